Context: an optimization exercise on an open-source flow, tuned for small area and a short achievable clock period. The choices shown serve that exercise and are no tape-out recipe.
The RTL was checked by simulation tests, not by an equivalence proof against the original design.
Order is by start time. A run may have started before the one above it ended, and the first run may already hold edits.
Not every run is shown, and edits may drop behaviour that the tests do not exercise.
No activity file was given, so power comes from the tool's default toggle rates.

==> flow/design.v <==
module IF_ID_Register (
    input wire clk,                    
    input wire rst,                    
    input wire [7:0] inPC,             
    input wire [31:0] inInstruction,   
	 output reg [7:0] newPC,
    output reg [7:0] outPC,            
    output reg [31:0] outInstruction   
);
    always @(posedge clk) begin
        if (rst) begin
          	newPC <= 8'b0;
            outPC <= 8'b0;
            outInstruction <= 32'b11111000000000000000000000000000;
        end else begin
          	newPC <= inPC + 1;
            outPC <= inPC;
            outInstruction <= inInstruction;
        end
    end
endmodule
module Mux2to1 (
  	input wire [7:0] in0,     
  	input wire [7:0] in1,     
    input wire sel,            
  	output wire [7:0] out     
);
    assign out = (sel == 1'b0) ? in0 : in1;
endmodule
module IF_STAGE(
	clk,
	rst,
	BranchTaken,
	imem_rdata,
	imem_addr,
	BranchTarget,
	IF_ID_Instruction,
	IF_ID_PC
);
input wire	clk;
input wire	rst;
input wire	BranchTaken;
input wire	[7:0] BranchTarget;
input wire	[31:0] imem_rdata;
output wire	[7:0] imem_addr;
output wire	[31:0] IF_ID_Instruction;
output wire	[7:0] IF_ID_PC;
wire	[31:0] SYNTHESIZED_WIRE_0;
wire	[7:0] SYNTHESIZED_WIRE_4;
wire	[7:0] SYNTHESIZED_WIRE_3;
IF_ID_Register	b2v_inst(
	.clk(clk),
	.rst(rst),
	.inInstruction(SYNTHESIZED_WIRE_0),
	.inPC(SYNTHESIZED_WIRE_4),
	.newPC(SYNTHESIZED_WIRE_3),
	.outInstruction(IF_ID_Instruction),
	.outPC(IF_ID_PC));
assign	imem_addr = SYNTHESIZED_WIRE_4;
assign	SYNTHESIZED_WIRE_0 = imem_rdata;
Mux2to1	b2v_inst4(
	.sel(BranchTaken),
	.in0(SYNTHESIZED_WIRE_3),
	.in1(BranchTarget),
	.out(SYNTHESIZED_WIRE_4));
endmodule
module InstructionDecoder (
    input wire [31:0] IF_ID_Instruction,   
    output wire [4:0] opcode,             
    output wire [4:0] rb,                 
    output wire [4:0] rd,                 
    output wire [15:0] immediate          
);
    assign opcode = IF_ID_Instruction[31:27];
    assign rb = IF_ID_Instruction[26:22];
    assign rd = IF_ID_Instruction[21:17];
    assign immediate = IF_ID_Instruction[15:0];
endmodule
module SignExtend (
    input wire [15:0] immediate,         
    output wire [31:0] signExtImm        
);
    assign signExtImm = {{16{immediate[15]}}, immediate};
endmodule
module Control (                
    input wire [4:0] opcode,          
    output reg RegDst,                
    output reg ALUSrc,                
    output reg MemToReg,              
    output reg RegWrite,              
    output reg MemRead,               
    output reg MemWrite,              
    output reg Branch,                
    output reg [4:0] ALUOp            
);
parameter LW_1  = 5'b00000,   
			 LW_2  = 5'b00001,   
			 LW_3  = 5'b00010,   
			 SW_1  = 5'b00011,   
			 SW_2  = 5'b00100,   
			 MOV   = 5'b00101,   
			 ADD   = 5'b00110,   
			 SUB   = 5'b00111,   
			 MUL   = 5'b01000,   
			 DIV   = 5'b01001,   
			 AND   = 5'b01010,   
			 OR    = 5'b01011,   
			 SHL   = 5'b01100,   
			 SHR   = 5'b01101,   
			 CMP   = 5'b01110,   
			 NOT   = 5'b01111,   
			 JR    = 5'b10000,   
			 JPC   = 5'b10001,   
			 BRFL  = 5'b10010,   
			 CALL  = 5'b10011,   
			 RET   = 5'b10100,   
			 NOP   = 5'b10101;   
always @(*) begin
    case (opcode)
        LW_1: begin
            RegDst = 0;
            ALUSrc = 1;
            MemToReg = 1;
            RegWrite = 1;
            MemRead = 1;
            MemWrite = 0;
            Branch = 0;
            ALUOp = LW_1;
        end
         LW_2: begin
            RegDst = 0;
            ALUSrc = 0;
            MemToReg = 1;
            RegWrite = 1;
            MemRead = 1;
            MemWrite = 0;
            Branch = 0;
            ALUOp = LW_2; 
        end
        LW_3: begin
            RegDst = 0;
            ALUSrc = 1;
            MemToReg = 1;
            RegWrite = 1;
            MemRead = 1;
            MemWrite = 0;
            Branch = 0;
            ALUOp = LW_3; 
        end
        SW_1: begin
           	RegDst = 1'b0;
            ALUSrc = 1;
            MemToReg = 1'b0;
            RegWrite = 0;
            MemRead = 0;
            MemWrite = 1;
            Branch = 0;
            ALUOp = SW_1;
        end
        SW_2: begin
            RegDst = 1'b0;
            ALUSrc = 0;
            MemToReg = 1'b0;
            RegWrite = 0;
            MemRead = 0;
            MemWrite = 1;
            Branch = 0;
            ALUOp = SW_2;
        end
        MOV: begin
            RegDst = 1;
            ALUSrc = 0;
            MemToReg = 0;
            RegWrite = 1;
            MemRead = 0;
            MemWrite = 0;
            Branch = 0;
            ALUOp = MOV;
        end
        ADD: begin
            RegDst = 1;
            ALUSrc = 0;
            MemToReg = 0;
            RegWrite = 1;
            MemRead = 0;
            MemWrite = 0;
            Branch = 0;
            ALUOp = ADD;
        end
        SUB: begin
            RegDst = 1;
            ALUSrc = 0;
            MemToReg = 0;
            RegWrite = 1;
            MemRead = 0;
            MemWrite = 0;
            Branch = 0;
            ALUOp = SUB;
        end
        MUL: begin
            RegDst = 1;
            ALUSrc = 0;
            MemToReg = 0;
            RegWrite = 1;
            MemRead = 0;
            MemWrite = 0;
            Branch = 0;
            ALUOp = MUL;
        end
        DIV: begin
            RegDst = 1;
            ALUSrc = 0;
            MemToReg = 0;
            RegWrite = 1;
            MemRead = 0;
            MemWrite = 0;
            Branch = 0;
            ALUOp = DIV;
        end
        AND: begin
            RegDst = 1;
            ALUSrc = 0;
            MemToReg = 0;
            RegWrite = 1;
            MemRead = 0;
            MemWrite = 0;
            Branch = 0;
            ALUOp = AND;
        end
        OR: begin
            RegDst = 1;
            ALUSrc = 0;
            MemToReg = 0;
            RegWrite = 1;
            MemRead = 0;
            MemWrite = 0;
            Branch = 0;
            ALUOp = OR;
        end
        SHL: begin
            RegDst = 1;
            ALUSrc = 0;
            MemToReg = 0;
            RegWrite = 1;
            MemRead = 0;
            MemWrite = 0;
            Branch = 0;
            ALUOp = SHL;
        end
        SHR: begin
            RegDst = 1;
            ALUSrc = 0;
            MemToReg = 0;
            RegWrite = 1;
            MemRead = 0;
            MemWrite = 0;
            Branch = 0;
            ALUOp = SHR;
        end
        CMP: begin
            RegDst = 1;
            ALUSrc = 0;
            MemToReg = 0;
            RegWrite = 0;
            MemRead = 0;
            MemWrite = 0;
            Branch = 0;
            ALUOp = CMP;
        end
        NOT: begin
            RegDst = 1;
            ALUSrc = 0;
            MemToReg = 0;
            RegWrite = 1;
            MemRead = 0;
            MemWrite = 0;
            Branch = 0;
            ALUOp = NOT;
        end
        JR: begin
            RegDst = 0;
            ALUSrc = 0;
            MemToReg = 0;
            RegWrite = 0;
            MemRead = 0;
            MemWrite = 0;
            Branch = 1;
            ALUOp = JR;
        end
        JPC: begin
            RegDst = 0;
            ALUSrc = 1;
            MemToReg = 0;
            RegWrite = 0;
            MemRead = 0;
            MemWrite = 0;
            Branch = 1;
            ALUOp = JPC;
        end
        BRFL: begin
            RegDst = 0;
            ALUSrc = 0;
            MemToReg = 0;
            RegWrite = 0;
            MemRead = 0;
            MemWrite = 0;
            Branch = 1;
            ALUOp = BRFL;
        end
        CALL: begin
            RegDst = 0;
            ALUSrc = 0;
            MemToReg = 0;
            RegWrite = 1;
            MemRead = 0;
            MemWrite = 0;
            Branch = 1;
            ALUOp = CALL;
        end
        RET: begin
            RegDst = 0;
            ALUSrc = 0;
            MemToReg = 0;
            RegWrite = 0;
            MemRead = 0;
            MemWrite = 0;
            Branch = 1;
            ALUOp = RET;
        end
        NOP: begin
            RegDst = 0;
            ALUSrc = 0;
            MemToReg = 0;
            RegWrite = 0;
            MemRead = 0;
            MemWrite = 0;
            Branch = 0;
            ALUOp = NOP;
        end
        default: begin
            RegDst = 0;
            ALUSrc = 0;
            MemToReg = 0;
            RegWrite = 0;
            MemRead = 0;
            MemWrite = 0;
            Branch = 0;
          	ALUOp = 5'b11111;  
        end
    endcase
end
endmodule
module RegisterFile (
    input wire clk,                  
    input wire rst,                  
    input wire [4:0] readReg1,       
    input wire [4:0] readReg2,       
    input wire [4:0] writeReg,       
    input wire [31:0] writeData,     
    input wire RegWrite,             
    output wire [31:0] readData1,    
    output wire [31:0] readData2     
);
    reg [31:0] registers [31:0];
    assign readData1 = (RegWrite && writeReg != 5'b00000 && writeReg == readReg1) ? writeData : registers[readReg1];
    assign readData2 = (RegWrite && writeReg != 5'b00000 && writeReg == readReg2) ? writeData : registers[readReg2];
    always @(posedge clk) begin
        if (rst) begin
            registers[0] <= 32'b0;
            registers[1] <= 32'b0;
            registers[2] <= 32'b0;
            registers[3] <= 32'b0;
            registers[4] <= 32'b0;
            registers[5] <= 32'b0;
            registers[6] <= 32'b0;
            registers[7] <= 32'b0;
            registers[8] <= 32'b0;
            registers[9] <= 32'b0;
            registers[10] <= 32'b0;
            registers[11] <= 32'b0;
            registers[12] <= 32'b0;
            registers[13] <= 32'b0;
            registers[14] <= 32'b0;
            registers[15] <= 32'b0;
            registers[16] <= 32'b0;
            registers[17] <= 32'b0;
            registers[18] <= 32'b0;
            registers[19] <= 32'b0;
            registers[20] <= 32'b0;
            registers[21] <= 32'b0;
            registers[22] <= 32'b0;
            registers[23] <= 32'b0;
            registers[24] <= 32'b0;
            registers[25] <= 32'b0;
            registers[26] <= 32'b0;
            registers[27] <= 32'b0;
            registers[28] <= 32'b0;
            registers[29] <= 32'b0;
            registers[30] <= 32'b0;
            registers[31] <= 32'b0;
        end else if (RegWrite && writeReg != 5'b00000) begin
            registers[writeReg] <= writeData;
        end
    end
endmodule
module ID_EX_Register (
    input wire clk,
    input wire rst,                   
	 input wire [7:0] inPc,
    input wire [31:0] inReadData1,         
    input wire [31:0] inReadData2,         
    input wire [31:0] inSignExtImm,        
    input wire [4:0] inRb,                 
    input wire [4:0] inRd,                 
    input wire inRegDst,                   
    input wire inALUSrc,                   
    input wire inMemToReg,                 
    input wire inRegWrite,                 
    input wire inMemRead,                  
    input wire inMemWrite,                 
    input wire inBranch,                   
  	 input wire [4:0] inALUOp,              
    output reg [31:0] outReadData1,        
    output reg [31:0] outReadData2,        
    output reg [31:0] outSignExtImm,       
    output reg [4:0] outRd,                
  	 output reg [7:0] outPc,
    output reg outALUSrc,                  
    output reg outMemToReg,                
    output reg outRegWrite,                
    output reg outMemRead,                 
    output reg outMemWrite,                
    output reg outBranch,                  
  	 output reg [4:0] outALUOp              
);
  always @(posedge clk) begin
        if (rst) begin
            outReadData1 <= 32'b0;
            outReadData2 <= 32'b0;
            outSignExtImm <= 32'b0;
            outRd <= 5'b0;
          	outPc <= 8'b0;
            outALUSrc <= 1'b0;  
            outMemToReg <= 1'b0;  
            outRegWrite <= 1'b0;  
            outMemRead <= 1'b0;  
            outMemWrite <= 1'b0;  
            outBranch <= 1'b0;  
            outALUOp <= 5'b11111;  
        end else begin
            outReadData1 <= inReadData1;
            outReadData2 <= inReadData2;
            outSignExtImm <= inSignExtImm;
            outRd <= inRd;
          	outPc <= inPc;
            outALUSrc <= inALUSrc;  
            outMemToReg <= inMemToReg;  
            outRegWrite <= inRegWrite;  
            outMemRead <= inMemRead;  
            outMemWrite <= inMemWrite;  
            outBranch <= inBranch;   
            outALUOp <= inALUOp;  
        end
    end
endmodule
module ID_STAGE(
	RegWrite,
	clk,
	rst,
	IF_ID_Instruction,
	IF_ID_PC,
	writeData,
	writeReg,
	ID_EX_ALUSrc,
	ID_EX_MemToReg,
	ID_EX_RegWrite,
	ID_EX_MemRead,
	ID_EX_MemWrite,
	ID_EX_Branch,
	ID_EX_ALUOp,
	ID_EX_PC,
	ID_EX_Rd,
	ID_EX_ReadData1,
	ID_EX_ReadData2,
	ID_EX_SignExtImm
);
input wire	RegWrite;
input wire	clk;
input wire	rst;
input wire	[31:0] IF_ID_Instruction;
input wire	[7:0] IF_ID_PC;
input wire	[31:0] writeData;
input wire	[4:0] writeReg;
output wire	ID_EX_ALUSrc;
output wire	ID_EX_MemToReg;
output wire	ID_EX_RegWrite;
output wire	ID_EX_MemRead;
output wire	ID_EX_MemWrite;
output wire	ID_EX_Branch;
output wire	[4:0] ID_EX_ALUOp;
output wire	[7:0] ID_EX_PC;
output wire	[4:0] ID_EX_Rd;
output wire	[31:0] ID_EX_ReadData1;
output wire	[31:0] ID_EX_ReadData2;
output wire	[31:0] ID_EX_SignExtImm;
wire	SYNTHESIZED_WIRE_0;
wire	SYNTHESIZED_WIRE_1;
wire	SYNTHESIZED_WIRE_2;
wire	SYNTHESIZED_WIRE_3;
wire	SYNTHESIZED_WIRE_4;
wire	SYNTHESIZED_WIRE_5;
wire	SYNTHESIZED_WIRE_6;
wire	[4:0] SYNTHESIZED_WIRE_7;
wire	[4:0] SYNTHESIZED_WIRE_17;
wire	[4:0] SYNTHESIZED_WIRE_18;
wire	[31:0] SYNTHESIZED_WIRE_10;
wire	[31:0] SYNTHESIZED_WIRE_11;
wire	[31:0] SYNTHESIZED_WIRE_12;
wire	[15:0] SYNTHESIZED_WIRE_13;
wire	[4:0] SYNTHESIZED_WIRE_16;
ID_EX_Register	b2v_inst5(
	.clk(clk),
	.rst(rst),
	.inRegDst(SYNTHESIZED_WIRE_0),
	.inALUSrc(SYNTHESIZED_WIRE_1),
	.inMemToReg(SYNTHESIZED_WIRE_2),
	.inRegWrite(SYNTHESIZED_WIRE_3),
	.inMemRead(SYNTHESIZED_WIRE_4),
	.inMemWrite(SYNTHESIZED_WIRE_5),
	.inBranch(SYNTHESIZED_WIRE_6),
	.inALUOp(SYNTHESIZED_WIRE_7),
	.inPc(IF_ID_PC),
	.inRb(SYNTHESIZED_WIRE_17),
	.inRd(SYNTHESIZED_WIRE_18),
	.inReadData1(SYNTHESIZED_WIRE_10),
	.inReadData2(SYNTHESIZED_WIRE_11),
	.inSignExtImm(SYNTHESIZED_WIRE_12),
	.outALUSrc(ID_EX_ALUSrc),
	.outMemToReg(ID_EX_MemToReg),
	.outRegWrite(ID_EX_RegWrite),
	.outMemRead(ID_EX_MemRead),
	.outMemWrite(ID_EX_MemWrite),
	.outBranch(ID_EX_Branch),
	.outALUOp(ID_EX_ALUOp),
	.outPc(ID_EX_PC),
	.outRd(ID_EX_Rd),
	.outReadData1(ID_EX_ReadData1),
	.outReadData2(ID_EX_ReadData2),
	.outSignExtImm(ID_EX_SignExtImm));
SignExtend	b2v_inst6(
	.immediate(SYNTHESIZED_WIRE_13),
	.signExtImm(SYNTHESIZED_WIRE_12));
RegisterFile	b2v_inst7(
	.clk(clk),
	.rst(rst),
	.RegWrite(RegWrite),
	.readReg1(SYNTHESIZED_WIRE_17),
	.readReg2(SYNTHESIZED_WIRE_18),
	.writeData(writeData),
	.writeReg(writeReg),
	.readData1(SYNTHESIZED_WIRE_10),
	.readData2(SYNTHESIZED_WIRE_11));
Control	b2v_inst8(
	.opcode(SYNTHESIZED_WIRE_16),
	.RegDst(SYNTHESIZED_WIRE_0),
	.ALUSrc(SYNTHESIZED_WIRE_1),
	.MemToReg(SYNTHESIZED_WIRE_2),
	.RegWrite(SYNTHESIZED_WIRE_3),
	.MemRead(SYNTHESIZED_WIRE_4),
	.MemWrite(SYNTHESIZED_WIRE_5),
	.Branch(SYNTHESIZED_WIRE_6),
	.ALUOp(SYNTHESIZED_WIRE_7));
	defparam	b2v_inst8.ADD = 5'b00110;
	defparam	b2v_inst8.AND = 5'b01010;
	defparam	b2v_inst8.BRFL = 5'b10010;
	defparam	b2v_inst8.CALL = 5'b10011;
	defparam	b2v_inst8.CMP = 5'b01110;
	defparam	b2v_inst8.DIV = 5'b01001;
	defparam	b2v_inst8.JPC = 5'b10001;
	defparam	b2v_inst8.JR = 5'b10000;
	defparam	b2v_inst8.LW_1 = 5'b00000;
	defparam	b2v_inst8.LW_2 = 5'b00001;
	defparam	b2v_inst8.LW_3 = 5'b00010;
	defparam	b2v_inst8.MOV = 5'b00101;
	defparam	b2v_inst8.MUL = 5'b01000;
	defparam	b2v_inst8.NOP = 5'b10101;
	defparam	b2v_inst8.NOT = 5'b01111;
	defparam	b2v_inst8.OR = 5'b01011;
	defparam	b2v_inst8.RET = 5'b10100;
	defparam	b2v_inst8.SHL = 5'b01100;
	defparam	b2v_inst8.SHR = 5'b01101;
	defparam	b2v_inst8.SUB = 5'b00111;
	defparam	b2v_inst8.SW_1 = 5'b00011;
	defparam	b2v_inst8.SW_2 = 5'b00100;
InstructionDecoder	b2v_inst9(
	.IF_ID_Instruction(IF_ID_Instruction),
	.immediate(SYNTHESIZED_WIRE_13),
	.opcode(SYNTHESIZED_WIRE_16),
	.rb(SYNTHESIZED_WIRE_17),
	.rd(SYNTHESIZED_WIRE_18));
endmodule
module ALU32Bits(
    input wire signed [31:0] data1, data2,
    input wire [4:0] ALUControl,
	 input wire [7:0] PC,
    output reg zero,
    output reg signed [31:0] ALUResult,
	 output reg [31:0] BranchTarget
);
reg signed [63:0] MUL_Result;
reg [4:0] RFlags;  
parameter LW_1  = 5'b00000,   
          LW_2  = 5'b00001,   
          LW_3  = 5'b00010,   
          SW_1  = 5'b00011,   
          SW_2  = 5'b00100,   
          MOV   = 5'b00101,   
          ADD   = 5'b00110,   
          SUB   = 5'b00111,   
          MUL   = 5'b01000,   
          DIV   = 5'b01001,   
          AND   = 5'b01010,   
          OR    = 5'b01011,   
          SHL   = 5'b01100,   
          SHR   = 5'b01101,   
          CMP   = 5'b01110,   
          NOT   = 5'b01111,   
          JR    = 5'b10000,   
          JPC   = 5'b10001,   
          BRFL  = 5'b10010,   
          CALL  = 5'b10011,   
          RET   = 5'b10100,   
          NOP   = 5'b10101;   
always @(*) begin
	 ALUResult = 32'b0;
	 BranchTarget = 32'b0;
    zero = 1'b0;
    RFlags = 5'b00000;
    MUL_Result = 64'b0;
    case (ALUControl)
        LW_1: begin
            ALUResult = data1 + data2;
        end
        LW_2: begin
            ALUResult = data1;
        end
        LW_3: begin
            ALUResult = data1;
        end
        SW_1: begin
            ALUResult = data1 + 8;
        end
        SW_2: begin
            ALUResult = data1;
        end
        MOV: begin
            ALUResult = {data1[4:0],data2[4:0]};
        end
        ADD: begin
            ALUResult = data1 + data2;
            if ((data1[31] == data2[31]) && (ALUResult[31] != data1[31])) begin
                RFlags[0] = 1'b1;  
                RFlags[4] = 1'b1;  
            end
            if (ALUResult == 0)
                zero = 1'b1;
        end
        SUB: begin
            ALUResult = data1 - data2;
            if ((data1[31] != data2[31]) && (ALUResult[31] != data1[31])) begin
                RFlags[0] = 1'b1;  
                RFlags[4] = 1'b1;  
            end
            if (ALUResult == 0)
                zero = 1'b1;
        end
        MUL: begin
            MUL_Result = data1 * data2;
            ALUResult = MUL_Result[31:0];
            if (MUL_Result[63:32] != 0) begin
                RFlags[0] = 1'b1;    
                RFlags[4] = 1'b1;    
            end
            if (ALUResult == 0)
                zero = 1'b1;
        end
        DIV: begin
            if (data2 == 0) begin
                ALUResult = 0;
                RFlags[4] = 1'b1;  
            end 
            else if (data1 == 32'sh80000000 && data2 == -32'sd1) begin
                ALUResult = 32'sh80000000;
            end
            else begin
                ALUResult = data1 / data2;
            end
            if (ALUResult == 0)
                zero = 1'b1;
        end
        AND: begin
            ALUResult = data1 & data2;
            if (ALUResult == 0)
                zero = 1'b1;
        end
        OR: begin
            ALUResult = data1 | data2;
            if (ALUResult == 0)
                zero = 1'b1;
        end
        SHL: begin
            ALUResult = data1 << data2;
        end
        SHR: begin
            ALUResult = data2 >> data2;
        end
        CMP: begin
            if (data1 == data2)
                RFlags[3] = 1'b1;  
            else if (data1 > data2)
                RFlags[1] = 1'b1;  
            else
                RFlags[2] = 1'b1;  
        end
        NOT: begin
            ALUResult = ~data1;
        end
        JR: begin
            BranchTarget = data1;
            zero = 1;
        end
        JPC: begin
            BranchTarget = PC + data2;
            zero = 1;
        end
        BRFL: begin
            if (data2[4:0] == 5'b00000) begin  
                zero = 1'b1;  
                ALUResult = data1;  
            end else begin
                ALUResult = 32'b0;  
                zero = 1'b1;
            end
        end
        CALL: begin
            ALUResult = data1;
            zero = 1'b1;
        end
        default: begin
				BranchTarget = 0;
            ALUResult = 0;
            zero = 1'b1;
        end
    endcase
end
endmodule
module Mux2to1_32bits (
    input [31:0] in0,        
    input [31:0] in1,        
    input select,            
    output reg [31:0] out    
);
    always @(*) begin
        case (select)
            1'b0: out = in0;   
            1'b1: out = in1;   
            default: out = 32'b0;  
        endcase
    end
endmodule
module EX_MEM_REGISTER (
    input wire clk, reset,
    input wire RegWrite, MemtoReg,
    input wire MemWrite, MemRead,
    input wire [31:0] ALUresult, writedata,
    input wire [4:0] writeReg,
	 input wire inBranchTaken,
	 input wire [31:0] inBranchTarget,
	 output reg [31:0] outALUResult,
	 output reg [31:0] writedataOut,
	 output reg MemWriteOut,
	 output reg [4:0]writeRegOut,
    output reg MemtoRegOut,  
    output reg RegWriteOut,
    output reg MemReadOut,
	 output reg outBranchTaken,
	 output reg [7:0] outBranchTarget
    );
always@(posedge clk)
if (reset) begin
    RegWriteOut <= 1'b0;
    MemtoRegOut <= 1'b0;
    MemWriteOut <= 1'b0;
    MemReadOut <= 1'b0;
    writedataOut <= 32'b0;
    writeRegOut <= 4'b0;
	 outALUResult <= 32'b0;
	 outBranchTaken <= 1'b0;
	 outBranchTarget <= 8'b0;
end
else begin
    RegWriteOut <= RegWrite;
    MemtoRegOut <= MemtoReg;
    MemWriteOut <= MemWrite;
    MemReadOut <= MemRead;
    writedataOut <= writedata;
    writeRegOut <= writeReg;
	 outALUResult <= ALUresult;
	 outBranchTaken <= inBranchTaken;
	 outBranchTarget <= inBranchTarget[7:0];
end
endmodule
module EX_STAGE(
	ID_EX_ALUSrc,
	rst,
	clk,
	ID_EX_RegWrite,
	ID_EX_MemtoReg,
	ID_EX_MemWrite,
	ID_EX_MemRead,
	ID_EX_Branch,
	ID_EX_ALUOp,
	ID_EX_PC,
	ID_EX_Rd,
	ID_EX_ReadData1,
	ID_EX_ReadData2,
	ID_EX_SignExtImm,
	EX_MEM_MemtoRegOut,
	EX_MEM_MemWriteOut,
	EX_MEM_MemReadOut,
	EX_MEM_Branch,
	EX_MEM_RegWrite,
	EX_MEM_ALUResult,
	EX_MEM_BranchTarget,
	EX_MEM_WriteData,
	EX_MEM_WriteReg
);
input wire	ID_EX_ALUSrc;
input wire	rst;
input wire	clk;
input wire	ID_EX_RegWrite;
input wire	ID_EX_MemtoReg;
input wire	ID_EX_MemWrite;
input wire	ID_EX_MemRead;
input wire	ID_EX_Branch;
input wire	[4:0] ID_EX_ALUOp;
input wire	[7:0] ID_EX_PC;
input wire	[4:0] ID_EX_Rd;
input wire	[31:0] ID_EX_ReadData1;
input wire	[31:0] ID_EX_ReadData2;
input wire	[31:0] ID_EX_SignExtImm;
output wire	EX_MEM_MemtoRegOut;
output wire	EX_MEM_MemWriteOut;
output wire	EX_MEM_MemReadOut;
output wire	EX_MEM_Branch;
output wire	EX_MEM_RegWrite;
output wire	[31:0] EX_MEM_ALUResult;
output wire	[7:0] EX_MEM_BranchTarget;
output wire	[31:0] EX_MEM_WriteData;
output wire	[4:0] EX_MEM_WriteReg;
wire	[31:0] SYNTHESIZED_WIRE_0;
wire	SYNTHESIZED_WIRE_1;
wire	[31:0] SYNTHESIZED_WIRE_2;
wire	[31:0] SYNTHESIZED_WIRE_3;
wire	SYNTHESIZED_WIRE_4;
ALU32Bits	b2v_inst(
	.ALUControl(ID_EX_ALUOp),
	.data1(ID_EX_ReadData1),
	.data2(SYNTHESIZED_WIRE_0),
	.PC(ID_EX_PC),
	.zero(SYNTHESIZED_WIRE_4),
	.ALUResult(SYNTHESIZED_WIRE_2),
	.BranchTarget(SYNTHESIZED_WIRE_3));
	defparam	b2v_inst.ADD = 5'b00110;
	defparam	b2v_inst.AND = 5'b01010;
	defparam	b2v_inst.BRFL = 5'b10010;
	defparam	b2v_inst.CALL = 5'b10011;
	defparam	b2v_inst.CMP = 5'b01110;
	defparam	b2v_inst.DIV = 5'b01001;
	defparam	b2v_inst.JPC = 5'b10001;
	defparam	b2v_inst.JR = 5'b10000;
	defparam	b2v_inst.LW_1 = 5'b00000;
	defparam	b2v_inst.LW_2 = 5'b00001;
	defparam	b2v_inst.LW_3 = 5'b00010;
	defparam	b2v_inst.MOV = 5'b00101;
	defparam	b2v_inst.MUL = 5'b01000;
	defparam	b2v_inst.NOP = 5'b10101;
	defparam	b2v_inst.NOT = 5'b01111;
	defparam	b2v_inst.OR = 5'b01011;
	defparam	b2v_inst.RET = 5'b10100;
	defparam	b2v_inst.SHL = 5'b01100;
	defparam	b2v_inst.SHR = 5'b01101;
	defparam	b2v_inst.SUB = 5'b00111;
	defparam	b2v_inst.SW_1 = 5'b00011;
	defparam	b2v_inst.SW_2 = 5'b00100;
EX_MEM_REGISTER	b2v_inst12(
	.clk(clk),
	.reset(rst),
	.RegWrite(ID_EX_RegWrite),
	.MemtoReg(ID_EX_MemtoReg),
	.MemWrite(ID_EX_MemWrite),
	.MemRead(ID_EX_MemRead),
	.inBranchTaken(SYNTHESIZED_WIRE_1),
	.ALUresult(SYNTHESIZED_WIRE_2),
	.inBranchTarget(SYNTHESIZED_WIRE_3),
	.writedata(ID_EX_SignExtImm),
	.writeReg(ID_EX_Rd),
	.MemWriteOut(EX_MEM_MemWriteOut),
	.MemtoRegOut(EX_MEM_MemtoRegOut),
	.RegWriteOut(EX_MEM_RegWrite),
	.MemReadOut(EX_MEM_MemReadOut),
	.outBranchTaken(EX_MEM_Branch),
	.outALUResult(EX_MEM_ALUResult),
	.outBranchTarget(EX_MEM_BranchTarget),
	.writedataOut(EX_MEM_WriteData),
	.writeRegOut(EX_MEM_WriteReg));
assign	SYNTHESIZED_WIRE_1 = ID_EX_Branch & SYNTHESIZED_WIRE_4;
Mux2to1_32bits	b2v_inst8(
	.select(ID_EX_ALUSrc),
	.in0(ID_EX_ReadData2),
	.in1(ID_EX_SignExtImm),
	.out(SYNTHESIZED_WIRE_0));
endmodule
module ExtractMSB (
    input  wire [31:0] data_in,   
    output wire [7:0]  data_out   
);
    assign data_out = data_in[7:0];
endmodule
module MEM_WB_Register (
    input wire clk,
    input wire rst,
    input wire [31:0] inALUResult,
    input wire [31:0] inReadData,
    input wire [4:0] inWriteReg,
    input wire inMemToReg,
    input wire inRegWrite,
    output reg [31:0] outALUResult,
    output reg [31:0] outReadData,
    output reg [4:0] outWriteReg,
    output reg outMemToReg,
    output reg outRegWrite
);
    always @(posedge clk) begin
        if (rst) begin
            outALUResult <= 32'b0;
            outReadData <= 32'b0;
            outWriteReg <= 5'b0;
            outMemToReg <= 1'b0;
            outRegWrite <= 1'b0;
        end else begin
            outALUResult <= inALUResult;
            outReadData <= inReadData;
            outWriteReg <= inWriteReg;
            outMemToReg <= inMemToReg;
            outRegWrite <= inRegWrite;
        end
    end
endmodule
module Mem_Stage(
	clk,
	EX_MEM_MemWrite,
	rst,
	EX_MEM_MemToReg,
	EX_MEM_RegWrite,
	EX_MEM_MemRead,
	EX_MEM_ALUResult,
	EX_MEM_Data,
	EX_MEM_WriteReg,
	dmem_rdata,
	dmem_addr,
	dmem_wdata,
	dmem_we,
	dmem_re,
	MEM_WB_MemToReg,
	MEM_WB_RegWrite,
	MEM_WB_ALUResult,
	MEM_WB_ReadData,
	MEM_WB_WriteReg
);
input wire	clk;
input wire	EX_MEM_MemWrite;
input wire	rst;
input wire	EX_MEM_MemToReg;
input wire	EX_MEM_RegWrite;
input wire	EX_MEM_MemRead;
input wire	[31:0] EX_MEM_ALUResult;
input wire	[31:0] EX_MEM_Data;
input wire	[4:0] EX_MEM_WriteReg;
input wire	[31:0] dmem_rdata;
output wire	[7:0] dmem_addr;
output wire	[31:0] dmem_wdata;
output wire	dmem_we;
output wire	dmem_re;
output wire	MEM_WB_MemToReg;
output wire	MEM_WB_RegWrite;
output wire	[31:0] MEM_WB_ALUResult;
output wire	[31:0] MEM_WB_ReadData;
output wire	[4:0] MEM_WB_WriteReg;
wire	[31:0] SYNTHESIZED_WIRE_0;
wire	[7:0] SYNTHESIZED_WIRE_1;
MEM_WB_Register	b2v_inst(
	.clk(clk),
	.rst(rst),
	.inMemToReg(EX_MEM_MemToReg),
	.inRegWrite(EX_MEM_RegWrite),
	.inALUResult(EX_MEM_ALUResult),
	.inReadData(SYNTHESIZED_WIRE_0),
	.inWriteReg(EX_MEM_WriteReg),
	.outMemToReg(MEM_WB_MemToReg),
	.outRegWrite(MEM_WB_RegWrite),
	.outALUResult(MEM_WB_ALUResult),
	.outReadData(MEM_WB_ReadData),
	.outWriteReg(MEM_WB_WriteReg));
assign	dmem_addr = SYNTHESIZED_WIRE_1;
assign	dmem_wdata = EX_MEM_Data;
assign	dmem_we = EX_MEM_MemWrite;
assign	dmem_re = EX_MEM_MemRead;
assign	SYNTHESIZED_WIRE_0 = dmem_rdata;
ExtractMSB	b2v_inst2(
	.data_in(EX_MEM_ALUResult),
	.data_out(SYNTHESIZED_WIRE_1));
endmodule
module WB_Stage (
	 input wire [31:0] ALUResult,         
	 input wire [31:0] MemData,           
	 input wire [4:0] WriteReg,           
    input wire MemToReg,                 
    input wire RegWrite,                 
    output wire [31:0] WriteData,        
    output wire [4:0] WriteRegOut,       
    output wire RegWriteOut              
);
    assign WriteData = (MemToReg) ? MemData : ALUResult;
    assign WriteRegOut = WriteReg;
    assign RegWriteOut = RegWrite;
endmodule
module ProcessadorPipeline(
	clk,
	rst,
	imem_rdata,
	dmem_rdata,
	imem_addr,
	dmem_addr,
	dmem_wdata,
	dmem_we,
	dmem_re,
	wb_we,
	wb_reg,
	wb_data
);
input wire	clk;
input wire	rst;
input wire	[31:0] imem_rdata;
input wire	[31:0] dmem_rdata;
output wire	[7:0] imem_addr;
output wire	[7:0] dmem_addr;
output wire	[31:0] dmem_wdata;
output wire	dmem_we;
output wire	dmem_re;
output wire	wb_we;
output wire	[4:0] wb_reg;
output wire	[31:0] wb_data;
wire	SYNTHESIZED_WIRE_0;
wire	[7:0] SYNTHESIZED_WIRE_1;
wire	SYNTHESIZED_WIRE_2;
wire	[31:0] SYNTHESIZED_WIRE_3;
wire	[7:0] SYNTHESIZED_WIRE_4;
wire	[31:0] SYNTHESIZED_WIRE_5;
wire	[4:0] SYNTHESIZED_WIRE_6;
wire	SYNTHESIZED_WIRE_7;
wire	SYNTHESIZED_WIRE_8;
wire	SYNTHESIZED_WIRE_9;
wire	SYNTHESIZED_WIRE_10;
wire	SYNTHESIZED_WIRE_11;
wire	SYNTHESIZED_WIRE_12;
wire	[4:0] SYNTHESIZED_WIRE_13;
wire	[7:0] SYNTHESIZED_WIRE_14;
wire	[4:0] SYNTHESIZED_WIRE_15;
wire	[31:0] SYNTHESIZED_WIRE_16;
wire	[31:0] SYNTHESIZED_WIRE_17;
wire	[31:0] SYNTHESIZED_WIRE_18;
wire	SYNTHESIZED_WIRE_19;
wire	SYNTHESIZED_WIRE_20;
wire	SYNTHESIZED_WIRE_21;
wire	SYNTHESIZED_WIRE_22;
wire	[31:0] SYNTHESIZED_WIRE_23;
wire	[31:0] SYNTHESIZED_WIRE_24;
wire	[4:0] SYNTHESIZED_WIRE_25;
wire	SYNTHESIZED_WIRE_26;
wire	SYNTHESIZED_WIRE_27;
wire	[31:0] SYNTHESIZED_WIRE_28;
wire	[31:0] SYNTHESIZED_WIRE_29;
wire	[4:0] SYNTHESIZED_WIRE_30;
assign	wb_we = SYNTHESIZED_WIRE_2;
assign	wb_reg = SYNTHESIZED_WIRE_6;
assign	wb_data = SYNTHESIZED_WIRE_5;
IF_STAGE	b2v_inst(
	.BranchTaken(SYNTHESIZED_WIRE_0),
	.clk(clk),
	.rst(rst),
	.BranchTarget(SYNTHESIZED_WIRE_1),
	.imem_rdata(imem_rdata),
	.imem_addr(imem_addr),
	.IF_ID_Instruction(SYNTHESIZED_WIRE_3),
	.IF_ID_PC(SYNTHESIZED_WIRE_4));
ID_STAGE	b2v_inst1(
	.RegWrite(SYNTHESIZED_WIRE_2),
	.clk(clk),
	.rst(rst),
	.IF_ID_Instruction(SYNTHESIZED_WIRE_3),
	.IF_ID_PC(SYNTHESIZED_WIRE_4),
	.writeData(SYNTHESIZED_WIRE_5),
	.writeReg(SYNTHESIZED_WIRE_6),
	.ID_EX_ALUSrc(SYNTHESIZED_WIRE_7),
	.ID_EX_MemToReg(SYNTHESIZED_WIRE_8),
	.ID_EX_RegWrite(SYNTHESIZED_WIRE_9),
	.ID_EX_MemRead(SYNTHESIZED_WIRE_10),
	.ID_EX_MemWrite(SYNTHESIZED_WIRE_11),
	.ID_EX_Branch(SYNTHESIZED_WIRE_12),
	.ID_EX_ALUOp(SYNTHESIZED_WIRE_13),
	.ID_EX_PC(SYNTHESIZED_WIRE_14),
	.ID_EX_Rd(SYNTHESIZED_WIRE_15),
	.ID_EX_ReadData1(SYNTHESIZED_WIRE_16),
	.ID_EX_ReadData2(SYNTHESIZED_WIRE_17),
	.ID_EX_SignExtImm(SYNTHESIZED_WIRE_18));
EX_STAGE	b2v_inst3(
	.ID_EX_ALUSrc(SYNTHESIZED_WIRE_7),
	.ID_EX_MemtoReg(SYNTHESIZED_WIRE_8),
	.ID_EX_RegWrite(SYNTHESIZED_WIRE_9),
	.ID_EX_MemRead(SYNTHESIZED_WIRE_10),
	.ID_EX_MemWrite(SYNTHESIZED_WIRE_11),
	.ID_EX_Branch(SYNTHESIZED_WIRE_12),
	.clk(clk),
	.rst(rst),
	.ID_EX_ALUOp(SYNTHESIZED_WIRE_13),
	.ID_EX_PC(SYNTHESIZED_WIRE_14),
	.ID_EX_Rd(SYNTHESIZED_WIRE_15),
	.ID_EX_ReadData1(SYNTHESIZED_WIRE_16),
	.ID_EX_ReadData2(SYNTHESIZED_WIRE_17),
	.ID_EX_SignExtImm(SYNTHESIZED_WIRE_18),
	.EX_MEM_MemWriteOut(SYNTHESIZED_WIRE_19),
	.EX_MEM_MemtoRegOut(SYNTHESIZED_WIRE_20),
	.EX_MEM_RegWrite(SYNTHESIZED_WIRE_21),
	.EX_MEM_MemReadOut(SYNTHESIZED_WIRE_22),
	.EX_MEM_Branch(SYNTHESIZED_WIRE_0),
	.EX_MEM_ALUResult(SYNTHESIZED_WIRE_23),
	.EX_MEM_BranchTarget(SYNTHESIZED_WIRE_1),
	.EX_MEM_WriteData(SYNTHESIZED_WIRE_24),
	.EX_MEM_WriteReg(SYNTHESIZED_WIRE_25));
Mem_Stage	b2v_inst4(
	.EX_MEM_MemWrite(SYNTHESIZED_WIRE_19),
	.EX_MEM_MemToReg(SYNTHESIZED_WIRE_20),
	.EX_MEM_RegWrite(SYNTHESIZED_WIRE_21),
	.EX_MEM_MemRead(SYNTHESIZED_WIRE_22),
	.clk(clk),
	.rst(rst),
	.EX_MEM_ALUResult(SYNTHESIZED_WIRE_23),
	.EX_MEM_Data(SYNTHESIZED_WIRE_24),
	.EX_MEM_WriteReg(SYNTHESIZED_WIRE_25),
	.dmem_rdata(dmem_rdata),
	.dmem_addr(dmem_addr),
	.dmem_wdata(dmem_wdata),
	.dmem_we(dmem_we),
	.dmem_re(dmem_re),
	.MEM_WB_MemToReg(SYNTHESIZED_WIRE_26),
	.MEM_WB_RegWrite(SYNTHESIZED_WIRE_27),
	.MEM_WB_ALUResult(SYNTHESIZED_WIRE_28),
	.MEM_WB_ReadData(SYNTHESIZED_WIRE_29),
	.MEM_WB_WriteReg(SYNTHESIZED_WIRE_30));
WB_Stage	b2v_inst5(
	.MemToReg(SYNTHESIZED_WIRE_26),
	.RegWrite(SYNTHESIZED_WIRE_27),
	.ALUResult(SYNTHESIZED_WIRE_28),
	.MemData(SYNTHESIZED_WIRE_29),
	.WriteReg(SYNTHESIZED_WIRE_30),
	.RegWriteOut(SYNTHESIZED_WIRE_2),
	.WriteData(SYNTHESIZED_WIRE_5),
	.WriteRegOut(SYNTHESIZED_WIRE_6));
endmodule
==> flow/run.sh <==
#!/bin/bash
# synth_recipe.tcl (not shown) runs the flow's synth.tcl, then flattens the netlist and writes it again
# the make line also repeats each setting of config.mk as NAME=value (left out here)
make -C /OpenROAD-flow-scripts/flow DESIGN_CONFIG=/design/flow/config.mk WORK_HOME=/design/flow/orfs CLKGATE_MAP_FILE= SYNTH_SCRIPT=/design/flow/synth_recipe.tcl finish
==> flow/config.mk <==
export PLATFORM = sky130hd
export DESIGN_NAME = ProcessadorPipeline
export DESIGN_NICKNAME = ProcessadorPipeline
export VERILOG_FILES = /design/flow/design.v
export SDC_FILE = /design/flow/constraint.sdc
export NUM_CORES = 4
export LEC_CHECK = 0
export CAP_MARGIN = 20
export CORE_MARGIN = 2
export CORE_UTILIZATION = 40
export SLEW_MARGIN = 20
==> flow/constraint.sdc <==
create_clock -name core_clock -period 95.0 [get_ports {clk}]
set_input_delay 19.0000 -clock core_clock [delete_from_list [all_inputs] [get_ports {clk}]]
set_output_delay 19.0000 -clock core_clock [all_outputs]
set_load 0.01 [all_outputs]
==> key figures, run 1 <==
Synth
  – Post-Syn Area per Cell: a little under 10 um2
  – FF+latch count, synth: roughly 1300
  – Register area share after synthesis: about a third
  – Count of cell types in the netlist: 115
  – Post-Syn Area: 0.115 mm2
  – Primary FF master, synth: edfxtp_1
  – Yosys warns: 8
  – Async S/R FF share, synth: 0%
  – Synth Instances: approximately 12000
  – EDFF count, synth: between 1000 and 1500

Clock network
  – Htree depth: 4
  – Cts hold-fix bufs: 0
  – Sinks on Clock Net: between 1000 and 1500
  – Clk Latency, worst-skew pair: 820 ps
  – CTS tree: built
  – Clock Tree Buf Depth: 4
  – TritonCTS Buffers: around 140
  – CTS clk-pin slew, worst paths: around 60 ps
  – CTS root buf: clkbuf_16

Cells and area
  – Synth-to-Final Area Change: 17.3%
  – Layout cell share with drive strength beyond 1: a little over a fifth
  – Fin nets: between 10000 and 15000

Floorplan
  – Row Count: 197
  – Die X: 541 um
  – IO Pins: between 150 and 200
  – Die area: around 0.29 mm2
  – Starting Density: about 40%
  – Chip height: 541 um
  – Core ar.: about 0.29 mm2

Critical path
  – Critical Path AT: slightly above 90000 ps
  – Buf/Inv on CP: 69
  – Worst path slowest cell: or4_1
  – Most frequent CP cell: buf_4
  – Worst R2R Start: b2v_inst1.b2v_inst5.outSignExtImm[1]
  – Crit. path cell count: 365
  – Slowest stage delay, CP: about 760 ps
  – CP endpoint kind: register
  – Worst R2R Setup Slack: roughly 4700 ps
  – Critical Setup Path Class: register to register
  – Critical path required time: approximately 96000 ps
  – FF-to-FF End: b2v_inst3.b2v_inst12.outBranchTaken
  – Crit path max fanout: 24
  – Worst Reg-to-Reg Cells: roughly 370
  – CP startpoint kind: register
  – Family with the most delay on the worst path: compound AO/OA/AOI/OAI gates

Route
  – Final ANT Viol Nets: 0
  – Via/cell ratio: between 6 and 7
  – Vias: slightly above 100k
  – WL final: ~480000 um
  – Iter 0 DRT Violations: approximately 12000
  – WL/cell: roughly 29 um
  – DRC errors left: 0
  – DR pass1 iterations: 8

Global route
  – First-pass GRT wire length: about 700000 um
  – Vias in the first global route: ~100k
  – Grt total ovfl: 0
  – Total GRT Usage: about 33%
  – Initial antenna violation count: 25
  – Largest net degree at the start of global routing: 150

Timing
  – Hold Vio Cnt, Final: 0
  – Final min period: ~90000 ps
  – Hold Slack: 439 ps
  – Least-Margin Pin Slew: around 1200 ps
  – Clk_skew: 47.3 ps
  – Final TNS setup: 0 ps
  – Final setup violating endpoints: 0
  – Slew Limit Fails: 0
  – Slew HR: approximately 18%
  – Period Utilization, post-route: 95.1%
  – RSZ-0062 raised after global routing: false
  – Max Freq: between 10 and 15 MHz

Min path
  – Hold EP: b2v_inst1.b2v_inst5.outSignExtImm[6]
  – Hold depth: 1
  – Start point of the worst hold path: b2v_inst.b2v_inst.outInstruction[6]
  – Hold Path Class: register to register

Place
  – HPWL after detailed placement: between 300000 and 400000 um
  – GP Congestion: about 1.1
  – PortBufs: about 150

Job
  – MaxCap Viol Count: 0

Run status
  – Status: timing/DRC/antenna clean
==> worst max path at each step <==
stage	from	endpoint	slack [ps]
after CTS	b2v_inst1.b2v_inst5.outSignExtImm[1]	b2v_inst3.b2v_inst12.outBranchTaken	3320
after global placement	b2v_inst1.b2v_inst5.outSignExtImm[1]	b2v_inst3.b2v_inst12.outBranchTaken	4150
final	b2v_inst1.b2v_inst5.outSignExtImm[1]	b2v_inst3.b2v_inst12.outBranchTaken	4680
after floorplan	b2v_inst1.b2v_inst5.outALUSrc	b2v_inst3.b2v_inst12.outBranchTaken	14980
after global routing	b2v_inst1.b2v_inst5.outSignExtImm[1]	b2v_inst3.b2v_inst12.outBranchTaken	180
after detailed placement	b2v_inst1.b2v_inst5.outSignExtImm[1]	b2v_inst3.b2v_inst12.outBranchTaken	3860
==> per-layer routing <==
layer	track usage, %	routed length (um)	up-vias
met5	0	136	-
met4	19.5	34000	18
met3	5.91	45900	1404
met2	52.7	224000	5583
met1	40.6	181000	50625
li1	-	-	44333
==> kinds of logic (layout without fill, tap and decap cells) <==
family,count (synthesis),count (layout),share of synthesized area (%)
AOI/OAI and AO/OA,2176,2176,12.6
xor gates and xnor gates,580,580,4.42
adders and majority gates,1199,1199,15.7
buffers and inverters,1606,2691,5.37
DFF,1310,1310,31.6
muxes,873,873,14.7
other,1,45,0.00325
and+or+nand+nor,3992,3992,15.6
==> final cells by class <==
| cell class | count | area, um2 |
|---|---|---|
| Inverter | 842 | 3160 |
| Sequential cell | 1310 | 36500 |
| Fill cell | 26804 | 152000 |
| Clock inverter | 59 | 542 |
| Clock buffer | 187 | 3880 |
| Multi-Input combinational cell | 8852 | 73800 |
| Antenna cell | 13 | 32.5 |
| Tap cell | 3781 | 4730 |
| Timing Repair Buffer | 1603 | 12600 |
==> placed cells by master, fill, tap and decap left out, types with 34 or more instances in the layout <==
cell type           n
nor2_1           2152
buf_4            1437
edfxtp_1         1024
inv_1             824
ha_1              788
mux4_2            640
nand2_1           594
a21oi_1           561
fa_1              411
xnor2_1           394
o21ai_0           326
dfxtp_1           274
nor2b_1           250
nor3_1            180
xor2_1            167
a21o_1            166
nand3_1           162
a211oi_1          157
clkdlybuf4s50_1   151
clkbuf_16         146
o21a_1            132
mux2_2            108
a31oi_1           105
nand4_1            96
mux2i_1            76
o31ai_1            71
o21bai_1           68
and3_1             67
o211ai_1           66
or3_1              65
nand2b_1           56
nor4_1             55
or2_2              50
a221oi_1           48
mux2i_4            45
and2_1             44
o22ai_1            39
clkbuf_1           34
==> what timing repair did <==
item,CTS,global route
endpoints found under the setup margin,0,33
resized for setup,0,18
buffers inserted,0,7
==> synth_stat cells, types with 96 or more instances <==
cell type / instances / share of area (%)
edfxtp_1: 1024 / 27
nor2_1: 2157 / 7.0
xor2_1: 167 / 1.3
clkbuf_1: 600 / 2.0
o21ai_0: 331 / 1.4
o21a_1: 132 / 0.86
fa_1: 411 / 7.1
nand3_1: 166 / 0.72
a21oi_1: 563 / 2.4
a21o_1: 167 / 1.1
inv_1: 823 / 2.7
nand4_1: 96 / 0.52
mux2i_1: 124 / 1.1
mux4_2: 640 / 13
a31oi_1: 105 / 0.57
nand2_1: 623 / 2.0
a211oi_1: 159 / 1.0
dfxtp_1: 286 / 5.0
mux2_2: 108 / 1.1
buf_1: 106 / 0.35
xnor2_1: 411 / 3.1
nor3_1: 184 / 0.80
nor2b_1: 250 / 1.4
ha_1: 788 / 8.6
==> flip-flops by register name, indices dropped and copies added (netlist names), 5 cells and up <==
register,flops
b2v_inst.b2v_inst.newPC,8
b2v_inst.b2v_inst.outInstruction,31
b2v_inst.b2v_inst.outPC,8
b2v_inst1.b2v_inst5.outALUOp,5
b2v_inst1.b2v_inst5.outPc,8
b2v_inst1.b2v_inst5.outRd,5
b2v_inst1.b2v_inst5.outReadData1,32
b2v_inst1.b2v_inst5.outReadData2,32
b2v_inst1.b2v_inst5.outSignExtImm,16
b2v_inst1.b2v_inst7.registers,1024
b2v_inst3.b2v_inst12.outALUResult,32
b2v_inst3.b2v_inst12.outBranchTarget,8
b2v_inst3.b2v_inst12.writeRegOut,5
b2v_inst3.b2v_inst12.writedataOut,16
b2v_inst4.b2v_inst.outALUResult,32
b2v_inst4.b2v_inst.outReadData,32
b2v_inst4.b2v_inst.outWriteReg,5
==> per-stage QoR <==
step	instances	cell area (um2)	util (%)	setup WS [ps]
after floorplan	11768	115000	-	14980
after global routing	16634	135000	47.0	183
after detailed placement	16381	131000	45.4	3860
after global placement	16380	131000	45.4	4150
final	16647	135000	47.0	4680
after CTS	16627	135000	47.0	3320
Power of run 1 is not shown: default switching activity piles up to over one toggle a cycle in this logic, so the estimate is an artifact.
==> run 2: changes to the inputs <==
==> flow/design.v (replaced) <==
module DivStageID (
    input  wire [31:0] P,     
    input  wire [31:0] D,     
    input  wire [33:0] D3,    
    output wire [31:0] Po,
    output wire [9:0] q
);
  wire [1:0] t2 = P[31:30];
  wire [2:0] e1_2 = {1'b0,t2} - {1'b0,D[1:0]};
  wire g1_2 = (~|D[31:2]) & ~e1_2[2];
  wire [2:0] e2_2 = {1'b0,t2} - {1'b0,{D[0:0],1'b0}};
  wire [2:0] e3_2 = {1'b0,t2} - {1'b0,D3[1:0]};
  wire g2_2 = (~|D[31:1]) & ~e2_2[2];
  wire g3_2 = (~|D3[33:2]) & ~e3_2[2];
  assign q[9] = g2_2;
  assign q[8] = g3_2 | (g1_2 & ~g2_2);
  wire [1:0] r2 = g3_2 ? e3_2[1:0] : g2_2 ? e2_2[1:0] : g1_2 ? e1_2[1:0] : t2;
  wire [31:0] p2 = {r2, P[29:0]};
  wire [3:0] t4 = p2[31:28];
  wire [4:0] e1_4 = {1'b0,t4} - {1'b0,D[3:0]};
  wire g1_4 = (~|D[31:4]) & ~e1_4[4];
  wire [4:0] e2_4 = {1'b0,t4} - {1'b0,{D[2:0],1'b0}};
  wire [4:0] e3_4 = {1'b0,t4} - {1'b0,D3[3:0]};
  wire g2_4 = (~|D[31:3]) & ~e2_4[4];
  wire g3_4 = (~|D3[33:4]) & ~e3_4[4];
  assign q[7] = g2_4;
  assign q[6] = g3_4 | (g1_4 & ~g2_4);
  wire [3:0] r4 = g3_4 ? e3_4[3:0] : g2_4 ? e2_4[3:0] : g1_4 ? e1_4[3:0] : t4;
  wire [31:0] p4 = {r4, p2[27:0]};
  wire [5:0] t6 = p4[31:26];
  wire [6:0] e1_6 = {1'b0,t6} - {1'b0,D[5:0]};
  wire g1_6 = (~|D[31:6]) & ~e1_6[6];
  wire [6:0] e2_6 = {1'b0,t6} - {1'b0,{D[4:0],1'b0}};
  wire [6:0] e3_6 = {1'b0,t6} - {1'b0,D3[5:0]};
  wire g2_6 = (~|D[31:5]) & ~e2_6[6];
  wire g3_6 = (~|D3[33:6]) & ~e3_6[6];
  assign q[5] = g2_6;
  assign q[4] = g3_6 | (g1_6 & ~g2_6);
  wire [5:0] r6 = g3_6 ? e3_6[5:0] : g2_6 ? e2_6[5:0] : g1_6 ? e1_6[5:0] : t6;
  wire [31:0] p6 = {r6, p4[25:0]};
  wire [7:0] t8 = p6[31:24];
  wire [8:0] e1_8 = {1'b0,t8} - {1'b0,D[7:0]};
  wire g1_8 = (~|D[31:8]) & ~e1_8[8];
  wire [8:0] e2_8 = {1'b0,t8} - {1'b0,{D[6:0],1'b0}};
  wire [8:0] e3_8 = {1'b0,t8} - {1'b0,D3[7:0]};
  wire g2_8 = (~|D[31:7]) & ~e2_8[8];
  wire g3_8 = (~|D3[33:8]) & ~e3_8[8];
  assign q[3] = g2_8;
  assign q[2] = g3_8 | (g1_8 & ~g2_8);
  wire [7:0] r8 = g3_8 ? e3_8[7:0] : g2_8 ? e2_8[7:0] : g1_8 ? e1_8[7:0] : t8;
  wire [31:0] p8 = {r8, p6[23:0]};
  wire [9:0] t10 = p8[31:22];
  wire [10:0] e1_10 = {1'b0,t10} - {1'b0,D[9:0]};
  wire g1_10 = (~|D[31:10]) & ~e1_10[10];
  wire [10:0] e2_10 = {1'b0,t10} - {1'b0,{D[8:0],1'b0}};
  wire [10:0] e3_10 = {1'b0,t10} - {1'b0,D3[9:0]};
  wire g2_10 = (~|D[31:9]) & ~e2_10[10];
  wire g3_10 = (~|D3[33:10]) & ~e3_10[10];
  assign q[1] = g2_10;
  assign q[0] = g3_10 | (g1_10 & ~g2_10);
  wire [9:0] r10 = g3_10 ? e3_10[9:0] : g2_10 ? e2_10[9:0] : g1_10 ? e1_10[9:0] : t10;
  wire [31:0] p10 = {r10, p8[21:0]};
  assign Po = p10;
endmodule
module DivStageEX (
    input  wire [31:0] P,     
    input  wire [31:0] D,     
    input  wire [33:0] D3,    
    output wire [31:0] Po,
    output wire [11:0] q
);
  wire [11:0] t12 = P[31:20];
  wire [12:0] e1_12 = {1'b0,t12} - {1'b0,D[11:0]};
  wire g1_12 = (~|D[31:12]) & ~e1_12[12];
  wire [12:0] e2_12 = {1'b0,t12} - {1'b0,{D[10:0],1'b0}};
  wire [12:0] e3_12 = {1'b0,t12} - {1'b0,D3[11:0]};
  wire g2_12 = (~|D[31:11]) & ~e2_12[12];
  wire g3_12 = (~|D3[33:12]) & ~e3_12[12];
  assign q[11] = g2_12;
  assign q[10] = g3_12 | (g1_12 & ~g2_12);
  wire [11:0] r12 = g3_12 ? e3_12[11:0] : g2_12 ? e2_12[11:0] : g1_12 ? e1_12[11:0] : t12;
  wire [31:0] p12 = {r12, P[19:0]};
  wire [13:0] t14 = p12[31:18];
  wire [14:0] e1_14 = {1'b0,t14} - {1'b0,D[13:0]};
  wire g1_14 = (~|D[31:14]) & ~e1_14[14];
  wire [14:0] e2_14 = {1'b0,t14} - {1'b0,{D[12:0],1'b0}};
  wire [14:0] e3_14 = {1'b0,t14} - {1'b0,D3[13:0]};
  wire g2_14 = (~|D[31:13]) & ~e2_14[14];
  wire g3_14 = (~|D3[33:14]) & ~e3_14[14];
  assign q[9] = g2_14;
  assign q[8] = g3_14 | (g1_14 & ~g2_14);
  wire [13:0] r14 = g3_14 ? e3_14[13:0] : g2_14 ? e2_14[13:0] : g1_14 ? e1_14[13:0] : t14;
  wire [31:0] p14 = {r14, p12[17:0]};
  wire [15:0] t16 = p14[31:16];
  wire [16:0] e1_16 = {1'b0,t16} - {1'b0,D[15:0]};
  wire g1_16 = (~|D[31:16]) & ~e1_16[16];
  wire [16:0] e2_16 = {1'b0,t16} - {1'b0,{D[14:0],1'b0}};
  wire [16:0] e3_16 = {1'b0,t16} - {1'b0,D3[15:0]};
  wire g2_16 = (~|D[31:15]) & ~e2_16[16];
  wire g3_16 = (~|D3[33:16]) & ~e3_16[16];
  assign q[7] = g2_16;
  assign q[6] = g3_16 | (g1_16 & ~g2_16);
  wire [15:0] r16 = g3_16 ? e3_16[15:0] : g2_16 ? e2_16[15:0] : g1_16 ? e1_16[15:0] : t16;
  wire [31:0] p16 = {r16, p14[15:0]};
  wire [17:0] t18 = p16[31:14];
  wire [18:0] e1_18 = {1'b0,t18} - {1'b0,D[17:0]};
  wire g1_18 = (~|D[31:18]) & ~e1_18[18];
  wire [18:0] e2_18 = {1'b0,t18} - {1'b0,{D[16:0],1'b0}};
  wire [18:0] e3_18 = {1'b0,t18} - {1'b0,D3[17:0]};
  wire g2_18 = (~|D[31:17]) & ~e2_18[18];
  wire g3_18 = (~|D3[33:18]) & ~e3_18[18];
  assign q[5] = g2_18;
  assign q[4] = g3_18 | (g1_18 & ~g2_18);
  wire [17:0] r18 = g3_18 ? e3_18[17:0] : g2_18 ? e2_18[17:0] : g1_18 ? e1_18[17:0] : t18;
  wire [31:0] p18 = {r18, p16[13:0]};
  wire [19:0] t20 = p18[31:12];
  wire [20:0] e1_20 = {1'b0,t20} - {1'b0,D[19:0]};
  wire g1_20 = (~|D[31:20]) & ~e1_20[20];
  wire [20:0] e2_20 = {1'b0,t20} - {1'b0,{D[18:0],1'b0}};
  wire [20:0] e3_20 = {1'b0,t20} - {1'b0,D3[19:0]};
  wire g2_20 = (~|D[31:19]) & ~e2_20[20];
  wire g3_20 = (~|D3[33:20]) & ~e3_20[20];
  assign q[3] = g2_20;
  assign q[2] = g3_20 | (g1_20 & ~g2_20);
  wire [19:0] r20 = g3_20 ? e3_20[19:0] : g2_20 ? e2_20[19:0] : g1_20 ? e1_20[19:0] : t20;
  wire [31:0] p20 = {r20, p18[11:0]};
  wire [21:0] t22 = p20[31:10];
  wire [22:0] e1_22 = {1'b0,t22} - {1'b0,D[21:0]};
  wire g1_22 = (~|D[31:22]) & ~e1_22[22];
  wire [22:0] e2_22 = {1'b0,t22} - {1'b0,{D[20:0],1'b0}};
  wire [22:0] e3_22 = {1'b0,t22} - {1'b0,D3[21:0]};
  wire g2_22 = (~|D[31:21]) & ~e2_22[22];
  wire g3_22 = (~|D3[33:22]) & ~e3_22[22];
  assign q[1] = g2_22;
  assign q[0] = g3_22 | (g1_22 & ~g2_22);
  wire [21:0] r22 = g3_22 ? e3_22[21:0] : g2_22 ? e2_22[21:0] : g1_22 ? e1_22[21:0] : t22;
  wire [31:0] p22 = {r22, p20[9:0]};
  assign Po = p22;
endmodule
module DivStageMEM (
    input  wire [31:0] P,     
    input  wire [31:0] D,     
    input  wire [33:0] D3,    
    output wire [31:0] Po,
    output wire [9:0] q
);
  wire [23:0] t24 = P[31:8];
  wire [24:0] e1_24 = {1'b0,t24} - {1'b0,D[23:0]};
  wire g1_24 = (~|D[31:24]) & ~e1_24[24];
  wire [24:0] e2_24 = {1'b0,t24} - {1'b0,{D[22:0],1'b0}};
  wire [24:0] e3_24 = {1'b0,t24} - {1'b0,D3[23:0]};
  wire g2_24 = (~|D[31:23]) & ~e2_24[24];
  wire g3_24 = (~|D3[33:24]) & ~e3_24[24];
  assign q[9] = g2_24;
  assign q[8] = g3_24 | (g1_24 & ~g2_24);
  wire [23:0] r24 = g3_24 ? e3_24[23:0] : g2_24 ? e2_24[23:0] : g1_24 ? e1_24[23:0] : t24;
  wire [31:0] p24 = {r24, P[7:0]};
  wire [25:0] t26 = p24[31:6];
  wire [26:0] e1_26 = {1'b0,t26} - {1'b0,D[25:0]};
  wire g1_26 = (~|D[31:26]) & ~e1_26[26];
  wire [26:0] e2_26 = {1'b0,t26} - {1'b0,{D[24:0],1'b0}};
  wire [26:0] e3_26 = {1'b0,t26} - {1'b0,D3[25:0]};
  wire g2_26 = (~|D[31:25]) & ~e2_26[26];
  wire g3_26 = (~|D3[33:26]) & ~e3_26[26];
  assign q[7] = g2_26;
  assign q[6] = g3_26 | (g1_26 & ~g2_26);
  wire [25:0] r26 = g3_26 ? e3_26[25:0] : g2_26 ? e2_26[25:0] : g1_26 ? e1_26[25:0] : t26;
  wire [31:0] p26 = {r26, p24[5:0]};
  wire [27:0] t28 = p26[31:4];
  wire [28:0] e1_28 = {1'b0,t28} - {1'b0,D[27:0]};
  wire g1_28 = (~|D[31:28]) & ~e1_28[28];
  wire [28:0] e2_28 = {1'b0,t28} - {1'b0,{D[26:0],1'b0}};
  wire [28:0] e3_28 = {1'b0,t28} - {1'b0,D3[27:0]};
  wire g2_28 = (~|D[31:27]) & ~e2_28[28];
  wire g3_28 = (~|D3[33:28]) & ~e3_28[28];
  assign q[5] = g2_28;
  assign q[4] = g3_28 | (g1_28 & ~g2_28);
  wire [27:0] r28 = g3_28 ? e3_28[27:0] : g2_28 ? e2_28[27:0] : g1_28 ? e1_28[27:0] : t28;
  wire [31:0] p28 = {r28, p26[3:0]};
  wire [29:0] t30 = p28[31:2];
  wire [30:0] e1_30 = {1'b0,t30} - {1'b0,D[29:0]};
  wire g1_30 = (~|D[31:30]) & ~e1_30[30];
  wire [30:0] e2_30 = {1'b0,t30} - {1'b0,{D[28:0],1'b0}};
  wire [30:0] e3_30 = {1'b0,t30} - {1'b0,D3[29:0]};
  wire g2_30 = (~|D[31:29]) & ~e2_30[30];
  wire g3_30 = (~|D3[33:30]) & ~e3_30[30];
  assign q[3] = g2_30;
  assign q[2] = g3_30 | (g1_30 & ~g2_30);
  wire [29:0] r30 = g3_30 ? e3_30[29:0] : g2_30 ? e2_30[29:0] : g1_30 ? e1_30[29:0] : t30;
  wire [31:0] p30 = {r30, p28[1:0]};
  wire [31:0] t32 = p30[31:0];
  wire [32:0] e1_32 = {1'b0,t32} - {1'b0,D[31:0]};
  wire g1_32 = (1'b1) & ~e1_32[32];
  wire [32:0] e2_32 = {1'b0,t32} - {1'b0,{D[30:0],1'b0}};
  wire [32:0] e3_32 = {1'b0,t32} - {1'b0,D3[31:0]};
  wire g2_32 = (~|D[31:31]) & ~e2_32[32];
  wire g3_32 = (~|D3[33:32]) & ~e3_32[32];
  assign q[1] = g2_32;
  assign q[0] = g3_32 | (g1_32 & ~g2_32);
  wire [31:0] r32 = g3_32 ? e3_32[31:0] : g2_32 ? e2_32[31:0] : g1_32 ? e1_32[31:0] : t32;
  wire [31:0] p32 = r32;
  assign Po = p32;
endmodule
module mul32(input [31:0] a, input [31:0] b, output [31:0] p);
  wire neg0 = b[1];
  wire one0 = b[0] ^ 1'b0;
  wire two0 = (b[1] & ~b[0] & ~1'b0) | (~b[1] & b[0] & 1'b0);
  wire pp0_0 = ((one0 & a[0]) | (two0 & 1'b0)) ^ neg0;
  wire pp0_1 = ((one0 & a[1]) | (two0 & a[0])) ^ neg0;
  wire pp0_2 = ((one0 & a[2]) | (two0 & a[1])) ^ neg0;
  wire pp0_3 = ((one0 & a[3]) | (two0 & a[2])) ^ neg0;
  wire pp0_4 = ((one0 & a[4]) | (two0 & a[3])) ^ neg0;
  wire pp0_5 = ((one0 & a[5]) | (two0 & a[4])) ^ neg0;
  wire pp0_6 = ((one0 & a[6]) | (two0 & a[5])) ^ neg0;
  wire pp0_7 = ((one0 & a[7]) | (two0 & a[6])) ^ neg0;
  wire pp0_8 = ((one0 & a[8]) | (two0 & a[7])) ^ neg0;
  wire pp0_9 = ((one0 & a[9]) | (two0 & a[8])) ^ neg0;
  wire pp0_10 = ((one0 & a[10]) | (two0 & a[9])) ^ neg0;
  wire pp0_11 = ((one0 & a[11]) | (two0 & a[10])) ^ neg0;
  wire pp0_12 = ((one0 & a[12]) | (two0 & a[11])) ^ neg0;
  wire pp0_13 = ((one0 & a[13]) | (two0 & a[12])) ^ neg0;
  wire pp0_14 = ((one0 & a[14]) | (two0 & a[13])) ^ neg0;
  wire pp0_15 = ((one0 & a[15]) | (two0 & a[14])) ^ neg0;
  wire pp0_16 = ((one0 & a[16]) | (two0 & a[15])) ^ neg0;
  wire pp0_17 = ((one0 & a[17]) | (two0 & a[16])) ^ neg0;
  wire pp0_18 = ((one0 & a[18]) | (two0 & a[17])) ^ neg0;
  wire pp0_19 = ((one0 & a[19]) | (two0 & a[18])) ^ neg0;
  wire pp0_20 = ((one0 & a[20]) | (two0 & a[19])) ^ neg0;
  wire pp0_21 = ((one0 & a[21]) | (two0 & a[20])) ^ neg0;
  wire pp0_22 = ((one0 & a[22]) | (two0 & a[21])) ^ neg0;
  wire pp0_23 = ((one0 & a[23]) | (two0 & a[22])) ^ neg0;
  wire pp0_24 = ((one0 & a[24]) | (two0 & a[23])) ^ neg0;
  wire pp0_25 = ((one0 & a[25]) | (two0 & a[24])) ^ neg0;
  wire pp0_26 = ((one0 & a[26]) | (two0 & a[25])) ^ neg0;
  wire pp0_27 = ((one0 & a[27]) | (two0 & a[26])) ^ neg0;
  wire pp0_28 = ((one0 & a[28]) | (two0 & a[27])) ^ neg0;
  wire pp0_29 = ((one0 & a[29]) | (two0 & a[28])) ^ neg0;
  wire pp0_30 = ((one0 & a[30]) | (two0 & a[29])) ^ neg0;
  wire pp0_31 = ((one0 & a[31]) | (two0 & a[30])) ^ neg0;
  wire neg1 = b[3];
  wire one1 = b[2] ^ b[1];
  wire two1 = (b[3] & ~b[2] & ~b[1]) | (~b[3] & b[2] & b[1]);
  wire pp1_0 = ((one1 & a[0]) | (two1 & 1'b0)) ^ neg1;
  wire pp1_1 = ((one1 & a[1]) | (two1 & a[0])) ^ neg1;
  wire pp1_2 = ((one1 & a[2]) | (two1 & a[1])) ^ neg1;
  wire pp1_3 = ((one1 & a[3]) | (two1 & a[2])) ^ neg1;
  wire pp1_4 = ((one1 & a[4]) | (two1 & a[3])) ^ neg1;
  wire pp1_5 = ((one1 & a[5]) | (two1 & a[4])) ^ neg1;
  wire pp1_6 = ((one1 & a[6]) | (two1 & a[5])) ^ neg1;
  wire pp1_7 = ((one1 & a[7]) | (two1 & a[6])) ^ neg1;
  wire pp1_8 = ((one1 & a[8]) | (two1 & a[7])) ^ neg1;
  wire pp1_9 = ((one1 & a[9]) | (two1 & a[8])) ^ neg1;
  wire pp1_10 = ((one1 & a[10]) | (two1 & a[9])) ^ neg1;
  wire pp1_11 = ((one1 & a[11]) | (two1 & a[10])) ^ neg1;
  wire pp1_12 = ((one1 & a[12]) | (two1 & a[11])) ^ neg1;
  wire pp1_13 = ((one1 & a[13]) | (two1 & a[12])) ^ neg1;
  wire pp1_14 = ((one1 & a[14]) | (two1 & a[13])) ^ neg1;
  wire pp1_15 = ((one1 & a[15]) | (two1 & a[14])) ^ neg1;
  wire pp1_16 = ((one1 & a[16]) | (two1 & a[15])) ^ neg1;
  wire pp1_17 = ((one1 & a[17]) | (two1 & a[16])) ^ neg1;
  wire pp1_18 = ((one1 & a[18]) | (two1 & a[17])) ^ neg1;
  wire pp1_19 = ((one1 & a[19]) | (two1 & a[18])) ^ neg1;
  wire pp1_20 = ((one1 & a[20]) | (two1 & a[19])) ^ neg1;
  wire pp1_21 = ((one1 & a[21]) | (two1 & a[20])) ^ neg1;
  wire pp1_22 = ((one1 & a[22]) | (two1 & a[21])) ^ neg1;
  wire pp1_23 = ((one1 & a[23]) | (two1 & a[22])) ^ neg1;
  wire pp1_24 = ((one1 & a[24]) | (two1 & a[23])) ^ neg1;
  wire pp1_25 = ((one1 & a[25]) | (two1 & a[24])) ^ neg1;
  wire pp1_26 = ((one1 & a[26]) | (two1 & a[25])) ^ neg1;
  wire pp1_27 = ((one1 & a[27]) | (two1 & a[26])) ^ neg1;
  wire pp1_28 = ((one1 & a[28]) | (two1 & a[27])) ^ neg1;
  wire pp1_29 = ((one1 & a[29]) | (two1 & a[28])) ^ neg1;
  wire neg2 = b[5];
  wire one2 = b[4] ^ b[3];
  wire two2 = (b[5] & ~b[4] & ~b[3]) | (~b[5] & b[4] & b[3]);
  wire pp2_0 = ((one2 & a[0]) | (two2 & 1'b0)) ^ neg2;
  wire pp2_1 = ((one2 & a[1]) | (two2 & a[0])) ^ neg2;
  wire pp2_2 = ((one2 & a[2]) | (two2 & a[1])) ^ neg2;
  wire pp2_3 = ((one2 & a[3]) | (two2 & a[2])) ^ neg2;
  wire pp2_4 = ((one2 & a[4]) | (two2 & a[3])) ^ neg2;
  wire pp2_5 = ((one2 & a[5]) | (two2 & a[4])) ^ neg2;
  wire pp2_6 = ((one2 & a[6]) | (two2 & a[5])) ^ neg2;
  wire pp2_7 = ((one2 & a[7]) | (two2 & a[6])) ^ neg2;
  wire pp2_8 = ((one2 & a[8]) | (two2 & a[7])) ^ neg2;
  wire pp2_9 = ((one2 & a[9]) | (two2 & a[8])) ^ neg2;
  wire pp2_10 = ((one2 & a[10]) | (two2 & a[9])) ^ neg2;
  wire pp2_11 = ((one2 & a[11]) | (two2 & a[10])) ^ neg2;
  wire pp2_12 = ((one2 & a[12]) | (two2 & a[11])) ^ neg2;
  wire pp2_13 = ((one2 & a[13]) | (two2 & a[12])) ^ neg2;
  wire pp2_14 = ((one2 & a[14]) | (two2 & a[13])) ^ neg2;
  wire pp2_15 = ((one2 & a[15]) | (two2 & a[14])) ^ neg2;
  wire pp2_16 = ((one2 & a[16]) | (two2 & a[15])) ^ neg2;
  wire pp2_17 = ((one2 & a[17]) | (two2 & a[16])) ^ neg2;
  wire pp2_18 = ((one2 & a[18]) | (two2 & a[17])) ^ neg2;
  wire pp2_19 = ((one2 & a[19]) | (two2 & a[18])) ^ neg2;
  wire pp2_20 = ((one2 & a[20]) | (two2 & a[19])) ^ neg2;
  wire pp2_21 = ((one2 & a[21]) | (two2 & a[20])) ^ neg2;
  wire pp2_22 = ((one2 & a[22]) | (two2 & a[21])) ^ neg2;
  wire pp2_23 = ((one2 & a[23]) | (two2 & a[22])) ^ neg2;
  wire pp2_24 = ((one2 & a[24]) | (two2 & a[23])) ^ neg2;
  wire pp2_25 = ((one2 & a[25]) | (two2 & a[24])) ^ neg2;
  wire pp2_26 = ((one2 & a[26]) | (two2 & a[25])) ^ neg2;
  wire pp2_27 = ((one2 & a[27]) | (two2 & a[26])) ^ neg2;
  wire neg3 = b[7];
  wire one3 = b[6] ^ b[5];
  wire two3 = (b[7] & ~b[6] & ~b[5]) | (~b[7] & b[6] & b[5]);
  wire pp3_0 = ((one3 & a[0]) | (two3 & 1'b0)) ^ neg3;
  wire pp3_1 = ((one3 & a[1]) | (two3 & a[0])) ^ neg3;
  wire pp3_2 = ((one3 & a[2]) | (two3 & a[1])) ^ neg3;
  wire pp3_3 = ((one3 & a[3]) | (two3 & a[2])) ^ neg3;
  wire pp3_4 = ((one3 & a[4]) | (two3 & a[3])) ^ neg3;
  wire pp3_5 = ((one3 & a[5]) | (two3 & a[4])) ^ neg3;
  wire pp3_6 = ((one3 & a[6]) | (two3 & a[5])) ^ neg3;
  wire pp3_7 = ((one3 & a[7]) | (two3 & a[6])) ^ neg3;
  wire pp3_8 = ((one3 & a[8]) | (two3 & a[7])) ^ neg3;
  wire pp3_9 = ((one3 & a[9]) | (two3 & a[8])) ^ neg3;
  wire pp3_10 = ((one3 & a[10]) | (two3 & a[9])) ^ neg3;
  wire pp3_11 = ((one3 & a[11]) | (two3 & a[10])) ^ neg3;
  wire pp3_12 = ((one3 & a[12]) | (two3 & a[11])) ^ neg3;
  wire pp3_13 = ((one3 & a[13]) | (two3 & a[12])) ^ neg3;
  wire pp3_14 = ((one3 & a[14]) | (two3 & a[13])) ^ neg3;
  wire pp3_15 = ((one3 & a[15]) | (two3 & a[14])) ^ neg3;
  wire pp3_16 = ((one3 & a[16]) | (two3 & a[15])) ^ neg3;
  wire pp3_17 = ((one3 & a[17]) | (two3 & a[16])) ^ neg3;
  wire pp3_18 = ((one3 & a[18]) | (two3 & a[17])) ^ neg3;
  wire pp3_19 = ((one3 & a[19]) | (two3 & a[18])) ^ neg3;
  wire pp3_20 = ((one3 & a[20]) | (two3 & a[19])) ^ neg3;
  wire pp3_21 = ((one3 & a[21]) | (two3 & a[20])) ^ neg3;
  wire pp3_22 = ((one3 & a[22]) | (two3 & a[21])) ^ neg3;
  wire pp3_23 = ((one3 & a[23]) | (two3 & a[22])) ^ neg3;
  wire pp3_24 = ((one3 & a[24]) | (two3 & a[23])) ^ neg3;
  wire pp3_25 = ((one3 & a[25]) | (two3 & a[24])) ^ neg3;
  wire neg4 = b[9];
  wire one4 = b[8] ^ b[7];
  wire two4 = (b[9] & ~b[8] & ~b[7]) | (~b[9] & b[8] & b[7]);
  wire pp4_0 = ((one4 & a[0]) | (two4 & 1'b0)) ^ neg4;
  wire pp4_1 = ((one4 & a[1]) | (two4 & a[0])) ^ neg4;
  wire pp4_2 = ((one4 & a[2]) | (two4 & a[1])) ^ neg4;
  wire pp4_3 = ((one4 & a[3]) | (two4 & a[2])) ^ neg4;
  wire pp4_4 = ((one4 & a[4]) | (two4 & a[3])) ^ neg4;
  wire pp4_5 = ((one4 & a[5]) | (two4 & a[4])) ^ neg4;
  wire pp4_6 = ((one4 & a[6]) | (two4 & a[5])) ^ neg4;
  wire pp4_7 = ((one4 & a[7]) | (two4 & a[6])) ^ neg4;
  wire pp4_8 = ((one4 & a[8]) | (two4 & a[7])) ^ neg4;
  wire pp4_9 = ((one4 & a[9]) | (two4 & a[8])) ^ neg4;
  wire pp4_10 = ((one4 & a[10]) | (two4 & a[9])) ^ neg4;
  wire pp4_11 = ((one4 & a[11]) | (two4 & a[10])) ^ neg4;
  wire pp4_12 = ((one4 & a[12]) | (two4 & a[11])) ^ neg4;
  wire pp4_13 = ((one4 & a[13]) | (two4 & a[12])) ^ neg4;
  wire pp4_14 = ((one4 & a[14]) | (two4 & a[13])) ^ neg4;
  wire pp4_15 = ((one4 & a[15]) | (two4 & a[14])) ^ neg4;
  wire pp4_16 = ((one4 & a[16]) | (two4 & a[15])) ^ neg4;
  wire pp4_17 = ((one4 & a[17]) | (two4 & a[16])) ^ neg4;
  wire pp4_18 = ((one4 & a[18]) | (two4 & a[17])) ^ neg4;
  wire pp4_19 = ((one4 & a[19]) | (two4 & a[18])) ^ neg4;
  wire pp4_20 = ((one4 & a[20]) | (two4 & a[19])) ^ neg4;
  wire pp4_21 = ((one4 & a[21]) | (two4 & a[20])) ^ neg4;
  wire pp4_22 = ((one4 & a[22]) | (two4 & a[21])) ^ neg4;
  wire pp4_23 = ((one4 & a[23]) | (two4 & a[22])) ^ neg4;
  wire neg5 = b[11];
  wire one5 = b[10] ^ b[9];
  wire two5 = (b[11] & ~b[10] & ~b[9]) | (~b[11] & b[10] & b[9]);
  wire pp5_0 = ((one5 & a[0]) | (two5 & 1'b0)) ^ neg5;
  wire pp5_1 = ((one5 & a[1]) | (two5 & a[0])) ^ neg5;
  wire pp5_2 = ((one5 & a[2]) | (two5 & a[1])) ^ neg5;
  wire pp5_3 = ((one5 & a[3]) | (two5 & a[2])) ^ neg5;
  wire pp5_4 = ((one5 & a[4]) | (two5 & a[3])) ^ neg5;
  wire pp5_5 = ((one5 & a[5]) | (two5 & a[4])) ^ neg5;
  wire pp5_6 = ((one5 & a[6]) | (two5 & a[5])) ^ neg5;
  wire pp5_7 = ((one5 & a[7]) | (two5 & a[6])) ^ neg5;
  wire pp5_8 = ((one5 & a[8]) | (two5 & a[7])) ^ neg5;
  wire pp5_9 = ((one5 & a[9]) | (two5 & a[8])) ^ neg5;
  wire pp5_10 = ((one5 & a[10]) | (two5 & a[9])) ^ neg5;
  wire pp5_11 = ((one5 & a[11]) | (two5 & a[10])) ^ neg5;
  wire pp5_12 = ((one5 & a[12]) | (two5 & a[11])) ^ neg5;
  wire pp5_13 = ((one5 & a[13]) | (two5 & a[12])) ^ neg5;
  wire pp5_14 = ((one5 & a[14]) | (two5 & a[13])) ^ neg5;
  wire pp5_15 = ((one5 & a[15]) | (two5 & a[14])) ^ neg5;
  wire pp5_16 = ((one5 & a[16]) | (two5 & a[15])) ^ neg5;
  wire pp5_17 = ((one5 & a[17]) | (two5 & a[16])) ^ neg5;
  wire pp5_18 = ((one5 & a[18]) | (two5 & a[17])) ^ neg5;
  wire pp5_19 = ((one5 & a[19]) | (two5 & a[18])) ^ neg5;
  wire pp5_20 = ((one5 & a[20]) | (two5 & a[19])) ^ neg5;
  wire pp5_21 = ((one5 & a[21]) | (two5 & a[20])) ^ neg5;
  wire neg6 = b[13];
  wire one6 = b[12] ^ b[11];
  wire two6 = (b[13] & ~b[12] & ~b[11]) | (~b[13] & b[12] & b[11]);
  wire pp6_0 = ((one6 & a[0]) | (two6 & 1'b0)) ^ neg6;
  wire pp6_1 = ((one6 & a[1]) | (two6 & a[0])) ^ neg6;
  wire pp6_2 = ((one6 & a[2]) | (two6 & a[1])) ^ neg6;
  wire pp6_3 = ((one6 & a[3]) | (two6 & a[2])) ^ neg6;
  wire pp6_4 = ((one6 & a[4]) | (two6 & a[3])) ^ neg6;
  wire pp6_5 = ((one6 & a[5]) | (two6 & a[4])) ^ neg6;
  wire pp6_6 = ((one6 & a[6]) | (two6 & a[5])) ^ neg6;
  wire pp6_7 = ((one6 & a[7]) | (two6 & a[6])) ^ neg6;
  wire pp6_8 = ((one6 & a[8]) | (two6 & a[7])) ^ neg6;
  wire pp6_9 = ((one6 & a[9]) | (two6 & a[8])) ^ neg6;
  wire pp6_10 = ((one6 & a[10]) | (two6 & a[9])) ^ neg6;
  wire pp6_11 = ((one6 & a[11]) | (two6 & a[10])) ^ neg6;
  wire pp6_12 = ((one6 & a[12]) | (two6 & a[11])) ^ neg6;
  wire pp6_13 = ((one6 & a[13]) | (two6 & a[12])) ^ neg6;
  wire pp6_14 = ((one6 & a[14]) | (two6 & a[13])) ^ neg6;
  wire pp6_15 = ((one6 & a[15]) | (two6 & a[14])) ^ neg6;
  wire pp6_16 = ((one6 & a[16]) | (two6 & a[15])) ^ neg6;
  wire pp6_17 = ((one6 & a[17]) | (two6 & a[16])) ^ neg6;
  wire pp6_18 = ((one6 & a[18]) | (two6 & a[17])) ^ neg6;
  wire pp6_19 = ((one6 & a[19]) | (two6 & a[18])) ^ neg6;
  wire neg7 = b[15];
  wire one7 = b[14] ^ b[13];
  wire two7 = (b[15] & ~b[14] & ~b[13]) | (~b[15] & b[14] & b[13]);
  wire pp7_0 = ((one7 & a[0]) | (two7 & 1'b0)) ^ neg7;
  wire pp7_1 = ((one7 & a[1]) | (two7 & a[0])) ^ neg7;
  wire pp7_2 = ((one7 & a[2]) | (two7 & a[1])) ^ neg7;
  wire pp7_3 = ((one7 & a[3]) | (two7 & a[2])) ^ neg7;
  wire pp7_4 = ((one7 & a[4]) | (two7 & a[3])) ^ neg7;
  wire pp7_5 = ((one7 & a[5]) | (two7 & a[4])) ^ neg7;
  wire pp7_6 = ((one7 & a[6]) | (two7 & a[5])) ^ neg7;
  wire pp7_7 = ((one7 & a[7]) | (two7 & a[6])) ^ neg7;
  wire pp7_8 = ((one7 & a[8]) | (two7 & a[7])) ^ neg7;
  wire pp7_9 = ((one7 & a[9]) | (two7 & a[8])) ^ neg7;
  wire pp7_10 = ((one7 & a[10]) | (two7 & a[9])) ^ neg7;
  wire pp7_11 = ((one7 & a[11]) | (two7 & a[10])) ^ neg7;
  wire pp7_12 = ((one7 & a[12]) | (two7 & a[11])) ^ neg7;
  wire pp7_13 = ((one7 & a[13]) | (two7 & a[12])) ^ neg7;
  wire pp7_14 = ((one7 & a[14]) | (two7 & a[13])) ^ neg7;
  wire pp7_15 = ((one7 & a[15]) | (two7 & a[14])) ^ neg7;
  wire pp7_16 = ((one7 & a[16]) | (two7 & a[15])) ^ neg7;
  wire pp7_17 = ((one7 & a[17]) | (two7 & a[16])) ^ neg7;
  wire neg8 = b[17];
  wire one8 = b[16] ^ b[15];
  wire two8 = (b[17] & ~b[16] & ~b[15]) | (~b[17] & b[16] & b[15]);
  wire pp8_0 = ((one8 & a[0]) | (two8 & 1'b0)) ^ neg8;
  wire pp8_1 = ((one8 & a[1]) | (two8 & a[0])) ^ neg8;
  wire pp8_2 = ((one8 & a[2]) | (two8 & a[1])) ^ neg8;
  wire pp8_3 = ((one8 & a[3]) | (two8 & a[2])) ^ neg8;
  wire pp8_4 = ((one8 & a[4]) | (two8 & a[3])) ^ neg8;
  wire pp8_5 = ((one8 & a[5]) | (two8 & a[4])) ^ neg8;
  wire pp8_6 = ((one8 & a[6]) | (two8 & a[5])) ^ neg8;
  wire pp8_7 = ((one8 & a[7]) | (two8 & a[6])) ^ neg8;
  wire pp8_8 = ((one8 & a[8]) | (two8 & a[7])) ^ neg8;
  wire pp8_9 = ((one8 & a[9]) | (two8 & a[8])) ^ neg8;
  wire pp8_10 = ((one8 & a[10]) | (two8 & a[9])) ^ neg8;
  wire pp8_11 = ((one8 & a[11]) | (two8 & a[10])) ^ neg8;
  wire pp8_12 = ((one8 & a[12]) | (two8 & a[11])) ^ neg8;
  wire pp8_13 = ((one8 & a[13]) | (two8 & a[12])) ^ neg8;
  wire pp8_14 = ((one8 & a[14]) | (two8 & a[13])) ^ neg8;
  wire pp8_15 = ((one8 & a[15]) | (two8 & a[14])) ^ neg8;
  wire neg9 = b[19];
  wire one9 = b[18] ^ b[17];
  wire two9 = (b[19] & ~b[18] & ~b[17]) | (~b[19] & b[18] & b[17]);
  wire pp9_0 = ((one9 & a[0]) | (two9 & 1'b0)) ^ neg9;
  wire pp9_1 = ((one9 & a[1]) | (two9 & a[0])) ^ neg9;
  wire pp9_2 = ((one9 & a[2]) | (two9 & a[1])) ^ neg9;
  wire pp9_3 = ((one9 & a[3]) | (two9 & a[2])) ^ neg9;
  wire pp9_4 = ((one9 & a[4]) | (two9 & a[3])) ^ neg9;
  wire pp9_5 = ((one9 & a[5]) | (two9 & a[4])) ^ neg9;
  wire pp9_6 = ((one9 & a[6]) | (two9 & a[5])) ^ neg9;
  wire pp9_7 = ((one9 & a[7]) | (two9 & a[6])) ^ neg9;
  wire pp9_8 = ((one9 & a[8]) | (two9 & a[7])) ^ neg9;
  wire pp9_9 = ((one9 & a[9]) | (two9 & a[8])) ^ neg9;
  wire pp9_10 = ((one9 & a[10]) | (two9 & a[9])) ^ neg9;
  wire pp9_11 = ((one9 & a[11]) | (two9 & a[10])) ^ neg9;
  wire pp9_12 = ((one9 & a[12]) | (two9 & a[11])) ^ neg9;
  wire pp9_13 = ((one9 & a[13]) | (two9 & a[12])) ^ neg9;
  wire neg10 = b[21];
  wire one10 = b[20] ^ b[19];
  wire two10 = (b[21] & ~b[20] & ~b[19]) | (~b[21] & b[20] & b[19]);
  wire pp10_0 = ((one10 & a[0]) | (two10 & 1'b0)) ^ neg10;
  wire pp10_1 = ((one10 & a[1]) | (two10 & a[0])) ^ neg10;
  wire pp10_2 = ((one10 & a[2]) | (two10 & a[1])) ^ neg10;
  wire pp10_3 = ((one10 & a[3]) | (two10 & a[2])) ^ neg10;
  wire pp10_4 = ((one10 & a[4]) | (two10 & a[3])) ^ neg10;
  wire pp10_5 = ((one10 & a[5]) | (two10 & a[4])) ^ neg10;
  wire pp10_6 = ((one10 & a[6]) | (two10 & a[5])) ^ neg10;
  wire pp10_7 = ((one10 & a[7]) | (two10 & a[6])) ^ neg10;
  wire pp10_8 = ((one10 & a[8]) | (two10 & a[7])) ^ neg10;
  wire pp10_9 = ((one10 & a[9]) | (two10 & a[8])) ^ neg10;
  wire pp10_10 = ((one10 & a[10]) | (two10 & a[9])) ^ neg10;
  wire pp10_11 = ((one10 & a[11]) | (two10 & a[10])) ^ neg10;
  wire neg11 = b[23];
  wire one11 = b[22] ^ b[21];
  wire two11 = (b[23] & ~b[22] & ~b[21]) | (~b[23] & b[22] & b[21]);
  wire pp11_0 = ((one11 & a[0]) | (two11 & 1'b0)) ^ neg11;
  wire pp11_1 = ((one11 & a[1]) | (two11 & a[0])) ^ neg11;
  wire pp11_2 = ((one11 & a[2]) | (two11 & a[1])) ^ neg11;
  wire pp11_3 = ((one11 & a[3]) | (two11 & a[2])) ^ neg11;
  wire pp11_4 = ((one11 & a[4]) | (two11 & a[3])) ^ neg11;
  wire pp11_5 = ((one11 & a[5]) | (two11 & a[4])) ^ neg11;
  wire pp11_6 = ((one11 & a[6]) | (two11 & a[5])) ^ neg11;
  wire pp11_7 = ((one11 & a[7]) | (two11 & a[6])) ^ neg11;
  wire pp11_8 = ((one11 & a[8]) | (two11 & a[7])) ^ neg11;
  wire pp11_9 = ((one11 & a[9]) | (two11 & a[8])) ^ neg11;
  wire neg12 = b[25];
  wire one12 = b[24] ^ b[23];
  wire two12 = (b[25] & ~b[24] & ~b[23]) | (~b[25] & b[24] & b[23]);
  wire pp12_0 = ((one12 & a[0]) | (two12 & 1'b0)) ^ neg12;
  wire pp12_1 = ((one12 & a[1]) | (two12 & a[0])) ^ neg12;
  wire pp12_2 = ((one12 & a[2]) | (two12 & a[1])) ^ neg12;
  wire pp12_3 = ((one12 & a[3]) | (two12 & a[2])) ^ neg12;
  wire pp12_4 = ((one12 & a[4]) | (two12 & a[3])) ^ neg12;
  wire pp12_5 = ((one12 & a[5]) | (two12 & a[4])) ^ neg12;
  wire pp12_6 = ((one12 & a[6]) | (two12 & a[5])) ^ neg12;
  wire pp12_7 = ((one12 & a[7]) | (two12 & a[6])) ^ neg12;
  wire neg13 = b[27];
  wire one13 = b[26] ^ b[25];
  wire two13 = (b[27] & ~b[26] & ~b[25]) | (~b[27] & b[26] & b[25]);
  wire pp13_0 = ((one13 & a[0]) | (two13 & 1'b0)) ^ neg13;
  wire pp13_1 = ((one13 & a[1]) | (two13 & a[0])) ^ neg13;
  wire pp13_2 = ((one13 & a[2]) | (two13 & a[1])) ^ neg13;
  wire pp13_3 = ((one13 & a[3]) | (two13 & a[2])) ^ neg13;
  wire pp13_4 = ((one13 & a[4]) | (two13 & a[3])) ^ neg13;
  wire pp13_5 = ((one13 & a[5]) | (two13 & a[4])) ^ neg13;
  wire neg14 = b[29];
  wire one14 = b[28] ^ b[27];
  wire two14 = (b[29] & ~b[28] & ~b[27]) | (~b[29] & b[28] & b[27]);
  wire pp14_0 = ((one14 & a[0]) | (two14 & 1'b0)) ^ neg14;
  wire pp14_1 = ((one14 & a[1]) | (two14 & a[0])) ^ neg14;
  wire pp14_2 = ((one14 & a[2]) | (two14 & a[1])) ^ neg14;
  wire pp14_3 = ((one14 & a[3]) | (two14 & a[2])) ^ neg14;
  wire neg15 = b[31];
  wire one15 = b[30] ^ b[29];
  wire two15 = (b[31] & ~b[30] & ~b[29]) | (~b[31] & b[30] & b[29]);
  wire pp15_0 = ((one15 & a[0]) | (two15 & 1'b0)) ^ neg15;
  wire pp15_1 = ((one15 & a[1]) | (two15 & a[0])) ^ neg15;
  wire s1 = pp0_24 ^ pp1_22;
  wire c2 = pp0_24 & pp1_22;
  wire s3 = pp0_25 ^ pp1_23;
  wire c4 = pp0_25 & pp1_23;
  wire s5 = pp0_26 ^ pp1_24 ^ pp2_22;
  wire c6 = (pp0_26 & pp1_24) | (pp0_26 & pp2_22) | (pp1_24 & pp2_22);
  wire s7 = pp3_20 ^ pp4_18;
  wire c8 = pp3_20 & pp4_18;
  wire s9 = pp0_27 ^ pp1_25 ^ pp2_23;
  wire c10 = (pp0_27 & pp1_25) | (pp0_27 & pp2_23) | (pp1_25 & pp2_23);
  wire s11 = pp3_21 ^ pp4_19;
  wire c12 = pp3_21 & pp4_19;
  wire s13 = pp0_28 ^ pp1_26 ^ pp2_24;
  wire c14 = (pp0_28 & pp1_26) | (pp0_28 & pp2_24) | (pp1_26 & pp2_24);
  wire s15 = pp3_22 ^ pp4_20 ^ pp5_18;
  wire c16 = (pp3_22 & pp4_20) | (pp3_22 & pp5_18) | (pp4_20 & pp5_18);
  wire s17 = pp6_16 ^ pp7_14;
  wire c18 = pp6_16 & pp7_14;
  wire s19 = pp0_29 ^ pp1_27 ^ pp2_25;
  wire c20 = (pp0_29 & pp1_27) | (pp0_29 & pp2_25) | (pp1_27 & pp2_25);
  wire s21 = pp3_23 ^ pp4_21 ^ pp5_19;
  wire c22 = (pp3_23 & pp4_21) | (pp3_23 & pp5_19) | (pp4_21 & pp5_19);
  wire s23 = pp6_17 ^ pp7_15;
  wire c24 = pp6_17 & pp7_15;
  wire s25 = pp0_30 ^ pp1_28 ^ pp2_26;
  wire c26 = (pp0_30 & pp1_28) | (pp0_30 & pp2_26) | (pp1_28 & pp2_26);
  wire s27 = pp3_24 ^ pp4_22 ^ pp5_20;
  wire c28 = (pp3_24 & pp4_22) | (pp3_24 & pp5_20) | (pp4_22 & pp5_20);
  wire s29 = pp6_18 ^ pp7_16 ^ pp8_14;
  wire c30 = (pp6_18 & pp7_16) | (pp6_18 & pp8_14) | (pp7_16 & pp8_14);
  wire s31 = pp9_12 ^ pp10_10;
  wire c32 = pp9_12 & pp10_10;
  wire s33 = pp0_31 ^ pp1_29 ^ pp2_27;
  wire c34 = (pp0_31 & pp1_29) | (pp0_31 & pp2_27) | (pp1_29 & pp2_27);
  wire s35 = pp3_25 ^ pp4_23 ^ pp5_21;
  wire c36 = (pp3_25 & pp4_23) | (pp3_25 & pp5_21) | (pp4_23 & pp5_21);
  wire s37 = pp6_19 ^ pp7_17 ^ pp8_15;
  wire c38 = (pp6_19 & pp7_17) | (pp6_19 & pp8_15) | (pp7_17 & pp8_15);
  wire s39 = pp9_13 ^ pp10_11;
  wire c40 = pp9_13 & pp10_11;
  wire s41 = pp0_16 ^ pp1_14;
  wire c42 = pp0_16 & pp1_14;
  wire s43 = pp0_17 ^ pp1_15;
  wire c44 = pp0_17 & pp1_15;
  wire s45 = pp0_18 ^ pp1_16 ^ pp2_14;
  wire c46 = (pp0_18 & pp1_16) | (pp0_18 & pp2_14) | (pp1_16 & pp2_14);
  wire s47 = pp3_12 ^ pp4_10;
  wire c48 = pp3_12 & pp4_10;
  wire s49 = pp0_19 ^ pp1_17 ^ pp2_15;
  wire c50 = (pp0_19 & pp1_17) | (pp0_19 & pp2_15) | (pp1_17 & pp2_15);
  wire s51 = pp3_13 ^ pp4_11;
  wire c52 = pp3_13 & pp4_11;
  wire s53 = pp0_20 ^ pp1_18 ^ pp2_16;
  wire c54 = (pp0_20 & pp1_18) | (pp0_20 & pp2_16) | (pp1_18 & pp2_16);
  wire s55 = pp3_14 ^ pp4_12 ^ pp5_10;
  wire c56 = (pp3_14 & pp4_12) | (pp3_14 & pp5_10) | (pp4_12 & pp5_10);
  wire s57 = pp6_8 ^ pp7_6;
  wire c58 = pp6_8 & pp7_6;
  wire s59 = pp0_21 ^ pp1_19 ^ pp2_17;
  wire c60 = (pp0_21 & pp1_19) | (pp0_21 & pp2_17) | (pp1_19 & pp2_17);
  wire s61 = pp3_15 ^ pp4_13 ^ pp5_11;
  wire c62 = (pp3_15 & pp4_13) | (pp3_15 & pp5_11) | (pp4_13 & pp5_11);
  wire s63 = pp6_9 ^ pp7_7;
  wire c64 = pp6_9 & pp7_7;
  wire s65 = pp0_22 ^ pp1_20 ^ pp2_18;
  wire c66 = (pp0_22 & pp1_20) | (pp0_22 & pp2_18) | (pp1_20 & pp2_18);
  wire s67 = pp3_16 ^ pp4_14 ^ pp5_12;
  wire c68 = (pp3_16 & pp4_14) | (pp3_16 & pp5_12) | (pp4_14 & pp5_12);
  wire s69 = pp6_10 ^ pp7_8 ^ pp8_6;
  wire c70 = (pp6_10 & pp7_8) | (pp6_10 & pp8_6) | (pp7_8 & pp8_6);
  wire s71 = pp9_4 ^ pp10_2;
  wire c72 = pp9_4 & pp10_2;
  wire s73 = pp0_23 ^ pp1_21 ^ pp2_19;
  wire c74 = (pp0_23 & pp1_21) | (pp0_23 & pp2_19) | (pp1_21 & pp2_19);
  wire s75 = pp3_17 ^ pp4_15 ^ pp5_13;
  wire c76 = (pp3_17 & pp4_15) | (pp3_17 & pp5_13) | (pp4_15 & pp5_13);
  wire s77 = pp6_11 ^ pp7_9 ^ pp8_7;
  wire c78 = (pp6_11 & pp7_9) | (pp6_11 & pp8_7) | (pp7_9 & pp8_7);
  wire s79 = pp9_5 ^ pp10_3;
  wire c80 = pp9_5 & pp10_3;
  wire s81 = s1 ^ pp2_20 ^ pp3_18;
  wire c82 = (s1 & pp2_20) | (s1 & pp3_18) | (pp2_20 & pp3_18);
  wire s83 = pp4_16 ^ pp5_14 ^ pp6_12;
  wire c84 = (pp4_16 & pp5_14) | (pp4_16 & pp6_12) | (pp5_14 & pp6_12);
  wire s85 = pp7_10 ^ pp8_8 ^ pp9_6;
  wire c86 = (pp7_10 & pp8_8) | (pp7_10 & pp9_6) | (pp8_8 & pp9_6);
  wire s87 = pp10_4 ^ pp11_2 ^ pp12_0;
  wire c88 = (pp10_4 & pp11_2) | (pp10_4 & pp12_0) | (pp11_2 & pp12_0);
  wire s89 = c2 ^ s3 ^ pp2_21;
  wire c90 = (c2 & s3) | (c2 & pp2_21) | (s3 & pp2_21);
  wire s91 = pp3_19 ^ pp4_17 ^ pp5_15;
  wire c92 = (pp3_19 & pp4_17) | (pp3_19 & pp5_15) | (pp4_17 & pp5_15);
  wire s93 = pp6_13 ^ pp7_11 ^ pp8_9;
  wire c94 = (pp6_13 & pp7_11) | (pp6_13 & pp8_9) | (pp7_11 & pp8_9);
  wire s95 = pp9_7 ^ pp10_5 ^ pp11_3;
  wire c96 = (pp9_7 & pp10_5) | (pp9_7 & pp11_3) | (pp10_5 & pp11_3);
  wire s97 = c4 ^ s5 ^ s7;
  wire c98 = (c4 & s5) | (c4 & s7) | (s5 & s7);
  wire s99 = pp5_16 ^ pp6_14 ^ pp7_12;
  wire c100 = (pp5_16 & pp6_14) | (pp5_16 & pp7_12) | (pp6_14 & pp7_12);
  wire s101 = pp8_10 ^ pp9_8 ^ pp10_6;
  wire c102 = (pp8_10 & pp9_8) | (pp8_10 & pp10_6) | (pp9_8 & pp10_6);
  wire s103 = pp11_4 ^ pp12_2 ^ pp13_0;
  wire c104 = (pp11_4 & pp12_2) | (pp11_4 & pp13_0) | (pp12_2 & pp13_0);
  wire s105 = c6 ^ c8 ^ s9;
  wire c106 = (c6 & c8) | (c6 & s9) | (c8 & s9);
  wire s107 = s11 ^ pp5_17 ^ pp6_15;
  wire c108 = (s11 & pp5_17) | (s11 & pp6_15) | (pp5_17 & pp6_15);
  wire s109 = pp7_13 ^ pp8_11 ^ pp9_9;
  wire c110 = (pp7_13 & pp8_11) | (pp7_13 & pp9_9) | (pp8_11 & pp9_9);
  wire s111 = pp10_7 ^ pp11_5 ^ pp12_3;
  wire c112 = (pp10_7 & pp11_5) | (pp10_7 & pp12_3) | (pp11_5 & pp12_3);
  wire s113 = c10 ^ c12 ^ s13;
  wire c114 = (c10 & c12) | (c10 & s13) | (c12 & s13);
  wire s115 = s15 ^ s17 ^ pp8_12;
  wire c116 = (s15 & s17) | (s15 & pp8_12) | (s17 & pp8_12);
  wire s117 = pp9_10 ^ pp10_8 ^ pp11_6;
  wire c118 = (pp9_10 & pp10_8) | (pp9_10 & pp11_6) | (pp10_8 & pp11_6);
  wire s119 = pp12_4 ^ pp13_2 ^ pp14_0;
  wire c120 = (pp12_4 & pp13_2) | (pp12_4 & pp14_0) | (pp13_2 & pp14_0);
  wire s121 = c14 ^ c16 ^ c18;
  wire c122 = (c14 & c16) | (c14 & c18) | (c16 & c18);
  wire s123 = s19 ^ s21 ^ s23;
  wire c124 = (s19 & s21) | (s19 & s23) | (s21 & s23);
  wire s125 = pp8_13 ^ pp9_11 ^ pp10_9;
  wire c126 = (pp8_13 & pp9_11) | (pp8_13 & pp10_9) | (pp9_11 & pp10_9);
  wire s127 = pp11_7 ^ pp12_5 ^ pp13_3;
  wire c128 = (pp11_7 & pp12_5) | (pp11_7 & pp13_3) | (pp12_5 & pp13_3);
  wire s129 = c20 ^ c22 ^ c24;
  wire c130 = (c20 & c22) | (c20 & c24) | (c22 & c24);
  wire s131 = s25 ^ s27 ^ s29;
  wire c132 = (s25 & s27) | (s25 & s29) | (s27 & s29);
  wire s133 = s31 ^ pp11_8 ^ pp12_6;
  wire c134 = (s31 & pp11_8) | (s31 & pp12_6) | (pp11_8 & pp12_6);
  wire s135 = pp13_4 ^ pp14_2 ^ pp15_0;
  wire c136 = (pp13_4 & pp14_2) | (pp13_4 & pp15_0) | (pp14_2 & pp15_0);
  wire s137 = c26 ^ c28 ^ c30;
  wire c138 = (c26 & c28) | (c26 & c30) | (c28 & c30);
  wire s139 = c32 ^ s33 ^ s35;
  wire c140 = (c32 & s33) | (c32 & s35) | (s33 & s35);
  wire s141 = s37 ^ s39 ^ pp11_9;
  wire c142 = (s37 & s39) | (s37 & pp11_9) | (s39 & pp11_9);
  wire s143 = pp12_7 ^ pp13_5 ^ pp14_3;
  wire c144 = (pp12_7 & pp13_5) | (pp12_7 & pp14_3) | (pp13_5 & pp14_3);
  wire s145 = pp0_10 ^ pp1_8;
  wire c146 = pp0_10 & pp1_8;
  wire s147 = pp0_11 ^ pp1_9;
  wire c148 = pp0_11 & pp1_9;
  wire s149 = pp0_12 ^ pp1_10 ^ pp2_8;
  wire c150 = (pp0_12 & pp1_10) | (pp0_12 & pp2_8) | (pp1_10 & pp2_8);
  wire s151 = pp3_6 ^ pp4_4;
  wire c152 = pp3_6 & pp4_4;
  wire s153 = pp0_13 ^ pp1_11 ^ pp2_9;
  wire c154 = (pp0_13 & pp1_11) | (pp0_13 & pp2_9) | (pp1_11 & pp2_9);
  wire s155 = pp3_7 ^ pp4_5;
  wire c156 = pp3_7 & pp4_5;
  wire s157 = pp0_14 ^ pp1_12 ^ pp2_10;
  wire c158 = (pp0_14 & pp1_12) | (pp0_14 & pp2_10) | (pp1_12 & pp2_10);
  wire s159 = pp3_8 ^ pp4_6 ^ pp5_4;
  wire c160 = (pp3_8 & pp4_6) | (pp3_8 & pp5_4) | (pp4_6 & pp5_4);
  wire s161 = pp6_2 ^ pp7_0;
  wire c162 = pp6_2 & pp7_0;
  wire s163 = pp0_15 ^ pp1_13 ^ pp2_11;
  wire c164 = (pp0_15 & pp1_13) | (pp0_15 & pp2_11) | (pp1_13 & pp2_11);
  wire s165 = pp3_9 ^ pp4_7 ^ pp5_5;
  wire c166 = (pp3_9 & pp4_7) | (pp3_9 & pp5_5) | (pp4_7 & pp5_5);
  wire s167 = pp6_3 ^ pp7_1;
  wire c168 = pp6_3 & pp7_1;
  wire s169 = s41 ^ pp2_12 ^ pp3_10;
  wire c170 = (s41 & pp2_12) | (s41 & pp3_10) | (pp2_12 & pp3_10);
  wire s171 = pp4_8 ^ pp5_6 ^ pp6_4;
  wire c172 = (pp4_8 & pp5_6) | (pp4_8 & pp6_4) | (pp5_6 & pp6_4);
  wire s173 = pp7_2 ^ pp8_0 ^ neg8;
  wire c174 = (pp7_2 & pp8_0) | (pp7_2 & neg8) | (pp8_0 & neg8);
  wire s175 = c42 ^ s43 ^ pp2_13;
  wire c176 = (c42 & s43) | (c42 & pp2_13) | (s43 & pp2_13);
  wire s177 = pp3_11 ^ pp4_9 ^ pp5_7;
  wire c178 = (pp3_11 & pp4_9) | (pp3_11 & pp5_7) | (pp4_9 & pp5_7);
  wire s179 = pp6_5 ^ pp7_3 ^ pp8_1;
  wire c180 = (pp6_5 & pp7_3) | (pp6_5 & pp8_1) | (pp7_3 & pp8_1);
  wire s181 = c44 ^ s45 ^ s47;
  wire c182 = (c44 & s45) | (c44 & s47) | (s45 & s47);
  wire s183 = pp5_8 ^ pp6_6 ^ pp7_4;
  wire c184 = (pp5_8 & pp6_6) | (pp5_8 & pp7_4) | (pp6_6 & pp7_4);
  wire s185 = pp8_2 ^ pp9_0 ^ neg9;
  wire c186 = (pp8_2 & pp9_0) | (pp8_2 & neg9) | (pp9_0 & neg9);
  wire s187 = c46 ^ c48 ^ s49;
  wire c188 = (c46 & c48) | (c46 & s49) | (c48 & s49);
  wire s189 = s51 ^ pp5_9 ^ pp6_7;
  wire c190 = (s51 & pp5_9) | (s51 & pp6_7) | (pp5_9 & pp6_7);
  wire s191 = pp7_5 ^ pp8_3 ^ pp9_1;
  wire c192 = (pp7_5 & pp8_3) | (pp7_5 & pp9_1) | (pp8_3 & pp9_1);
  wire s193 = c50 ^ c52 ^ s53;
  wire c194 = (c50 & c52) | (c50 & s53) | (c52 & s53);
  wire s195 = s55 ^ s57 ^ pp8_4;
  wire c196 = (s55 & s57) | (s55 & pp8_4) | (s57 & pp8_4);
  wire s197 = pp9_2 ^ pp10_0 ^ neg10;
  wire c198 = (pp9_2 & pp10_0) | (pp9_2 & neg10) | (pp10_0 & neg10);
  wire s199 = c54 ^ c56 ^ c58;
  wire c200 = (c54 & c56) | (c54 & c58) | (c56 & c58);
  wire s201 = s59 ^ s61 ^ s63;
  wire c202 = (s59 & s61) | (s59 & s63) | (s61 & s63);
  wire s203 = pp8_5 ^ pp9_3 ^ pp10_1;
  wire c204 = (pp8_5 & pp9_3) | (pp8_5 & pp10_1) | (pp9_3 & pp10_1);
  wire s205 = c60 ^ c62 ^ c64;
  wire c206 = (c60 & c62) | (c60 & c64) | (c62 & c64);
  wire s207 = s65 ^ s67 ^ s69;
  wire c208 = (s65 & s67) | (s65 & s69) | (s67 & s69);
  wire s209 = s71 ^ pp11_0 ^ neg11;
  wire c210 = (s71 & pp11_0) | (s71 & neg11) | (pp11_0 & neg11);
  wire s211 = c66 ^ c68 ^ c70;
  wire c212 = (c66 & c68) | (c66 & c70) | (c68 & c70);
  wire s213 = c72 ^ s73 ^ s75;
  wire c214 = (c72 & s73) | (c72 & s75) | (s73 & s75);
  wire s215 = s77 ^ s79 ^ pp11_1;
  wire c216 = (s77 & s79) | (s77 & pp11_1) | (s79 & pp11_1);
  wire s217 = c74 ^ c76 ^ c78;
  wire c218 = (c74 & c76) | (c74 & c78) | (c76 & c78);
  wire s219 = c80 ^ s81 ^ s83;
  wire c220 = (c80 & s81) | (c80 & s83) | (s81 & s83);
  wire s221 = s85 ^ s87 ^ neg12;
  wire c222 = (s85 & s87) | (s85 & neg12) | (s87 & neg12);
  wire s223 = c82 ^ c84 ^ c86;
  wire c224 = (c82 & c84) | (c82 & c86) | (c84 & c86);
  wire s225 = c88 ^ s89 ^ s91;
  wire c226 = (c88 & s89) | (c88 & s91) | (s89 & s91);
  wire s227 = s93 ^ s95 ^ pp12_1;
  wire c228 = (s93 & s95) | (s93 & pp12_1) | (s95 & pp12_1);
  wire s229 = c90 ^ c92 ^ c94;
  wire c230 = (c90 & c92) | (c90 & c94) | (c92 & c94);
  wire s231 = c96 ^ s97 ^ s99;
  wire c232 = (c96 & s97) | (c96 & s99) | (s97 & s99);
  wire s233 = s101 ^ s103 ^ neg13;
  wire c234 = (s101 & s103) | (s101 & neg13) | (s103 & neg13);
  wire s235 = c98 ^ c100 ^ c102;
  wire c236 = (c98 & c100) | (c98 & c102) | (c100 & c102);
  wire s237 = c104 ^ s105 ^ s107;
  wire c238 = (c104 & s105) | (c104 & s107) | (s105 & s107);
  wire s239 = s109 ^ s111 ^ pp13_1;
  wire c240 = (s109 & s111) | (s109 & pp13_1) | (s111 & pp13_1);
  wire s241 = c106 ^ c108 ^ c110;
  wire c242 = (c106 & c108) | (c106 & c110) | (c108 & c110);
  wire s243 = c112 ^ s113 ^ s115;
  wire c244 = (c112 & s113) | (c112 & s115) | (s113 & s115);
  wire s245 = s117 ^ s119 ^ neg14;
  wire c246 = (s117 & s119) | (s117 & neg14) | (s119 & neg14);
  wire s247 = c114 ^ c116 ^ c118;
  wire c248 = (c114 & c116) | (c114 & c118) | (c116 & c118);
  wire s249 = c120 ^ s121 ^ s123;
  wire c250 = (c120 & s121) | (c120 & s123) | (s121 & s123);
  wire s251 = s125 ^ s127 ^ pp14_1;
  wire c252 = (s125 & s127) | (s125 & pp14_1) | (s127 & pp14_1);
  wire s253 = c122 ^ c124 ^ c126;
  wire c254 = (c122 & c124) | (c122 & c126) | (c124 & c126);
  wire s255 = c128 ^ s129 ^ s131;
  wire c256 = (c128 & s129) | (c128 & s131) | (s129 & s131);
  wire s257 = s133 ^ s135 ^ neg15;
  wire c258 = (s133 & s135) | (s133 & neg15) | (s135 & neg15);
  wire s259 = c130 ^ c132 ^ c134;
  wire c260 = (c130 & c132) | (c130 & c134) | (c132 & c134);
  wire s261 = c136 ^ s137 ^ s139;
  wire c262 = (c136 & s137) | (c136 & s139) | (s137 & s139);
  wire s263 = s141 ^ s143 ^ pp15_1;
  wire c264 = (s141 & s143) | (s141 & pp15_1) | (s143 & pp15_1);
  wire s265 = pp0_6 ^ pp1_4;
  wire c266 = pp0_6 & pp1_4;
  wire s267 = pp0_7 ^ pp1_5;
  wire c268 = pp0_7 & pp1_5;
  wire s269 = pp0_8 ^ pp1_6 ^ pp2_4;
  wire c270 = (pp0_8 & pp1_6) | (pp0_8 & pp2_4) | (pp1_6 & pp2_4);
  wire s271 = pp3_2 ^ pp4_0;
  wire c272 = pp3_2 & pp4_0;
  wire s273 = pp0_9 ^ pp1_7 ^ pp2_5;
  wire c274 = (pp0_9 & pp1_7) | (pp0_9 & pp2_5) | (pp1_7 & pp2_5);
  wire s275 = pp3_3 ^ pp4_1;
  wire c276 = pp3_3 & pp4_1;
  wire s277 = s145 ^ pp2_6 ^ pp3_4;
  wire c278 = (s145 & pp2_6) | (s145 & pp3_4) | (pp2_6 & pp3_4);
  wire s279 = pp4_2 ^ pp5_0 ^ neg5;
  wire c280 = (pp4_2 & pp5_0) | (pp4_2 & neg5) | (pp5_0 & neg5);
  wire s281 = c146 ^ s147 ^ pp2_7;
  wire c282 = (c146 & s147) | (c146 & pp2_7) | (s147 & pp2_7);
  wire s283 = pp3_5 ^ pp4_3 ^ pp5_1;
  wire c284 = (pp3_5 & pp4_3) | (pp3_5 & pp5_1) | (pp4_3 & pp5_1);
  wire s285 = c148 ^ s149 ^ s151;
  wire c286 = (c148 & s149) | (c148 & s151) | (s149 & s151);
  wire s287 = pp5_2 ^ pp6_0 ^ neg6;
  wire c288 = (pp5_2 & pp6_0) | (pp5_2 & neg6) | (pp6_0 & neg6);
  wire s289 = c150 ^ c152 ^ s153;
  wire c290 = (c150 & c152) | (c150 & s153) | (c152 & s153);
  wire s291 = s155 ^ pp5_3 ^ pp6_1;
  wire c292 = (s155 & pp5_3) | (s155 & pp6_1) | (pp5_3 & pp6_1);
  wire s293 = c154 ^ c156 ^ s157;
  wire c294 = (c154 & c156) | (c154 & s157) | (c156 & s157);
  wire s295 = s159 ^ s161 ^ neg7;
  wire c296 = (s159 & s161) | (s159 & neg7) | (s161 & neg7);
  wire s297 = c158 ^ c160 ^ c162;
  wire c298 = (c158 & c160) | (c158 & c162) | (c160 & c162);
  wire s299 = s163 ^ s165 ^ s167;
  wire c300 = (s163 & s165) | (s163 & s167) | (s165 & s167);
  wire s301 = c164 ^ c166 ^ c168;
  wire c302 = (c164 & c166) | (c164 & c168) | (c166 & c168);
  wire s303 = s169 ^ s171 ^ s173;
  wire c304 = (s169 & s171) | (s169 & s173) | (s171 & s173);
  wire s305 = c170 ^ c172 ^ c174;
  wire c306 = (c170 & c172) | (c170 & c174) | (c172 & c174);
  wire s307 = s175 ^ s177 ^ s179;
  wire c308 = (s175 & s177) | (s175 & s179) | (s177 & s179);
  wire s309 = c176 ^ c178 ^ c180;
  wire c310 = (c176 & c178) | (c176 & c180) | (c178 & c180);
  wire s311 = s181 ^ s183 ^ s185;
  wire c312 = (s181 & s183) | (s181 & s185) | (s183 & s185);
  wire s313 = c182 ^ c184 ^ c186;
  wire c314 = (c182 & c184) | (c182 & c186) | (c184 & c186);
  wire s315 = s187 ^ s189 ^ s191;
  wire c316 = (s187 & s189) | (s187 & s191) | (s189 & s191);
  wire s317 = c188 ^ c190 ^ c192;
  wire c318 = (c188 & c190) | (c188 & c192) | (c190 & c192);
  wire s319 = s193 ^ s195 ^ s197;
  wire c320 = (s193 & s195) | (s193 & s197) | (s195 & s197);
  wire s321 = c194 ^ c196 ^ c198;
  wire c322 = (c194 & c196) | (c194 & c198) | (c196 & c198);
  wire s323 = s199 ^ s201 ^ s203;
  wire c324 = (s199 & s201) | (s199 & s203) | (s201 & s203);
  wire s325 = c200 ^ c202 ^ c204;
  wire c326 = (c200 & c202) | (c200 & c204) | (c202 & c204);
  wire s327 = s205 ^ s207 ^ s209;
  wire c328 = (s205 & s207) | (s205 & s209) | (s207 & s209);
  wire s329 = c206 ^ c208 ^ c210;
  wire c330 = (c206 & c208) | (c206 & c210) | (c208 & c210);
  wire s331 = s211 ^ s213 ^ s215;
  wire c332 = (s211 & s213) | (s211 & s215) | (s213 & s215);
  wire s333 = c212 ^ c214 ^ c216;
  wire c334 = (c212 & c214) | (c212 & c216) | (c214 & c216);
  wire s335 = s217 ^ s219 ^ s221;
  wire c336 = (s217 & s219) | (s217 & s221) | (s219 & s221);
  wire s337 = c218 ^ c220 ^ c222;
  wire c338 = (c218 & c220) | (c218 & c222) | (c220 & c222);
  wire s339 = s223 ^ s225 ^ s227;
  wire c340 = (s223 & s225) | (s223 & s227) | (s225 & s227);
  wire s341 = c224 ^ c226 ^ c228;
  wire c342 = (c224 & c226) | (c224 & c228) | (c226 & c228);
  wire s343 = s229 ^ s231 ^ s233;
  wire c344 = (s229 & s231) | (s229 & s233) | (s231 & s233);
  wire s345 = c230 ^ c232 ^ c234;
  wire c346 = (c230 & c232) | (c230 & c234) | (c232 & c234);
  wire s347 = s235 ^ s237 ^ s239;
  wire c348 = (s235 & s237) | (s235 & s239) | (s237 & s239);
  wire s349 = c236 ^ c238 ^ c240;
  wire c350 = (c236 & c238) | (c236 & c240) | (c238 & c240);
  wire s351 = s241 ^ s243 ^ s245;
  wire c352 = (s241 & s243) | (s241 & s245) | (s243 & s245);
  wire s353 = c242 ^ c244 ^ c246;
  wire c354 = (c242 & c244) | (c242 & c246) | (c244 & c246);
  wire s355 = s247 ^ s249 ^ s251;
  wire c356 = (s247 & s249) | (s247 & s251) | (s249 & s251);
  wire s357 = c248 ^ c250 ^ c252;
  wire c358 = (c248 & c250) | (c248 & c252) | (c250 & c252);
  wire s359 = s253 ^ s255 ^ s257;
  wire c360 = (s253 & s255) | (s253 & s257) | (s255 & s257);
  wire s361 = c254 ^ c256 ^ c258;
  wire c362 = (c254 & c256) | (c254 & c258) | (c256 & c258);
  wire s363 = s259 ^ s261 ^ s263;
  wire c364 = (s259 & s261) | (s259 & s263) | (s261 & s263);
  wire s365 = pp0_4 ^ pp1_2;
  wire c366 = pp0_4 & pp1_2;
  wire s367 = pp0_5 ^ pp1_3;
  wire c368 = pp0_5 & pp1_3;
  wire s369 = s265 ^ pp2_2 ^ pp3_0;
  wire c370 = (s265 & pp2_2) | (s265 & pp3_0) | (pp2_2 & pp3_0);
  wire s371 = c266 ^ s267 ^ pp2_3;
  wire c372 = (c266 & s267) | (c266 & pp2_3) | (s267 & pp2_3);
  wire s373 = c268 ^ s269 ^ s271;
  wire c374 = (c268 & s269) | (c268 & s271) | (s269 & s271);
  wire s375 = c270 ^ c272 ^ s273;
  wire c376 = (c270 & c272) | (c270 & s273) | (c272 & s273);
  wire s377 = c274 ^ c276 ^ s277;
  wire c378 = (c274 & c276) | (c274 & s277) | (c276 & s277);
  wire s379 = c278 ^ c280 ^ s281;
  wire c380 = (c278 & c280) | (c278 & s281) | (c280 & s281);
  wire s381 = c282 ^ c284 ^ s285;
  wire c382 = (c282 & c284) | (c282 & s285) | (c284 & s285);
  wire s383 = c286 ^ c288 ^ s289;
  wire c384 = (c286 & c288) | (c286 & s289) | (c288 & s289);
  wire s385 = c290 ^ c292 ^ s293;
  wire c386 = (c290 & c292) | (c290 & s293) | (c292 & s293);
  wire s387 = c294 ^ c296 ^ s297;
  wire c388 = (c294 & c296) | (c294 & s297) | (c296 & s297);
  wire s389 = c298 ^ c300 ^ s301;
  wire c390 = (c298 & c300) | (c298 & s301) | (c300 & s301);
  wire s391 = c302 ^ c304 ^ s305;
  wire c392 = (c302 & c304) | (c302 & s305) | (c304 & s305);
  wire s393 = c306 ^ c308 ^ s309;
  wire c394 = (c306 & c308) | (c306 & s309) | (c308 & s309);
  wire s395 = c310 ^ c312 ^ s313;
  wire c396 = (c310 & c312) | (c310 & s313) | (c312 & s313);
  wire s397 = c314 ^ c316 ^ s317;
  wire c398 = (c314 & c316) | (c314 & s317) | (c316 & s317);
  wire s399 = c318 ^ c320 ^ s321;
  wire c400 = (c318 & c320) | (c318 & s321) | (c320 & s321);
  wire s401 = c322 ^ c324 ^ s325;
  wire c402 = (c322 & c324) | (c322 & s325) | (c324 & s325);
  wire s403 = c326 ^ c328 ^ s329;
  wire c404 = (c326 & c328) | (c326 & s329) | (c328 & s329);
  wire s405 = c330 ^ c332 ^ s333;
  wire c406 = (c330 & c332) | (c330 & s333) | (c332 & s333);
  wire s407 = c334 ^ c336 ^ s337;
  wire c408 = (c334 & c336) | (c334 & s337) | (c336 & s337);
  wire s409 = c338 ^ c340 ^ s341;
  wire c410 = (c338 & c340) | (c338 & s341) | (c340 & s341);
  wire s411 = c342 ^ c344 ^ s345;
  wire c412 = (c342 & c344) | (c342 & s345) | (c344 & s345);
  wire s413 = c346 ^ c348 ^ s349;
  wire c414 = (c346 & c348) | (c346 & s349) | (c348 & s349);
  wire s415 = c350 ^ c352 ^ s353;
  wire c416 = (c350 & c352) | (c350 & s353) | (c352 & s353);
  wire s417 = c354 ^ c356 ^ s357;
  wire c418 = (c354 & c356) | (c354 & s357) | (c356 & s357);
  wire s419 = c358 ^ c360 ^ s361;
  wire c420 = (c358 & c360) | (c358 & s361) | (c360 & s361);
  wire s421 = pp0_2 ^ pp1_0;
  wire c422 = pp0_2 & pp1_0;
  wire s423 = pp0_3 ^ pp1_1;
  wire c424 = pp0_3 & pp1_1;
  wire s425 = s365 ^ pp2_0 ^ neg2;
  wire c426 = (s365 & pp2_0) | (s365 & neg2) | (pp2_0 & neg2);
  wire s427 = c366 ^ s367 ^ pp2_1;
  wire c428 = (c366 & s367) | (c366 & pp2_1) | (s367 & pp2_1);
  wire s429 = c368 ^ s369 ^ neg3;
  wire c430 = (c368 & s369) | (c368 & neg3) | (s369 & neg3);
  wire s431 = c370 ^ s371 ^ pp3_1;
  wire c432 = (c370 & s371) | (c370 & pp3_1) | (s371 & pp3_1);
  wire s433 = c372 ^ s373 ^ neg4;
  wire c434 = (c372 & s373) | (c372 & neg4) | (s373 & neg4);
  wire s435 = c374 ^ s375 ^ s275;
  wire c436 = (c374 & s375) | (c374 & s275) | (s375 & s275);
  wire s437 = c376 ^ s377 ^ s279;
  wire c438 = (c376 & s377) | (c376 & s279) | (s377 & s279);
  wire s439 = c378 ^ s379 ^ s283;
  wire c440 = (c378 & s379) | (c378 & s283) | (s379 & s283);
  wire s441 = c380 ^ s381 ^ s287;
  wire c442 = (c380 & s381) | (c380 & s287) | (s381 & s287);
  wire s443 = c382 ^ s383 ^ s291;
  wire c444 = (c382 & s383) | (c382 & s291) | (s383 & s291);
  wire s445 = c384 ^ s385 ^ s295;
  wire c446 = (c384 & s385) | (c384 & s295) | (s385 & s295);
  wire s447 = c386 ^ s387 ^ s299;
  wire c448 = (c386 & s387) | (c386 & s299) | (s387 & s299);
  wire s449 = c388 ^ s389 ^ s303;
  wire c450 = (c388 & s389) | (c388 & s303) | (s389 & s303);
  wire s451 = c390 ^ s391 ^ s307;
  wire c452 = (c390 & s391) | (c390 & s307) | (s391 & s307);
  wire s453 = c392 ^ s393 ^ s311;
  wire c454 = (c392 & s393) | (c392 & s311) | (s393 & s311);
  wire s455 = c394 ^ s395 ^ s315;
  wire c456 = (c394 & s395) | (c394 & s315) | (s395 & s315);
  wire s457 = c396 ^ s397 ^ s319;
  wire c458 = (c396 & s397) | (c396 & s319) | (s397 & s319);
  wire s459 = c398 ^ s399 ^ s323;
  wire c460 = (c398 & s399) | (c398 & s323) | (s399 & s323);
  wire s461 = c400 ^ s401 ^ s327;
  wire c462 = (c400 & s401) | (c400 & s327) | (s401 & s327);
  wire s463 = c402 ^ s403 ^ s331;
  wire c464 = (c402 & s403) | (c402 & s331) | (s403 & s331);
  wire s465 = c404 ^ s405 ^ s335;
  wire c466 = (c404 & s405) | (c404 & s335) | (s405 & s335);
  wire s467 = c406 ^ s407 ^ s339;
  wire c468 = (c406 & s407) | (c406 & s339) | (s407 & s339);
  wire s469 = c408 ^ s409 ^ s343;
  wire c470 = (c408 & s409) | (c408 & s343) | (s409 & s343);
  wire s471 = c410 ^ s411 ^ s347;
  wire c472 = (c410 & s411) | (c410 & s347) | (s411 & s347);
  wire s473 = c412 ^ s413 ^ s351;
  wire c474 = (c412 & s413) | (c412 & s351) | (s413 & s351);
  wire s475 = c414 ^ s415 ^ s355;
  wire c476 = (c414 & s415) | (c414 & s355) | (s415 & s355);
  wire s477 = c416 ^ s417 ^ s359;
  wire c478 = (c416 & s417) | (c416 & s359) | (s417 & s359);
  wire s479 = c418 ^ s419 ^ s363;
  wire c480 = (c418 & s419) | (c418 & s363) | (s419 & s363);
  wire [31:0] x0 = {c478,c476,c474,c472,c470,c468,c466,c464,c462,c460,c458,c456,c454,c452,c450,c448,c446,c444,c442,c440,c438,c436,c434,c432,c430,c428,c426,c424,c422,s421,pp0_1,pp0_0};
  wire [31:0] x1 = {s479,s477,s475,s473,s471,s469,s467,s465,s463,s461,s459,s457,s455,s453,s451,s449,s447,s445,s443,s441,s439,s437,s435,s433,s431,s429,s427,s425,s423,neg1,1'b0,neg0};
  assign p = x0 + x1;
endmodule
module ProcessadorPipeline(
	clk,
	rst,
	imem_rdata,
	dmem_rdata,
	imem_addr,
	dmem_addr,
	dmem_wdata,
	dmem_we,
	dmem_re,
	wb_we,
	wb_reg,
	wb_data
);
input wire	clk;
input wire	rst;
input wire	[31:0] imem_rdata;
input wire	[31:0] dmem_rdata;
output wire	[7:0] imem_addr;
output wire	[7:0] dmem_addr;
output wire	[31:0] dmem_wdata;
output wire	dmem_we;
output wire	dmem_re;
output wire	wb_we;
output wire	[4:0] wb_reg;
output wire	[31:0] wb_data;
localparam LW_1 = 5'd0,  LW_2 = 5'd1,  LW_3 = 5'd2,  SW_1 = 5'd3,  SW_2 = 5'd4,
           MOV  = 5'd5,  ADD  = 5'd6,  SUB  = 5'd7,  MUL  = 5'd8,  DIV  = 5'd9,
           AND  = 5'd10, OR   = 5'd11, SHL  = 5'd12, SHR  = 5'd13, CMP  = 5'd14,
           NOT  = 5'd15, JR   = 5'd16, JPC  = 5'd17, BRFL = 5'd18, CALL = 5'd19,
           RET  = 5'd20, NOP  = 5'd21;
localparam QID = 10, QEX = 12;
reg  [7:0]  pc;            
reg  [7:0]  f_pc;          
reg  [4:0]  f_op;
reg  [4:0]  f_rb, f_rd;
reg  [15:0] f_imm;
reg  [31:0] x_a;           
reg  [31:0] x_b;           
reg  [15:0] x_imm;         
reg  [33:0] x_d3;          
reg  [4:0]  x_op, x_rd;
reg  [7:0]  x_tgt;
reg         x_we, x_mr, x_mw, x_br, x_sgn, x_bz;
reg  [31:0] m_res;         
reg  [15:0] m_imm;
reg  [31:0] m_d;
reg  [33:0] m_d3;
reg  [QID+QEX-1:0] m_q;
reg  [4:0]  m_rd;
reg         m_we, m_mr, m_mw, m_div, m_sgn, m_bz;
reg  [31:0] w_data;
reg  [4:0]  w_rd;
reg         w_we;
reg  [31:0] rf [1:31];
reg         rst_q;
assign imem_addr = pc;
always @(posedge clk) begin
	if (rst) begin
		pc    <= 8'd0;
		f_op  <= 5'b11111;
	end else begin
		pc    <= x_br ? x_tgt : pc + 8'd1;
		f_op  <= imem_rdata[31:27];
	end
	f_pc  <= pc;
	f_rb  <= imem_rdata[26:22];
	f_rd  <= imem_rdata[21:17];
	f_imm <= imem_rdata[15:0];
end
wire bypass_a = w_we && (w_rd == f_rb);
wire bypass_b = w_we && (w_rd == f_rd);
reg  [31:0] rd_a, rd_b;
integer i;
always @(*) begin
	rd_a = 32'b0;
	rd_b = 32'b0;
	for (i = 1; i < 32; i = i + 1) begin
		rd_a = rd_a | (rf[i] & {32{f_rb == i}});
		rd_b = rd_b | (rf[i] & {32{f_rd == i}});
	end
end
wire [31:0] ra = (bypass_a && f_rb != 5'd0) ? w_data : rd_a;
wire [31:0] rb = (bypass_b && f_rd != 5'd0) ? w_data : rd_b;
wire [31:0] simm = {{16{f_imm[15]}}, f_imm};
wire d_load   = (f_op == LW_1) || (f_op == LW_2) || (f_op == LW_3);
wire d_store  = (f_op == SW_1) || (f_op == SW_2);
wire d_branch = (f_op == JR) || (f_op == JPC) || (f_op == BRFL) || (f_op == CALL) || (f_op == RET);
wire d_we     = d_load || (f_op == MOV) || (f_op == ADD) || (f_op == SUB) || (f_op == MUL) ||
                (f_op == DIV) || (f_op == AND) || (f_op == OR) || (f_op == SHL) ||
                (f_op == SHR) || (f_op == NOT) || (f_op == CALL);
wire d_div    = (f_op == DIV);
wire [7:0] d_tgt = (f_op == JR)  ? ra[7:0] :
                   (f_op == JPC) ? f_pc + f_imm[7:0] : 8'd0;
wire [31:0] a_mag = ra[31] ? -ra : ra;
wire [31:0] b_mag = rb[31] ? -rb : rb;
wire [33:0] b_mag3 = {2'b0, b_mag} + {1'b0, b_mag, 1'b0};
wire [31:0] div_p1;
wire [QID-1:0] div_q1;
DivStageID u_div1 (.P(a_mag), .D(b_mag), .D3(b_mag3), .Po(div_p1), .q(div_q1));
always @(posedge clk) begin
	if (rst) begin
		x_we <= 1'b0;
		x_mr <= 1'b0;
		x_mw <= 1'b0;
		x_br <= 1'b0;
	end else begin
		x_we <= d_we;
		x_mr <= d_load;
		x_mw <= d_store;
		x_br <= d_branch;
	end
	x_op  <= f_op;
	x_rd  <= f_rd;
	x_tgt <= d_tgt;
	x_a   <= d_div ? div_p1 : ra;
	x_b   <= d_div ? b_mag : (f_op == LW_1) ? simm : (f_op == SW_1) ? 32'd8 : rb;
	x_imm <= d_div ? {{(16-QID){1'b0}}, div_q1} : f_imm;
	x_d3  <= b_mag3;
	x_sgn <= ra[31] ^ rb[31];
	x_bz  <= (rb == 32'd0);
end
wire [31:0] div_p2;
wire [QEX-1:0] div_q2;
DivStageEX u_div2 (.P(x_a), .D(x_b), .D3(x_d3), .Po(div_p2), .q(div_q2));
wire [31:0] prod;
mul32 u_mul (.a(x_a), .b(x_b), .p(prod));
wire        is_sub = (x_op == SUB);
wire [31:0] sum    = x_a + (is_sub ? ~x_b : x_b) + {31'b0, is_sub};
wire [31:0] shl    = (|x_b[31:5]) ? 32'b0 : (x_a << x_b[4:0]);
reg  [31:0] alu;
always @(*) begin
	case (x_op)
		LW_1, SW_1, ADD, SUB: alu = sum;
		MOV:                  alu = {22'b0, x_a[4:0], x_b[4:0]};
		MUL:                  alu = prod;
		DIV:                  alu = div_p2;
		AND:                  alu = x_a & x_b;
		OR:                   alu = x_a | x_b;
		SHL:                  alu = shl;
		NOT:                  alu = ~x_a;
		LW_2, LW_3, SW_2, CALL: alu = x_a;
		default:              alu = 32'b0;    
	endcase
end
always @(posedge clk) begin
	if (rst) begin
		m_we <= 1'b0;
		m_mr <= 1'b0;
		m_mw <= 1'b0;
	end else begin
		m_we <= x_we;
		m_mr <= x_mr;
		m_mw <= x_mw;
	end
	m_res <= alu;
	m_imm <= x_imm;
	m_rd  <= x_rd;
	m_div <= (x_op == DIV);
	m_d   <= x_b;
	m_d3  <= x_d3;
	m_q   <= {x_imm[QID-1:0], div_q2};
	m_sgn <= x_sgn;
	m_bz  <= x_bz;
end
assign dmem_addr  = m_res[7:0];
assign dmem_wdata = {{16{m_imm[15]}}, m_imm};
assign dmem_we    = m_mw;
assign dmem_re    = m_mr;
wire [31:0] div_p3;
wire [31-QID-QEX:0] div_q3;
DivStageMEM u_div3 (.P(m_res), .D(m_d), .D3(m_d3), .Po(div_p3), .q(div_q3));
wire [31:0] quo = {m_q, div_q3};
wire [31:0] div_res = m_bz ? 32'b0 : m_sgn ? -quo : quo;
always @(posedge clk) begin
	if (rst)
		w_we <= 1'b0;
	else
		w_we <= m_we;
	w_rd   <= m_rd;
	w_data <= m_mr ? dmem_rdata : m_div ? div_res : m_res;
end
assign wb_we   = w_we;
assign wb_reg  = w_rd;
assign wb_data = w_data;
integer k;
always @(posedge clk) begin
	rst_q <= rst;
	for (k = 1; k < 32; k = k + 1)
		if (rst_q || (w_we && w_rd == k))
			rf[k] <= rst_q ? 32'b0 : w_data;
end
endmodule
==> flow/flow/run.sh (new file) <==
#!/bin/bash
set -euo pipefail
cd "$(dirname "${BASH_SOURCE[0]}")/.."
margin=$(python3 -c "print(round(${FLOW_PERIOD_NS} - 20.0, 3))")
bash standard.sh SETUP_SLACK_MARGIN="${margin}" finish > flow_make.log 2>&1
==> flow/standard.sh (new file) <==
#!/bin/bash
# synth_recipe.tcl (not shown) runs the flow's synth.tcl, then flattens the netlist and writes it again
# the make line also repeats each setting of config.mk as NAME=value (left out here)
make -C /OpenROAD-flow-scripts/flow DESIGN_CONFIG=/design/flow/config.mk WORK_HOME=/design/flow/orfs CLKGATE_MAP_FILE= SYNTH_SCRIPT=/design/flow/synth_recipe.tcl "${@:-finish}"
--- a/flow/config.mk
+++ b/flow/config.mk
@@ -7,2 +7,3 @@
 export LEC_CHECK = 0
+export ABC_CLOCK_PERIOD_IN_PS = 19000
 export CAP_MARGIN = 20
@@ -10,2 +11,3 @@
 export CORE_UTILIZATION = 40
+export PLACE_DENSITY = 0.55
 export SLEW_MARGIN = 20
removed: flow/run.sh
==> run 2 against run 1 <==
Against the previous run: global-route usage up 7.0 points; highest routed layer unchanged; critical path type is now register to output pin; first-iteration DRC count increased by 49%; register-to-register slack improved by 70000 ps; area after synthesis shrank 0.38%; maximum frequency rose to 4.4 times the previous value; critical path depth is 364 lower; clock skew increased by 130 ps; synthesized cell count grew 10%; worst setup slack better by 70000 ps; flip-flop and latch count up 43.
==> key figures, run 2 <==
Run status
  – Status: timing/DRC/antenna clean

Timing
  – Final min period: 20500 ps (-69820 ps)
  – Final setup violating endpoints: 0 (unchanged)
  – Hold Vio Cnt, Final: 0 (unchanged)
  – Clk_skew: 174 ps (+127 ps)
  – Slew HR: 18.5% (+0.62 points)
  – Period Utilization, post-route: 21.6% (-73 points)
  – RSZ-0062 raised after global routing: true
  – Max Freq: 48.8 MHz (+340%)
  – Least-Margin Pin Slew: 1220 ps (-9.27 ps)
  – Slew Limit Fails: 0 (unchanged)
  – Final TNS setup: 0 ps (unchanged)

Route
  – WL final: 605000 um (+25%)
  – DRC errors left: 0 (unchanged)
  – DR pass1 iterations: 10 (+2)
  – Via/cell ratio: 6.72 (+9.6%)
  – Vias: 116872 (+15%)
  – Iter 0 DRT Violations: 17385 (+49%)
  – WL/cell: 34.8 um (+19%)
  – Final ANT Viol Nets: 0 (unchanged)

Synth
  – Count of cell types in the netlist: 122 (+6.1%)
  – Synth Instances: 12933 (+10%)
  – Post-Syn Area: 0.115 mm2 (-0.38%)
  – Primary FF master, synth: edfxtp_1
  – Most frequent cell after synthesis: edfxtp_1
  – Yosys warns: 2 (-6)
  – Top cells by area, synth: edfxtp_1 26%, ha_1 11%, dfxtp_1 6.3%
  – Async S/R FF share, synth: 0% (unchanged)
  – Post-Syn Area per Cell: 8.88 um2 (-9.6%)
  – Synth area leader: edfxtp_1
  – FF+latch count, synth: 1353 (+3.3%)
  – EDFF count, synth: 992 (-3.1%)
  – Post-synth top cells: 992 x edfxtp_1, 976 x ha_1, 945 x nand2_1
  – Register area share after synthesis: 32.2% (+0.59 points)
  – Top cell type's share of synthesized area: 25.9% (-0.73 points)

Critical path
  – Family with the most delay on the worst path: flip-flops
  – Crit. path cell count: 1 (-99.7%)
  – Buf/Inv on CP: 1 (-99%)
  – Worst-path cell chain: buf_6
  – Worst path slowest cell: dfxtp_4
  – Critical path startpoint: w_data[30]
  – Worst Reg-to-Reg Cells: 120 (-67%)
  – Critical Path AT: 1500 ps (-89550 ps)
  – Slowest stage delay, CP: 550 ps (-210 ps)
  – CP endpoint kind: output pin
  – Critical path required time: 76000 ps (-19730 ps)
  – Setup crit end: wb_data[30]
  – Worst R2R Setup Slack: 74840 ps (+70160 ps)
  – Crit path max fanout: 4 (-83%)
  – CP startpoint kind: register
  – Critical Setup Path Class: register to output pin
  – FF-to-FF End: w_data[28]
  – Worst R2R Start: m_d[1]

Cells and area
  – Most common cell after layout, fill and taps aside: edfxtp_1
  – Most frequent cells in the layout: 992 x edfxtp_1, 940 x ha_1, 919 x nand2_1, 880 x buf_4, 776 x inv_1
  – Register area: 0.0373 mm2 (+2.2%)
  – Top Registers: rf: 992 flops, m_d3: 34 flops, x_d3: 34 flops
  – Area used by multi-input combinational logic: 0.0765 mm2 (+3.7%)
  – Fill cells: 26965 (+0.60%)
  – Synth-to-Final Area Change: 18.9%
  – Layout cell share with drive strength beyond 1: 16.7% (-4.5 points)
  – Top reg by flops: rf
  – Final non-filler cell total: 17404 (+4.5%)
  – Fin nets: 14780 (+5.5%)
  – Largest register FFs: 992 (-3.1%)

Clock network
  – Clk Latency, worst-skew pair: 920 ps (+100 ps)
  – Clock Tree Buf Depth: 4 (unchanged)
  – CTS clk-pin slew, worst paths: 60 ps (about the same)
  – CTS tree: built
  – TritonCTS Buffers: 156 (+11%)
  – Sinks on Clock Net: 1353 (+3.3%)
  – Cts hold-fix bufs: 0 (unchanged)
  – CTS root buf: clkbuf_16
  – Htree depth: 4 (unchanged)

Job
  – MaxCap Viol Count: 0 (unchanged)

Floorplan
  – Die area: 0.291 mm2 (-0.38%)
  – Die X: 540 um (-0.19%)
  – Chip height: 540 um (-0.19%)
  – Starting Density: 40.2% (+0.12 points)
  – IO Pins: 154 (unchanged)
  – Row Count: 196 (-0.51%)
  – Core ar.: 0.285 mm2 (-0.68%)

Place
  – GP Congestion: 1.01 (-5.3%)
  – HPWL after detailed placement: 400000 um (+14%)
  – Inst Count DP: 16539 (+0.96%)
  – PortBufs: 152 (unchanged)

Global route
  – Vias in the first global route: 109784 (+5.9%)
  – Total GRT Usage: 39.5% (+7.0 points)
  – Grt total ovfl: 0 (unchanged)
  – First-pass GRT wire length: 830000 um (+18%)
  – Initial antenna violation count: 43 (+72%)
  – Largest net degree at the start of global routing: 83 (-45%)

Min path
  – Start point of the worst hold path: x_imm[0]
  – Hold Path Class: register to register
run 2: changes by cell type in the layout (fill, tap and decap cells not counted), moves of 112 or more:
cell,delta
nand2_1,+325
fa_1,-179
buf_4,-557
buf_6,+112
o21ai_0,+318
xnor2_1,+226
nand3_1,+402
nor2_1,-1390
a22oi_1,+717
and3_1,+232
mux4_2,-639
ha_1,+152
run 2: timing repair:
action | in CTS | in global routing
pin swaps | 274 | 355
cloned | 9 | 5
resized for setup | 1228 | 479
setup endpoints to repair | 158 | 156
buffers inserted | 402 | 151
run 2: through the flow:
stage	worst slack (ps)	utilization (%)	area, um2	hold WS [ps]
floorplan	74990	-	115000	310
global placement	65670	42.8	122000	311
detailed placement	65700	42.8	122000	312
CTS	74490	46.7	133000	321
global route	74260	47.8	137000	319
finish	74500	47.8	137000	323
run 2: worst min-delay path by stage:
stage | slack, ps | end | cells past startpoint
2_1_floorplan | 310 | m_bz | 0
6_report | 320 | m_q[12] | 0
5_1_grt | 320 | w_rd[1] | 0
4_1_cts | 320 | w_rd[1] | 0
3_3_place_gp | 310 | m_rd[2] | 0
3_5_place_dp | 310 | m_q[20] | 0
run 2: logic make-up after synthesis:
kind of cell	count (synthesis)	share of synthesized area [%]
flops	1353	32.2
mux	145	1.32
compound gates	3936	22.9
simple gates	3871	16.7
fa+ha+maj	1242	15.0
xor+xnor	855	6.55
buf+inv	1531	5.25
run 2: routing by layer:
layer,up-vias,wire (um),track usage (%)
met5,-,157,0
met4,20,54400,28.7
met3,2439,75500,11.8
met2,8598,255000,59.5
met1,56451,220000,47.9
li1,49364,-,-
run 2: area by class of cell:
| type | instances | area share [%] |
|---|---|---|
| multi-input combinational | 10050 | 56.0 |
| sequential | 1353 | 27.3 |
| timing repair buffer | 1126 | 7.13 |
| tap | 3762 | 3.45 |
| clock buffer | 187 | 3.06 |
| inverter | 815 | 2.32 |
| clock inverter | 84 | 0.673 |
| antenna | 27 | 0.0495 |
Power of run 2 is left out for the same reason.
==> run 3: changes to the inputs <==
--- a/flow/design.v
+++ b/flow/design.v
@@ -203,3 +203,3 @@
 endmodule
-module mul32(input [31:0] a, input [31:0] b, output [31:0] p);
+module mul32(input [31:0] a, input [31:0] b, output [31:0] x0, output [31:0] x1);   
   wire neg0 = b[1];
@@ -1004,5 +1004,4 @@
   wire c480 = (c418 & s419) | (c418 & s363) | (s419 & s363);
-  wire [31:0] x0 = {c478,c476,c474,c472,c470,c468,c466,c464,c462,c460,c458,c456,c454,c452,c450,c448,c446,c444,c442,c440,c438,c436,c434,c432,c430,c428,c426,c424,c422,s421,pp0_1,pp0_0};
-  wire [31:0] x1 = {s479,s477,s475,s473,s471,s469,s467,s465,s463,s461,s459,s457,s455,s453,s451,s449,s447,s445,s443,s441,s439,s437,s435,s433,s431,s429,s427,s425,s423,neg1,1'b0,neg0};
-  assign p = x0 + x1;
+  assign x0 = {c478,c476,c474,c472,c470,c468,c466,c464,c462,c460,c458,c456,c454,c452,c450,c448,c446,c444,c442,c440,c438,c436,c434,c432,c430,c428,c426,c424,c422,s421,pp0_1,pp0_0};
+  assign x1 = {s479,s477,s475,s473,s471,s469,s467,s465,s463,s461,s459,s457,s455,s453,s451,s449,s447,s445,s443,s441,s439,s437,s435,s433,s431,s429,s427,s425,s423,neg1,1'b0,neg0};
 endmodule
@@ -1133,6 +1132,9 @@
 DivStageEX u_div2 (.P(x_a), .D(x_b), .D3(x_d3), .Po(div_p2), .q(div_q2));
-wire [31:0] prod;
-mul32 u_mul (.a(x_a), .b(x_b), .p(prod));
+wire [31:0] mul_x0, mul_x1;
+mul32 u_mul (.a(x_a), .b(x_b), .x0(mul_x0), .x1(mul_x1));
 wire        is_sub = (x_op == SUB);
-wire [31:0] sum    = x_a + (is_sub ? ~x_b : x_b) + {31'b0, is_sub};
+wire        is_mul = (x_op == MUL);
+wire [31:0] add_a  = is_mul ? mul_x0 : x_a;
+wire [31:0] add_b  = is_mul ? mul_x1 : is_sub ? ~x_b : x_b;
+wire [31:0] sum    = add_a + add_b + {31'b0, is_sub};
 wire [31:0] shl    = (|x_b[31:5]) ? 32'b0 : (x_a << x_b[4:0]);
@@ -1141,5 +1143,4 @@
 	case (x_op)
-		LW_1, SW_1, ADD, SUB: alu = sum;
+		LW_1, SW_1, ADD, SUB, MUL: alu = sum;
 		MOV:                  alu = {22'b0, x_a[4:0], x_b[4:0]};
-		MUL:                  alu = prod;
 		DIV:                  alu = div_p2;
==> flow/flow/run.sh (replaced) <==
#!/bin/bash
set -euo pipefail
cd "$(dirname "${BASH_SOURCE[0]}")/.."
margin=$(python3 -c "print(round(${FLOW_PERIOD_NS} - 20.3, 3))")
bash standard.sh SETUP_SLACK_MARGIN="${margin}" finish > flow_make.log 2>&1
--- a/flow/config.mk
+++ b/flow/config.mk
@@ -7,2 +7,3 @@
 export LEC_CHECK = 0
+export ABC_AREA = 1
 export ABC_CLOCK_PERIOD_IN_PS = 19000
==> run 3 against run 2 <==
Against the previous run: hold slack worse by 4.0 ps; sequential share of layout area is 2.0 points higher; routed wire length is 9.6% lower; critical endpoint is now wb_data[19].
==> key figures, run 3 <==
Synth
  – Primary FF master, synth: edfxtp_1
  – Simple-gate share of the synthesized area: 19.7% (+3.0 points)
  – EDFF count, synth: 992 (unchanged)
  – Top cells by area, synth: edfxtp_1 27%, ha_1 11%, nand2_1 10%
  – Post-Syn Area: 0.111 mm2 (-3.0%)
  – Post-synthesis mux area share: 0.0955% (-1.2 points)
  – Synth area leader: edfxtp_1
  – Register area share after synthesis: 33.2% (+1.0 points)
  – Post-synth top cells: 2971 x nand2_1, 1606 x inv_1, 1019 x a21oi_1
  – Synth Instances: 14045 (+8.6%)
  – Count of cell types in the netlist: 70 (-43%)
  – Largest family of logic cells by synthesized area: simple AND/OR/NAND/NOR gates
  – Synth Area in Compound Gates: 17.4% (-5.5 points)
  – Post-Syn Area per Cell: 7.93 um2 (-11%)
  – Synth Area in Adders: 14.8% (-0.17 points)
  – Yosys warns: 2 (unchanged)
  – Top cell type's share of synthesized area: 26.8% (+0.81 points)
  – Post-Synth XOR/XNOR Area: 6.93% (+0.38 points)
  – Async S/R FF share, synth: 0% (unchanged)
  – Most frequent cell after synthesis: nand2_1
  – FF+latch count, synth: 1353 (unchanged)

Global route
  – Grt total ovfl: 0 (unchanged)
  – Met1 Use GR: 45.2% (-2.7 points)
  – M2 GR Usage: 54.7% (-4.8 points)
  – Largest net degree at the start of global routing: 77 (-7.2%)
  – Initial antenna violation count: 44 (+2.3%)
  – Total GRT Usage: 36.9% (-2.6 points)
  – Vias in the first global route: 101062 (-7.9%)
  – Global route hottest layer: met2
  – First-pass GRT wire length: 753000 um (-9.2%)
  – Met3 Resource Use GR: 10.7% (-1.2 points)

Clock network
  – Clock Tree Buf Depth: 4 (unchanged)
  – Clk Latency, worst-skew pair: 920 ps (about the same)
  – CTS tree: built
  – CTS root buf: clkbuf_16
  – CTS clk-pin slew, worst paths: 60 ps (about the same)
  – TritonCTS Buffers: 159 (+1.9%)
  – Htree depth: 4 (unchanged)
  – Sinks on Clock Net: 1353 (unchanged)

Cells and area
  – Most frequent cells in the layout: 2952 x nand2_1, 1560 x inv_1, 992 x edfxtp_1, 988 x a21oi_1, 924 x ha_1
  – Largest register FFs: 992 (unchanged)
  – Layout cell share with drive strength beyond 1: 10.0% (-6.7 points)
  – Top reg by flops: rf
  – Fin nets: 15580 (+5.4%)
  – Most common cell after layout, fill and taps aside: nand2_1
  – Synth-to-Final Area Change: 14.2%
  – Top Registers: rf: 992 flops, m_d3: 34 flops, x_d3: 34 flops
  – Final core occ: 46.0% (-1.9 points)

Min path
  – Hold Path Class: register to register

Critical path
  – Worst-path cell chain: buf_6
  – Slowest stage delay, CP: 520 ps (-30 ps)
  – Critical Path AT: 1550 ps (+50 ps)
  – Crit path max fanout: 2 (-2)
  – Family with the most delay on the worst path: flip-flops
  – Buf/Inv on CP: 1 (unchanged)
  – Worst path slowest cell: dfxtp_4
  – Critical path required time: 76000 ps (about the same)
  – CP endpoint kind: output pin
  – CP startpoint kind: register
  – Critical Setup Path Class: register to output pin

Floorplan
  – Core ar.: 0.277 mm2 (-3.1%)
  – Row Count: 193 (-1.5%)
  – Starting Density: 40.2% (about the same)
  – Die area: 0.283 mm2 (-3.0%)
  – Chip height: 532 um (-1.5%)
  – Die X: 532 um (-1.5%)
  – IO Pins: 154 (unchanged)

Timing
  – Slew HR: 14.2% (-4.3 points)
  – Hold Slack: 319 ps (-3.97 ps)
  – Final setup violating endpoints: 0 (unchanged)
  – Least-Margin Pin Slew: 1280 ps (+61.4 ps)
  – RSZ-0062 raised after global routing: true
  – Hold Vio Cnt, Final: 0 (unchanged)
  – Period Utilization, post-route: 21.6% (+0.046 points)
  – Final min period: 20550 ps (+43.7 ps)
  – Final TNS setup: 0 ps (unchanged)
  – Slew Limit Fails: 0 (unchanged)
  – Clk_skew: 127 ps (-47.0 ps)
  – Max Freq: 48.7 MHz (-0.21%)

Route
  – DR pass1 iterations: 10 (unchanged)
  – Iter 0 DRT Violations: 14749 (-15%)
  – WL final: 547000 um (-9.6%)
  – WL/cell: 30.1 um (-14%)
  – Vias: 110798 (-5.2%)
  – DRC errors left: 0 (unchanged)
  – Final ANT Viol Nets: 0 (unchanged)
  – Via/cell ratio: 6.09 (-9.3%)

Place
  – HPWL after detailed placement: 380000 um (-5.0%)
  – PortBufs: 152 (unchanged)
  – GP Congestion: 1.03 (+2.8%)

Run status
  – Status: timing/DRC/antenna clean

Power and ir drop
  – Leakage power: between 50 and 60 nW
  – Pwr dens: around 34 mW/mm2
  – Total chip power: about 4.4 mW
  – Max IR drop VDD: about 0.051 mV

Job
  – MaxCap Viol Count: 0 (unchanged)
-- run 3: changes by cell type after synthesis, moves of 314 or more --
cell and delta:
nand2_1 +2026, inv_1 +812, a22oi_1 -692, xor2_1 +418
xnor2_1 -390, o22ai_1 +314
-- run 3: power by group --
| group | internal (mW) | switching (mW) |
|---|---|---|
| logic | 1.11 | 1.85 |
| registers | 0.703 | 0.0821 |
| clock network | 0.361 | 0.277 |
-- run 3: metrics by stage --
step,setup slack [ps],cell area [um2],std cells
2_1_floorplan,75200,111000,14045
3_3_place_gp,69830,118000,17691
3_5_place_dp,69810,118000,17692
4_1_cts,74420,125000,18090
5_1_grt,74430,127000,18167
6_report,74450,127000,18193
-- run 3: what timing repair did --
| item | in CTS | in global routing |
|---|---|---|
| setup endpoints to repair | 156 | 151 |
| hold buffers | 0 | 0 |
| gates resized for setup | 734 | 345 |
| setup buffers | 107 | 70 |
| pin swaps | 8 | 40 |
| gates cloned | 3 | 3 |
-- run 3: path summary, 6_finish.rpt --
check	endpoint	depth (start not counted)	from	slack, ps
hold / removal	w_rd[3]	0	m_rd[3]	320
setup reg to reg	x_a[25]	97	f_rd[0]	75560
setup / recovery	wb_data[19]	1	w_data[19]	74450
hold reg to reg	w_rd[3]	0	m_rd[3]	320
-- run 3: cell type report --
type,count,area (um2)
Antenna cell,26,65.1
Clock buffer,200,4390
Multi-Input combinational cell,10462,67500
Timing Repair inverter,1,5.00
Fill cell,27914,150000
Sequential cell,1353,37300
Clock inverter,88,896
Inverter,1699,6590
Tap cell,3705,4640
Timing Repair Buffer,659,5790
-- run 3: cell families after synthesis --
| logic type | Yosys count |
|---|---|
| mux | 10 |
| flops | 1353 |
| xor+xnor | 881 |
| simple gates | 5186 |
| fa+ha+maj | 1179 |
| compound gates | 3203 |
| buf+inv | 2233 |
-- run 3: metal layers --
metal	up-vias	routed length, um	part of all wire, %
met4	26	51900	9.5
li1	49249	-	-
met3	2083	67000	12
met1	52148	201000	37
met5	-	163	0.030
met2	7292	227000	42
==> run 4: changes to the inputs <==
--- a/flow/design.v
+++ b/flow/design.v
@@ -5,3 +5,3 @@
     output wire [31:0] Po,
-    output wire [9:0] q
+    output wire [11:0] q
 );
@@ -14,4 +14,4 @@
   wire g3_2 = (~|D3[33:2]) & ~e3_2[2];
-  assign q[9] = g2_2;
-  assign q[8] = g3_2 | (g1_2 & ~g2_2);
+  assign q[11] = g2_2;
+  assign q[10] = g3_2 | (g1_2 & ~g2_2);
   wire [1:0] r2 = g3_2 ? e3_2[1:0] : g2_2 ? e2_2[1:0] : g1_2 ? e1_2[1:0] : t2;
@@ -25,4 +25,4 @@
   wire g3_4 = (~|D3[33:4]) & ~e3_4[4];
-  assign q[7] = g2_4;
-  assign q[6] = g3_4 | (g1_4 & ~g2_4);
+  assign q[9] = g2_4;
+  assign q[8] = g3_4 | (g1_4 & ~g2_4);
   wire [3:0] r4 = g3_4 ? e3_4[3:0] : g2_4 ? e2_4[3:0] : g1_4 ? e1_4[3:0] : t4;
@@ -36,4 +36,4 @@
   wire g3_6 = (~|D3[33:6]) & ~e3_6[6];
-  assign q[5] = g2_6;
-  assign q[4] = g3_6 | (g1_6 & ~g2_6);
+  assign q[7] = g2_6;
+  assign q[6] = g3_6 | (g1_6 & ~g2_6);
   wire [5:0] r6 = g3_6 ? e3_6[5:0] : g2_6 ? e2_6[5:0] : g1_6 ? e1_6[5:0] : t6;
@@ -47,4 +47,4 @@
   wire g3_8 = (~|D3[33:8]) & ~e3_8[8];
-  assign q[3] = g2_8;
-  assign q[2] = g3_8 | (g1_8 & ~g2_8);
+  assign q[5] = g2_8;
+  assign q[4] = g3_8 | (g1_8 & ~g2_8);
   wire [7:0] r8 = g3_8 ? e3_8[7:0] : g2_8 ? e2_8[7:0] : g1_8 ? e1_8[7:0] : t8;
@@ -58,16 +58,7 @@
   wire g3_10 = (~|D3[33:10]) & ~e3_10[10];
-  assign q[1] = g2_10;
-  assign q[0] = g3_10 | (g1_10 & ~g2_10);
+  assign q[3] = g2_10;
+  assign q[2] = g3_10 | (g1_10 & ~g2_10);
   wire [9:0] r10 = g3_10 ? e3_10[9:0] : g2_10 ? e2_10[9:0] : g1_10 ? e1_10[9:0] : t10;
   wire [31:0] p10 = {r10, p8[21:0]};
-  assign Po = p10;
-endmodule
-module DivStageEX (
-    input  wire [31:0] P,     
-    input  wire [31:0] D,     
-    input  wire [33:0] D3,    
-    output wire [31:0] Po,
-    output wire [11:0] q
-);
-  wire [11:0] t12 = P[31:20];
+  wire [11:0] t12 = p10[31:20];
   wire [12:0] e1_12 = {1'b0,t12} - {1'b0,D[11:0]};
@@ -78,7 +69,16 @@
   wire g3_12 = (~|D3[33:12]) & ~e3_12[12];
-  assign q[11] = g2_12;
-  assign q[10] = g3_12 | (g1_12 & ~g2_12);
+  assign q[1] = g2_12;
+  assign q[0] = g3_12 | (g1_12 & ~g2_12);
   wire [11:0] r12 = g3_12 ? e3_12[11:0] : g2_12 ? e2_12[11:0] : g1_12 ? e1_12[11:0] : t12;
-  wire [31:0] p12 = {r12, P[19:0]};
-  wire [13:0] t14 = p12[31:18];
+  wire [31:0] p12 = {r12, p10[19:0]};
+  assign Po = p12;
+endmodule
+module DivStageEX (
+    input  wire [31:0] P,     
+    input  wire [31:0] D,     
+    input  wire [33:0] D3,    
+    output wire [31:0] Po,
+    output wire [9:0] q
+);
+  wire [13:0] t14 = P[31:18];
   wire [14:0] e1_14 = {1'b0,t14} - {1'b0,D[13:0]};
@@ -92,3 +92,3 @@
   wire [13:0] r14 = g3_14 ? e3_14[13:0] : g2_14 ? e2_14[13:0] : g1_14 ? e1_14[13:0] : t14;
-  wire [31:0] p14 = {r14, p12[17:0]};
+  wire [31:0] p14 = {r14, P[17:0]};
   wire [15:0] t16 = p14[31:16];
@@ -1038,3 +1038,3 @@
            RET  = 5'd20, NOP  = 5'd21;
-localparam QID = 10, QEX = 12;
+localparam QID = 12, QEX = 10;
 reg  [7:0]  pc;            
@@ -1061,2 +1061,5 @@
 reg         w_we;
+reg  [31:0] o_wdata;
+reg  [4:0]  o_wreg;
+reg  [7:0]  o_daddr;
 reg  [31:0] rf [1:31];
@@ -1165,2 +1168,3 @@
 	m_res <= alu;
+	o_daddr <= rst ? 8'd0 : alu[7:0];
 	m_imm <= x_imm;
@@ -1174,3 +1178,3 @@
 end
-assign dmem_addr  = m_res[7:0];
+assign dmem_addr  = o_daddr;
 assign dmem_wdata = {{16{m_imm[15]}}, m_imm};
@@ -1183,2 +1187,3 @@
 wire [31:0] div_res = m_bz ? 32'b0 : m_sgn ? -quo : quo;
+wire [31:0] wb_next = m_mr ? dmem_rdata : m_div ? div_res : m_res;
 always @(posedge clk) begin
@@ -1189,7 +1194,9 @@
 	w_rd   <= m_rd;
-	w_data <= m_mr ? dmem_rdata : m_div ? div_res : m_res;
+	w_data <= wb_next;
+	o_wreg  <= rst ? 5'd0 : m_rd;
+	o_wdata <= rst ? 32'd0 : wb_next;
 end
 assign wb_we   = w_we;
-assign wb_reg  = w_rd;
-assign wb_data = w_data;
+assign wb_reg  = o_wreg;
+assign wb_data = o_wdata;
 integer k;
==> run 4 against run 3 <==
Against the previous run: worst setup slack better by 37 ps; sequential share of layout area up 0.37 points; maximum frequency up 0.18%; combinational power up 15%; critical endpoint is now dmem_wdata[30]; largest cell class unchanged; highest routed layer unchanged.
==> key figures, run 4 <==
Clock network
  – Clk Latency, worst-skew pair: 940 ps (+20 ps)
  – CTS tree: built
  – CTS root buf: clkbuf_16
  – Cts hold-fix bufs: 0 (unchanged)
  – Htree depth: 4 (unchanged)
  – Sinks on Clock Net: 1396 (+3.2%)
  – TritonCTS Buffers: 164 (+3.1%)
  – Clock Tree Buf Depth: 4 (unchanged)
  – CTS clk-pin slew, worst paths: 60 ps (about the same)

Synth
  – Largest family of logic cells by synthesized area: simple AND/OR/NAND/NOR gates
  – Synth Instances: 13937 (-0.77%)
  – Primary FF master, synth: edfxtp_1
  – FF+latch count, synth: 1396 (+3.2%)
  – Post-Synth XOR/XNOR Area: 7.16% (+0.23 points)
  – Yosys warns: 2 (unchanged)
  – Top cells by area, synth: edfxtp_1 27%, ha_1 10%, nand2_1 8.9%
  – Post-Syn Area per Cell: 8.03 um2 (+1.3%)
  – Register area share after synthesis: 33.9% (+0.61 points)
  – Synth Area in Adders: 14.7% (-0.12 points)
  – Post-synth top cells: 2667 x nand2_1, 1564 x inv_1, 1072 x a21oi_1
  – Synth Area in Compound Gates: 17.8% (+0.37 points)
  – Post-Syn Area: 0.112 mm2 (+0.48%)
  – Count of cell types in the netlist: 75 (+7.1%)
  – Post-synthesis mux area share: 0.0772% (-0.018 points)
  – Async S/R FF share, synth: 0% (unchanged)
  – Simple-gate share of the synthesized area: 18.8% (-0.94 points)
  – Most frequent cell after synthesis: nand2_1
  – EDFF count, synth: 992 (unchanged)
  – Synth area leader: edfxtp_1
  – Top cell type's share of synthesized area: 26.6% (-0.13 points)

Timing
  – Clk_skew: 106 ps (-21.1 ps)
  – Least-Margin Pin Slew: 1320 ps (+36.5 ps)
  – Slew HR: 11.4% (-2.8 points)
  – RSZ-0062 raised after global routing: true
  – Final setup violating endpoints: 0 (unchanged)
  – Period Utilization, post-route: 21.6% (-0.039 points)
  – Final min period: 20510 ps (-37.4 ps)
  – Hold Slack: 323 ps (+4.39 ps)
  – Max Freq: 48.8 MHz (+0.18%)
  – Final worst slack: 74490 ps (+37.4 ps)
  – Slew Limit Fails: 0 (unchanged)
  – Hold Vio Cnt, Final: 0 (unchanged)
  – Final TNS setup: 0 ps (unchanged)

Cells and area
  – Layout cell share with drive strength beyond 1: 10.2% (+0.19 points)
  – Most frequent cells in the layout: 2631 x nand2_1, 1527 x inv_1, 1028 x a21oi_1, 992 x edfxtp_1, 926 x ha_1
  – Synth-to-Final Area Change: 14.5%
  – Top reg by flops: rf
  – Largest register FFs: 992 (unchanged)
  – Post-route cell area: 0.128 mm2 (+0.75%)
  – Fin nets: 15448 (-0.85%)
  – Top Registers: rf: 992 flops, m_d3: 34 flops, x_d3: 34 flops
  – Most common cell after layout, fill and taps aside: nand2_1

Place
  – Placement Cell Area: 0.119 mm2 (+0.77%)
  – HPWL after detailed placement: 387000 um (+1.8%)
  – PortBufs: 152 (unchanged)
  – Worst slack, placed: 69330 ps (-479 ps)
  – GP Congestion: 1.04 (+0.26%)

Floorplan
  – IO Pins: 154 (unchanged)
  – Starting Density: 40.1% (-0.12 points)
  – Row Count: 194 (+0.52%)
  – Chip height: 533 um (+0.24%)
  – Core ar.: 0.279 mm2 (+0.78%)
  – Die area: 0.284 mm2 (+0.48%)
  – Die X: 533 um (+0.24%)

Route
  – DRC errors left: 0 (unchanged)
  – WL/cell: 31.0 um (+3.0%)
  – Iter 0 DRT Violations: 15057 (+2.1%)
  – Via/cell ratio: 6.12 (+0.46%)
  – Final ANT Viol Nets: 0 (unchanged)
  – DR pass1 iterations: 7 (-3)
  – Vias: 110836 (+0.034%)
  – WL final: 561000 um (+2.5%)

Global route
  – First-pass GRT wire length: 769000 um (+2.1%)
  – Met1 Use GR: 45.3% (+0.14 points)
  – Total GRT Usage: 37.8% (+0.89 points)
  – Vias in the first global route: 101780 (+0.71%)
  – M2 GR Usage: 57.1% (+2.4 points)
  – Met3 Resource Use GR: 11.1% (+0.44 points)
  – Largest net degree at the start of global routing: 68 (-12%)
  – Initial antenna violation count: 45 (+2.3%)
  – Global route hottest layer: met2
  – Grt total ovfl: 0 (unchanged)

Min path
  – Hold Path Class: register to register

Critical path
  – Critical Path AT: 1510 ps (-40 ps)
  – Critical Setup Path Class: register to output pin
  – CP endpoint kind: output pin
  – Setup crit end: dmem_wdata[30]
  – Critical path startpoint: m_imm[15]
  – FF-to-FF End: m_res[30]
  – CP startpoint kind: register
  – Critical path required time: 76000 ps (about the same)
  – Worst Reg-to-Reg Cells: 113 (+16%)
  – Crit path max fanout: 8 (+6)
  – Worst R2R Setup Slack: 75890 ps (+330 ps)
  – Worst R2R Start: x_b[21]

Power and ir drop
  – Pwr dens: 37.8 mW/mm2 (+9.6%)
  – Total chip power: 4.84 mW (+10%)
  – Leakage power: 56.5 nW (-0.70%)
  – Max IR drop VDD: 0.107 mV (+110%)

Run status
  – Status: timing/DRC/antenna clean

Job
  – MaxCap Viol Count: 0 (unchanged)
==> run 4: cell types whose count changed after synthesis, sizes merged, moves of 27 or more <==
cell   delta
nand2   -310
o21ai    +96
a21oi    +56
dfxtp    +43
inv      -42
and2     +32
nor2     +28
or2      -27
==> run 4: how the worst min path moves through the flow <==
| stage | end | start | slack (ps) | cells past startpoint |
|---|---|---|---|---|
| 6_report | m_q[14] | x_imm[4] | 320 | 0 |
| 3_3_place_gp | m_rd[1] | x_rd[1] | 310 | 0 |
| 4_1_cts | m_q[14] | x_imm[4] | 320 | 0 |
| 3_5_place_dp | m_q[14] | x_imm[4] | 310 | 0 |
| 5_1_grt | m_imm[12] | x_imm[12] | 330 | 0 |
| 2_1_floorplan | m_bz | x_bz | 310 | 0 |
==> run 4: power by group <==
group | switching, mW | internal, mW | total (mW)
registers | 0.0779 | 0.725 | 0.803
clock network | 0.284 | 0.350 | 0.634
logic | 2.13 | 1.27 | 3.40
==> run 4: worst max-delay path, cell delays in order, from the launching register on <==
cell and delay, ps:
dfxtp_4 360, buf_6 130, buf_4 140
==> run 4: stage by stage <==
step	util [%]	instances
after global routing	45.9	18088
after CTS	45.1	17978
after global placement	42.7	17621
final	45.9	18116
after detailed placement	42.7	17621
after floorplan	-	13937
==> run 4: kinds of logic (layout without fill, tap and decap cells) <==
family	Yosys count	in the layout
and+or+nand+nor	4921	4924
AOI/OAI and AO/OA	3315	3315
other	0	58
DFF	1396	1396
adders and majority gates	1175	1175
muxes	8	8
xor gates and xnor gates	915	915
buffers and inverters	2207	2601
==> run 4: repair_timing <==
item	in CTS	in global routing
setup endpoints to repair	190	182
setup buffers	57	72
pin swaps	14	57
gates cloned	7	5
resized for setup	754	349
==> run 4: metal layers <==
layer / part of all wire [%] / wire length [um]
met1: 36 / 203000
met2: 43 / 239000
met3: 12 / 66200
met4: 9.3 / 52200
met5: 0.043 / 244
==> run 4: cell type report <==
class | instances | area [um2]
Clock buffer | 203 | 4470
Sequential cell | 1396 | 38000
Multi-Input combinational cell | 10337 | 67800
Clock inverter | 90 | 708
Tap cell | 3724 | 4660
Antenna cell | 58 | 145
Inverter | 1651 | 6340
Fill cell | 27808 | 151000
Timing Repair Buffer | 657 | 5950
==> run 5: changes to the inputs <==
--- a/flow/design.v
+++ b/flow/design.v
@@ -5,3 +5,3 @@
     output wire [31:0] Po,
-    output wire [11:0] q
+    output wire [9:0] q
 );
@@ -14,4 +14,4 @@
   wire g3_2 = (~|D3[33:2]) & ~e3_2[2];
-  assign q[11] = g2_2;
-  assign q[10] = g3_2 | (g1_2 & ~g2_2);
+  assign q[9] = g2_2;
+  assign q[8] = g3_2 | (g1_2 & ~g2_2);
   wire [1:0] r2 = g3_2 ? e3_2[1:0] : g2_2 ? e2_2[1:0] : g1_2 ? e1_2[1:0] : t2;
@@ -25,4 +25,4 @@
   wire g3_4 = (~|D3[33:4]) & ~e3_4[4];
-  assign q[9] = g2_4;
-  assign q[8] = g3_4 | (g1_4 & ~g2_4);
+  assign q[7] = g2_4;
+  assign q[6] = g3_4 | (g1_4 & ~g2_4);
   wire [3:0] r4 = g3_4 ? e3_4[3:0] : g2_4 ? e2_4[3:0] : g1_4 ? e1_4[3:0] : t4;
@@ -36,4 +36,4 @@
   wire g3_6 = (~|D3[33:6]) & ~e3_6[6];
-  assign q[7] = g2_6;
-  assign q[6] = g3_6 | (g1_6 & ~g2_6);
+  assign q[5] = g2_6;
+  assign q[4] = g3_6 | (g1_6 & ~g2_6);
   wire [5:0] r6 = g3_6 ? e3_6[5:0] : g2_6 ? e2_6[5:0] : g1_6 ? e1_6[5:0] : t6;
@@ -47,4 +47,4 @@
   wire g3_8 = (~|D3[33:8]) & ~e3_8[8];
-  assign q[5] = g2_8;
-  assign q[4] = g3_8 | (g1_8 & ~g2_8);
+  assign q[3] = g2_8;
+  assign q[2] = g3_8 | (g1_8 & ~g2_8);
   wire [7:0] r8 = g3_8 ? e3_8[7:0] : g2_8 ? e2_8[7:0] : g1_8 ? e1_8[7:0] : t8;
@@ -58,18 +58,7 @@
   wire g3_10 = (~|D3[33:10]) & ~e3_10[10];
-  assign q[3] = g2_10;
-  assign q[2] = g3_10 | (g1_10 & ~g2_10);
+  assign q[1] = g2_10;
+  assign q[0] = g3_10 | (g1_10 & ~g2_10);
   wire [9:0] r10 = g3_10 ? e3_10[9:0] : g2_10 ? e2_10[9:0] : g1_10 ? e1_10[9:0] : t10;
   wire [31:0] p10 = {r10, p8[21:0]};
-  wire [11:0] t12 = p10[31:20];
-  wire [12:0] e1_12 = {1'b0,t12} - {1'b0,D[11:0]};
-  wire g1_12 = (~|D[31:12]) & ~e1_12[12];
-  wire [12:0] e2_12 = {1'b0,t12} - {1'b0,{D[10:0],1'b0}};
-  wire [12:0] e3_12 = {1'b0,t12} - {1'b0,D3[11:0]};
-  wire g2_12 = (~|D[31:11]) & ~e2_12[12];
-  wire g3_12 = (~|D3[33:12]) & ~e3_12[12];
-  assign q[1] = g2_12;
-  assign q[0] = g3_12 | (g1_12 & ~g2_12);
-  wire [11:0] r12 = g3_12 ? e3_12[11:0] : g2_12 ? e2_12[11:0] : g1_12 ? e1_12[11:0] : t12;
-  wire [31:0] p12 = {r12, p10[19:0]};
-  assign Po = p12;
+  assign Po = p10;
 endmodule
@@ -80,5 +69,16 @@
     output wire [31:0] Po,
-    output wire [9:0] q
+    output wire [11:0] q
 );
-  wire [13:0] t14 = P[31:18];
+  wire [11:0] t12 = P[31:20];
+  wire [12:0] e1_12 = {1'b0,t12} - {1'b0,D[11:0]};
+  wire g1_12 = (~|D[31:12]) & ~e1_12[12];
+  wire [12:0] e2_12 = {1'b0,t12} - {1'b0,{D[10:0],1'b0}};
+  wire [12:0] e3_12 = {1'b0,t12} - {1'b0,D3[11:0]};
+  wire g2_12 = (~|D[31:11]) & ~e2_12[12];
+  wire g3_12 = (~|D3[33:12]) & ~e3_12[12];
+  assign q[11] = g2_12;
+  assign q[10] = g3_12 | (g1_12 & ~g2_12);
+  wire [11:0] r12 = g3_12 ? e3_12[11:0] : g2_12 ? e2_12[11:0] : g1_12 ? e1_12[11:0] : t12;
+  wire [31:0] p12 = {r12, P[19:0]};
+  wire [13:0] t14 = p12[31:18];
   wire [14:0] e1_14 = {1'b0,t14} - {1'b0,D[13:0]};
@@ -92,3 +92,3 @@
   wire [13:0] r14 = g3_14 ? e3_14[13:0] : g2_14 ? e2_14[13:0] : g1_14 ? e1_14[13:0] : t14;
-  wire [31:0] p14 = {r14, P[17:0]};
+  wire [31:0] p14 = {r14, p12[17:0]};
   wire [15:0] t16 = p14[31:16];
@@ -1038,3 +1038,3 @@
            RET  = 5'd20, NOP  = 5'd21;
-localparam QID = 12, QEX = 10;
+localparam QID = 10, QEX = 12;
 reg  [7:0]  pc;            
==> run 5 against run 4 <==
Against the previous run: highest routed layer unchanged; combinational power fell by 8.8%; synthesized cell count is 1.4% higher; critical path depth unchanged; worst setup slack improved by 48 ps; sequential power decreased by 2.7%; still clean on timing, DRC and antenna.
==> key figures, run 5 <==
Synth
  – Synth Area in Adders: 14.6% (-0.12 points)
  – Post-Synth XOR/XNOR Area: 6.90% (-0.26 points)
  – Most frequent cell after synthesis: nand2_1
  – Post-synthesis mux area share: 0.121% (+0.043 points)
  – Top cell type's share of synthesized area: 26.3% (-0.29 points)
  – Top cells by area, synth: edfxtp_1 26%, ha_1 10%, nand2_1 9.6%
  – Post-Syn Area per Cell: 8.00 um2 (-0.34%)
  – EDFF count, synth: 992 (unchanged)
  – Post-synth top cells: 2897 x nand2_1, 1634 x inv_1, 1022 x a21oi_1
  – Register area share after synthesis: 33.5% (-0.33 points)
  – Synth Area in Compound Gates: 17.2% (-0.59 points)
  – Synth area leader: edfxtp_1
  – Async S/R FF share, synth: 0% (unchanged)
  – Synth Instances: 14138 (+1.4%)
  – Simple-gate share of the synthesized area: 19.8% (+1.0 points)
  – FF+latch count, synth: 1398 (+0.14%)
  – Primary FF master, synth: edfxtp_1
  – Largest family of logic cells by synthesized area: simple AND/OR/NAND/NOR gates
  – Count of cell types in the netlist: 73 (-2.7%)
  – Yosys warns: 2 (unchanged)
  – Post-Syn Area: 0.113 mm2 (+1.1%)

Job
  – MaxCap Viol Count: 0 (unchanged)

Critical path
  – Buf/Inv on CP: 2 (unchanged)
  – Family with the most delay on the worst path: flip-flops
  – FF-to-FF End: o_wdata[9]
  – Worst-path cell chain: buf_6 -> buf_2
  – Worst R2R Start: m_res[8]
  – Crit path max fanout: 8 (unchanged)
  – Critical Path AT: 1460 ps (-50 ps)
  – Slowest stage delay, CP: 360 ps (about the same)
  – CP endpoint kind: output pin
  – Worst Reg-to-Reg Cells: 120 (+6.2%)
  – Worst path slowest cell: dfxtp_4
  – Critical Setup Path Class: register to output pin
  – Critical path required time: 76000 ps (about the same)
  – CP startpoint kind: register
  – Worst R2R Setup Slack: 75620 ps (-270 ps)

Power and ir drop
  – Max IR drop VDD: 0.135 mV (+26%)
  – Leakage power: 57.2 nW (+1.3%)
  – Pwr dens: 35.2 mW/mm2 (-6.9%)

Floorplan
  – Chip height: 536 um (+0.54%)
  – Row Count: 195 (+0.52%)
  – Die X: 536 um (+0.54%)
  – Starting Density: 40.1% (about the same)
  – Core ar.: 0.282 mm2 (+1.0%)
  – IO Pins: 154 (unchanged)
  – Die area: 0.287 mm2 (+1.1%)

Global route
  – Vias in the first global route: 103220 (+1.4%)
  – Largest net degree at the start of global routing: 89 (+31%)
  – Grt total ovfl: 0 (unchanged)
  – Initial antenna violation count: 37 (-18%)
  – First-pass GRT wire length: 763000 um (-0.76%)
  – Total GRT Usage: 37.1% (-0.76 points)

Route
  – WL final: 550000 um (-1.9%)
  – DRC errors left: 0 (unchanged)
  – Iter 0 DRT Violations: 14168 (-5.9%)
  – Via/cell ratio: 6.07 (-0.75%)
  – Final ANT Viol Nets: 0 (unchanged)
  – Vias: 111177 (+0.31%)
  – DR pass1 iterations: 7 (unchanged)
  – WL/cell: 30.1 um (-2.9%)

Cells and area
  – Final non-filler cell total: 18309 (+1.1%)
  – Fill cells: 28314 (+1.8%)
  – Layout cell share with drive strength beyond 1: 10.1% (-0.084 points)
  – Largest register FFs: 992 (unchanged)
  – Top reg by flops: rf
  – Fin nets: 15658 (+1.4%)
  – Synth-to-Final Area Change: 13.3%
  – Area used by multi-input combinational logic: 0.0681 mm2 (+0.46%)
  – Most common cell after layout, fill and taps aside: nand2_1
  – Register area: 0.0381 mm2 (about the same)
  – Most frequent cells in the layout: 2863 x nand2_1, 1593 x inv_1, 992 x edfxtp_1, 982 x a21oi_1, 921 x ha_1
  – Top Registers: rf: 992 flops, m_d3: 34 flops, x_d3: 34 flops

Min path
  – Hold EP: m_rd[1]
  – Start point of the worst hold path: x_rd[1]
  – Hold depth: 0 (unchanged)
  – Hold Path Class: register to register

Clock network
  – CTS tree: built
  – TritonCTS Buffers: 162 (-1.2%)
  – Clk Latency, worst-skew pair: 900 ps (-40 ps)
  – Clock Tree Buf Depth: 4 (unchanged)
  – CTS clk-pin slew, worst paths: 60 ps (about the same)
  – Htree depth: 4 (unchanged)
  – Sinks on Clock Net: 1398 (+0.14%)
  – CTS root buf: clkbuf_16
  – Cts hold-fix bufs: 0 (unchanged)

Timing
  – Final min period: 20460 ps (-48.2 ps)
  – Max Freq: 48.9 MHz (+0.24%)
  – Hold Vio Cnt, Final: 0 (unchanged)
  – Final setup violating endpoints: 0 (unchanged)
  – Final TNS setup: 0 ps (unchanged)
  – Least-Margin Pin Slew: 1320 ps (-0.873 ps)
  – Clk_skew: 114 ps (+7.94 ps)
  – Hold Slack: 318 ps (-5.30 ps)
  – Slew Limit Fails: 0 (unchanged)
  – RSZ-0062 raised after global routing: true
  – Period Utilization, post-route: 21.5% (-0.051 points)
  – Slew HR: 12.0% (+0.65 points)

Place
  – GP Congestion: 1.01 (-2.5%)
  – HPWL after detailed placement: 386000 um (-0.23%)
  – Inst Count DP: 17843 (+1.3%)
  – PortBufs: 152 (unchanged)

Run status
  – Status: timing/DRC/antenna clean
run 5: through the flow:
stage	total power [mW]	setup slack, ps	instance area [um2]	utilization [%]
after global routing	4.85	74520	128000	45.5
after detailed placement	3.67	69240	120000	42.6
final	4.51	74540	128000	45.5
after global placement	3.66	69320	120000	42.6
after floorplan	2.77	75200	113000	-
after CTS	4.35	74510	126000	44.8
run 5: kinds of logic after synthesis:
kind of cell,after synthesis
xor+xnor,891
buf+inv,2260
mux,13
flops,1398
fa+ha+maj,1179
simple gates,5195
compound gates,3202
run 5: how the worst max path moves through the flow:
stage               cells past startpoint        endpoint      start  slack, ps
floorplan                               1  dmem_wdata[16]  m_imm[15]      75200
global placement                      117      w_data[31]   m_res[8]      69320
detailed placement                    117      w_data[31]     m_d[0]      69240
CTS                                     2  dmem_wdata[16]  m_imm[15]      74510
global route                            2  dmem_wdata[19]  m_imm[15]      74520
finish                                  2  dmem_wdata[28]  m_imm[15]      74540
run 5: layer usage:
metal	vias up	share of wire, %	global-route usage (%)
li1	49590	-	-
met5	-	0.029	0
met3	1953	11	8.47
met2	6974	43	56.4
met4	22	10	30.6
met1	52638	37	44.6
run 5: area by class of cell:
type	count	area share [%]
diodes	34	0.0664
clock buffers	200	3.40
flip-flops and latches	1398	29.7
multi-input cells	10482	53.2
repair buffers	653	4.31
clock inverters	83	0.552
well taps	3743	3.65
inverters	1715	5.15
repair inverters	1	0.00390
run 5: repair_timing:
item	in CTS	in global routing
gates resized for setup	704	273
cloned	0	5
pin swaps	10	45
buffers inserted	66	75
endpoints found under the setup margin	176	169
run 5: worst reg2reg max path: cells and delay by family (launching register included):
| family | cells | cell delay, ps |
|---|---|---|
| compound gates | 51 | 8600 |
| xor+xnor | 1 | 170 |
| fa+ha+maj | 6 | 1930 |
| buf+inv | 18 | 2890 |
| flops | 1 | 360 |
| simple gates | 44 | 5370 |
run 5: where the power goes:
part / internal, mW / switching (mW) / total (mW) / leakage, nW
Sequential: 0.724 / 0.0574 / 0.781 / 13.6
Combinational: 1.15 / 1.95 / 3.10 / 41.1
Clock: 0.349 / 0.275 / 0.624 / 2.48
Total: 2.22 / 2.29 / 4.51 / 57.2
==> run 6: changes to the inputs <==
--- a/flow/design.v
+++ b/flow/design.v
@@ -1064,2 +1064,4 @@
 reg  [7:0]  o_daddr;
+reg         m_sx0, m_sx1, m_sx2;
+reg         m_sel;
 reg  [31:0] rf [1:31];
@@ -1170,2 +1172,6 @@
 	m_imm <= x_imm;
+	m_sx0 <= x_imm[15];
+	m_sx1 <= rst ? 1'b0 : x_imm[15];
+	m_sx2 <= rst ? 1'b1 : x_imm[15];
+	m_sel <= x_mr;
 	m_rd  <= x_rd;
@@ -1179,3 +1185,3 @@
 assign dmem_addr  = o_daddr;
-assign dmem_wdata = {{16{m_imm[15]}}, m_imm};
+assign dmem_wdata = {{5{m_sx2}}, {5{m_sx1}}, {6{m_sx0}}, m_imm};
 assign dmem_we    = m_mw;
@@ -1187,3 +1193,3 @@
 wire [31:0] div_res = m_bz ? 32'b0 : m_sgn ? -quo : quo;
-wire [31:0] wb_next = m_mr ? dmem_rdata : m_div ? div_res : m_res;
+wire [31:0] wb_next = m_sel ? dmem_rdata : m_div ? div_res : m_res;
 always @(posedge clk) begin
--- a/flow/config.mk
+++ b/flow/config.mk
@@ -12,2 +12,4 @@
 export CORE_UTILIZATION = 40
+export CTS_CLUSTER_DIAMETER = 100
+export CTS_CLUSTER_SIZE = 20
 export PLACE_DENSITY = 0.55
==> run 6 against run 5 <==
Against the previous run: still clean on timing, DRC and antenna; count of clock-buffer cells in the layout is 63 lower; combinational power about the same; die area down 0.50%; routed wire length fell by 1.4%; non-clock buffer count decreased by 4; critical path depth fell by 1; global-route usage is 0.61 points lower; design area is 1.9% lower; critical endpoint is now wb_we; largest cell class unchanged.
==> key figures, run 6 <==
Cells and area
  – Layout cell share with drive strength beyond 1: 9.22% (-0.90 points)
  – Final non-filler cell total: 18091 (-1.2%)
  – Fill cells: 28394 (+0.28%)
  – Top reg by flops: rf
  – Top Registers: rf: 992 flops, m_d3: 34 flops, x_d3: 34 flops
  – Most common cell after layout, fill and taps aside: nand2_1
  – Largest register FFs: 992 (unchanged)
  – Synth-to-Final Area Change: 11.7%
  – Fin nets: 15495 (-1.0%)
  – Most frequent cells in the layout: 2790 x nand2_1, 1590 x inv_1, 1010 x a21oi_1, 992 x edfxtp_1, 914 x ha_1

Floorplan
  – Die area: 0.286 mm2 (-0.50%)
  – Die X: 534 um (-0.25%)
  – IO Pins: 154 (unchanged)
  – Core ar.: 0.280 mm2 (-0.77%)
  – Row Count: 194 (-0.51%)
  – Starting Density: 40.2% (+0.11 points)
  – Chip height: 534 um (-0.25%)

Min path
  – Hold Path Class: register to register
  – Hold EP: m_imm[12]
  – Hold depth: 0 (unchanged)
  – Start point of the worst hold path: x_imm[12]

Synth
  – Count of cell types in the netlist: 79 (+8.2%)
  – Top cells by area, synth: edfxtp_1 26%, ha_1 10%, nand2_1 9.4%
  – Most frequent cell after synthesis: nand2_1
  – Primary FF master, synth: edfxtp_1
  – Post-Syn Area per Cell: 8.01 um2 (+0.12%)
  – Post-synth top cells: 2824 x nand2_1, 1630 x inv_1, 1056 x a21oi_1
  – FF+latch count, synth: 1401 (+0.21%)
  – Async S/R FF share, synth: 0% (unchanged)
  – EDFF count, synth: 992 (unchanged)
  – Synth Instances: 14050 (-0.62%)
  – Register area share after synthesis: 33.7% (+0.22 points)
  – Yosys warns: 2 (unchanged)
  – Top cell type's share of synthesized area: 26.5% (+0.13 points)
  – Synth area leader: edfxtp_1
  – Post-Syn Area: 0.113 mm2 (-0.50%)

Timing
  – Final setup violating endpoints: 0 (unchanged)
  – Final TNS setup: 0 ps (unchanged)
  – Period Utilization, post-route: 21.5% (-0.079 points)
  – Clk_skew: 133 ps (+18.7 ps)
  – Final min period: 20390 ps (-75.2 ps)
  – RSZ-0062 raised after global routing: true
  – Max Freq: 49.1 MHz (+0.37%)
  – Slew Limit Fails: 0 (unchanged)
  – Least-Margin Pin Slew: 1250 ps (-71.0 ps)
  – Slew HR: 16.4% (+4.4 points)
  – Hold Vio Cnt, Final: 0 (unchanged)

Route
  – WL final: 543000 um (-1.4%)
  – DR pass1 iterations: 9 (+2)
  – Via/cell ratio: 6.08 (+0.17%)
  – DRC errors left: 0 (unchanged)
  – Final ANT Viol Nets: 0 (unchanged)
  – WL/cell: 30.0 um (-0.20%)
  – Vias: 110045 (-1.0%)
  – Iter 0 DRT Violations: 14192 (+0.17%)

Critical path
  – CP startpoint kind: register
  – FF-to-FF End: m_res[13]
  – Critical path required time: 76000 ps (about the same)
  – Worst R2R Start: x_b[28]
  – CP endpoint kind: output pin
  – Worst path slowest cell: dfxtp_4
  – Critical Path AT: 1390 ps (-70 ps)
  – Buf/Inv on CP: 1 (-1)
  – Worst Reg-to-Reg Cells: 127 (+5.8%)
  – Critical Setup Path Class: register to output pin
  – Family with the most delay on the worst path: flip-flops
  – Worst R2R Setup Slack: 75720 ps (+100 ps)
  – Slowest stage delay, CP: 360 ps (about the same)
  – Crit path max fanout: 2 (-6)
  – Worst-path cell chain: buf_6

Global route
  – Vias in the first global route: 101651 (-1.5%)
  – First-pass GRT wire length: 750000 um (-1.8%)
  – Grt total ovfl: 0 (unchanged)
  – Global route hottest layer: met2
  – M2 GR Usage: 55.2% (-1.2 points)
  – Largest net degree at the start of global routing: 128 (+44%)
  – Met1 Use GR: 44.5% (-0.11 points)
  – Met3 Resource Use GR: 8.80% (+0.33 points)
  – Initial antenna violation count: 39 (+5.4%)
  – Total GRT Usage: 36.5% (-0.61 points)

Power and ir drop
  – Pwr dens: 34.3 mW/mm2 (-2.3%)
  – Max IR drop VDD: 0.0933 mV (-31%)
  – Leakage power: 55.9 nW (-2.3%)

Clock network
  – CTS root buf: clkbuf_16
  – CTS tree: built
  – Clk Latency, worst-skew pair: 920 ps (+20 ps)
  – CTS clk-pin slew, worst paths: 80 ps (+20 ps)
  – Htree depth: 3 (-1)
  – Clock Tree Buf Depth: 4 (unchanged)
  – Sinks on Clock Net: 1401 (+0.21%)
  – TritonCTS Buffers: 94 (-42%)

Place
  – HPWL after detailed placement: 375000 um (-2.9%)
  – Inst Count DP: 17720 (-0.69%)
  – GP Congestion: 1.04 (+2.7%)
  – PortBufs: 152 (unchanged)

Run status
  – Status: timing/DRC/antenna clean

Job
  – MaxCap Viol Count: 0 (unchanged)
-- run 6: per-stage QoR --
stage | setup slack [ps] | area (um2) | util [%] | hold slack [ps] | total power [mW]
2_1_floorplan | 75270 | 113000 | - | 310 | 2.78
3_3_place_gp | 68330 | 120000 | 42.7 | 310 | 3.69
6_report | 74610 | 126000 | 45.0 | 328 | 4.32
4_1_cts | 74600 | 123000 | 44.1 | 329 | 4.19
5_1_grt | 74580 | 126000 | 44.9 | 334 | 4.66
3_5_place_dp | 68270 | 120000 | 42.7 | 312 | 3.71
-- run 6: how the worst max path moves through the flow --
stage | cells after the start | startpoint | slack [ps] | end
floorplan | 5 | rst | 75270 | pc[1]
global placement | 125 | x_b[23] | 68330 | m_res[10]
detailed placement | 125 | x_b[23] | 68270 | m_res[10]
CTS | 1 | m_imm[15] | 74600 | dmem_wdata[19]
global route | 1 | m_imm[15] | 74580 | dmem_wdata[19]
finish | 1 | w_we | 74610 | wb_we
-- run 6: kinds of logic after synthesis --
logic type	Yosys count	synth area share, %
xor gates and xnor gates	911	7.10
buffers and inverters	2252	7.81
DFF	1401	33.7
adders and majority gates	1179	14.7
and+or+nand+nor	4992	19.0
muxes	14	0.130
AOI/OAI and AO/OA	3301	17.6
-- run 6: metal layers --
layer | wire length, um | vias up | share of wire [%]
met5 | 241 | - | 0.044
met4 | 50700 | 36 | 9.3
met3 | 58700 | 1925 | 11
met2 | 232000 | 6753 | 43
met1 | 201000 | 52326 | 37
li1 | - | 49005 | -
-- run 6: final cells by class --
| class | count | area [um2] | share of cell area (%) |
|---|---|---|---|
| timing repair inverter | 2 | 10.0 | 0.00796 |
| inverter | 1704 | 6550 | 5.21 |
| clock inverter | 20 | 263 | 0.209 |
| clock buffer | 137 | 2590 | 2.06 |
| sequential | 1401 | 38100 | 30.3 |
| antenna | 56 | 140 | 0.111 |
| multi-input combinational | 10398 | 68000 | 54.1 |
| tap | 3724 | 4660 | 3.71 |
| timing repair buffer | 649 | 5470 | 4.35 |
-- run 6: repair_timing --
item,CTS,global route
pin swaps,18,59
cloned,1,5
hold buffers,0,0
resized for setup,691,292
endpoints found under the setup margin,177,137
setup buffers,65,85
-- run 6: power breakdown --
group	switching [mW]	internal (mW)	leakage, nW	total [mW]
clock	0.237	0.195	1.37	0.432
sequential	0.0590	0.723	13.6	0.782
combinational	1.94	1.16	40.9	3.10
total	2.24	2.08	55.9	4.32
==> run 7: changes to the inputs <==
--- a/flow/config.mk
+++ b/flow/config.mk
@@ -14,3 +14,3 @@
 export CTS_CLUSTER_SIZE = 20
-export PLACE_DENSITY = 0.55
+export PLACE_DENSITY = 0.62
 export SLEW_MARGIN = 20
==> run 7 against run 6 <==
Against the previous run: routed wire length is 3.4% lower; count of clock-buffer cells in the layout is 7 lower; total power shrank 1.8%; die area is the same.
==> key figures, run 7 <==
Critical path
  – Crit path max fanout: 7 (+5)
  – FF-to-FF End: m_res[21]
  – Worst R2R Setup Slack: 75760 ps (+40 ps)
  – Slowest stage delay, CP: 410 ps (+50 ps)
  – Worst R2R Start: x_b[25]
  – Worst Reg-to-Reg Cells: 129 (+1.6%)
  – Buf/Inv on CP: 1 (unchanged)
  – CP endpoint kind: output pin
  – CP startpoint kind: register
  – Worst path slowest cell: dfxtp_4
  – Family with the most delay on the worst path: flip-flops
  – Critical Path AT: 1390 ps (about the same)
  – Critical Setup Path Class: register to output pin
  – Critical path required time: 76000 ps (about the same)
  – Worst-path cell chain: buf_2

Synth
  – Register area share after synthesis: 33.7% (unchanged)
  – Synth Instances: 14050 (unchanged)
  – Async S/R FF share, synth: 0% (unchanged)
  – Most frequent cell after synthesis: nand2_1
  – Top cells by area, synth: edfxtp_1 26%, ha_1 10%, nand2_1 9.4%
  – Yosys warns: 2 (unchanged)
  – Post-Syn Area: 0.113 mm2 (unchanged)
  – FF+latch count, synth: 1401 (unchanged)
  – Synth area leader: edfxtp_1
  – Count of cell types in the netlist: 79 (unchanged)
  – Post-Syn Area per Cell: 8.01 um2 (unchanged)
  – Post-synth top cells: 2824 x nand2_1, 1630 x inv_1, 1056 x a21oi_1
  – Primary FF master, synth: edfxtp_1
  – Top cell type's share of synthesized area: 26.5% (unchanged)
  – EDFF count, synth: 992 (unchanged)

Timing
  – RSZ-0062 raised after global routing: true
  – Final setup violating endpoints: 0 (unchanged)
  – Hold Vio Cnt, Final: 0 (unchanged)
  – Final min period: 20390 ps (+1.20 ps)
  – Clk_skew: 96.9 ps (-35.7 ps)
  – Final TNS setup: 0 ps (unchanged)
  – Final worst slack: 74610 ps (-1.20 ps)
  – Period Utilization, post-route: 21.5% (about the same)
  – Max Freq: 49.1 MHz (about the same)
  – Slew Limit Fails: 0 (unchanged)
  – Least-Margin Pin Slew: 1360 ps (+115 ps)
  – Slew HR: 8.97% (-7.4 points)
  – Hold Slack: 330 ps (+2.55 ps)

Cells and area
  – Most common cell after layout, fill and taps aside: nand2_1
  – Final non-filler cell total: 18068 (-0.13%)
  – Largest register FFs: 992 (unchanged)
  – Top Registers: rf: 992 flops, m_d3: 34 flops, x_d3: 34 flops
  – Fin nets: 15471 (-0.15%)
  – Synth-to-Final Area Change: 11.5%
  – Most frequent cells in the layout: 2785 x nand2_1, 1585 x inv_1, 1010 x a21oi_1, 992 x edfxtp_1, 911 x ha_1
  – Top reg by flops: rf
  – Layout cell share with drive strength beyond 1: 9.08% (-0.14 points)

Global route
  – Total GRT Usage: 35.1% (-1.4 points)
  – Grt total ovfl: 0 (unchanged)
  – Largest net degree at the start of global routing: 89 (-30%)
  – Initial antenna violation count: 41 (+5.1%)
  – First-pass GRT wire length: 728000 um (-2.9%)
  – Vias in the first global route: 102058 (+0.40%)

Power and ir drop
  – Max IR drop VDD: 0.0840 mV (-10%)
  – Leakage power: 55.7 nW (-0.38%)
  – Total chip power: 4.24 mW (-1.8%)
  – Pwr dens: 33.8 mW/mm2 (-1.6%)

Job
  – MaxCap Viol Count: 0 (unchanged)

Min path
  – Hold depth: 0 (unchanged)
  – Start point of the worst hold path: x_imm[8]
  – Hold Path Class: register to register
  – Hold EP: m_q[20]

Clock network
  – CTS clk-pin slew, worst paths: 80 ps (about the same)
  – Cts hold-fix bufs: 0 (unchanged)
  – CTS tree: built
  – CTS root buf: clkbuf_16
  – Clock Tree Buf Depth: 4 (unchanged)
  – Clk Latency, worst-skew pair: 920 ps (about the same)
  – TritonCTS Buffers: 93 (-1.1%)
  – Htree depth: 3 (unchanged)
  – Sinks on Clock Net: 1401 (unchanged)

Route
  – DR pass1 iterations: 9 (unchanged)
  – Final ANT Viol Nets: 0 (unchanged)
  – DRC errors left: 0 (unchanged)
  – Iter 0 DRT Violations: 16215 (+14%)
  – WL final: 525000 um (-3.4%)
  – WL/cell: 29.0 um (-3.2%)
  – Vias: 110567 (+0.47%)
  – Via/cell ratio: 6.12 (+0.60%)

Place
  – GP Congestion: 1.03 (-0.54%)
  – PortBufs: 152 (unchanged)
  – Worst slack, placed: 68570 ps (+307 ps)
  – Inst Count DP: 17687 (-0.19%)
  – HPWL after detailed placement: 358000 um (-4.5%)

Floorplan
  – Chip height: 534 um (unchanged)
  – IO Pins: 154 (unchanged)
  – Starting Density: 40.2% (unchanged)
  – Die area: 0.286 mm2 (unchanged)
  – Core ar.: 0.280 mm2 (unchanged)
  – Die X: 534 um (unchanged)
  – Row Count: 194 (unchanged)

Run status
  – Status: timing/DRC/antenna clean
[run 7: cell types whose count changed in the layout (fill, tap and decap cells not counted), moves of 6 or more]
cell | before | now
o21bai_1 | 105 | 111
inv_6 | 2 | 8
nor2_1 | 822 | 829
o21ai_1 | 53 | 66
o21ai_2 | 59 | 53
nor2_4 | 49 | 35
o21ai_0 | 826 | 818
buf_4 | 457 | 432
dfxtp_1 | 362 | 353
nor2_2 | 23 | 31
dfxtp_2 | 23 | 33
buf_12 | 18 | 12
[run 7: power by group]
part           internal [mW]  total, mW  switching [mW]
clock                  0.187      0.422           0.235
sequential             0.723      0.782          0.0590
combinational           1.14       3.03            1.89
total                   2.05       4.24            2.19
[run 7: final cells by class]
| cell class | instances | area (um2) |
|---|---|---|
| flip-flops and latches | 1401 | 38100 |
| repair inverters | 1 | 5.00 |
| clock buffers | 130 | 2480 |
| clock inverters | 23 | 284 |
| inverters | 1704 | 6570 |
| repair buffers | 625 | 5270 |
| diodes | 60 | 150 |
| multi-input cells | 10400 | 67900 |
| fillers | 28020 | 154000 |
| well taps | 3724 | 4660 |
[run 7: how the worst max path moves through the flow]
| stage | slack, ps | cells past startpoint | to | startpoint |
|---|---|---|---|---|
| 3_5_place_dp | 68570 | 120 | m_res[12] | x_d3[27] |
| 5_1_grt | 74500 | 137 | m_res[13] | x_b[2] |
| 6_report | 74610 | 1 | dmem_wdata[21] | m_imm[15] |
| 2_1_floorplan | 75270 | 5 | pc[1] | rst |
| 3_3_place_gp | 68680 | 120 | m_res[12] | x_d3[27] |
| 4_1_cts | 74590 | 1 | dmem_wdata[17] | m_imm[15] |
[run 7: worst register-to-register path: cells and delay by family (launching register included)]
kind	cells	cell delay, ps
buffers and inverters	22	2800
AND/OR/NAND/NOR	42	4920
adder cells (fa/ha/maj)	6	1950
flip-flops	1	310
AO/OA/AOI/OAI	59	9040
[run 7: kinds of logic (layout without fill, tap and decap cells)]
kind of cell             after synthesis  in the layout  share of synthesized area (%)
flip-flops                          1401           1401                           33.7
AND/OR/NAND/NOR                     4992           4995                           19.0
adder cells (fa/ha/maj)             1179           1179                           14.7
buffers and inverters               2252           2483                           7.81
other                                  0             60                              0
XOR/XNOR                             911            911                           7.10
multiplexers                          14             14                          0.130
AO/OA/AOI/OAI                       3301           3301                           17.6
[run 7: through the flow]
step / utilization, % / instance area (um2)
after floorplan: - / 113000
after global placement: 42.6 / 119000
after detailed placement: 42.6 / 119000
after CTS: 44.1 / 123000
after global routing: 44.8 / 125000
final: 44.9 / 125000
[run 7: what timing repair did]
item	4_1_cts	5_1_grt
gates resized for setup	697	305
setup endpoints to repair	177	153
cloned	1	5
setup buffers	73	83
pin swaps	21	55
[run 7: per-layer routing]
layer	up-vias	track usage, %	wire (um)
met4	44	26.0	48100
li1	48985	-	-
met3	2067	10.6	66400
met1	52129	42.4	190000
met2	7342	52.7	220000
met5	-	0.450	538
==> run 8: changes to the inputs <==
==> flow/flow/run.sh (replaced) <==
#!/bin/bash
set -euo pipefail
cd "$(dirname "${BASH_SOURCE[0]}")/.."
margin=$(python3 -c "print(round(${FLOW_PERIOD_NS} - 20.8, 3))")
bash standard.sh SETUP_SLACK_MARGIN="${margin}" finish > flow_make.log 2>&1
--- a/flow/config.mk
+++ b/flow/config.mk
@@ -14,3 +14,3 @@
 export CTS_CLUSTER_SIZE = 20
-export PLACE_DENSITY = 0.62
+export PLACE_DENSITY = 0.55
 export SLEW_MARGIN = 20
==> run 8 against run 7 <==
Against the previous run: still clean on timing, DRC and antenna; final cell count fell by 0.13%; critical path depth did not move; maximum frequency decreased by 1.8%; register-to-register slack lost 410 ps; utilization shrank 0.17 points; sequential power hardly changed; combinational power up 1%; sequential share of layout area grew 0.064 points; largest cell class unchanged.
==> key figures, run 8 <==
Run status
  – Status: timing/DRC/antenna clean

Timing
  – Hold Vio Cnt, Final: 0 (unchanged)
  – Max Freq: 48.2 MHz (-1.8%)
  – Hold Slack: 329 ps (-1.71 ps)
  – Slew HR: 17.9% (+9.0 points)
  – RSZ-0062 raised after global routing: false
  – Least-Margin Pin Slew: 1230 ps (-139 ps)
  – Clk_skew: 138 ps (+40.6 ps)
  – Final min period: 20760 ps (+369 ps)
  – Final TNS setup: 0 ps (unchanged)
  – Slew Limit Fails: 0 (unchanged)
  – Period Utilization, post-route: 21.8% (+0.39 points)
  – Final setup violating endpoints: 0 (unchanged)

Synth
  – FF+latch count, synth: 1401 (unchanged)
  – Top cells by area, synth: edfxtp_1 26%, ha_1 10%, nand2_1 9.4%
  – Synth Instances: 14050 (unchanged)
  – Synth Area in Adders: 14.7% (unchanged)
  – Register area share after synthesis: 33.7% (unchanged)
  – Top cell type's share of synthesized area: 26.5% (unchanged)
  – Post-synthesis mux area share: 0.130% (unchanged)
  – Simple-gate share of the synthesized area: 19.0% (unchanged)
  – Most frequent cell after synthesis: nand2_1
  – Synth area leader: edfxtp_1
  – EDFF count, synth: 992 (unchanged)
  – Post-Synth XOR/XNOR Area: 7.10% (unchanged)
  – Largest family of logic cells by synthesized area: simple AND/OR/NAND/NOR gates
  – Count of cell types in the netlist: 79 (unchanged)
  – Post-Syn Area: 0.113 mm2 (unchanged)
  – Post-synth top cells: 2824 x nand2_1, 1630 x inv_1, 1056 x a21oi_1
  – Yosys warns: 2 (unchanged)
  – Post-Syn Area per Cell: 8.01 um2 (unchanged)
  – Async S/R FF share, synth: 0% (unchanged)
  – Synth Area in Compound Gates: 17.6% (unchanged)
  – Primary FF master, synth: edfxtp_1

Min path
  – Start point of the worst hold path: x_imm[12]
  – Hold Path Class: register to register

Critical path
  – CP endpoint kind: output pin
  – Buf/Inv on CP: 1 (unchanged)
  – Critical Path AT: 1760 ps (+370 ps)
  – Family with the most delay on the worst path: buffers and inverters
  – Critical path required time: 76000 ps (about the same)
  – Critical path startpoint: m_q[16]
  – Crit path max fanout: 5 (-2)
  – Worst R2R Setup Slack: 75350 ps (-410 ps)
  – Critical Setup Path Class: register to output pin
  – Slowest stage delay, CP: 540 ps (+130 ps)
  – Worst Reg-to-Reg Cells: 131 (+1.6%)
  – FF-to-FF End: m_res[13]
  – Crit. path cell count: 1 (unchanged)
  – CP startpoint kind: register
  – Worst path slowest cell: clkdlybuf4s50_1
  – Setup crit end: dmem_wdata[4]
  – Worst-path cell chain: clkdlybuf4s50_1
  – Worst R2R Start: x_b[28]

Cells and area
  – Top reg by flops: rf
  – Final core occ: 44.7% (-0.17 points)
  – Final non-filler cell total: 18044 (-0.13%)
  – Layout cell share with drive strength beyond 1: 7.79% (-1.3 points)
  – Synth-to-Final Area Change: 11.0%
  – Fill cells: 28467 (+1.6%)
  – Most frequent cells in the layout: 2793 x nand2_1, 1597 x inv_1, 1021 x a21oi_1, 992 x edfxtp_1, 923 x ha_1
  – Post-route cell area: 0.125 mm2 (-0.38%)
  – Most common cell after layout, fill and taps aside: nand2_1
  – Fin nets: 15447 (-0.16%)
  – Largest register FFs: 992 (unchanged)
  – Top Registers: rf: 992 flops, m_d3: 34 flops, x_d3: 34 flops

Power and ir drop
  – Sequential power share: 18.2% (-0.2 points)
  – Max IR drop VDD: 0.0912 mV (+8.5%)
  – Sw Ratio: 51.9% (+0.31 points)
  – Clock share of power: 10.1% (about the same)
  – Leakage power: 55.4 nW (-0.49%)
  – Logic gate share of total power: 71.7% (about the same)
  – Pwr dens: 34.3 mW/mm2 (+1.6%)
  – Pint: 2.06 mW (+0.53%)
  – Psw: 2.23 mW (+1.8%)

Floorplan
  – Core ar.: 0.280 mm2 (unchanged)
  – IO Pins: 154 (unchanged)
  – Starting Density: 40.2% (unchanged)
  – Row Count: 194 (unchanged)
  – Die area: 0.286 mm2 (unchanged)
  – Die X: 534 um (unchanged)
  – Chip height: 534 um (unchanged)

Global route
  – Largest net degree at the start of global routing: 128 (+44%)
  – Initial antenna violation count: 41 (unchanged)
  – Vias in the first global route: 101425 (-0.62%)
  – First-pass GRT wire length: 749000 um (+2.8%)
  – Total GRT Usage: 36.4% (+1.3 points)
  – Grt total ovfl: 0 (unchanged)

Clock network
  – Sinks on Clock Net: 1401 (unchanged)
  – Clock Tree Buf Depth: 4 (unchanged)
  – Clk Latency, worst-skew pair: 920 ps (about the same)
  – Cts hold-fix bufs: 0 (unchanged)
  – CTS tree: built
  – Htree depth: 3 (unchanged)
  – CTS clk-pin slew, worst paths: 90 ps (about the same)
  – CTS root buf: clkbuf_16
  – TritonCTS Buffers: 94 (+1.1%)

Route
  – DRC errors left: 0 (unchanged)
  – Vias: 109465 (-1.0%)
  – WL/cell: 30.0 um (+3.3%)
  – Via/cell ratio: 6.07 (-0.86%)
  – WL final: 541000 um (+3.2%)
  – DR pass1 iterations: 9 (unchanged)
  – Final ANT Viol Nets: 0 (unchanged)
  – Iter 0 DRT Violations: 14025 (-14%)

Job
  – MaxCap Viol Count: 0 (unchanged)

Place
  – PortBufs: 152 (unchanged)
  – Placement Cell Area: 0.120 mm2 (+0.25%)
  – Inst Count DP: 17720 (+0.19%)
  – GP Congestion: 1.04 (+0.54%)
  – HPWL after detailed placement: 375000 um (+4.7%)
==> run 8: routing by layer <==
metal / global-route usage, % / wire length (um) / vias to the layer above
li1: - / - / 48875
met1: 44.4 / 200000 / 52061
met2: 55.2 / 231000 / 6620
met3: 8.89 / 59000 / 1865
met4: 28.3 / 50100 / 44
met5: 0 / 304 / -
==> run 8: how the worst min path moves through the flow <==
stage / to / slack (ps) / depth (start not counted)
after floorplan: m_bz / 310 / 0
after global placement: m_rd[0] / 310 / 0
after detailed placement: m_rd[1] / 310 / 0
after CTS: m_rd[1] / 330 / 0
after global routing: m_rd[3] / 330 / 0
final: m_imm[12] / 330 / 0
==> run 8: logic make-up after synthesis <==
logic type,after synthesis
flops,1401
fa+ha+maj,1179
buf+inv,2252
compound gates,3301
mux,14
xor+xnor,911
simple gates,4992
==> run 8: power groups by stage <==
stage	logic [mW]	registers [mW]	clock network (mW)
finish	3.07	0.781	0.433
global route	3.40	0.783	0.451
CTS	2.97	0.778	0.432
detailed placement	2.92	0.791	0
global placement	2.90	0.790	0
floorplan	2.02	0.764	0
==> run 8: stage by stage <==
| stage | total power [mW] | worst slack, ps |
|---|---|---|
| after CTS | 4.18 | 74200 |
| after floorplan | 2.78 | 75270 |
| final | 4.29 | 74240 |
| after global placement | 3.69 | 68330 |
| after detailed placement | 3.71 | 68270 |
| after global routing | 4.64 | 74120 |
==> run 8: final cells by class <==
type / instances / area (um2) / area share, %
well taps: 3724 / 4660 / 3.73
flip-flops and latches: 1401 / 38000 / 30.4
repair inverters: 1 / 5.00 / 0.00400
diodes: 57 / 143 / 0.114
clock inverters: 20 / 263 / 0.210
multi-input cells: 10397 / 67600 / 54.1
clock buffers: 137 / 2590 / 2.07
repair buffers: 603 / 5130 / 4.11
inverters: 1704 / 6530 / 5.23
==> run 8: timing repair <==
action,CTS,global route
gates cloned,1,1
gates resized for setup,228,229
endpoints found under the setup margin,124,95
buffers inserted,42,64
pin swaps,13,35

re-timing with driven ports:
How much do the figures lean on ideal ports? The routed layouts below were timed once more, with nothing changed but the port constraints. Step 1 sets driving cells, clkbuf_16 on the clock port and buf_2 on the other inputs (assumed; they add their load-dependent delay and slew). Step 2 times the ports against the registers' clock, not the clock port: input delays grow and output delays shrink by t, the midpoint of the rising clock arrivals with the driver on. Three values: ideal, step 1, step 2; two values: the first two.
run | shift t [ns] | slack for setup (ns) | worst hold slack (ns) | worst setup path at the end | worst slew at a driven data input, ns
run 1 | 0.887 | 4.678 / 4.678 / 4.678 | 0.439 / 0.439 / 0.439 | register to register | 0.07
run 2 | 0.936 | 74.497 / 74.396 / 74.379 | 0.323 / 0.323 / 0.323 | input to register | 0.08
run 3 | 0.942 | 74.454 / 74.367 / 74.464 | 0.319 / 0.319 / 0.319 | input to register | 0.06
run 4 | 0.980 | 74.491 / 74.396 / 74.412 | 0.323 / 0.323 / 0.323 | input to register | 0.07
run 5 | 0.937 | 74.539 / 74.449 / 74.177 | 0.318 / 0.318 / 0.318 | input to register | 0.10
run 6 | 0.938 | 74.614 / 74.525 / 74.175 | 0.328 / 0.328 / 0.328 | input to register | 0.08
run 7 | 0.941 | 74.613 / 74.533 / 74.065 | 0.330 / 0.330 / 0.330 | input to register | 0.07
run 8 | 0.942 | 74.244 / 74.151 / 74.144 | 0.329 / 0.329 / 0.329 | input to register | 0.08
After both steps setup and hold are still met in every run listed. For run 7, which loses most, drivers alone change the setup slack by -0.080 ns; drivers and shift together by -0.548 ns.
